Source: an optimization exercise on an open RTL-to-GDS flow (aim: small area and a short achievable clock period). Production flows keep margins and buffers that such runs may drop. RTL that was checked went through simulation tests only; none was proved equivalent to the original. The runs stand in the order in which they began. Some may have run side by side, so a run need not build on the results above it, and the first need not be the original design. The series may have gaps, and a smaller design here may also do less where the tests do not look. Function not checked in run 2: the RTL went through the layout flow alone. Power is estimated from default activity; no workload was simulated.

[design/flow/design.v]
module dff (
    output reg q,   
    input d,   
    input wen,   
    input clk,
    input rst   
);
  always @(posedge clk) begin
    q <= rst ? 0 : (wen ? d : q);
  end
endmodule   
module pldff #(
    parameter WIDTH = 2
) (
    output reg [WIDTH-1:0] q,   
    input [WIDTH-1:0] d,   
    input wen,   
    input clk,
    input rst   
);
  always @(posedge clk) begin
    q <= rst ? 'h0 : (wen ? d : q);
  end
endmodule   
module full_adder (
    input a,
    input b,
    input cin,
    output sum,
    output cout
);
wire w1, w2, w3;
assign w1 = a^b;
assign w2 = w1 & cin;
assign w3 = a & b;
assign sum = w1 ^ cin;
assign cout = w2 | w3;
endmodule
module CLA4 (
    input [3:0]a,
    input [3:0]b,
    input cin,
    output [3:0]sum,
    output cout,
    output ovfl,
    output tg,
    output tp
    );
    wire [4:0]c;
    wire [3:0]g;
    wire [3:0]p;
    assign g[0] = a[0] & b[0];
    assign g[1] = a[1] & b[1];
    assign g[2] = a[2] & b[2];
    assign g[3] = a[3] & b[3];
    assign p[0] = a[0] | b[0];
    assign p[1] = a[1] | b[1];
    assign p[2] = a[2] | b[2];
    assign p[3] = a[3] | b[3];
    assign tp = p[3] & p[2] & p[1] & p[0];
    assign tg = g[3] | (p[3] & g[2]) | (p[3] & p[2] & g[1]) | (p[3] & p[2] & p[1] & g[0]);
    assign c[0] = cin;
    assign c[1] = g[0] | (p[0] & c[0]);
    assign c[2] = g[1] | (p[1] & c[1]);
    assign c[3] = g[2] | (p[2] & c[2]);
    assign c[4] = g[3] | (p[3] & c[3]);
    assign cout = c[4];
    full_adder U_fullAdder_1bit_0(
        .a(a[0]),
        .b(b[0]),
        .cin(c[0]),
        .sum(sum[0]),
        .cout()
        );
    full_adder U_fullAdder_1bit_1(
        .a(a[1]),
        .b(b[1]),
        .cin(c[1]),
        .sum(sum[1]),
        .cout()
        );
    full_adder U_fullAdder_1bit_2(
        .a(a[2]),
        .b(b[2]),
        .cin(c[2]),
        .sum(sum[2]),
        .cout()
        );
    full_adder U_fullAdder_1bit_3(
        .a(a[3]),
        .b(b[3]),
        .cin(c[3]),
        .sum(sum[3]),
        .cout()
        );
    assign ovfl = (b[3] ~^ a[3]) & (sum[3] != a[3]);
endmodule
module adder_sub_16bit (
    input [15:0]  a,  
    input [15:0]  b,  
    input        is_sub,  
    output [15:0] sum,  
    output       ovfl
);
    wire [4:0]c;
    wire [15:0]b_in;
    wire [3:0]g;
    wire [3:0]p;
    wire [15:0]sum_temp;
    assign b_in = is_sub ? ~b : b;
    assign c[0] = is_sub;
    assign c[1] = g[0] | (p[0] & c[0]);
    assign c[2] = g[1] | (p[1] & c[1]);
    assign c[3] = g[2] | (p[2] & c[2]);
    assign c[4] = g[3] | (p[3] & c[3]);
    CLA4 U_CLA4_0(
        .a(a[3:0]),
        .b(b_in[3:0]),
        .cin(c[0]),
        .sum(sum_temp[3:0]),
        .cout(),
        .ovfl(),
        .tg(g[0]),
        .tp(p[0])
        );
    CLA4 U_CLA4_1(
        .a(a[7:4]),
        .b(b_in[7:4]),
        .cin(c[1]),
        .sum(sum_temp[7:4]),
        .cout(),
        .ovfl(),
        .tg(g[1]),
        .tp(p[1])
        );
    CLA4 U_CLA4_2(
        .a(a[11:8]),
        .b(b_in[11:8]),
        .cin(c[2]),
        .sum(sum_temp[11:8]),
        .cout(),
        .ovfl(),
        .tg(g[2]),
        .tp(p[2])
        );
    CLA4 U_CLA4_3(
        .a(a[15:12]),
        .b(b_in[15:12]),
        .cin(c[3]),
        .sum(sum_temp[15:12]),
        .cout(),
        .ovfl(),
        .tg(g[3]),
        .tp(p[3])
        );
    assign ovfl = is_sub ? 
                 ((a[15] ^ b[15]) & (sum_temp[15] == a[15])) :
                 ((~(a[15] ^ b[15])) & (sum_temp[15] ^ a[15]));
    assign sum = ovfl ? (sum_temp[15] ? 16'h8000 : 16'h7fff) : sum_temp;
endmodule
module psa_16bit (
	input  [15:0] a,  
  	input  [15:0] b,  
  	output [15:0] sum  
);
	wire ovfl1, ovfl2, ovfl3, ovfl4;
	wire[15:0] temp_sum;
	wire[3:0] is_positive;
	wire[3:0] is_negative;
	wire positive_ovfl1, negative_ovfl1,positive_ovfl2, negative_ovfl2, positive_ovfl3, negative_ovfl3, positive_ovfl4, negative_ovfl4;
	assign is_negative[0] = a[3] & b[3];
	assign is_positive[0] = ~(a[3]|b[3]);
	assign is_negative[1] = a[7] & b[7];
	assign is_positive[1] = ~(a[7]|b[7]);
	assign is_negative[2] = a[11] & b[11];
	assign is_positive[2] = ~(a[11]|b[11]);
	assign is_negative[3] = a[15] & b[15];
	assign is_positive[3] = ~(a[15]|b[15]);
	CLA4 add1(.a(a[3:0]), .b(b[3:0]), .cin(1'b0), .sum(temp_sum[3:0]), .cout(), .ovfl(ovfl1), .tg(), .tp());
	assign positive_ovfl1 = is_positive[0] & ovfl1;
	assign negative_ovfl1 = is_negative[0] & ovfl1;
	assign sum[3:0] = positive_ovfl1 ? 4'b0111 :
	                  negative_ovfl1 ? 4'b1111 :
	                  temp_sum[3:0];
	CLA4 add2(.a(a[7:4]), .b(b[7:4]), .cin(1'b0), .sum(temp_sum[7:4]), .cout(), .ovfl(ovfl2), .tg(), .tp());
	assign positive_ovfl2 = is_positive[1] & ovfl2;
	assign negative_ovfl2 = is_negative[1] & ovfl2;
	assign sum[7:4] = positive_ovfl2 ? 4'b0111 :
	                  negative_ovfl2 ? 4'b1111 :
	                  temp_sum[7:4];
	CLA4 add3(.a(a[11:8]), .b(b[11:8]), .cin(1'b0), .sum(temp_sum[11:8]), .cout(), .ovfl(ovfl3), .tg(), .tp());
	assign positive_ovfl3 = is_positive[2] & ovfl3;
	assign negative_ovfl3 = is_negative[2] & ovfl3;
	assign sum[11:8] = positive_ovfl3 ? 4'b0111 :
	                   negative_ovfl3 ? 4'b1111 :
	                   temp_sum[11:8];
	CLA4 add4(.a(a[15:12]), .b(b[15:12]), .cin(1'b0), .sum(temp_sum[15:12]), .cout(), .ovfl(ovfl4), .tg(), .tp());
	assign positive_ovfl4 = is_positive[3] & ovfl4;
	assign negative_ovfl4 = is_negative[3] & ovfl4;
	assign sum[15:12] = positive_ovfl4 ? 4'b0111 :
	                    negative_ovfl4 ? 4'b1111 :
	                    temp_sum[15:12];
endmodule  
module RED (
    input [15:0]rs,
    input [15:0]rt,
    output [15:0]rd,
    output ovfl
);
    wire c1,c2,c3,c4,c5,c6,c7,c8;
    wire d1,d2,d3,d4,d5,d6,d7,d8;
    wire e1,e2,e3,e4,e5,e6,e7,e8,e9;
    wire [8:0]sum1, sum2;
    wire [8:0]final_sum;
    full_adder fa0 (rs[0] ,rt[0] ,1'b0,sum1[0],c1);
    full_adder fa1 (rs[1] ,rt[1] ,c1 ,sum1[1] ,c2);
    full_adder fa2 (rs[2] ,rt[2] ,c2 ,sum1[2] ,c3);
    full_adder fa3 (rs[3] ,rt[3] ,c3 ,sum1[3] ,c4);
    full_adder fa4 (rs[4] ,rt[4] ,c4 ,sum1[4] ,c5);
    full_adder fa5 (rs[5] ,rt[5] ,c5 ,sum1[5] ,c6);
    full_adder fa6 (rs[6] ,rt[6] ,c6 ,sum1[6] ,c7);
    full_adder fa7 (rs[7] ,rt[7] ,c7 ,sum1[7] ,c8);
    assign sum1[8] = c8 ^ rs[8] ^ rt[8];
    full_adder fb0 (rs[8] ,rt[8] ,1'b0,sum2[0],d1);
    full_adder fb1 (rs[9] ,rt[9] ,d1 ,sum2[1] ,d2);
    full_adder fb2 (rs[10] ,rt[10] ,d2 ,sum2[2] ,d3);
    full_adder fb3 (rs[11] ,rt[11] ,d3 ,sum2[3] ,d4);
    full_adder fb4 (rs[12] ,rt[12] ,d4 ,sum2[4] ,d5);
    full_adder fb5 (rs[13] ,rt[13] ,d5 ,sum2[5] ,d6);
    full_adder fb6 (rs[14] ,rt[14] ,d6 ,sum2[6] ,d7);
    full_adder fb7 (rs[15] ,rt[15] ,d7 ,sum2[7] ,d8);
    assign sum2[8] = d8 ^ rs[15] ^ rt[15];
    full_adder fc0 (sum1[0] ,sum2[0] ,1'b0  ,final_sum[0] ,e1);
    full_adder fc1 (sum1[1] ,sum2[1] ,e1 ,final_sum[1] ,e2);
    full_adder fc2 (sum1[2] ,sum2[2] ,e2 ,final_sum[2] ,e3);
    full_adder fc3 (sum1[3] ,sum2[3] ,e3 ,final_sum[3] ,e4);
    full_adder fc4 (sum1[4] ,sum2[4] ,e4 ,final_sum[4] ,e5);
    full_adder fc5 (sum1[5] ,sum2[5] ,e5 ,final_sum[5] ,e6);
    full_adder fc6 (sum1[6] ,sum2[6] ,e6 ,final_sum[6] ,e7);
    full_adder fc7 (sum1[7] ,sum2[7] ,e7 ,final_sum[7] ,e8);
    full_adder fc8 (sum1[8] ,sum2[8] ,e8 ,final_sum[8] ,e9);
    assign ovfl = e9;
    assign rd = {{7{e9}}, final_sum[8:0]};
endmodule
module mux_3_1 (
    input in0,
    input in1,
    input in2,
    input [1:0]sel,
    output reg out
);
    always @(*) begin
        case(sel)
            2'b00:out=in0;
            2'b01:out=in1;
            2'b10:out=in2;
            default: out=in0;
        endcase
    end
endmodule
module shifter (
	input [15:0]  shift_in,   
	input [15:0]   shift_val,  
	input [1:0]   mode,       
	output [15:0] shift_out   
);
	reg [5:0]cnt;
	wire [15:0]sll_row1, sll_row2, sll_row3;
	wire [15:0]sra_row1, sra_row2, sra_row3;
	wire [15:0]ror_row1, ror_row2, ror_row3;
	always @(*) begin
		case (shift_val[3:0])
			4'b0000:cnt=6'b00_00_00;  
			4'b0001:cnt=6'b00_00_01;  
			4'b0010:cnt=6'b00_00_10;  
			4'b0011:cnt=6'b00_01_00;  
			4'b0100:cnt=6'b00_01_01;  
			4'b0101:cnt=6'b00_01_10;  
			4'b0110:cnt=6'b00_10_00;  
			4'b0111:cnt=6'b00_10_01;  
			4'b1000:cnt=6'b00_10_10;  
			4'b1001:cnt=6'b01_00_00;  
			4'b1010:cnt=6'b01_00_01;  
			4'b1011:cnt=6'b01_00_10;  
			4'b1100:cnt=6'b01_01_00;  
			4'b1101:cnt=6'b01_01_01;  
			4'b1110:cnt=6'b01_01_10;  
			4'b1111:cnt=6'b01_10_00;  
		endcase
	end
	mux_3_1 sll0 (.in0(shift_in[0]), .in1(1'b0), .in2(1'b0), .sel(cnt[1:0]), .out(sll_row1[0]));
	mux_3_1 sll1 (.in0(shift_in[1]), .in1(shift_in[0]), .in2(1'b0), .sel(cnt[1:0]), .out(sll_row1[1]));
	mux_3_1 sll2 (.in0(shift_in[2]), .in1(shift_in[1]), .in2(shift_in[0]), .sel(cnt[1:0]), .out(sll_row1[2]));
	mux_3_1 sll3 (.in0(shift_in[3]), .in1(shift_in[2]), .in2(shift_in[1]), .sel(cnt[1:0]), .out(sll_row1[3]));
	mux_3_1 sll4 (.in0(shift_in[4]), .in1(shift_in[3]), .in2(shift_in[2]), .sel(cnt[1:0]), .out(sll_row1[4]));
	mux_3_1 sll5 (.in0(shift_in[5]), .in1(shift_in[4]), .in2(shift_in[3]), .sel(cnt[1:0]), .out(sll_row1[5]));
	mux_3_1 sll6 (.in0(shift_in[6]), .in1(shift_in[5]), .in2(shift_in[4]), .sel(cnt[1:0]), .out(sll_row1[6]));
	mux_3_1 sll7 (.in0(shift_in[7]), .in1(shift_in[6]), .in2(shift_in[5]), .sel(cnt[1:0]), .out(sll_row1[7]));
	mux_3_1 sll8 (.in0(shift_in[8]), .in1(shift_in[7]), .in2(shift_in[6]), .sel(cnt[1:0]), .out(sll_row1[8]));
	mux_3_1 sll9 (.in0(shift_in[9]), .in1(shift_in[8]), .in2(shift_in[7]), .sel(cnt[1:0]), .out(sll_row1[9]));
	mux_3_1 sll10 (.in0(shift_in[10]), .in1(shift_in[9]), .in2(shift_in[8]), .sel(cnt[1:0]), .out(sll_row1[10]));
	mux_3_1 sll11 (.in0(shift_in[11]), .in1(shift_in[10]), .in2(shift_in[9]), .sel(cnt[1:0]), .out(sll_row1[11]));
	mux_3_1 sll12 (.in0(shift_in[12]), .in1(shift_in[11]), .in2(shift_in[10]), .sel(cnt[1:0]), .out(sll_row1[12]));
	mux_3_1 sll13 (.in0(shift_in[13]), .in1(shift_in[12]), .in2(shift_in[11]), .sel(cnt[1:0]), .out(sll_row1[13]));
	mux_3_1 sll14 (.in0(shift_in[14]), .in1(shift_in[13]), .in2(shift_in[12]), .sel(cnt[1:0]), .out(sll_row1[14]));
	mux_3_1 sll15 (.in0(shift_in[15]), .in1(shift_in[14]), .in2(shift_in[13]), .sel(cnt[1:0]), .out(sll_row1[15]));
	mux_3_1 sll16 (.in0(sll_row1[0]), .in1(1'b0), .in2(1'b0), .sel(cnt[3:2]), .out(sll_row2[0]));
	mux_3_1 sll17 (.in0(sll_row1[1]), .in1(1'b0), .in2(1'b0), .sel(cnt[3:2]), .out(sll_row2[1]));
	mux_3_1 sll18 (.in0(sll_row1[2]), .in1(1'b0), .in2(1'b0), .sel(cnt[3:2]), .out(sll_row2[2]));
	mux_3_1 sll19 (.in0(sll_row1[3]), .in1(sll_row1[0]), .in2(1'b0), .sel(cnt[3:2]), .out(sll_row2[3]));
	mux_3_1 sll20 (.in0(sll_row1[4]), .in1(sll_row1[1]), .in2(1'b0), .sel(cnt[3:2]), .out(sll_row2[4]));
	mux_3_1 sll21 (.in0(sll_row1[5]), .in1(sll_row1[2]), .in2(1'b0), .sel(cnt[3:2]), .out(sll_row2[5]));
	mux_3_1 sll22 (.in0(sll_row1[6]), .in1(sll_row1[3]), .in2(sll_row1[0]), .sel(cnt[3:2]), .out(sll_row2[6]));
	mux_3_1 sll23 (.in0(sll_row1[7]), .in1(sll_row1[4]), .in2(sll_row1[1]), .sel(cnt[3:2]), .out(sll_row2[7]));
	mux_3_1 sll24 (.in0(sll_row1[8]), .in1(sll_row1[5]), .in2(sll_row1[2]), .sel(cnt[3:2]), .out(sll_row2[8]));
	mux_3_1 sll25 (.in0(sll_row1[9]), .in1(sll_row1[6]), .in2(sll_row1[3]), .sel(cnt[3:2]), .out(sll_row2[9]));
	mux_3_1 sll26 (.in0(sll_row1[10]), .in1(sll_row1[7]), .in2(sll_row1[4]), .sel(cnt[3:2]), .out(sll_row2[10]));
	mux_3_1 sll27 (.in0(sll_row1[11]), .in1(sll_row1[8]), .in2(sll_row1[5]), .sel(cnt[3:2]), .out(sll_row2[11]));
	mux_3_1 sll28 (.in0(sll_row1[12]), .in1(sll_row1[9]), .in2(sll_row1[6]), .sel(cnt[3:2]), .out(sll_row2[12]));
	mux_3_1 sll29 (.in0(sll_row1[13]), .in1(sll_row1[10]), .in2(sll_row1[7]), .sel(cnt[3:2]), .out(sll_row2[13]));
	mux_3_1 sll30 (.in0(sll_row1[14]), .in1(sll_row1[11]), .in2(sll_row1[8]), .sel(cnt[3:2]), .out(sll_row2[14]));
	mux_3_1 sll31 (.in0(sll_row1[15]), .in1(sll_row1[12]), .in2(sll_row1[9]), .sel(cnt[3:2]), .out(sll_row2[15]));
	mux_3_1 sll32 (.in0(sll_row2[0]), .in1(1'b0), .in2(1'b0), .sel(cnt[5:4]), .out(sll_row3[0]));
	mux_3_1 sll33 (.in0(sll_row2[1]), .in1(1'b0), .in2(1'b0), .sel(cnt[5:4]), .out(sll_row3[1]));
	mux_3_1 sll34 (.in0(sll_row2[2]), .in1(1'b0), .in2(1'b0), .sel(cnt[5:4]), .out(sll_row3[2]));
	mux_3_1 sll35 (.in0(sll_row2[3]), .in1(1'b0), .in2(1'b0), .sel(cnt[5:4]), .out(sll_row3[3]));
	mux_3_1 sll36 (.in0(sll_row2[4]), .in1(1'b0), .in2(1'b0), .sel(cnt[5:4]), .out(sll_row3[4]));
	mux_3_1 sll37 (.in0(sll_row2[5]), .in1(1'b0), .in2(1'b0), .sel(cnt[5:4]), .out(sll_row3[5]));
	mux_3_1 sll38 (.in0(sll_row2[6]), .in1(1'b0), .in2(1'b0), .sel(cnt[5:4]), .out(sll_row3[6]));
	mux_3_1 sll39 (.in0(sll_row2[7]), .in1(1'b0), .in2(1'b0), .sel(cnt[5:4]), .out(sll_row3[7]));
	mux_3_1 sll40 (.in0(sll_row2[8]), .in1(1'b0), .in2(1'b0), .sel(cnt[5:4]), .out(sll_row3[8]));
	mux_3_1 sll41 (.in0(sll_row2[9]), .in1(sll_row2[0]), .in2(1'b0), .sel(cnt[5:4]), .out(sll_row3[9]));
	mux_3_1 sll42 (.in0(sll_row2[10]), .in1(sll_row2[1]), .in2(1'b0), .sel(cnt[5:4]), .out(sll_row3[10]));
	mux_3_1 sll43 (.in0(sll_row2[11]), .in1(sll_row2[2]), .in2(1'b0), .sel(cnt[5:4]), .out(sll_row3[11]));
	mux_3_1 sll44 (.in0(sll_row2[12]), .in1(sll_row2[3]), .in2(1'b0), .sel(cnt[5:4]), .out(sll_row3[12]));
	mux_3_1 sll45 (.in0(sll_row2[13]), .in1(sll_row2[4]), .in2(1'b0), .sel(cnt[5:4]), .out(sll_row3[13]));
	mux_3_1 sll46 (.in0(sll_row2[14]), .in1(sll_row2[5]), .in2(1'b0), .sel(cnt[5:4]), .out(sll_row3[14]));
	mux_3_1 sll47 (.in0(sll_row2[15]), .in1(sll_row2[6]), .in2(1'b0), .sel(cnt[5:4]), .out(sll_row3[15]));
	mux_3_1 sra0 (.in0(shift_in[0]), .in1(shift_in[1]), .in2(shift_in[2]), .sel(cnt[1:0]), .out(sra_row1[0]));
	mux_3_1 sra1 (.in0(shift_in[1]), .in1(shift_in[2]), .in2(shift_in[3]), .sel(cnt[1:0]), .out(sra_row1[1]));
	mux_3_1 sra2 (.in0(shift_in[2]), .in1(shift_in[3]), .in2(shift_in[4]), .sel(cnt[1:0]), .out(sra_row1[2]));
	mux_3_1 sra3 (.in0(shift_in[3]), .in1(shift_in[4]), .in2(shift_in[5]), .sel(cnt[1:0]), .out(sra_row1[3]));
	mux_3_1 sra4 (.in0(shift_in[4]), .in1(shift_in[5]), .in2(shift_in[6]), .sel(cnt[1:0]), .out(sra_row1[4]));
	mux_3_1 sra5 (.in0(shift_in[5]), .in1(shift_in[6]), .in2(shift_in[7]), .sel(cnt[1:0]), .out(sra_row1[5]));
	mux_3_1 sra6 (.in0(shift_in[6]), .in1(shift_in[7]), .in2(shift_in[8]), .sel(cnt[1:0]), .out(sra_row1[6]));
	mux_3_1 sra7 (.in0(shift_in[7]), .in1(shift_in[8]), .in2(shift_in[9]), .sel(cnt[1:0]), .out(sra_row1[7]));
	mux_3_1 sra8 (.in0(shift_in[8]), .in1(shift_in[9]), .in2(shift_in[10]), .sel(cnt[1:0]), .out(sra_row1[8]));
	mux_3_1 sra9 (.in0(shift_in[9]), .in1(shift_in[10]), .in2(shift_in[11]), .sel(cnt[1:0]), .out(sra_row1[9]));
	mux_3_1 sra10 (.in0(shift_in[10]), .in1(shift_in[11]), .in2(shift_in[12]), .sel(cnt[1:0]), .out(sra_row1[10]));
	mux_3_1 sra11 (.in0(shift_in[11]), .in1(shift_in[12]), .in2(shift_in[13]), .sel(cnt[1:0]), .out(sra_row1[11]));
	mux_3_1 sra12 (.in0(shift_in[12]), .in1(shift_in[13]), .in2(shift_in[14]), .sel(cnt[1:0]), .out(sra_row1[12]));
	mux_3_1 sra13 (.in0(shift_in[13]), .in1(shift_in[14]), .in2(shift_in[15]), .sel(cnt[1:0]), .out(sra_row1[13]));
	mux_3_1 sra14 (.in0(shift_in[14]), .in1(shift_in[15]), .in2(shift_in[15]), .sel(cnt[1:0]), .out(sra_row1[14]));
	mux_3_1 sra15 (.in0(shift_in[15]), .in1(shift_in[15]), .in2(shift_in[15]), .sel(cnt[1:0]), .out(sra_row1[15]));
	mux_3_1 sra16 (.in0(sra_row1[0]), .in1(sra_row1[3]), .in2(sra_row1[6]), .sel(cnt[3:2]), .out(sra_row2[0]));
	mux_3_1 sra17 (.in0(sra_row1[1]), .in1(sra_row1[4]), .in2(sra_row1[7]), .sel(cnt[3:2]), .out(sra_row2[1]));
	mux_3_1 sra18 (.in0(sra_row1[2]), .in1(sra_row1[5]), .in2(sra_row1[8]), .sel(cnt[3:2]), .out(sra_row2[2]));
	mux_3_1 sra19 (.in0(sra_row1[3]), .in1(sra_row1[6]), .in2(sra_row1[9]), .sel(cnt[3:2]), .out(sra_row2[3]));
	mux_3_1 sra20 (.in0(sra_row1[4]), .in1(sra_row1[7]), .in2(sra_row1[10]), .sel(cnt[3:2]), .out(sra_row2[4]));
	mux_3_1 sra21 (.in0(sra_row1[5]), .in1(sra_row1[8]), .in2(sra_row1[11]), .sel(cnt[3:2]), .out(sra_row2[5]));
	mux_3_1 sra22 (.in0(sra_row1[6]), .in1(sra_row1[9]), .in2(sra_row1[12]), .sel(cnt[3:2]), .out(sra_row2[6]));
	mux_3_1 sra23 (.in0(sra_row1[7]), .in1(sra_row1[10]), .in2(sra_row1[13]), .sel(cnt[3:2]), .out(sra_row2[7]));
	mux_3_1 sra24 (.in0(sra_row1[8]), .in1(sra_row1[11]), .in2(sra_row1[14]), .sel(cnt[3:2]), .out(sra_row2[8]));
	mux_3_1 sra25 (.in0(sra_row1[9]), .in1(sra_row1[12]), .in2(sra_row1[15]), .sel(cnt[3:2]), .out(sra_row2[9]));
	mux_3_1 sra26 (.in0(sra_row1[10]), .in1(sra_row1[13]), .in2(sra_row1[15]), .sel(cnt[3:2]), .out(sra_row2[10]));
	mux_3_1 sra27 (.in0(sra_row1[11]), .in1(sra_row1[14]), .in2(sra_row1[15]), .sel(cnt[3:2]), .out(sra_row2[11]));
	mux_3_1 sra28 (.in0(sra_row1[12]), .in1(sra_row1[15]), .in2(sra_row1[15]), .sel(cnt[3:2]), .out(sra_row2[12]));
	mux_3_1 sra29 (.in0(sra_row1[13]), .in1(sra_row1[15]), .in2(sra_row1[15]), .sel(cnt[3:2]), .out(sra_row2[13]));
	mux_3_1 sra30 (.in0(sra_row1[14]), .in1(sra_row1[15]), .in2(sra_row1[15]), .sel(cnt[3:2]), .out(sra_row2[14]));
	mux_3_1 sra31 (.in0(sra_row1[15]), .in1(sra_row1[15]), .in2(sra_row1[15]), .sel(cnt[3:2]), .out(sra_row2[15]));
	mux_3_1 sra32 (.in0(sra_row2[0]), .in1(sra_row2[9]), .in2(sra_row2[15]), .sel(cnt[5:4]), .out(sra_row3[0]));
	mux_3_1 sra33 (.in0(sra_row2[1]), .in1(sra_row2[10]), .in2(sra_row2[15]), .sel(cnt[5:4]), .out(sra_row3[1]));
	mux_3_1 sra34 (.in0(sra_row2[2]), .in1(sra_row2[11]), .in2(sra_row2[15]), .sel(cnt[5:4]), .out(sra_row3[2]));
	mux_3_1 sra35 (.in0(sra_row2[3]), .in1(sra_row2[12]), .in2(sra_row2[15]), .sel(cnt[5:4]), .out(sra_row3[3]));
	mux_3_1 sra36 (.in0(sra_row2[4]), .in1(sra_row2[13]), .in2(sra_row2[15]), .sel(cnt[5:4]), .out(sra_row3[4]));
	mux_3_1 sra37 (.in0(sra_row2[5]), .in1(sra_row2[14]), .in2(sra_row2[15]), .sel(cnt[5:4]), .out(sra_row3[5]));
	mux_3_1 sra38 (.in0(sra_row2[6]), .in1(sra_row2[15]), .in2(sra_row2[15]), .sel(cnt[5:4]), .out(sra_row3[6]));
	mux_3_1 sra39 (.in0(sra_row2[7]), .in1(sra_row2[15]), .in2(sra_row2[15]), .sel(cnt[5:4]), .out(sra_row3[7]));
	mux_3_1 sra40 (.in0(sra_row2[8]), .in1(sra_row2[15]), .in2(sra_row2[15]), .sel(cnt[5:4]), .out(sra_row3[8]));
	mux_3_1 sra41 (.in0(sra_row2[9]), .in1(sra_row2[15]), .in2(sra_row2[15]), .sel(cnt[5:4]), .out(sra_row3[9]));
	mux_3_1 sra42 (.in0(sra_row2[10]), .in1(sra_row2[15]), .in2(sra_row2[15]), .sel(cnt[5:4]), .out(sra_row3[10]));
	mux_3_1 sra43 (.in0(sra_row2[11]), .in1(sra_row2[15]), .in2(sra_row2[15]), .sel(cnt[5:4]), .out(sra_row3[11]));
	mux_3_1 sra44 (.in0(sra_row2[12]), .in1(sra_row2[15]), .in2(sra_row2[15]), .sel(cnt[5:4]), .out(sra_row3[12]));
	mux_3_1 sra45 (.in0(sra_row2[13]), .in1(sra_row2[15]), .in2(sra_row2[15]), .sel(cnt[5:4]), .out(sra_row3[13]));
	mux_3_1 sra46 (.in0(sra_row2[14]), .in1(sra_row2[15]), .in2(sra_row2[15]), .sel(cnt[5:4]), .out(sra_row3[14]));
	mux_3_1 sra47 (.in0(sra_row2[15]), .in1(sra_row2[15]), .in2(sra_row2[15]), .sel(cnt[5:4]), .out(sra_row3[15]));
	mux_3_1 ror0 (.in0(shift_in[0]), .in1(shift_in[1]), .in2(shift_in[2]), .sel(cnt[1:0]), .out(ror_row1[0]));
	mux_3_1 ror1 (.in0(shift_in[1]), .in1(shift_in[2]), .in2(shift_in[3]), .sel(cnt[1:0]), .out(ror_row1[1]));
	mux_3_1 ror2 (.in0(shift_in[2]), .in1(shift_in[3]), .in2(shift_in[4]), .sel(cnt[1:0]), .out(ror_row1[2]));
	mux_3_1 ror3 (.in0(shift_in[3]), .in1(shift_in[4]), .in2(shift_in[5]), .sel(cnt[1:0]), .out(ror_row1[3]));
	mux_3_1 ror4 (.in0(shift_in[4]), .in1(shift_in[5]), .in2(shift_in[6]), .sel(cnt[1:0]), .out(ror_row1[4]));
	mux_3_1 ror5 (.in0(shift_in[5]), .in1(shift_in[6]), .in2(shift_in[7]), .sel(cnt[1:0]), .out(ror_row1[5]));
	mux_3_1 ror6 (.in0(shift_in[6]), .in1(shift_in[7]), .in2(shift_in[8]), .sel(cnt[1:0]), .out(ror_row1[6]));
	mux_3_1 ror7 (.in0(shift_in[7]), .in1(shift_in[8]), .in2(shift_in[9]), .sel(cnt[1:0]), .out(ror_row1[7]));
	mux_3_1 ror8 (.in0(shift_in[8]), .in1(shift_in[9]), .in2(shift_in[10]), .sel(cnt[1:0]), .out(ror_row1[8]));
	mux_3_1 ror9 (.in0(shift_in[9]), .in1(shift_in[10]), .in2(shift_in[11]), .sel(cnt[1:0]), .out(ror_row1[9]));
	mux_3_1 ror10 (.in0(shift_in[10]), .in1(shift_in[11]), .in2(shift_in[12]), .sel(cnt[1:0]), .out(ror_row1[10]));
	mux_3_1 ror11 (.in0(shift_in[11]), .in1(shift_in[12]), .in2(shift_in[13]), .sel(cnt[1:0]), .out(ror_row1[11]));
	mux_3_1 ror12 (.in0(shift_in[12]), .in1(shift_in[13]), .in2(shift_in[14]), .sel(cnt[1:0]), .out(ror_row1[12]));
	mux_3_1 ror13 (.in0(shift_in[13]), .in1(shift_in[14]), .in2(shift_in[15]), .sel(cnt[1:0]), .out(ror_row1[13]));
	mux_3_1 ror14 (.in0(shift_in[14]), .in1(shift_in[15]), .in2(shift_in[0]), .sel(cnt[1:0]), .out(ror_row1[14]));
	mux_3_1 ror15 (.in0(shift_in[15]), .in1(shift_in[0]), .in2(shift_in[1]), .sel(cnt[1:0]), .out(ror_row1[15]));
	mux_3_1 ror16 (.in0(ror_row1[0]), .in1(ror_row1[3]), .in2(ror_row1[6]), .sel(cnt[3:2]), .out(ror_row2[0]));
	mux_3_1 ror17 (.in0(ror_row1[1]), .in1(ror_row1[4]), .in2(ror_row1[7]), .sel(cnt[3:2]), .out(ror_row2[1]));
	mux_3_1 ror18 (.in0(ror_row1[2]), .in1(ror_row1[5]), .in2(ror_row1[8]), .sel(cnt[3:2]), .out(ror_row2[2]));
	mux_3_1 ror19 (.in0(ror_row1[3]), .in1(ror_row1[6]), .in2(ror_row1[9]), .sel(cnt[3:2]), .out(ror_row2[3]));
	mux_3_1 ror20 (.in0(ror_row1[4]), .in1(ror_row1[7]), .in2(ror_row1[10]), .sel(cnt[3:2]), .out(ror_row2[4]));
	mux_3_1 ror21 (.in0(ror_row1[5]), .in1(ror_row1[8]), .in2(ror_row1[11]), .sel(cnt[3:2]), .out(ror_row2[5]));
	mux_3_1 ror22 (.in0(ror_row1[6]), .in1(ror_row1[9]), .in2(ror_row1[12]), .sel(cnt[3:2]), .out(ror_row2[6]));
	mux_3_1 ror23 (.in0(ror_row1[7]), .in1(ror_row1[10]), .in2(ror_row1[13]), .sel(cnt[3:2]), .out(ror_row2[7]));
	mux_3_1 ror24 (.in0(ror_row1[8]), .in1(ror_row1[11]), .in2(ror_row1[14]), .sel(cnt[3:2]), .out(ror_row2[8]));
	mux_3_1 ror25 (.in0(ror_row1[9]), .in1(ror_row1[12]), .in2(ror_row1[15]), .sel(cnt[3:2]), .out(ror_row2[9]));
	mux_3_1 ror26 (.in0(ror_row1[10]), .in1(ror_row1[13]), .in2(ror_row1[0]), .sel(cnt[3:2]), .out(ror_row2[10]));
	mux_3_1 ror27 (.in0(ror_row1[11]), .in1(ror_row1[14]), .in2(ror_row1[1]), .sel(cnt[3:2]), .out(ror_row2[11]));
	mux_3_1 ror28 (.in0(ror_row1[12]), .in1(ror_row1[15]), .in2(ror_row1[2]), .sel(cnt[3:2]), .out(ror_row2[12]));
	mux_3_1 ror29 (.in0(ror_row1[13]), .in1(ror_row1[0]), .in2(ror_row1[3]), .sel(cnt[3:2]), .out(ror_row2[13]));
	mux_3_1 ror30 (.in0(ror_row1[14]), .in1(ror_row1[1]), .in2(ror_row1[4]), .sel(cnt[3:2]), .out(ror_row2[14]));
	mux_3_1 ror31 (.in0(ror_row1[15]), .in1(ror_row1[2]), .in2(ror_row1[5]), .sel(cnt[3:2]), .out(ror_row2[15]));
	mux_3_1 ror32 (.in0(ror_row2[0]), .in1(ror_row2[9]), .in2(ror_row2[3]), .sel(cnt[5:4]), .out(ror_row3[0]));
	mux_3_1 ror33 (.in0(ror_row2[1]), .in1(ror_row2[10]), .in2(ror_row2[4]), .sel(cnt[5:4]), .out(ror_row3[1]));
	mux_3_1 ror34 (.in0(ror_row2[2]), .in1(ror_row2[11]), .in2(ror_row2[5]), .sel(cnt[5:4]), .out(ror_row3[2]));
	mux_3_1 ror35 (.in0(ror_row2[3]), .in1(ror_row2[12]), .in2(ror_row2[6]), .sel(cnt[5:4]), .out(ror_row3[3]));
	mux_3_1 ror36 (.in0(ror_row2[4]), .in1(ror_row2[13]), .in2(ror_row2[7]), .sel(cnt[5:4]), .out(ror_row3[4]));
	mux_3_1 ror37 (.in0(ror_row2[5]), .in1(ror_row2[14]), .in2(ror_row2[8]), .sel(cnt[5:4]), .out(ror_row3[5]));
	mux_3_1 ror38 (.in0(ror_row2[6]), .in1(ror_row2[15]), .in2(ror_row2[9]), .sel(cnt[5:4]), .out(ror_row3[6]));
	mux_3_1 ror39 (.in0(ror_row2[7]), .in1(ror_row2[0]), .in2(ror_row2[10]), .sel(cnt[5:4]), .out(ror_row3[7]));
	mux_3_1 ror40 (.in0(ror_row2[8]), .in1(ror_row2[1]), .in2(ror_row2[11]), .sel(cnt[5:4]), .out(ror_row3[8]));
	mux_3_1 ror41 (.in0(ror_row2[9]), .in1(ror_row2[2]), .in2(ror_row2[12]), .sel(cnt[5:4]), .out(ror_row3[9]));
	mux_3_1 ror42 (.in0(ror_row2[10]), .in1(ror_row2[3]), .in2(ror_row2[13]), .sel(cnt[5:4]), .out(ror_row3[10]));
	mux_3_1 ror43 (.in0(ror_row2[11]), .in1(ror_row2[4]), .in2(ror_row2[14]), .sel(cnt[5:4]), .out(ror_row3[11]));
	mux_3_1 ror44 (.in0(ror_row2[12]), .in1(ror_row2[5]), .in2(ror_row2[15]), .sel(cnt[5:4]), .out(ror_row3[12]));
	mux_3_1 ror45 (.in0(ror_row2[13]), .in1(ror_row2[6]), .in2(ror_row2[0]), .sel(cnt[5:4]), .out(ror_row3[13]));
	mux_3_1 ror46 (.in0(ror_row2[14]), .in1(ror_row2[7]), .in2(ror_row2[1]), .sel(cnt[5:4]), .out(ror_row3[14]));
	mux_3_1 ror47 (.in0(ror_row2[15]), .in1(ror_row2[8]), .in2(ror_row2[2]), .sel(cnt[5:4]), .out(ror_row3[15]));
	mux_3_1 res0(.in0(sll_row3[0]), .in1(sra_row3[0]), .in2(ror_row3[0]), .sel(mode), .out(shift_out[0]));
	mux_3_1 res1(.in0(sll_row3[1]), .in1(sra_row3[1]), .in2(ror_row3[1]), .sel(mode), .out(shift_out[1]));
	mux_3_1 res2(.in0(sll_row3[2]), .in1(sra_row3[2]), .in2(ror_row3[2]), .sel(mode), .out(shift_out[2]));
	mux_3_1 res3(.in0(sll_row3[3]), .in1(sra_row3[3]), .in2(ror_row3[3]), .sel(mode), .out(shift_out[3]));
	mux_3_1 res4(.in0(sll_row3[4]), .in1(sra_row3[4]), .in2(ror_row3[4]), .sel(mode), .out(shift_out[4]));
	mux_3_1 res5(.in0(sll_row3[5]), .in1(sra_row3[5]), .in2(ror_row3[5]), .sel(mode), .out(shift_out[5]));
	mux_3_1 res6(.in0(sll_row3[6]), .in1(sra_row3[6]), .in2(ror_row3[6]), .sel(mode), .out(shift_out[6]));
	mux_3_1 res7(.in0(sll_row3[7]), .in1(sra_row3[7]), .in2(ror_row3[7]), .sel(mode), .out(shift_out[7]));
	mux_3_1 res8(.in0(sll_row3[8]), .in1(sra_row3[8]), .in2(ror_row3[8]), .sel(mode), .out(shift_out[8]));
	mux_3_1 res9(.in0(sll_row3[9]), .in1(sra_row3[9]), .in2(ror_row3[9]), .sel(mode), .out(shift_out[9]));
	mux_3_1 res10(.in0(sll_row3[10]), .in1(sra_row3[10]), .in2(ror_row3[10]), .sel(mode), .out(shift_out[10]));
	mux_3_1 res11(.in0(sll_row3[11]), .in1(sra_row3[11]), .in2(ror_row3[11]), .sel(mode), .out(shift_out[11]));
	mux_3_1 res12(.in0(sll_row3[12]), .in1(sra_row3[12]), .in2(ror_row3[12]), .sel(mode), .out(shift_out[12]));
	mux_3_1 res13(.in0(sll_row3[13]), .in1(sra_row3[13]), .in2(ror_row3[13]), .sel(mode), .out(shift_out[13]));
	mux_3_1 res14(.in0(sll_row3[14]), .in1(sra_row3[14]), .in2(ror_row3[14]), .sel(mode), .out(shift_out[14]));
	mux_3_1 res15(.in0(sll_row3[15]), .in1(sra_row3[15]), .in2(ror_row3[15]), .sel(mode), .out(shift_out[15]));
endmodule
module alu_16bit(
	input [15:0] alu_in1,
	input [15:0] alu_in2,
	input [3:0] opcode,
	output [15:0] alu_out,
	output zero,
	output reg err
);
	wire [15:0] temp_sub_result,temp_add_result, add_result, sub_result, xor_result, paddsb_result, red_result, shift_result, pcs_result;
	wire [1:0]mode;
	wire ovfl1,ovfl2,ovfl3;
	wire add_is_positive, sub_is_positive, add_is_negative, sub_is_negative;
	wire positive_ovfl1, positive_ovfl2;
	wire negative_ovfl1, negative_ovfl2;
	wire [15:0]	llb_result, lhb_result;	
	adder_sub_16bit add1(.a(alu_in1), .b(alu_in2), .is_sub(1'b0), .sum(temp_add_result), .ovfl(ovfl1));
	assign positive_ovfl1 = (~alu_in1[15]) & (~alu_in2[15]) & temp_add_result[15] ;
	assign negative_ovfl1 = alu_in1[15] & alu_in2[15] & (~temp_add_result[15]);
	assign add_result = positive_ovfl1 ? 16'b0111111111111111 :
	                    negative_ovfl1 ? 16'b1000000000000000 :
	                    temp_add_result;
	adder_sub_16bit sub1(.a(alu_in1), .b(alu_in2), .is_sub(1'b1), .sum(temp_sub_result), .ovfl(ovfl2));
	assign positive_ovfl2 = (~alu_in1[15])& alu_in2[15] & temp_sub_result[15];
	assign negative_ovfl2 = alu_in1[15] & (~alu_in2[15])& ~temp_sub_result[15];
	assign sub_result = positive_ovfl2 ? 16'b0111111111111111 :
	                    negative_ovfl2 ? 16'b1000000000000000 :
	                    temp_sub_result;
	assign xor_result = alu_in1^alu_in2;
	psa_16bit psa(.a(alu_in1), .b(alu_in2), .sum(paddsb_result));
	RED red1(.rs(alu_in1), .rt(alu_in2), .rd(red_result), .ovfl(ovfl3));
	assign mode = (opcode == 4'b0100) ? 2'b00:  
	              (opcode == 4'b0101) ? 2'b01:  
	              2'b10;                        
	shifter shift(.shift_in(alu_in1), .shift_val(alu_in2), .mode(mode), .shift_out(shift_result));           
	assign	llb_result = (opcode == 4'b1010) ? ((alu_in1 & 16'hff00)| alu_in2): 16'b0; 
    assign  lhb_result = (opcode == 4'b1011) ? ((alu_in1 & 16'h00ff)| alu_in2): 16'b0; 
	assign alu_out = (opcode == 4'b0000) ? add_result:
	         (opcode == 4'b1110) ? add_result:  
			 (opcode == 4'b0001) ? sub_result:
			 (opcode == 4'b0010) ? xor_result:
			 (opcode == 4'b0011) ? red_result:
			 (opcode == 4'b0111) ? paddsb_result:
			 (opcode == 4'b1000) ? add_result:
			 (opcode == 4'b1001) ? add_result:
			 (opcode == 4'b1010) ? llb_result:    
             (opcode == 4'b1011) ? lhb_result:    
			 shift_result;
    assign zero = (alu_out == 16'b0) ? 1'b1 : 1'b0;
	always@(*)
		begin
			err=0;
			case(ovfl1|ovfl2|ovfl3)
				1'b1:err=1;
				1'b0:err=0;
			endcase
		end
endmodule
module FLAG_Register(
    input clk,
    input rst,
    input [15:0] alu_result,
    input [15:0] EX_instr,
    input [3:0] opcode,
    input FLAG_Enable,
    input alu_overflow,
    output [2:0] f  
    );
    wire First_instr;
    wire nop;
    assign First_instr = EX_instr == 16'b0;
    assign nop = EX_instr == 16'h4000;
    wire Z_enable = ~nop & ~First_instr & FLAG_Enable & (rst == 1'b0) ;
    wire V_enable = ~nop & ~First_instr & FLAG_Enable & (rst == 1'b0) & (opcode[3:0] == 4'b0000 | opcode[3:0] == 4'b0001);
    wire N_enable = ~nop & ~First_instr & FLAG_Enable & (rst == 1'b0) & (opcode[3:0] == 4'b0000 | opcode[3:0] == 4'b0001);
    reg Z_q, V_q, N_q;
    wire Z_out = rst ? 1'b0 : Z_enable ? (alu_result == 16'b0) : Z_q;
    wire V_out = rst ? 1'b0 : V_enable ? alu_overflow : V_q;
    wire N_out = rst ? 1'b0 : N_enable ? alu_result[15] : N_q;
    always @(posedge clk) begin
        Z_q <= Z_out;
        V_q <= V_out;
        N_q <= N_out;
    end
    assign f = {Z_out, V_out, N_out};
endmodule
module read_decoder_4_16(
  input [3:0] reg_id,
  output [15:0] wordline
);
  assign wordline[0]  = ~reg_id[3] & ~reg_id[2] & ~reg_id[1] & ~reg_id[0];
  assign wordline[1]  = ~reg_id[3] & ~reg_id[2] & ~reg_id[1] &  reg_id[0];
  assign wordline[2]  = ~reg_id[3] & ~reg_id[2] &  reg_id[1] & ~reg_id[0];
  assign wordline[3]  = ~reg_id[3] & ~reg_id[2] &  reg_id[1] &  reg_id[0];
  assign wordline[4]  = ~reg_id[3] &  reg_id[2] & ~reg_id[1] & ~reg_id[0];
  assign wordline[5]  = ~reg_id[3] &  reg_id[2] & ~reg_id[1] &  reg_id[0];
  assign wordline[6]  = ~reg_id[3] &  reg_id[2] &  reg_id[1] & ~reg_id[0];
  assign wordline[7]  = ~reg_id[3] &  reg_id[2] &  reg_id[1] &  reg_id[0];
  assign wordline[8]  =  reg_id[3] & ~reg_id[2] & ~reg_id[1] & ~reg_id[0];
  assign wordline[9]  =  reg_id[3] & ~reg_id[2] & ~reg_id[1] &  reg_id[0];
  assign wordline[10] =  reg_id[3] & ~reg_id[2] &  reg_id[1] & ~reg_id[0];
  assign wordline[11] =  reg_id[3] & ~reg_id[2] &  reg_id[1] &  reg_id[0];
  assign wordline[12] =  reg_id[3] &  reg_id[2] & ~reg_id[1] & ~reg_id[0];
  assign wordline[13] =  reg_id[3] &  reg_id[2] & ~reg_id[1] &  reg_id[0];
  assign wordline[14] =  reg_id[3] &  reg_id[2] &  reg_id[1] & ~reg_id[0];
  assign wordline[15] =  reg_id[3] &  reg_id[2] &  reg_id[1] &  reg_id[0];
endmodule 
module write_decoder_4_16(
  input [3:0] reg_id,
  input write_reg,
  output [15:0] wordline
);
  wire [15:0] wordline_temp;
  assign wordline_temp[0]  = ~reg_id[3] & ~reg_id[2] & ~reg_id[1] & ~reg_id[0];
  assign wordline_temp[1]  = ~reg_id[3] & ~reg_id[2] & ~reg_id[1] &  reg_id[0];
  assign wordline_temp[2]  = ~reg_id[3] & ~reg_id[2] &  reg_id[1] & ~reg_id[0];
  assign wordline_temp[3]  = ~reg_id[3] & ~reg_id[2] &  reg_id[1] &  reg_id[0];
  assign wordline_temp[4]  = ~reg_id[3] &  reg_id[2] & ~reg_id[1] & ~reg_id[0];
  assign wordline_temp[5]  = ~reg_id[3] &  reg_id[2] & ~reg_id[1] &  reg_id[0];
  assign wordline_temp[6]  = ~reg_id[3] &  reg_id[2] &  reg_id[1] & ~reg_id[0];
  assign wordline_temp[7]  = ~reg_id[3] &  reg_id[2] &  reg_id[1] &  reg_id[0];
  assign wordline_temp[8]  =  reg_id[3] & ~reg_id[2] & ~reg_id[1] & ~reg_id[0];
  assign wordline_temp[9]  =  reg_id[3] & ~reg_id[2] & ~reg_id[1] &  reg_id[0];
  assign wordline_temp[10] =  reg_id[3] & ~reg_id[2] &  reg_id[1] & ~reg_id[0];
  assign wordline_temp[11] =  reg_id[3] & ~reg_id[2] &  reg_id[1] &  reg_id[0];
  assign wordline_temp[12] =  reg_id[3] &  reg_id[2] & ~reg_id[1] & ~reg_id[0];
  assign wordline_temp[13] =  reg_id[3] &  reg_id[2] & ~reg_id[1] &  reg_id[0];
  assign wordline_temp[14] =  reg_id[3] &  reg_id[2] &  reg_id[1] & ~reg_id[0];
  assign wordline_temp[15] =  reg_id[3] &  reg_id[2] &  reg_id[1] &  reg_id[0];
  assign wordline = write_reg ? wordline_temp : 16'b0;
endmodule
module bit_cell(
  input clk,
  input rst,
  input d,
  input wren,
  input rden1,
  input rden2,
  output bitline1,
  output bitline2
  );
    wire q;
    dff dff1(.q(q), .d(d), .wen(wren), .clk(clk), .rst(rst));
        assign bitline1 = rden1 ? q : 1'b0;
        assign bitline2 = rden2 ? q : 1'b0;
endmodule
module register(
  input clk,
  input rst,
  input [15:0] d,
  input write_reg,
  input rden1,
  input rden2,
  output [15:0] bitline1,
  output [15:0] bitline2
  );
    bit_cell c0(.clk(clk), .rst(rst), .d(d[0]), .wren(write_reg), .rden1(rden1), .rden2(rden2), .bitline1(bitline1[0]), .bitline2(bitline2[0]));
    bit_cell c1(.clk(clk), .rst(rst), .d(d[1]), .wren(write_reg), .rden1(rden1), .rden2(rden2), .bitline1(bitline1[1]), .bitline2(bitline2[1]));
    bit_cell c2(.clk(clk), .rst(rst), .d(d[2]), .wren(write_reg), .rden1(rden1), .rden2(rden2), .bitline1(bitline1[2]), .bitline2(bitline2[2]));
    bit_cell c3(.clk(clk), .rst(rst), .d(d[3]), .wren(write_reg), .rden1(rden1), .rden2(rden2), .bitline1(bitline1[3]), .bitline2(bitline2[3]));
    bit_cell c4(.clk(clk), .rst(rst), .d(d[4]), .wren(write_reg), .rden1(rden1), .rden2(rden2), .bitline1(bitline1[4]), .bitline2(bitline2[4]));
    bit_cell c5(.clk(clk), .rst(rst), .d(d[5]), .wren(write_reg), .rden1(rden1), .rden2(rden2), .bitline1(bitline1[5]), .bitline2(bitline2[5]));
    bit_cell c6(.clk(clk), .rst(rst), .d(d[6]), .wren(write_reg), .rden1(rden1), .rden2(rden2), .bitline1(bitline1[6]), .bitline2(bitline2[6]));
    bit_cell c7(.clk(clk), .rst(rst), .d(d[7]), .wren(write_reg), .rden1(rden1), .rden2(rden2), .bitline1(bitline1[7]), .bitline2(bitline2[7]));
    bit_cell c8(.clk(clk), .rst(rst), .d(d[8]), .wren(write_reg), .rden1(rden1), .rden2(rden2), .bitline1(bitline1[8]), .bitline2(bitline2[8]));
    bit_cell c9(.clk(clk), .rst(rst), .d(d[9]), .wren(write_reg), .rden1(rden1), .rden2(rden2), .bitline1(bitline1[9]), .bitline2(bitline2[9]));
    bit_cell c10(.clk(clk), .rst(rst), .d(d[10]), .wren(write_reg), .rden1(rden1), .rden2(rden2), .bitline1(bitline1[10]), .bitline2(bitline2[10]));
    bit_cell c11(.clk(clk), .rst(rst), .d(d[11]), .wren(write_reg), .rden1(rden1), .rden2(rden2), .bitline1(bitline1[11]), .bitline2(bitline2[11]));
    bit_cell c12(.clk(clk), .rst(rst), .d(d[12]), .wren(write_reg), .rden1(rden1), .rden2(rden2), .bitline1(bitline1[12]), .bitline2(bitline2[12]));
    bit_cell c13(.clk(clk), .rst(rst), .d(d[13]), .wren(write_reg), .rden1(rden1), .rden2(rden2), .bitline1(bitline1[13]), .bitline2(bitline2[13]));
    bit_cell c14(.clk(clk), .rst(rst), .d(d[14]), .wren(write_reg), .rden1(rden1), .rden2(rden2), .bitline1(bitline1[14]), .bitline2(bitline2[14]));
    bit_cell c15(.clk(clk), .rst(rst), .d(d[15]), .wren(write_reg), .rden1(rden1), .rden2(rden2), .bitline1(bitline1[15]), .bitline2(bitline2[15]));
endmodule
module register_file(
    input clk,
    input rst,
    input [3:0] src_reg1,
    input [3:0] src_reg2,
    input [3:0] dst_reg,
    input write_reg,
    input [15:0] dst_data,
    output [15:0] src_data1,
    output [15:0] src_data2
);
    wire [15:0] read_wordline1;
	wire [15:0] read_wordline2;
	wire [15:0] write_wordline;
    wire [15:0] bitline1_0,bitline1_1,bitline1_2,bitline1_3,bitline1_4,bitline1_5,bitline1_6,bitline1_7,bitline1_8,bitline1_9,bitline1_10,bitline1_11,bitline1_12,bitline1_13,bitline1_14,bitline1_15;
	wire [15:0] bitline2_0,bitline2_1,bitline2_2,bitline2_3,bitline2_4,bitline2_5,bitline2_6,bitline2_7,bitline2_8,bitline2_9,bitline2_10,bitline2_11,bitline2_12,bitline2_13,bitline2_14,bitline2_15;
    read_decoder_4_16 r1(.reg_id(src_reg1), .wordline(read_wordline1));
    read_decoder_4_16 r2(.reg_id(src_reg2), .wordline(read_wordline2));
    write_decoder_4_16 w1(.reg_id(dst_reg), .write_reg(write_reg), .wordline(write_wordline));
    register reg0(
        .clk(clk),
        .rst(rst),
        .d(dst_data),
        .write_reg(write_wordline[0]),
        .rden1(read_wordline1[0]),
        .rden2(read_wordline2[0]),
        .bitline1(bitline1_0),
        .bitline2(bitline2_0)
      );
    register reg1(
        .clk(clk),
        .rst(rst),
        .d(dst_data),
        .write_reg(write_wordline[1]),
        .rden1(read_wordline1[1]),
        .rden2(read_wordline2[1]),
        .bitline1(bitline1_1),
        .bitline2(bitline2_1)
      );
    register reg2(
        .clk(clk),
        .rst(rst),
        .d(dst_data),
        .write_reg(write_wordline[2]),
        .rden1(read_wordline1[2]),
        .rden2(read_wordline2[2]),
        .bitline1(bitline1_2),
        .bitline2(bitline2_2)
      );
    register reg3(
        .clk(clk),
        .rst(rst),
        .d(dst_data),
        .write_reg(write_wordline[3]),
        .rden1(read_wordline1[3]),
        .rden2(read_wordline2[3]),
        .bitline1(bitline1_3),
        .bitline2(bitline2_3)
      );
    register reg4(
        .clk(clk),
        .rst(rst),
        .d(dst_data),
        .write_reg(write_wordline[4]),
        .rden1(read_wordline1[4]),
        .rden2(read_wordline2[4]),
        .bitline1(bitline1_4),
        .bitline2(bitline2_4)
      );
    register reg5(
        .clk(clk),
        .rst(rst),
        .d(dst_data),
        .write_reg(write_wordline[5]),
        .rden1(read_wordline1[5]),
        .rden2(read_wordline2[5]),
        .bitline1(bitline1_5),
        .bitline2(bitline2_5)
      );
    register reg6(
        .clk(clk),
        .rst(rst),
        .d(dst_data),
        .write_reg(write_wordline[6]),
        .rden1(read_wordline1[6]),
        .rden2(read_wordline2[6]),
        .bitline1(bitline1_6),
        .bitline2(bitline2_6)
      );
    register reg7(
        .clk(clk),
        .rst(rst),
        .d(dst_data),
        .write_reg(write_wordline[7]),
        .rden1(read_wordline1[7]),
        .rden2(read_wordline2[7]),
        .bitline1(bitline1_7),
        .bitline2(bitline2_7)
      );
    register reg8(
        .clk(clk),
        .rst(rst),
        .d(dst_data),
        .write_reg(write_wordline[8]),
        .rden1(read_wordline1[8]),
        .rden2(read_wordline2[8]),
        .bitline1(bitline1_8),
        .bitline2(bitline2_8)
      );
    register reg9(
        .clk(clk),
        .rst(rst),
        .d(dst_data),
        .write_reg(write_wordline[9]),
        .rden1(read_wordline1[9]),
        .rden2(read_wordline2[9]),
        .bitline1(bitline1_9),
        .bitline2(bitline2_9)
      );
    register reg10(
        .clk(clk),
        .rst(rst),
        .d(dst_data),
        .write_reg(write_wordline[10]),
        .rden1(read_wordline1[10]),
        .rden2(read_wordline2[10]),
        .bitline1(bitline1_10),
        .bitline2(bitline2_10)
      );
    register reg11(
        .clk(clk),
        .rst(rst),
        .d(dst_data),
        .write_reg(write_wordline[11]),
        .rden1(read_wordline1[11]),
        .rden2(read_wordline2[11]),
        .bitline1(bitline1_11),
        .bitline2(bitline2_11)
      );
     register reg12(
        .clk(clk),
        .rst(rst),
        .d(dst_data),
        .write_reg(write_wordline[12]),
        .rden1(read_wordline1[12]),
        .rden2(read_wordline2[12]),
        .bitline1(bitline1_12),
        .bitline2(bitline2_12)
      );
    register reg13(
        .clk(clk),
        .rst(rst),
        .d(dst_data),
        .write_reg(write_wordline[13]),
        .rden1(read_wordline1[13]),
        .rden2(read_wordline2[13]),
        .bitline1(bitline1_13),
        .bitline2(bitline2_13)
      );
    register reg14(
        .clk(clk),
        .rst(rst),
        .d(dst_data),
        .write_reg(write_wordline[14]),
        .rden1(read_wordline1[14]),
        .rden2(read_wordline2[14]),
        .bitline1(bitline1_14),
        .bitline2(bitline2_14)
      );
    register reg15(
        .clk(clk),
        .rst(rst),
        .d(dst_data),
        .write_reg(write_wordline[15]),
        .rden1(read_wordline1[15]),
        .rden2(read_wordline2[15]),
        .bitline1(bitline1_15),
        .bitline2(bitline2_15)
      );
    assign src_data1 =  (write_reg && (dst_reg == src_reg1)) ? dst_data :
                        (read_wordline1[0]) ? 16'b0:
						(read_wordline1[1]) ? bitline1_1:
						(read_wordline1[2]) ? bitline1_2:
						(read_wordline1[3]) ? bitline1_3:
						(read_wordline1[4]) ? bitline1_4:
						(read_wordline1[5]) ? bitline1_5:
						(read_wordline1[6]) ? bitline1_6:
						(read_wordline1[7]) ? bitline1_7:
						(read_wordline1[8]) ? bitline1_8:
						(read_wordline1[9]) ? bitline1_9:
						(read_wordline1[10]) ? bitline1_10:
						(read_wordline1[11]) ? bitline1_11:
						(read_wordline1[12]) ? bitline1_12:
						(read_wordline1[13]) ? bitline1_13:
						(read_wordline1[14]) ? bitline1_14:
						(read_wordline1[15]) ? bitline1_15: 16'b0;
	assign src_data2 =  (write_reg && (dst_reg == src_reg2)) ? dst_data :
	                    (read_wordline2[0]) ? 16'b0:
						(read_wordline2[1]) ? bitline2_1:
						(read_wordline2[2]) ? bitline2_2:
						(read_wordline2[3]) ? bitline2_3:
						(read_wordline2[4]) ? bitline2_4:
						(read_wordline2[5]) ? bitline2_5:
						(read_wordline2[6]) ? bitline2_6:
						(read_wordline2[7]) ? bitline2_7:
						(read_wordline2[8]) ? bitline2_8:
						(read_wordline2[9]) ? bitline2_9:
						(read_wordline2[10]) ? bitline2_10:
						(read_wordline2[11]) ? bitline2_11:
						(read_wordline2[12]) ? bitline2_12:
						(read_wordline2[13]) ? bitline2_13:
						(read_wordline2[14]) ? bitline2_14:
						(read_wordline2[15]) ? bitline2_15: 16'b0;
endmodule
module pc_register(
	input clk, rst, WriteEnable,
	input [15:0] d,
	output [15:0] q
);
dff ff0(.q(q[0]), .d(d[0]), .wen(WriteEnable), .clk(clk), .rst(rst));
dff ff1(.q(q[1]), .d(d[1]), .wen(WriteEnable), .clk(clk), .rst(rst));
dff ff2(.q(q[2]), .d(d[2]), .wen(WriteEnable), .clk(clk), .rst(rst));
dff ff3(.q(q[3]), .d(d[3]), .wen(WriteEnable), .clk(clk), .rst(rst));
dff ff4(.q(q[4]), .d(d[4]), .wen(WriteEnable), .clk(clk), .rst(rst));
dff ff5(.q(q[5]), .d(d[5]), .wen(WriteEnable), .clk(clk), .rst(rst));
dff ff6(.q(q[6]), .d(d[6]), .wen(WriteEnable), .clk(clk), .rst(rst));
dff ff7(.q(q[7]), .d(d[7]), .wen(WriteEnable), .clk(clk), .rst(rst));
dff ff8(.q(q[8]), .d(d[8]), .wen(WriteEnable), .clk(clk), .rst(rst));
dff ff9(.q(q[9]), .d(d[9]), .wen(WriteEnable), .clk(clk), .rst(rst));
dff ff10(.q(q[10]), .d(d[10]), .wen(WriteEnable), .clk(clk), .rst(rst));
dff ff11(.q(q[11]), .d(d[11]), .wen(WriteEnable), .clk(clk), .rst(rst));
dff ff12(.q(q[12]), .d(d[12]), .wen(WriteEnable), .clk(clk), .rst(rst));
dff ff13(.q(q[13]), .d(d[13]), .wen(WriteEnable), .clk(clk), .rst(rst));
dff ff14(.q(q[14]), .d(d[14]), .wen(WriteEnable), .clk(clk), .rst(rst));
dff ff15(.q(q[15]), .d(d[15]), .wen(WriteEnable), .clk(clk), .rst(rst));
endmodule
module pc_control(
    input [2:0] c,
    input [8:0] i, 
    input [2:0] f,
    input Branch,
    input BranchReg,
    input Halt, 
    input [15:0] Rs_data,
    input [15:0] pc_in, 
    output [15:0] pc_out,
    output reg Branch_taken
);
    wire [15:0] offset;
    wire [15:0] target;
    wire [15:0] pc_next;
    wire FLAG_Z, FLAG_V, FLAG_N;
    reg [15:0] next_pc;
    assign {FLAG_Z,FLAG_V,FLAG_N} = f;
    assign offset = {{7{i[8]}}, i} << 1;
    adder_sub_16bit pc_add(.a(pc_in), .b(16'd2), .is_sub(1'b0), .sum(pc_next), .ovfl());
    adder_sub_16bit target_add(.a(pc_in), .b(offset), .is_sub(1'b0), .sum(target), .ovfl());
    reg Branch_cond;
    always @(*) begin
            case(c)
                    3'b000: Branch_cond = ~FLAG_Z;
                    3'b001: Branch_cond = FLAG_Z;
                    3'b010: Branch_cond = ~FLAG_Z & ~FLAG_N;
                    3'b011: Branch_cond = FLAG_N;
                    3'b100: Branch_cond = FLAG_N | (~FLAG_Z & ~FLAG_N);
                    3'b101: Branch_cond = FLAG_N | FLAG_Z;
                    3'b110: Branch_cond = FLAG_V;
                    3'b111: Branch_cond = 1'b1;
                    default: Branch_cond = 1'b0;
            endcase
            end
    always @(*) begin
        case ({Branch, BranchReg})
            2'b10: Branch_taken = Branch_cond;
            2'b01: Branch_taken = Branch_cond;
            default: Branch_taken = 1'b0;
        endcase
    end
    always @(*) begin
                case({BranchReg, Branch, Branch_taken})
                    3'b000: next_pc = pc_next;
                    3'b001: next_pc = pc_next;
                    3'b010: next_pc = pc_next;
                    3'b011: next_pc = target;
                    3'b100: next_pc = pc_next;
                    3'b101: next_pc = Rs_data;
                    3'b110: next_pc = pc_next;
                    3'b111: next_pc = pc_next;
                    default: next_pc = pc_next;
                endcase
    end
    wire [15:0]pc_target;
    assign pc_target = Halt ? pc_in : next_pc;
    assign pc_out = pc_target;
endmodule 
module Control_Unit(
	input [15:0]instr,
	input [3:0] opcode,
	input rst,
	output  RegDst,
	output  Branch,
	output  MemRead,
	output  MemtoReg,
	output  MemWrite,
	output  ALUSrc,
	output  RegWrite,
	output  BranchReg,
	output  MemEnable,
	output  LoadUpper,
	output  PCSave,
	output  Halt,
	output  FLAG_Enable
);
	wire nop;
	assign nop = (instr==16'h4000);
         reg r_RegDst;
         reg r_Branch;
         reg r_MemRead;
         reg r_MemtoReg;
         reg r_MemWrite;
         reg r_ALUSrc;
         reg r_RegWrite;
	     reg r_BranchReg;
	     reg r_MemEnable;
	     reg r_LoadUpper;
	     reg r_PCSave;
	     reg r_Halt;
	     reg r_FLAG_Enable;
	always @(*) begin
          r_RegDst = 1'b0;
          r_Branch = 1'b0;
          r_MemRead = 1'b0;
          r_MemtoReg = 1'b0;
          r_MemWrite = 1'b0;
          r_ALUSrc = 1'b0;
          r_RegWrite = 1'b0;
	      r_BranchReg = 1'b0;
	      r_MemEnable = 1'b0;
	      r_LoadUpper =1'b0;
	      r_PCSave = 1'b0;
	      r_Halt = 1'b0;
	      r_FLAG_Enable = 1'b0;
      case(opcode)
        4'b0000: begin  	 
                r_RegDst = 1'b1;
                r_RegWrite = 1'b1;
		        r_ALUSrc = 1'b0;
		        r_FLAG_Enable = 1'b1 && (~rst);
            end
 	    4'b0001: begin	 
                r_RegDst = 1'b1;
                r_RegWrite = 1'b1;
		        r_ALUSrc = 1'b0;
		        r_FLAG_Enable = 1'b1;
            end
	    4'b0010: begin	 
                r_RegDst = 1'b1;
                r_RegWrite = 1'b1;
		        r_ALUSrc = 1'b0;
		        r_FLAG_Enable = 1'b1;
            end
	    4'b0011: begin	 
                r_RegDst = 1'b1;
                r_RegWrite = 1'b1;
		        r_ALUSrc = 1'b0;
				r_FLAG_Enable = 1'b0;
            end
	    4'b0111: begin	 
                r_RegDst = 1'b1;
                r_RegWrite = 1'b1;
		        r_ALUSrc = 1'b0;
				r_FLAG_Enable = 1'b0;
            end
	    4'b0100: begin	 
		        r_ALUSrc = 1'b1;
		        r_RegDst = 1'b1;
		        r_RegWrite = 1'b1;
		        r_FLAG_Enable = 1'b1;
	        end
	    4'b0101: begin	 
		        r_ALUSrc = 1'b1;
		        r_RegDst = 1'b1;
		        r_RegWrite = 1'b1;
		        r_FLAG_Enable = 1'b1;
	        end
	    4'b0110: begin	 
		        r_ALUSrc = 1'b1;
		        r_RegDst = 1'b1;
		        r_RegWrite = 1'b1;
		        r_FLAG_Enable = 1'b1;
	        end
	    4'b1000: begin	 
		        r_ALUSrc = 1'b1;
		        r_MemRead = 1'b1;
		        r_MemtoReg = 1'b1;
		        r_RegWrite = 1'b1;
		        r_MemEnable = 1'b1;
		        r_RegDst = 1'b1;
				r_FLAG_Enable = 1'b0;
	        end
	    4'b1001: begin	 
		        r_ALUSrc = 1'b1;
		        r_MemWrite = 1'b1;
		        r_MemEnable = 1'b1;
				r_FLAG_Enable = 1'b0;
	        end
	    4'b1010: begin 	 
		        r_RegDst = 1'b1;
		        r_RegWrite = 1'b1;
		        r_ALUSrc = 1'b1;
				r_FLAG_Enable = 1'b0;
	        end
	    4'b1011: begin 	 
		        r_RegDst = 1'b1;
		        r_RegWrite = 1'b1;
		        r_ALUSrc = 1'b1;
				r_FLAG_Enable = 1'b0;
	        end
	    4'b1100: begin 	 
		        r_Branch = 1'b1;
		        r_BranchReg =1'b0;
				r_FLAG_Enable = 1'b0;
	        end	
	    4'b1101: begin	 
		        r_Branch = 1'b0;
		        r_BranchReg = 1'b1;
				r_FLAG_Enable = 1'b0;
	        end
	    4'b1110: begin	 
		        r_RegWrite = 1'b1;
		        r_PCSave = 1'b1;
		        r_RegDst = 1'b1;
				r_FLAG_Enable = 1'b0;
	        end
	    4'b1111: begin	 
		        r_Halt = 1'b1;
				r_RegDst = 1'b1;
				r_FLAG_Enable = 1'b0;
	        end
      endcase
    end
    assign  RegDst = nop ? 1'b0 : r_RegDst;
	assign  Branch = r_Branch;
	assign  MemRead = r_MemRead;
	assign  MemtoReg = nop ? 1'b0 : r_MemtoReg;
	assign  MemWrite = r_MemWrite;
	assign  ALUSrc = nop ? 1'b0 : r_ALUSrc;
	assign  RegWrite = nop ? 1'b0 : r_RegWrite;
	assign  BranchReg = r_BranchReg;
	assign  MemEnable = r_MemEnable;
	assign  LoadUpper = r_LoadUpper;
	assign  PCSave = r_PCSave;
	assign  Halt = r_Halt;
	assign FLAG_Enable = nop ? 1'b0 :  r_FLAG_Enable;
endmodule
module Forwarding_Unit (
    input [3:0]EX_rs,
    input [3:0]EX_rt,
    input [3:0]EX_rd,
    input [3:0]EX_opcode,
    input [3:0]MEM_opcode,
    input [3:0]MEM_rd,
    input MEM_RegWrite,
    input MEM_MemWrite,
    input [3:0]WB_rd,
    input WB_RegWrite,
    output reg [1:0] ForwardA,
    output reg [1:0] ForwardB,
    output mem_to_mem
);
    wire MEM_rd_isnotzero = (MEM_rd != 0) ? 1'b1 : 1'b0;
    wire WB_rd_isnotzero = (WB_rd != 0) ? 1'b1 : 1'b0;
    wire EX_isLB = (EX_opcode == 4'b1010) | (EX_opcode == 4'b1011);
    wire EX_isSave = (EX_opcode == 4'b1001) ? 1'b1 : 1'b0;
    assign mem_to_mem =(MEM_MemWrite) & (WB_RegWrite) & (WB_rd != 4'b0000) & (WB_rd == MEM_rd);
    wire is_ForwardA;
    assign is_ForwardA = WB_RegWrite & WB_rd_isnotzero & (WB_rd==EX_rs);
    always @(*)begin  
        case({MEM_RegWrite, MEM_rd_isnotzero, (MEM_rd==EX_rs)})
            3'b111: ForwardA = 2'b10; 
            default
                ForwardA = is_ForwardA ? 2'b01 : 2'b00;
        endcase
    end
    wire is_ForwardB, is_LBorSave;
    assign is_ForwardB = WB_RegWrite & WB_rd_isnotzero & (WB_rd==EX_rt);
    assign is_LBorSave = EX_isLB | EX_isSave;
    always @(*)begin  
        case({MEM_RegWrite, MEM_rd_isnotzero, (MEM_rd==EX_rt),EX_isLB, EX_isSave})
            5'b11100: ForwardB = 2'b10; 
            default ForwardB = is_ForwardB ? 
                              (is_LBorSave ? 2'b00 : 2'b01) : 2'b00;
        endcase
    end
endmodule 
 module Hazard_Detection_Unit(
    input [3:0] ID_rs,
    input [3:0] ID_rt,
    input [3:0] EX_rs,
    input [3:0] EX_rd,
    input [3:0] MEM_rd,
    input [15:0]ID_instr,
    input [15:0]EX_instr,
    input [15:0]MEM_instr,
    input ID_MemRead,
    input EX_RegWrite,
    input MEM_RegWrite,
    input EX_MemRead,
    input Branch_taken,
    output  stall,
    output  flush,
    output LoadToUse_rs,
    output LoadToSave,
    output reg LoadToUse
);
    wire ID_isBranch = ((ID_instr[15:12] == 4'b1100) ||(ID_instr[15:12] == 4'b1101)) ? 1'b1 : 1'b0;
    wire ID_isStore = (ID_instr[15:12] == 4'b1001) ? 1'b1 : 1'b0;
    wire EX_isLoad = (EX_instr[15:12] == 4'b1000) ? 1'b1 : 1'b0;
    wire LoadToUse_rt = (EX_isLoad && (ID_rt == EX_rd) && (ID_isStore)) ? 1'b1: 1'b0;
    wire MEM_isLoad = (MEM_instr[15:12] == 4'b1000) ? 1'b1: 1'b0;
    assign LoadToSave = (MEM_isLoad & (ID_instr[15:12] == 4'b1001));
    assign LoadToUse_rs = (MEM_isLoad) & (EX_rs == MEM_rd);  
    reg Branch;    
    wire branch_data_hazard = 
        (ID_isBranch && 
         ((EX_RegWrite && (EX_rd != 4'b0) && (EX_rd == ID_rs)) || 
          (MEM_RegWrite && (MEM_rd != 4'b0) && (MEM_rd == ID_rs)))); 
    always @(*) begin
        case((LoadToUse_rt) && ~MEM_isLoad)
            1'b0:LoadToUse = 1'b0;
            1'b1:LoadToUse = 1'b1;
        endcase
    end
    always @(*) begin
        case(ID_isBranch & Branch_taken)
            1'b0:Branch = 1'b0;
            1'b1:Branch = 1'b1;
        endcase
    end
    assign stall = (ID_isBranch & MEM_isLoad & ID_rs == MEM_rd) ? 1'b1 : 1'b0;
    assign flush = Branch;
endmodule 
module IFID(
    input clk,
    input rst,
    input flush,
    input stall,
    input [15:0] IF_pc,
    input [15:0] IF_instr,
    output [15:0] ID_pc,
    output [15:0] ID_instr
);
    wire write_en = ~stall;
    wire [15:0]pc_in, instr_in;
    assign pc_in = flush ? 16'b0 : IF_pc;
    assign instr_in = flush ? 16'h4000 : IF_instr;
    pldff #(.WIDTH(16)) pc_pldff(
        .clk(clk),
        .rst(rst),
        .wen(write_en),
        .d(pc_in),
        .q(ID_pc)
    );
    pldff #(.WIDTH(16)) instr_pldff(
        .clk(clk),
        .rst(rst),
        .wen(write_en),
        .d(instr_in),
        .q(ID_instr)
    );
endmodule
module IDEX(
    input clk,
    input rst,
    input flush,
    input stall,
    input [15:0]ID_pc,
    input [15:0]ID_instr,
    input [15:0]ID_ReadData1,
    input [15:0]ID_ReadData2,
    input [15:0]ID_Imm,
    input [3:0]ID_rd,
    input [3:0]ID_rs,
    input [3:0]ID_rt,
    input  ID_RegDst,
	input  ID_Branch,
	input  ID_MemRead,
	input  ID_MemtoReg,
	input  ID_MemWrite,
	input  ID_ALUSrc,
	input  ID_RegWrite,
	input  ID_BranchReg,
	input  ID_MemEnable,
	input  ID_LoadUpper,
	input  ID_PCSave,
	input  ID_Halt,
	input  ID_FLAG_Enable,
    output  EX_RegDst,
	output  EX_Branch,
	output  EX_MemRead,
	output  EX_MemtoReg,
	output  EX_MemWrite,
	output  EX_ALUSrc,
	output  EX_RegWrite,
	output  EX_BranchReg,
	output  EX_MemEnable,
	output  EX_LoadUpper,
	output  EX_PCSave,
	output  EX_Halt,
	output  EX_FLAG_Enable,
    output [15:0]EX_pc,
    output [15:0]EX_instr,
    output [15:0]EX_ReadData1,
    output [15:0]EX_ReadData2,
    output [15:0]EX_Imm,
    output [3:0]EX_rd,
    output [3:0]EX_rs,
    output [3:0]EX_rt
);
    wire write_en = ~stall;
    wire [15:0]pc_in;
    wire [15:0]instr_in;
    wire [15:0]ReadData1_in;
    wire [15:0]ReadData2_in;
    wire [15:0]Imm_in;
    wire [3:0]rd_in;
    wire [3:0]rs_in;
    wire [3:0]rt_in;
    wire  RegDst_in;
	wire  Branch_in;
	wire  MemRead_in;
	wire  MemtoReg_in;
	wire  MemWrite_in;
	wire  ALUSrc_in;
	wire  RegWrite_in;
	wire  BranchReg_in;
	wire  MemEnable_in;
	wire  LoadUpper_in;
	wire  PCSave_in;
	wire  Halt_in;
	wire  FLAG_Enable_in;
    assign pc_in = flush ? 16'b0 : ID_pc;
    assign instr_in = flush ? 16'h4000 : ID_instr;
    assign ReadData1_in = flush ? 16'b0 : ID_ReadData1;
    assign ReadData2_in = flush ? 16'b0 : ID_ReadData2;
    assign Imm_in = flush ? 16'b0 : ID_Imm;
    assign rd_in = flush ? 4'b0 : ID_rd;
    assign rs_in = flush ? 4'b0 : ID_rs;
    assign rt_in = flush ? 4'b0 : ID_rt;
    assign RegDst_in = flush ? 1'b0 : ID_RegDst;
    assign Branch_in = flush ? 1'b0 : ID_Branch;
    assign MemRead_in = flush ? 1'b0 : ID_MemRead;
    assign MemtoReg_in = flush ? 1'b0 : ID_MemtoReg;
    assign MemWrite_in = flush ? 1'b0 : ID_MemWrite;
    assign ALUSrc_in = flush ? 1'b0 : ID_ALUSrc;
    assign RegWrite_in = flush ? 1'b0 : ID_RegWrite;
    assign BranchReg_in = flush ? 1'b0 : ID_BranchReg;
    assign MemEnable_in = flush ? 1'b0 : ID_MemEnable;
    assign LoadUpper_in = flush ? 1'b0 : ID_LoadUpper;
    assign PCSave_in = flush ? 1'b0 : ID_PCSave;
    assign Halt_in = flush ? 1'b0 : ID_Halt;
    assign FLAG_Enable_in = flush ? 1'b0 : ID_FLAG_Enable;
    pldff #(.WIDTH(16)) pc_pldff(
        .clk(clk),
        .rst(rst|flush),
        .wen(write_en),
        .d(pc_in),
        .q(EX_pc)
    );
    pldff #(.WIDTH(16)) instr_pldff(
        .clk(clk),
        .rst(rst|flush),
        .wen(write_en),
        .d(instr_in),
        .q(EX_instr)
    );
    pldff #(.WIDTH(16)) ReadData1_pldff(
        .clk(clk),
        .rst(rst|flush),
        .wen(write_en),
        .d(ReadData1_in),
        .q(EX_ReadData1)
    );
    pldff #(.WIDTH(16)) ReadData2_pldff(
        .clk(clk),
        .rst(rst|flush),
        .wen(write_en),
        .d(ReadData2_in),
        .q(EX_ReadData2)
    );
    pldff #(.WIDTH(16)) Imm_pldff(
        .clk(clk),
        .rst(rst|flush),
        .wen(write_en),
        .d(Imm_in),
        .q(EX_Imm)
    );
    pldff #(.WIDTH(4)) rd_pldff(
        .clk(clk),
        .rst(rst|flush),
        .wen(write_en),
        .d(rd_in),
        .q(EX_rd)
    );
    pldff #(.WIDTH(4)) rs_pldff(
        .clk(clk),
        .rst(rst|flush),
        .wen(write_en),
        .d(rs_in),
        .q(EX_rs)
    );
    pldff #(.WIDTH(4)) rt_pldff(
        .clk(clk),
        .rst(rst|flush),
        .wen(write_en),
        .d(rt_in),
        .q(EX_rt)
    );
    pldff #(.WIDTH(13)) control_pldff(
        .clk(clk),
        .rst(rst|flush),
        .wen(write_en),
        .d({RegDst_in,Branch_in,MemRead_in,MemtoReg_in,MemWrite_in,ALUSrc_in,RegWrite_in,BranchReg_in,MemEnable_in,LoadUpper_in,PCSave_in,Halt_in,FLAG_Enable_in}),
        .q({EX_RegDst,EX_Branch,EX_MemRead,EX_MemtoReg,EX_MemWrite,EX_ALUSrc,EX_RegWrite,EX_BranchReg,EX_MemEnable,EX_LoadUpper,EX_PCSave,EX_Halt,EX_FLAG_Enable})
    );
endmodule
module EXMEM (
   input clk, 
   input rst,
   input stall,
   input wire EX_MemRead,
   input wire EX_MemtoReg,
   input wire EX_MemWrite,
   input wire EX_RegWrite,
   input wire EX_Halt,
   input wire EX_PCSave,
   input wire [3:0]EX_rd,  
   input wire [15:0]EX_AluResult, 
   input wire [15:0]EX_ReadData2,
   input wire [15:0]EX_instr,
   input wire [15:0]EX_pc,
   output wire MEM_Halt,
   output wire MEM_MemRead,
   output wire MEM_MemWrite,
   output wire MEM_MemtoReg,
   output wire MEM_RegWrite,
   output wire MEM_PCSave,
   output wire [3:0]MEM_rd,  
   output wire [15:0]MEM_AluResult,
   output wire [15:0]MEM_ReadData2,   
   output wire [15:0]MEM_instr,
   output wire [15:0]MEM_pc
);  
wire write_en = ~stall;
pldff #(.WIDTH(16)) AluResult_pldff(
    .clk(clk),
    .rst(rst),
    .wen(write_en),
    .d(EX_AluResult),
    .q(MEM_AluResult)
);
pldff #(.WIDTH(16)) instr_pldff(
    .clk(clk),
    .rst(rst),
    .wen(write_en),
    .d(EX_instr),
    .q(MEM_instr)
);
pldff #(.WIDTH(16)) ReadData2_pldff(
    .clk(clk),
    .rst(rst),
    .wen(write_en),
    .d(EX_ReadData2),
    .q(MEM_ReadData2)
);
pldff #(.WIDTH(4)) rd_pldff(
    .clk(clk),
    .rst(rst),
    .wen(write_en),
    .d(EX_rd),
    .q(MEM_rd)
);
pldff #(.WIDTH(16)) pc_pldff(
    .clk(clk),
    .rst(rst),
    .wen(write_en),
    .d(EX_pc),
    .q(MEM_pc)
);
pldff #(.WIDTH(6)) control_pldff(
      .clk(clk),
      .rst(rst),
      .wen(write_en),
      .d({EX_MemRead, EX_MemWrite, EX_MemtoReg, EX_RegWrite, EX_Halt, EX_PCSave}),
      .q({MEM_MemRead, MEM_MemWrite, MEM_MemtoReg, MEM_RegWrite, MEM_Halt, MEM_PCSave})
);
endmodule
module MEMWB(
    input clk,
    input rst,
    input stall,
    input MEM_RegWrite,
    input MEM_MemtoReg,
    input MEM_Halt,
    input MEM_PCSave,
    input [3:0]MEM_rd,   
    input [15:0]MEM_AluResult,
    input [15:0]MEM_ReadData2,  
    input [15:0]MEM_DataOut,
    input [15:0]MEM_instr,
    input [15:0]MEM_pc,
    output WB_RegWrite,
    output WB_MemtoReg,
    output WB_Halt,
    output WB_PCSave,
    output [3:0]WB_rd,   
    output [15:0]WB_AluResult,
    output [15:0]WB_ReadData2,    
    output [15:0]WB_instr,
    output [15:0]WB_pc,
    output [15:0]WB_MemDataOut
);
    wire write_en=~stall; 
    pldff #(.WIDTH(16)) AluResult_pldff(
        .clk(clk),
        .rst(rst),
        .wen(write_en),
        .d(MEM_AluResult),
        .q(WB_AluResult)
    );
    pldff #(.WIDTH(16)) ReadData2_pldff(
        .clk(clk),
        .rst(rst),
        .wen(write_en),
        .d(MEM_ReadData2),
        .q(WB_ReadData2)
    );
     pldff #(.WIDTH(16)) MemData_pldff(
        .clk(clk),
        .rst(rst),
        .wen(write_en),
        .d(MEM_DataOut),
        .q(WB_MemDataOut)
    );
    pldff #(.WIDTH(16)) instr_pldff(
        .clk(clk),
        .rst(rst),
        .wen(write_en),
        .d(MEM_instr),
        .q(WB_instr)
    );
    pldff #(.WIDTH(16)) pc_pldff(
        .clk(clk),
        .rst(rst),
        .wen(write_en),
        .d(MEM_pc),
        .q(WB_pc)
    );
    pldff #(.WIDTH(4)) rd_pldff(
        .clk(clk),
        .rst(rst),
        .wen(write_en),
        .d(MEM_rd),
        .q(WB_rd)
    );
    pldff #(.WIDTH(4)) control_pldff(
        .clk(clk),
        .rst(rst),
        .wen(write_en),
        .d({MEM_RegWrite, MEM_MemtoReg, MEM_Halt, MEM_PCSave}),
        .q({WB_RegWrite, WB_MemtoReg, WB_Halt, WB_PCSave})
    );
endmodule
module one_hot_8 (
    input [2:0] offset,
    output [7:0] word_select
);
    wire [7:0]result;
    assign result =(offset == 3'b000) ? 8'b00000001 :
                   (offset == 3'b001) ? 8'b00000010 :
                   (offset == 3'b010) ? 8'b00000100 :
                   (offset == 3'b011) ? 8'b00001000 :
                   (offset == 3'b100) ? 8'b00010000 :
                   (offset == 3'b101) ? 8'b00100000 :
                   (offset == 3'b110) ? 8'b01000000 :
                   (offset == 3'b111) ? 8'b10000000 : 8'b0;
    assign word_select= result;
endmodule
module one_hot_64(
    input [5:0] offset,
    output [63:0] set_enable
);
    wire [63:0] shift_source = 64'd1;
    wire [63:0] stage1, stage2, stage3, stage4, stage5, stage6;
    assign stage1 = (offset[0] == 1) ? (shift_source << 1) : shift_source;
    assign stage2 = (offset[1] == 1) ? (stage1 << 2) : stage1;
    assign stage3 = (offset[2] == 1) ? (stage2 << 4) : stage2;
    assign stage4 = (offset[3] == 1) ? (stage3 << 8) : stage3;
    assign stage5 = (offset[4] == 1) ? (stage4 << 16) : stage4;
    assign stage6 = (offset[5] == 1) ? (stage5 << 32) : stage5;
    assign set_enable = stage6;
endmodule
module one_hot_4(
    input [1:0] offset,
    output [3:0] set_enable
);
    assign set_enable = 4'd1 << offset;
endmodule
module cache_cell (
    input  clk,
    input  rst,
    input  data_in,
    input  wen,
    input  enable,
    output data_out
);
  wire q;
  assign data_out = enable ? q : 1'b0;
  dff dffm (
      .q  (q),
      .d  (data_in),
      .wen(enable & wen),
      .clk(clk),
      .rst(rst)
  );
endmodule
module cache_word #(
    parameter WIDTH = 16
) (
    input clk,
    input rst,
    input [WIDTH-1:0] data_in,
    input wen,
    input enable,
    output [WIDTH-1:0] data_out
);
  cache_cell cells[WIDTH-1:0] (
      .clk(clk),
      .rst(rst),
      .data_in(data_in),
      .wen(wen),
      .enable(enable),
      .data_out(data_out)
  );
endmodule   
module data_set (
    input clk,
    input rst,
    input [15:0] data_in,
    input wen,
    input enable,
    input [7:0] word_enable,
    output [15:0] data_out
);
  wire [7:0] set_and_word_enable = {8{enable}} & word_enable;
  wire [16*8-1:0] word_out;
  cache_word #(
      .WIDTH(16)
  ) words[7:0] (
      .clk(clk),
      .rst(rst),
      .data_in(data_in),
      .wen(wen),
      .enable(set_and_word_enable),
      .data_out(word_out)
  );
  assign data_out = word_out[15:0]   | word_out[31:16]  | word_out[47:32]  | word_out[63:48] |
                    word_out[79:64]  | word_out[95:80]  | word_out[111:96] | word_out[127:112];
endmodule
module data_way_array (
    input clk,
    input rst,
    input [15:0] data_in,
    input wen,
    input [3:0] set_enable,
    input [7:0] word_enable,
    output [15:0] data_out
);
  wire [16*4-1:0] set_out;
  data_set sets[3:0] (
      .clk(clk),
      .rst(rst),
      .data_in(data_in),
      .wen(wen),
      .enable(set_enable),
      .word_enable(word_enable),
      .data_out(set_out)
  );
  assign data_out = set_out[15:0] | set_out[31:16] | set_out[47:32] | set_out[63:48];
endmodule
module metadata_way_array (
    input clk,
    input rst,
    input [11:0] data_in,    
    input wen,
    input [3:0] set_enable,
    output [11:0] tag_out
);
    wire LRU, Valid;
    wire [11:0]metadata;
    wire [12*4-1:0] set_out;
    assign LRU = data_in[0];
    assign Valid = wen;
    assign metadata = {data_in[11:2], Valid, LRU};
  cache_word #(
      .WIDTH(12)
  ) sets[3:0] (
      .clk(clk),
      .rst(rst),
      .data_in(metadata),
      .wen(wen),
      .enable(set_enable),
      .data_out(set_out)
  );
  assign tag_out = set_out[11:0] | set_out[23:12] | set_out[35:24] | set_out[47:36];
endmodule
module cache(
    input clk,
    input rst,
    input DataEnable, 
    input TagEnable,
    input way0,
    input way1,      
    input [7:0] word_select,
    input [11:0] tag_in,
    input [15:0] data_in,
    input [3:0] SetEnable,
    output [11:0] tag_out0,
    output [11:0] tag_out1,
    output [15:0] data_out0,
    output [15:0] data_out1
);
    data_way_array way_0(
        .clk(clk),
        .rst(rst),
        .data_in(data_in),
        .wen(DataEnable & way0),
        .set_enable(SetEnable),
        .word_enable(word_select),
        .data_out(data_out0)
    );
    data_way_array way_1(
        .clk(clk),
        .rst(rst),
        .data_in(data_in),
        .wen(DataEnable & way1),
        .set_enable(SetEnable),
        .word_enable(word_select),
        .data_out(data_out1)
    );
    metadata_way_array way0_meta(
        .clk(clk),
        .rst(rst),
        .data_in(tag_in),
        .wen(TagEnable & way0),
        .set_enable(SetEnable),
        .tag_out(tag_out0)
    );
    metadata_way_array way1_meta(
        .clk(clk),
        .rst(rst),
        .data_in(tag_in),
        .wen(TagEnable & way1),
        .set_enable(SetEnable),
        .tag_out(tag_out1)
    );
endmodule
module cache_fill_fsm(
    input clk,
    input rst, 
    input miss_detected,  
    input [15:0] miss_address,  
    output fsm_busy,  
    output write_data_array,  
    output write_tag_array,  
    output [7:0] word_select,    
    output [15:0] memory_address,  
    input memory_data_valid  
);
    wire [15:0] fill_address;
    wire current_state, next_state;  
    wire fsm_busy_in, fsm_busy_out;
    wire chunks_left;
    wire [7:0] word_sel;
    wire [3:0] req_cout_in, req_cout_out, req_cout_sum;      
    wire [3:0] recv_cout_in, recv_cout_out, recv_cout_sum;   
    dff state_dff(
        .clk(clk),
        .rst(rst),
        .d(next_state),
        .q(current_state),
        .wen(1'b1)
    );
    dff fsm_busy_dff(
        .clk(clk),
        .rst(rst),
        .d(fsm_busy_in),
        .q(fsm_busy_out),
        .wen(1'b1)
    );
    dff req_counter_dff[3:0] (
        .clk(clk),
        .rst(rst | (req_cout_out == 4'b1011)), 
        .d(req_cout_in),
        .q(req_cout_out),
        .wen(next_state)
    );
    dff recv_counter_dff[3:0] (
        .clk(clk),
        .rst(rst | ~current_state | ~memory_data_valid),
        .d(recv_cout_in),
        .q(recv_cout_out),
        .wen(memory_data_valid)
    );
    CLA4 req_inc(
        .a(req_cout_out),
        .b(4'b1),
        .cin(4'b0),
        .sum(req_cout_sum),
        .cout(),
        .ovfl(),
        .tg(),
        .tp()
    );
    CLA4 recv_inc(
        .a(recv_cout_out),
        .b(4'b1),
        .cin(4'b0),
        .sum(recv_cout_in),
        .cout(),
        .ovfl(),
        .tg(),
        .tp()
    );
    one_hot_8 word_sel1(
        .offset(fill_address[3:1]),
        .word_select(word_sel)
    );
    assign next_state = (~current_state)? miss_detected: chunks_left;
    assign chunks_left = (current_state & ~(req_cout_out ==4'b1011)); 
    assign req_cout_in = (~current_state)? 1'b1 :
                         (miss_detected)? req_cout_sum : req_cout_out;
    assign fsm_busy_in = (~current_state)? miss_detected : chunks_left;
    assign write_data_array = current_state  && memory_data_valid;
    assign write_tag_array = current_state && (req_cout_out == 4'b1011); 
    assign fill_address = ~miss_detected ? 16'h0000 : {miss_address[15:4], recv_cout_out[2:0], 1'b0};
    assign memory_address = ~miss_detected ? 16'h0000 : {miss_address[15:4], req_cout_out[2:0], 1'b0};
    assign word_select = miss_detected & memory_data_valid ? word_sel : 8'b0;
    assign fsm_busy = fsm_busy_out | next_state;
endmodule 
module pipelined_cache_control(
    input clk,
    input rst,
    input Icache_write,
    input Icache_read,
    input Dcache_write,
    input Dcache_read,
    input [15:0] Icache_addr,
    input [15:0] Dcache_addr,
    input [15:0] memory_data_in,
    output [15:0] Icache_instr_out,
    output [15:0] Dcache_data_out,
    output Icache_stall,
    output Dcache_stall,
    output Icache_Hit,
    output Dcache_Hit,
    output [15:0] mem_addr,
    output mem_enable,
    output mem_wr,
    output [15:0] mem_data_in,
    input [15:0] mem_data_out,
    input mem_data_valid
);
    wire [15:0] miss_address, memory_data_out, memory_address, memory_out, Icache_miss_address, Dcache_miss_address;
    wire [15:0] Dcache_data_in, Icache_data_in, Icache_instr_out0, Icache_instr_out1, Dcache_data_out0, Dcache_data_out1, Icache_memory_address, Dcache_memory_address;
    wire memory_data_valid, Icache_memory_data_valid, Dcache_memory_data_valid;
    wire Icache_LRU, Dcache_LRU;
    wire CacheEnable, Instr_VaildWay0, Instr_VaildWay1, Data_VaildWay0, Data_VaildWay1;
    wire Icache_MissDetected, Dcache_MissDetected;
    wire Instr_write_way0, Instr_write_way1, Data_write_way0, Data_write_way1;
    wire Icache_fsm_DataWrite, Dcache_fsm_DataWrite, Dcache_fsm_TagWrite, Icache_fsm_TagWrite, Icache_fsm_busy, Dcache_fsm_busy;
    wire [3:0] Icache_set_enable, Dcache_set_enable;
    wire [7:0] Icache_word_select, Dcache_word_select, Icache_fsm_word_select, Dcache_fsm_word_select, Icache_word_sel, Dcache_word_sel;
    wire [11:0] Instr_metadata0, Instr_metadata1, Data_metadata0, Data_metadata1;
    wire [11:0] Instr_metadata0_out, Instr_metadata1_out, Data_metadata0_out, Data_metadata1_out;
    one_hot_4 IcacheIndex(.offset(Icache_addr[5:4]), .set_enable(Icache_set_enable));
    one_hot_4 DcacheIndex(.offset(Dcache_addr[5:4]), .set_enable(Dcache_set_enable));
    one_hot_8 IcacheOffset(.offset(Icache_addr[3:1]), .word_select(Icache_word_sel));
    one_hot_8 DcacheOffset(.offset(Dcache_addr[3:1]), .word_select(Dcache_word_sel));
    cache Instr_cache(
        .clk(clk),
        .rst(rst),
        .DataEnable(Icache_write | Icache_fsm_DataWrite),
        .TagEnable(Icache_fsm_TagWrite),
        .way0(Instr_VaildWay0 | Instr_write_way0),
        .way1(Instr_VaildWay1 | Instr_write_way1),
        .word_select(Icache_word_select),
        .tag_in({Icache_addr[15:6], 1'b1, Icache_LRU}),
        .data_in(Icache_data_in),
        .SetEnable(Icache_set_enable),
        .tag_out0(Instr_metadata0),
        .tag_out1(Instr_metadata1),
        .data_out0(Icache_instr_out0),
        .data_out1(Icache_instr_out1)
    );
    cache Data_cache(
        .clk(clk),
        .rst(rst),
        .DataEnable(Dcache_write | Dcache_fsm_DataWrite),
        .TagEnable(Dcache_fsm_TagWrite),
        .way0(Data_VaildWay0 | Data_write_way0),
        .way1(Data_VaildWay1 | Data_write_way1),
        .word_select(Dcache_word_select),
        .tag_in({Dcache_addr[15:6], Dcache_read, Dcache_LRU}),
        .data_in(Dcache_data_in),
        .SetEnable(Dcache_set_enable),
        .tag_out0(Data_metadata0),
        .tag_out1(Data_metadata1),
        .data_out0(Dcache_data_out0),
        .data_out1(Dcache_data_out1)
    );
    cache_fill_fsm Icache_fsm(
        .clk(clk),
        .rst(rst),
        .miss_detected(Icache_MissDetected),
        .miss_address(Icache_miss_address),
        .fsm_busy(Icache_fsm_busy),
        .write_data_array(Icache_fsm_DataWrite),
        .write_tag_array(Icache_fsm_TagWrite),
        .word_select(Icache_fsm_word_select),
        .memory_address(Icache_memory_address),
        .memory_data_valid(Icache_memory_data_valid)
    );
    cache_fill_fsm Dcache_fsm(
        .clk(clk),
        .rst(rst),
        .miss_detected((Dcache_read | Dcache_write) & (Dcache_MissDetected)),
        .miss_address(Dcache_miss_address),
        .fsm_busy(Dcache_fsm_busy),
        .write_data_array(Dcache_fsm_DataWrite),
        .write_tag_array(Dcache_fsm_TagWrite),
        .word_select(Dcache_fsm_word_select),
        .memory_address(Dcache_memory_address),
        .memory_data_valid(Dcache_memory_data_valid)
    );
    assign mem_addr = memory_address;
    assign mem_enable = Icache_fsm_busy | Dcache_fsm_busy;
    assign mem_wr = Dcache_write & ~Dcache_fsm_busy;
    assign mem_data_in = memory_data_in;
    assign memory_data_out = mem_data_out;
    assign memory_data_valid = mem_data_valid;
    dff InstrMetadata0[11:0](.q(Instr_metadata0_out), .d(Instr_metadata0), .wen(1'b1), .clk(clk), .rst(rst));
    dff InstrMetadata1[11:0](.q(Instr_metadata1_out), .d(Instr_metadata1), .wen(1'b1), .clk(clk), .rst(rst));
    dff DataMetadata0[11:0](.q(Data_metadata0_out), .d(Data_metadata0), .wen(1'b1), .clk(clk), .rst(rst));
    dff DataMetadata1[11:0](.q(Data_metadata1_out), .d(Data_metadata1), .wen(1'b1), .clk(clk), .rst(rst));
    assign CacheEnable = Icache_read | Icache_write | Dcache_read | Dcache_write;
    assign memory_address = Icache_MissDetected ? Icache_memory_address : Dcache_memory_address;
    assign Instr_VaildWay0 = ((Icache_addr[15:6] == Instr_metadata0[11:2]) & Instr_metadata0[1]) & ~Icache_fsm_TagWrite;
    assign Instr_VaildWay1 = ((Icache_addr[15:6] == Instr_metadata1[11:2]) & Instr_metadata1[1]) & ~Icache_fsm_TagWrite;
    assign Data_VaildWay0 = ((Dcache_addr[15:6] == Data_metadata0[11:2]) & Data_metadata0[1]) & ~Dcache_fsm_TagWrite;
    assign Data_VaildWay1 = ((Dcache_addr[15:6] == Data_metadata1[11:2]) & Data_metadata1[1]) & ~Dcache_fsm_TagWrite;
    assign Dcache_LRU = Data_VaildWay0 ? 1'b1 : 
                        Data_VaildWay1 ? 1'b0 :
                        Data_metadata0_out[0];
    assign Icache_LRU = Instr_VaildWay0 ? 1'b1 : 
                        Instr_VaildWay1 ? 1'b0 :
                        Instr_metadata0_out[0];
    assign Icache_MissDetected = ~(Instr_VaildWay0 | Instr_VaildWay1) & Icache_read;
    assign Icache_Hit = ~Icache_MissDetected;
    assign Dcache_MissDetected = ~(Data_VaildWay0 | Data_VaildWay1) & (Dcache_read | Dcache_write);
    assign Dcache_Hit = ~Dcache_MissDetected & (Dcache_read | Dcache_write);
    assign Icache_miss_address = Icache_addr;
    assign Dcache_miss_address = Dcache_addr;
    assign Dcache_data_in = (Dcache_MissDetected & Dcache_memory_data_valid) ? memory_data_out : memory_data_in; 
    assign Icache_data_in = (Icache_MissDetected & Icache_memory_data_valid) ? memory_data_out : 16'h4000;
    assign Icache_word_select = Icache_MissDetected ? Icache_fsm_word_select: Icache_word_sel;
    assign Dcache_word_select = Dcache_MissDetected ? Dcache_fsm_word_select : Dcache_word_sel;
    assign Icache_memory_data_valid = (Icache_MissDetected) & memory_data_valid;
    assign Dcache_memory_data_valid = (Dcache_MissDetected) & memory_data_valid;
    assign Icache_instr_out = (Icache_fsm_busy) ? 16'h4000 :
                              (Dcache_fsm_busy) ? 16'h4000 :
                              Instr_VaildWay0 ? Icache_instr_out0: Icache_instr_out1;
    assign Dcache_data_out = (Dcache_fsm_busy) ? 14'b0000 :
                             Data_VaildWay0 ? Dcache_data_out0 : Dcache_data_out1;
    assign Icache_stall = (Icache_read | Icache_write) & Icache_fsm_busy;
    assign Dcache_stall = (Dcache_read | Dcache_write) & Dcache_fsm_busy;
    assign Instr_write_way0 = (Instr_metadata0_out[0] == 0) ? 1'b1 : (Instr_metadata0_out[1]);
    assign Instr_write_way1 = (Instr_metadata1_out[0] == 0 & ~Instr_write_way0) ? 1'b1 : (Instr_metadata1_out[1]);
    assign Data_write_way0 = (Data_metadata0_out[0] == 0) ? 1'b1 : (Data_metadata0_out[1]);
    assign Data_write_way1 = (Data_metadata1_out[0] == 0 & ~Data_write_way0) ? 1'b1 : (Data_metadata1_out[1]);
endmodule
module cpu (
    input clk,rst,
    output hlt,
    output [15:0]pc,
    output [15:0]mem_addr,
    output mem_enable,
    output mem_wr,
    output [15:0]mem_data_in,
    input [15:0]mem_data_out,
    input mem_data_valid
);
wire [15:0]IF_pc, IF_pc_next, IF_instr, Cache_instr, IF_instr_next;
wire Icache_stall, Dcache_stall, Icache_Hit, Dcache_Hit;
wire stall_cache, nop;
wire [15:0]ID_pc, ID_instr, ID_ReadData1, ID_ReadData2, ID_ReadData2_rf, ID_Imm;
wire [3:0]ID_rd, ID_rs, ID_rt;
wire ID_RegDst, ID_Branch, ID_MemRead, ID_MemtoReg, ID_MemWrite, ID_ALUSrc;
wire ID_RegWrite, ID_BranchReg, ID_MemEnable,ID_LoadUpper, ID_PCSave, ID_Halt, ID_FLAG_Enable;
wire [15:0]EX_pc, EX_instr, EX_ReadData1, EX_ReadData2, EX_Imm, EX_AluResult, EX_aluB;
wire [3:0]EX_rd, EX_rs, EX_rt;
wire EX_RegDst, EX_Branch, EX_MemRead, EX_MemtoReg, EX_MemWrite, EX_ALUSrc;
wire EX_RegWrite, EX_BranchReg, EX_MemEnable, EX_LoadUpper, EX_PCSave, EX_Halt, EX_FLAG_Enable;
wire [2:0]EX_flags;
wire EX_alu_overflow, EX_alu_zero;
wire [15:0]alu_in1, alu_in2;
wire [15:0]MEM_instr, MEM_ReadData2, MEM_AluResult, MEM_pc, MEM_DataOut, MEM_DataIn;
wire [3:0]MEM_rd;
wire  MEM_Halt, MEM_MemRead, MEM_MemWrite, MEM_MemtoReg, MEM_RegWrite, MEM_PCSave;
wire [15:0]WB_instr,WB_ReadData2, WB_AluResult, WB_WriteData, WB_pc, WB_MemDataOut;
wire [3:0]WB_rd;
wire WB_Halt, WB_MemtoReg, WB_RegWrite, WB_PCSave;
wire [1:0]ForwardA, ForwardB;
wire stall, flush, LoadToUse;
wire Branch_taken, mem_to_mem;
wire LoadToUse_rt, LoadToUse_rs, LoadToSave;
pc_register pcReg(
	.clk(clk), 
	.rst(rst),  
	.WriteEnable(~stall & ~ID_Halt & ~stall_cache), 
    .d(IF_pc_next),
    .q(IF_pc)
);
pipelined_cache_control cache_ctrl(
    .clk(clk),
    .rst(rst),
    .Icache_write(1'b0),
    .Icache_read(~rst & ~stall),
    .Dcache_write(MEM_MemWrite),
    .Dcache_read(MEM_MemRead),
    .Icache_addr(IF_pc),
    .Dcache_addr(MEM_AluResult),
    .memory_data_in(MEM_DataIn),
    .Icache_instr_out(IF_instr),
    .Dcache_data_out(MEM_DataOut),
    .Icache_stall(Icache_stall),
    .Dcache_stall(Dcache_stall),
    .Icache_Hit(Icache_Hit),
    .Dcache_Hit(Dcache_Hit),
    .mem_addr(mem_addr),
    .mem_enable(mem_enable),
    .mem_wr(mem_wr),
    .mem_data_in(mem_data_in),
    .mem_data_out(mem_data_out),
    .mem_data_valid(mem_data_valid)
);
IFID if_id(
    .clk(clk),
    .rst(rst),
    .flush(flush),
    .stall(stall | Dcache_stall),
    .IF_pc(IF_pc),
    .IF_instr(IF_instr),
    .ID_pc(ID_pc),
    .ID_instr(ID_instr)
);
register_file rf(
    .clk(clk),
    .rst(rst),
    .src_reg1(ID_rs),
    .src_reg2(ID_rt),
    .dst_reg(WB_rd),
    .write_reg(WB_RegWrite),
    .dst_data(WB_WriteData),
    .src_data1(ID_ReadData1),
    .src_data2(ID_ReadData2_rf)
);
Control_Unit cu(
    .instr(ID_instr),
    .opcode(ID_instr[15:12]),
    .rst(rst),
    .RegDst(ID_RegDst),
    .Branch(ID_Branch),
    .MemRead(ID_MemRead),
    .MemtoReg(ID_MemtoReg),
    .MemWrite(ID_MemWrite),
    .ALUSrc(ID_ALUSrc),
    .RegWrite(ID_RegWrite),
    .BranchReg(ID_BranchReg),
    .MemEnable(ID_MemEnable),
    .LoadUpper(ID_LoadUpper),
    .PCSave(ID_PCSave),
    .Halt(),
    .FLAG_Enable(ID_FLAG_Enable)
);
IDEX id_ex(
    .clk(clk),
    .rst(rst),
    .flush(flush),
    .stall(Dcache_stall),
    .ID_pc(ID_pc),
    .ID_instr(ID_instr),
    .ID_ReadData1(ID_ReadData1),
    .ID_ReadData2(ID_ReadData2),
    .ID_Imm(ID_Imm),
    .ID_rd(ID_rd),
    .ID_rs(ID_rs),
    .ID_rt(ID_rt),
    .ID_RegDst(ID_RegDst),
    .ID_Branch(ID_Branch),
    .ID_MemRead(ID_MemRead),
    .ID_MemtoReg(ID_MemtoReg),
    .ID_MemWrite(ID_MemWrite),
    .ID_ALUSrc(ID_ALUSrc),
    .ID_RegWrite(ID_RegWrite),
    .ID_BranchReg(ID_BranchReg),
    .ID_MemEnable(ID_MemEnable),
    .ID_LoadUpper(ID_LoadUpper),
    .ID_PCSave(ID_PCSave),
    .ID_Halt(ID_Halt),
    .ID_FLAG_Enable(ID_FLAG_Enable),
    .EX_pc(EX_pc),
    .EX_instr(EX_instr),
    .EX_ReadData1(EX_ReadData1),
    .EX_ReadData2(EX_ReadData2),
    .EX_Imm(EX_Imm),
    .EX_rd(EX_rd),
    .EX_rs(EX_rs),
    .EX_rt(EX_rt),
    .EX_RegDst(EX_RegDst),
    .EX_Branch(EX_Branch),
    .EX_MemRead(EX_MemRead),
    .EX_MemtoReg(EX_MemtoReg),
    .EX_MemWrite(EX_MemWrite),
    .EX_ALUSrc(EX_ALUSrc),
    .EX_RegWrite(EX_RegWrite),
    .EX_BranchReg(EX_BranchReg),
    .EX_MemEnable(EX_MemEnable),
    .EX_LoadUpper(EX_LoadUpper),
    .EX_PCSave(EX_PCSave),
    .EX_Halt(EX_Halt),
    .EX_FLAG_Enable(EX_FLAG_Enable)
);
alu_16bit ALU(
    .alu_in1(alu_in1),
    .alu_in2(alu_in2),
    .opcode(EX_instr[15:12]),
    .alu_out(EX_AluResult),
    .zero(EX_alu_zero),
    .err(EX_alu_overflow)
);
FLAG_Register fr(
    .clk(clk),
    .rst(rst),
    .alu_result(EX_AluResult),
    .EX_instr(EX_instr),
    .opcode(EX_instr[15:12]),
    .FLAG_Enable(EX_FLAG_Enable),
    .alu_overflow(EX_alu_overflow),
    .f(EX_flags)
);
EXMEM ex_mem(
    .clk(clk),
    .rst(rst),
    .stall(Dcache_stall),
    .EX_MemRead(EX_MemRead),
    .EX_MemtoReg(EX_MemtoReg),
    .EX_MemWrite(EX_MemWrite),
    .EX_RegWrite(EX_RegWrite),
    .EX_Halt(EX_Halt),
    .EX_rd(EX_rd),
    .EX_AluResult(EX_AluResult),
    .EX_ReadData2(EX_ReadData2),
    .EX_instr(EX_instr),
    .EX_PCSave(EX_PCSave),
    .EX_pc(EX_pc),
    .MEM_Halt(MEM_Halt),
    .MEM_MemRead(MEM_MemRead),
    .MEM_MemWrite(MEM_MemWrite),
    .MEM_MemtoReg(MEM_MemtoReg),
    .MEM_RegWrite(MEM_RegWrite),
    .MEM_rd(MEM_rd),
    .MEM_AluResult(MEM_AluResult),
    .MEM_ReadData2(MEM_ReadData2),
    .MEM_instr(MEM_instr),
    .MEM_PCSave(MEM_PCSave),
    .MEM_pc(MEM_pc)
);
MEMWB mem_wb(
    .clk(clk),
    .rst(rst),
    .stall(Dcache_stall),
    .MEM_DataOut(MEM_DataOut),
    .MEM_RegWrite(MEM_RegWrite),
    .MEM_MemtoReg(MEM_MemtoReg),
    .MEM_Halt(MEM_Halt),
    .MEM_rd(MEM_rd),
    .MEM_AluResult(MEM_AluResult),
    .MEM_ReadData2(MEM_DataIn),
    .MEM_instr(MEM_instr),
    .MEM_PCSave(MEM_PCSave),
    .MEM_pc(MEM_pc),
    .WB_MemDataOut(WB_MemDataOut),
    .WB_RegWrite(WB_RegWrite),
    .WB_MemtoReg(WB_MemtoReg),
    .WB_Halt(WB_Halt),
    .WB_rd(WB_rd),
    .WB_AluResult(WB_AluResult),
    .WB_ReadData2(WB_ReadData2),
    .WB_instr(WB_instr),
    .WB_PCSave(WB_PCSave),
    .WB_pc(WB_pc)
);
pc_control pc_ctrl(
    .c(ID_instr[11:9]),
    .i(ID_instr[8:0]),
    .f(EX_flags),
    .Branch(ID_Branch),
    .BranchReg(ID_BranchReg),
    .Halt(ID_Halt),
    .Rs_data(ID_ReadData1),
    .pc_in(IF_pc),
    .pc_out(IF_pc_next),
    .Branch_taken(Branch_taken)
);
Forwarding_Unit forwarding(
    .EX_rs(EX_rs),
    .EX_rt(EX_rt),
    .EX_rd(EX_rd),
    .EX_opcode(EX_instr[15:12]),
    .MEM_opcode(MEM_instr[15:12]),
    .MEM_rd(MEM_rd),
    .MEM_RegWrite(MEM_RegWrite),
    .MEM_MemWrite(MEM_MemWrite),
    .WB_rd(WB_rd),
    .WB_RegWrite(WB_RegWrite),
    .ForwardA(ForwardA),
    .ForwardB(ForwardB),
    .mem_to_mem(mem_to_mem)
);
Hazard_Detection_Unit hazard(
    .ID_rs(ID_rs),
    .ID_rt(ID_rt),
    .EX_rd(EX_rd),
    .EX_rs(EX_rs),
    .MEM_rd(MEM_rd),
    .ID_instr(ID_instr),
    .EX_instr(EX_instr),
    .MEM_instr(MEM_instr),
    .EX_RegWrite(EX_RegWrite),
    .MEM_RegWrite(MEM_RegWrite),
    .ID_MemRead(ID_MemRead),
    .EX_MemRead(EX_MemRead),
    .Branch_taken(Branch_taken),
    .stall(stall),
    .flush(flush),
    .LoadToUse(LoadToUse),
    .LoadToUse_rs(LoadToUse_rs),
    .LoadToSave(LoadToSave)
);
assign ID_rs = (ID_instr[15:12] == 4'b1010) ? ID_rd :     
	           (ID_instr[15:12] == 4'b1011) ? ID_rd :     
	   		    ID_instr[7:4]; 
assign ID_rt = ID_MemEnable ? ID_instr[11:8]:
              (ID_instr[15:12]==4'b0100)? ID_rd:     
              (ID_instr[15:12]==4'b0101)? ID_rd:     
              (ID_instr[15:12]==4'b0110)? ID_rd:     
			   ID_instr[3:0];
assign ID_rd = ID_instr[11:8];
assign ID_Imm = (ID_instr[15:12] == 4'b1000) ? ({{12'b1{ID_instr[3]}},ID_instr[3:0]} << 1'b1) :  
                (ID_instr[15:12] == 4'b1001) ? ({{12'b1{ID_instr[3]}},ID_instr[3:0]} << 1'b1) :  
                (ID_instr[15:12] == 4'b1010) ? {8'b0,ID_instr[7:0]}:  
                (ID_instr[15:12] == 4'b1011) ? {ID_instr[7:0], 8'b0}:  
                {{5'd12{1'b0}},ID_instr[3:0]};
assign EX_aluB =(EX_ALUSrc) ? EX_Imm : EX_ReadData2;
assign alu_in1 =(LoadToUse_rs) ? MEM_DataOut : 
                (ForwardA == 2'b10) ? MEM_AluResult :
                (ForwardA == 2'b01) ?  WB_WriteData: 
                (EX_instr[15:12] == 4'b1110) ? EX_pc:
                EX_ReadData1;
assign alu_in2 = 
                (ForwardB == 2'b10) ? MEM_AluResult :
                (ForwardB == 2'b01) ? WB_WriteData :
                (EX_instr[15:12] == 4'b1110) ? 16'd2 :
                EX_aluB;
assign ID_ReadData2= LoadToSave ? MEM_DataOut : ID_ReadData2_rf;
assign WB_WriteData = (WB_MemtoReg) ? WB_MemDataOut : 
                       WB_AluResult;
assign MEM_DataIn = mem_to_mem ? WB_MemDataOut :
                    MEM_ReadData2;
assign stall_cache = Dcache_stall | Icache_stall;
assign nop = (IF_instr == 16'h4000);
assign ID_Halt = (ID_instr[15:12] == 4'b1111);
assign hlt = WB_Halt;
assign pc = IF_pc;
endmodule 
[design/flow/run.sh]
#!/bin/bash
# synth_recipe.tcl (not shown) runs the flow's synth.tcl, then flattens the netlist and writes it again
# the make line also repeats each setting of config.mk as NAME=value (left out here)
make -C /OpenROAD-flow-scripts/flow DESIGN_CONFIG=/design/flow/config.mk WORK_HOME=/design/flow/orfs CLKGATE_MAP_FILE= SYNTH_SCRIPT=/design/flow/synth_recipe.tcl finish
[design/flow/config.mk]
export PLATFORM = sky130hd
export DESIGN_NAME = cpu
export DESIGN_NICKNAME = cpu
export VERILOG_FILES = /design/flow/design.v
export SDC_FILE = /design/flow/constraint.sdc
export NUM_CORES = 4
export LEC_CHECK = 0
export CAP_MARGIN = 20
export CORE_MARGIN = 2
export CORE_UTILIZATION = 30
export SLEW_MARGIN = 20
[design/flow/constraint.sdc]
create_clock -name core_clock -period 14.2 [get_ports {clk}]
set_input_delay 2.8400 -clock core_clock [delete_from_list [all_inputs] [get_ports {clk}]]
set_output_delay 2.8400 -clock core_clock [all_outputs]
set_load 0.01 [all_outputs]
==> flow_metrics.tcl, run 1 <==
set metrics [dict create \
    status "no timing/DRC/antenna violations" \
    antenna_found_initial 33 \
    worst_path_max_delay_cell "a2111oi_0" \
    rr_worst_depth 44 \
    drt_iter0_drc 18900 \
    endpoint_kind "register" \
    drt-total-wl_um 619000 \
    ir_drop_mv 0.100 \
    ioPinCount 70 \
    die_area_um2 432000 \
    rrSetupSlack_ns 0.78 \
    synthAdderAreaFrac_pct 2.08 \
    fmax_ghz 0.0738 \
    crit_fanout 17 \
    highest_layer "met5" \
    syn2layout_area_growth_pct 13.7 \
    met2_length_um 259000 \
    grt_pass1_vias 115000 \
    synth_top_family_by_area "compound AO/OA/AOI/OAI gates" \
    cp.arrival_ns 14.36 \
    cp-start-kind "input pin" \
    initial_core_util_pct 30.2 \
    antenna_left 0 \
    crit_start "mem_data_valid" \
    setup-tns-final_ns 0 \
    h-tree-depth 5 \
    r2r_end "pcReg.ff12.q$_SDFFE_PP0P_" \
    synthSimpleGateAreaFrac_pct 21.6 \
    grt_setup_unrepaired "false" \
    relSlewSlack_pct 19.2 \
    tritoncts "yes" \
    yosysSeqAreaShare_pct 42.7 \
    critPathBufInv 11 \
    synth-xor-area-share_pct 0.690 \
    wl_met1_um 253000 \
    clock_skew_ns 0.0913 \
    io_buffers 68 \
    maxCapViolCount 0 \
    cp.depth 43 \
    post_synth_num_cell_types 112 \
    place_congestion 1.05 \
    cts_hold_buffers 0 \
    die_y_um 657 \
    post-dp-hpwl_um 415000 \
    clkSinkCount 2734 \
    std_cell_rows 239 \
    cts_resized 0 \
    worstSkewPairLatency_ns 0.99 \
    synth_ff_type "dfxtp_1" \
    routed-wl-met3_um 65600 \
    syn-mean-instance-area_um2 7.56 \
    crit_type "input pin to register" \
    drc_errors 0 \
    ys_seq_elements 2734 \
    core-area_um2 424000 \
    synth-edff-count 0 \
    track_usage_pct 27.2 \
    synth_compound_area_share_pct 23.5 \
    nNetsFinal 16500 \
    period_minus_slack_ns 13.54 \
    overflow 0 \
    final-hold-violation-count 0 \
    synthCells 16900 \
    grt_pass1_wl_um 873000 \
    fin_util_pct 34.3 \
    max_stage_delay_ns 1.00 \
    drv_slew 0 \
    synth.mux.area_fraction_pct 4.38 \
    post_cts_buffers 0 \
    power_density_nw_per_um2 113 \
    synthArstFlopShare_pct 0 \
    rr_startpoint "ex_mem.AluResult_pldff.q[5]$_SDFFE_PP0N_" \
    synth_area_um2 128000 \
    routed_via_density 5.76 \
    tightest_slew_ns 1.21 \
    vias 128000 \
    numCtsBuffers 298 \
    yosysWarnings 13 \
    setup_viol 0 \
    endpoint "pcReg.ff12.q$_SDFFE_PP0P_" \
    die_w_um 657 \
    firstDrtPassIters 9 \
    worstPathRequired_ns 15.01 \
    cts.clk_slew.worst_paths_ns 0.06 \
    p_leak_nw 46.8 \
    crit_top_cell "fa_1" \
    root_buffer "clkbuf_16" \
    wl_per_cell_um 27.8 \
    cts.path.max_buffers 4 \
    min_period_over_period_pct 95.4 \
    crit_family "compound AO/OA/AOI/OAI gates" \
    grt_max_degree 243 \
    drive_gt1_share_pct 8.82 \
    hold_path_class "register to register" \
    nFillCells 44600 \
]
-- worst min-delay path by stage --
stage                     slack (ns)  depth (start not counted)                                     start                                        to
final                           0.43                          2    ex_mem.control_pldff.q[3]$_SDFFE_PP0N_    mem_wb.control_pldff.q[2]$_SDFFE_PP0N_
after CTS                       0.44                          2    ex_mem.control_pldff.q[3]$_SDFFE_PP0N_    mem_wb.control_pldff.q[2]$_SDFFE_PP0N_
after global routing            0.46                          2  ex_mem.ReadData2_pldff.q[3]$_SDFFE_PP0N_  ex_mem.ReadData2_pldff.q[3]$_SDFFE_PP0N_
after detailed placement        0.44                          2                                  register                                  register
after global placement          0.43                          2                                  register                                  register
after floorplan                 0.42                          2                                  register                                  register
-- sequential cells by signal, indices dropped and copies added, names as in the netlist, 48 cells and up --
signal	flops
cache_ctrl.Instr_cache.way0_meta.sets.cells.dffm.q	48
cache_ctrl.Instr_cache.way_0.sets.words.cells.dffm.q	512
cache_ctrl.Data_cache.way0_meta.sets.cells.dffm.q	48
cache_ctrl.Instr_cache.way_1.sets.words.cells.dffm.q	512
cache_ctrl.Data_cache.way_1.sets.words.cells.dffm.q	512
cache_ctrl.Instr_cache.way1_meta.sets.cells.dffm.q	48
cache_ctrl.Data_cache.way1_meta.sets.cells.dffm.q	48
cache_ctrl.Data_cache.way_0.sets.words.cells.dffm.q	512
-- power breakdown --
part	switching [mW]	leakage, nW	internal (mW)	total (mW)
clock network	3.42	4.79	4.49	7.91
logic	0.648	20.0	0.175	0.823
registers	0.0332	22.0	7.68	7.72
total	4.10	46.8	12.3	16.4
-- worst min-delay path, cell delays in order, from the launching register on --
cell	delay, ns
dfxtp_1	0.31
nand2_1	0.05
a21oi_1	0.05
-- synth_stat cells (32+ instances only) --
cell type  instances  area share (%)
nand2_1         4283              13
dfxtp_1         2734              43
a21oi_1         2722              11
nor2_1          1822             5.3
clkbuf_1        1314             3.9
a211oi_1         400             2.3
o21ai_0          376             1.5
a22oi_1          300             1.8
mux2i_1          275             2.1
nor3_1           202            0.79
a22o_1           189             1.3
a221oi_1         183             1.3
nand3_1          182            0.71
inv_1            166            0.49
ha_1             114             1.1
nand4_1          107            0.52
mux4_2            90             1.6
o211ai_1          86            0.50
buf_1             85            0.25
o22ai_1           78            0.38
a31oi_1           76            0.37
mux2_2            70            0.62
buf_2             63            0.25
xnor2_1           63            0.43
fa_1              61            0.95
and3_1            51            0.25
nor4_1            46            0.22
a221o_1           44            0.34
nand2b_1          44            0.21
a32o_1            40            0.31
and2_1            38            0.19
o221ai_1          38            0.26
xor2_1            36            0.25
a2111oi_0         33            0.23
or3_1             32            0.16
-- routing by layer --
metal / track usage (%) / vias up
met5: 0 / -
met4: 15.4 / 26
met3: 5.92 / 1487
met2: 39.9 / 7497
met1: 36.9 / 61900
li1: - / 57300
-- cells in the final DEF, fill, tap and decap left out, drive strengths merged, types with 190 or more instances in the layout --
cell type / count
a21oi: 2723
dfxtp: 2734
nand2: 4285
nor2: 1825
nor3: 203
a211oi: 402
buf: 539
clkbuf: 444
inv: 190
mux2i: 276
a22oi: 300
o21ai: 392
-- final cells by class --
cell class / instances / area, µm² / area share, %
Multi-Input combinational cell: 12500 / 68300 / 46.9
Clock buffer: 443 / 8810 / 6.05
Sequential cell: 2734 / 54700 / 37.6
Tap cell: 5663 / 7090 / 4.87
Timing Repair Buffer: 607 / 5070 / 3.48
Clock inverter: 87 / 875 / 0.601
Antenna cell: 16 / 40.0 / 0.0275
Inverter: 175 / 657 / 0.451
-- cell families (layout without fill, tap and decap cells) --
kind of cell | after synthesis | in the layout
AO/OA/AOI/OAI | 4902 | 4902
XOR/XNOR | 100 | 100
adder cells (fa/ha/maj) | 176 | 176
buffers and inverters | 1671 | 1312
flip-flops | 2734 | 2734
multiplexers | 437 | 437
other | 1 | 17
AND/OR/NAND/NOR | 6908 | 6908
-- per-stage QoR --
step	area (µm²)	total power [mW]	instances	hold WS (ns)	worst slack, ns
4_1_cts	145000	16.4	22200	0.438	1.24
3_5_place_dp	136000	8.68	21700	0.436	0.293
5_1_grt	146000	16.8	22200	0.459	0.503
2_1_floorplan	128000	8.30	16900	0.422	2.35
3_3_place_gp	136000	8.68	21700	0.435	0.225
6_report	146000	16.4	22200	0.430	0.656
==> run 2, diff against run 1 <==
==> design/flow/design.v (replaced) <==
module cpu (
    input clk, rst,
    output hlt,
    output [15:0] pc,
    output [15:0] mem_addr,
    output mem_enable,
    output mem_wr,
    output [15:0] mem_data_in,
    input [15:0] mem_data_out,
    input mem_data_valid
);
reg [15:0] pc_q;
reg [15:0] id_pc, id_instr;
reg [15:0] ex_pc, ex_instr, ex_rd1, ex_rd2;
reg        ex_regwrite;
reg [15:0] mem_alu, mem_rd2;
reg [3:0]  mem_rd;
reg        mem_memread, mem_memwrite, mem_regwrite, mem_halt;
reg [15:0] wb_alu, wb_mdo;
reg [3:0]  wb_rd;
reg        wb_regwrite, wb_memtoreg, wb_halt;
reg        fz, fv, fn;
wire [15:0] wb_data = wb_memtoreg ? wb_mdo : wb_alu;
wire [3:0] id_op = id_instr[15:12];
wire id_nop = (id_instr == 16'h4000);
wire id_isLB = (id_op == 4'hA) | (id_op == 4'hB);
wire id_rtsel = (id_op == 4'h8) | (id_op == 4'h9) | (id_op == 4'h4) | (id_op == 4'h5) | (id_op == 4'h6);
wire [3:0] id_rs = id_isLB ? id_instr[11:8] : id_instr[7:4];
wire [3:0] id_rt = id_rtsel ? id_instr[11:8] : id_instr[3:0];
wire id_regwrite = ~id_nop & ~((id_op == 4'h9) | (id_op == 4'hC) | (id_op == 4'hD) | (id_op == 4'hF));
wire id_halt = (id_op == 4'hF);
wire id_isB = (id_op == 4'hC);
wire id_isBR = (id_op == 4'hD);
wire id_isBranch = id_isB | id_isBR;
reg [15:0] rf [1:15];
integer ri;
always @(posedge clk) begin
    if (rst) begin
        for (ri = 1; ri < 16; ri = ri + 1) rf[ri] <= 16'h0;
    end else if (wb_regwrite && wb_rd != 4'd0) begin
        rf[wb_rd] <= wb_data;
    end
end
wire [15:0] rf_r1 = (id_rs == 4'd0) ? 16'h0 : rf[id_rs];
wire [15:0] rf_r2 = (id_rt == 4'd0) ? 16'h0 : rf[id_rt];
wire [15:0] id_rd1 = (wb_regwrite && wb_rd == id_rs) ? wb_data : rf_r1;
wire [15:0] id_rd2_rf = (wb_regwrite && wb_rd == id_rt) ? wb_data : rf_r2;
wire [15:0] mem_dout;
wire id_load_to_save = mem_memread & (id_op == 4'h9);
wire [15:0] id_rd2 = id_load_to_save ? mem_dout : id_rd2_rf;
wire stall = id_isBranch & mem_memread & (id_rs == mem_rd);
wire [2:0] bc = id_instr[11:9];
wire Zf, Vf, Nf;
reg bcond;
always @(*) begin
    case (bc)
        3'b000: bcond = ~Zf;
        3'b001: bcond = Zf;
        3'b010: bcond = ~Zf & ~Nf;
        3'b011: bcond = Nf;
        3'b100: bcond = Nf | (~Zf & ~Nf);
        3'b101: bcond = Nf | Zf;
        3'b110: bcond = Vf;
        default: bcond = 1'b1;
    endcase
end
wire taken = id_isBranch & bcond;
wire flush = taken;
wire [15:0] pc_p2_raw = pc_q + 16'd2;
wire pc_p2_ov = ~pc_q[15] & pc_p2_raw[15];
wire [15:0] pc_p2 = pc_p2_ov ? 16'h8000 : pc_p2_raw;
wire [15:0] boff = {{6{id_instr[8]}}, id_instr[8:0], 1'b0};
wire [15:0] tgt_raw = pc_q + boff;
wire tgt_ov = ~(pc_q[15] ^ boff[15]) & (tgt_raw[15] ^ pc_q[15]);
wire [15:0] tgt = tgt_ov ? (tgt_raw[15] ? 16'h8000 : 16'h7fff) : tgt_raw;
wire [15:0] next_pc = (id_isB & taken) ? tgt : (id_isBR & taken) ? id_rd1 : pc_p2;
wire [3:0] ex_op = ex_instr[15:12];
wire ex_nop = (ex_instr == 16'h4000);
wire ex_isLB = (ex_op == 4'hA) | (ex_op == 4'hB);
wire ex_isSave = (ex_op == 4'h9);
wire ex_isMem = (ex_op == 4'h8) | (ex_op == 4'h9);
wire ex_rtsel = ex_isMem | (ex_op == 4'h4) | (ex_op == 4'h5) | (ex_op == 4'h6);
wire [3:0] ex_rs = ex_isLB ? ex_instr[11:8] : ex_instr[7:4];
wire [3:0] ex_rt = ex_rtsel ? ex_instr[11:8] : ex_instr[3:0];
wire [3:0] ex_rd = ex_instr[11:8];
wire ex_alusrc = ~ex_nop & (ex_rtsel | ex_isLB);
wire [15:0] ex_imm = ex_isMem ? {10'b0, ex_instr[3], ex_instr[3:0], 1'b0} :
                     (ex_op == 4'hA) ? {8'b0, ex_instr[7:0]} :
                     (ex_op == 4'hB) ? {ex_instr[7:0], 8'b0} :
                     {12'b0, ex_instr[3:0]};
wire ex_flag_en = ~ex_nop & ((ex_op == 4'h0) | (ex_op == 4'h1) | (ex_op == 4'h2) |
                             (ex_op == 4'h4) | (ex_op == 4'h5) | (ex_op == 4'h6));
wire ex_isPCS = (ex_op == 4'hE);
wire mem_fwd = mem_regwrite & (mem_rd != 4'd0);
wire wb_fwd = wb_regwrite & (wb_rd != 4'd0);
wire fa10 = mem_fwd & (mem_rd == ex_rs);
wire fa01 = wb_fwd & (wb_rd == ex_rs);
wire l2u = mem_memread & (ex_rs == mem_rd);
wire fb_dis = ex_isLB | ex_isSave;
wire fb10 = mem_fwd & (mem_rd == ex_rt) & ~fb_dis;
wire fb01 = wb_fwd & (wb_rd == ex_rt) & ~fb_dis;
wire [15:0] a = l2u ? mem_dout : fa10 ? mem_alu : fa01 ? wb_data : ex_isPCS ? ex_pc : ex_rd1;
wire [15:0] b = fb10 ? mem_alu : fb01 ? wb_data : ex_isPCS ? 16'd2 : (ex_alusrc ? ex_imm : ex_rd2);
wire [15:0] add_raw = a + b;
wire add_ov = ~(a[15] ^ b[15]) & (add_raw[15] ^ a[15]);
wire [15:0] add_res = add_ov ? (a[15] ? 16'h8000 : 16'h7fff) : add_raw;
wire [15:0] sub_raw = a - b;
wire sub_ovq = (a[15] ^ b[15]) & (sub_raw[15] == a[15]);    
wire [15:0] sub_res = (a[15] ^ b[15]) ? (a[15] ? 16'h8000 : 16'h7fff) : sub_raw;
wire [15:0] xor_res = a ^ b;
wire [8:0] red_s1 = {1'b0, a[7:0]} + {1'b0, b[7:0]};
wire [8:0] red_s2 = {1'b0, a[15:8]} + {1'b0, b[15:8]};
wire [8:0] red_h1 = {red_s1[8] ^ a[8] ^ b[8], red_s1[7:0]};
wire [8:0] red_h2 = {red_s2[8] ^ a[15] ^ b[15], red_s2[7:0]};
wire [9:0] red_f = {1'b0, red_h1} + {1'b0, red_h2};
wire [15:0] red_res = {{7{red_f[9]}}, red_f[8:0]};
wire [15:0] psa_res;
genvar gn;
generate for (gn = 0; gn < 4; gn = gn + 1) begin : PSA
    wire [3:0] an = a[4*gn+3:4*gn];
    wire [3:0] bn = b[4*gn+3:4*gn];
    wire [3:0] sn = an + bn;
    wire ovn = ~(an[3] ^ bn[3]) & (sn[3] ^ an[3]);
    assign psa_res[4*gn+3:4*gn] = ovn ? (an[3] ? 4'b1111 : 4'b0111) : sn;
end endgenerate
wire [3:0] sh = b[3:0];
wire [15:0] sll_res = a << sh;
wire [15:0] sra_res = $signed(a) >>> sh;
wire [31:0] ror_w = {a, a} >> sh;
wire [15:0] ror_res = ror_w[15:0];
wire [15:0] llb_res = (a & 16'hff00) | b;
wire [15:0] lhb_res = (a & 16'h00ff) | b;
reg [15:0] alu;
always @(*) begin
    case (ex_op)
        4'h0, 4'h8, 4'h9, 4'hE: alu = add_res;
        4'h1: alu = sub_res;
        4'h2: alu = xor_res;
        4'h3: alu = red_res;
        4'h7: alu = psa_res;
        4'hA: alu = llb_res;
        4'hB: alu = lhb_res;
        4'h4: alu = sll_res;
        4'h5: alu = sra_res;
        default: alu = ror_res;
    endcase
end
wire alu_err = add_ov | sub_ovq | red_f[9];
wire zen = ex_flag_en & (ex_instr != 16'h0) & ~rst;
wire vnen = zen & ((ex_op == 4'h0) | (ex_op == 4'h1));
assign Zf = rst ? 1'b0 : zen ? (alu == 16'h0) : fz;
assign Vf = rst ? 1'b0 : vnen ? alu_err : fv;
assign Nf = rst ? 1'b0 : vnen ? alu[15] : fn;
always @(posedge clk) begin
    fz <= Zf; fv <= Vf; fn <= Nf;
end
wire mem_to_mem = mem_memwrite & wb_fwd & (wb_rd == mem_rd);
wire [15:0] mem_din = mem_to_mem ? wb_mdo : mem_rd2;
wire dread = mem_memread, dwrite = mem_memwrite;
wire dacc = dread | dwrite;
wire iread = ~rst & ~stall;
wire [15:0] daddr = mem_alu;
wire [1:0] iset = pc_q[5:4];
wire [1:0] dset = daddr[5:4];
reg [9:0] it0 [0:3], it1 [0:3], dt0 [0:3], dt1 [0:3];
reg [3:0] iv0, iv1, il0, il1, dv0, dv1, dl0, dl1;
reg iml0, imv0, iml1, imv1, dml0, dmv0, dml1, dmv1;
reg icur, dcur;
reg [3:0] ireq, dreq;
reg [2:0] irecv, drecv;
wire itw = icur & (ireq == 4'd11);
wire dtw = dcur & (dreq == 4'd11);
wire iV0 = (pc_q[15:6] == it0[iset]) & iv0[iset] & ~itw;
wire iV1 = (pc_q[15:6] == it1[iset]) & iv1[iset] & ~itw;
wire dW0 = (daddr[15:6] == dt0[dset]) & dv0[dset] & ~dtw;
wire dW1 = (daddr[15:6] == dt1[dset]) & dv1[dset] & ~dtw;
wire imiss = ~(iV0 | iV1) & iread;
wire dmiss = ~(dW0 | dW1) & dacc;
wire inext = icur ? (ireq != 4'd11) : imiss;
wire dnext = dcur ? (dreq != 4'd11) : dmiss;
wire ibusy = icur | imiss;
wire dbusy = dcur | dmiss;
wire iww0 = ~iml0 | imv0;
wire iww1 = (~iml1 & ~iww0) | imv1;
wire dww0 = ~dml0 | dmv0;
wire dww1 = (~dml1 & ~dww0) | dmv1;
wire ifill = icur & imiss & mem_data_valid;
wire [4:0] iwidx = {iset, irecv};
wire iwe0 = ifill & iww0;
wire iwe1 = ifill & iww1;
wire dfillv = dmiss & mem_data_valid;
wire dde = dwrite | (dcur & dfillv);
wire dwsel = dmiss ? mem_data_valid : 1'b1;
wire [4:0] dwidx = {dset, dmiss ? drecv : daddr[3:1]};
wire dwe0 = dde & (dW0 | dww0) & dwsel;
wire dwe1 = dde & (dW1 | dww1) & dwsel;
wire [15:0] dwdata = dfillv ? mem_data_out : mem_din;
wire [4:0] iridx = {iset, pc_q[3:1]};
wire [4:0] dridx = {dset, daddr[3:1]};
wire [16*32-1:0] ic0f, ic1f, dc0f, dc1f;
genvar gw;
generate for (gw = 0; gw < 32; gw = gw + 1) begin : W
    reg [15:0] i0, i1, d0, d1;
    always @(posedge clk) begin
        if (rst) begin
            i0 <= 16'h0; i1 <= 16'h0; d0 <= 16'h0; d1 <= 16'h0;
        end else begin
            if (iwe0 && iwidx == gw) i0 <= mem_data_out;
            if (iwe1 && iwidx == gw) i1 <= mem_data_out;
            if (dwe0 && dwidx == gw) d0 <= dwdata;
            if (dwe1 && dwidx == gw) d1 <= dwdata;
        end
    end
    assign ic0f[16*gw +: 16] = i0;
    assign ic1f[16*gw +: 16] = i1;
    assign dc0f[16*gw +: 16] = d0;
    assign dc1f[16*gw +: 16] = d1;
end endgenerate
wire [15:0] ird0 = ic0f[16*iridx +: 16];
wire [15:0] ird1 = ic1f[16*iridx +: 16];
wire [15:0] drd0 = dc0f[16*dridx +: 16];
wire [15:0] drd1 = dc1f[16*dridx +: 16];
wire [15:0] if_instr = (ibusy | dbusy) ? 16'h4000 : (iV0 ? ird0 : ird1);
assign mem_dout = dbusy ? 16'h0 : (dW0 ? drd0 : drd1);
integer mi;
always @(posedge clk) begin
    if (rst) begin
        for (mi = 0; mi < 4; mi = mi + 1) begin
            it0[mi] <= 10'h0; it1[mi] <= 10'h0; dt0[mi] <= 10'h0; dt1[mi] <= 10'h0;
        end
        iv0 <= 4'h0; iv1 <= 4'h0; il0 <= 4'h0; il1 <= 4'h0;
        dv0 <= 4'h0; dv1 <= 4'h0; dl0 <= 4'h0; dl1 <= 4'h0;
    end else begin
        if (itw & iww0) begin it0[iset] <= pc_q[15:6]; iv0[iset] <= 1'b1; il0[iset] <= iml0; end
        if (itw & iww1) begin it1[iset] <= pc_q[15:6]; iv1[iset] <= 1'b1; il1[iset] <= iml0; end
        if (dtw & dww0) begin dt0[dset] <= daddr[15:6]; dv0[dset] <= 1'b1; dl0[dset] <= dml0; end
        if (dtw & dww1) begin dt1[dset] <= daddr[15:6]; dv1[dset] <= 1'b1; dl1[dset] <= dml0; end
    end
end
always @(posedge clk) begin
    if (rst) begin
        iml0 <= 1'b0; imv0 <= 1'b0; iml1 <= 1'b0; imv1 <= 1'b0;
        dml0 <= 1'b0; dmv0 <= 1'b0; dml1 <= 1'b0; dmv1 <= 1'b0;
        icur <= 1'b0; ireq <= 4'd0; irecv <= 3'd0;
        dcur <= 1'b0; dreq <= 4'd0; drecv <= 3'd0;
    end else begin
        iml0 <= il0[iset]; imv0 <= iv0[iset]; iml1 <= il1[iset]; imv1 <= iv1[iset];
        dml0 <= dl0[dset]; dmv0 <= dv0[dset]; dml1 <= dl1[dset]; dmv1 <= dv1[dset];
        icur <= inext;
        dcur <= dnext;
        if (ireq == 4'd11) ireq <= 4'd0;
        else if (inext) ireq <= icur ? (imiss ? ireq + 4'd1 : ireq) : 4'd1;
        if (dreq == 4'd11) dreq <= 4'd0;
        else if (dnext) dreq <= dcur ? (dmiss ? dreq + 4'd1 : dreq) : 4'd1;
        irecv <= (icur & imiss & mem_data_valid) ? irecv + 3'd1 : 3'd0;
        drecv <= (dcur & dmiss & mem_data_valid) ? drecv + 3'd1 : 3'd0;
    end
end
wire dcache_stall = dacc & dbusy;
wire icache_stall = iread & ibusy;
assign mem_addr = imiss ? {pc_q[15:4], ireq[2:0], 1'b0} :
                  dmiss ? {daddr[15:4], dreq[2:0], 1'b0} : 16'h0;
assign mem_enable = ibusy | dbusy;
assign mem_wr = dwrite & ~dbusy;
assign mem_data_in = mem_din;
always @(posedge clk) begin
    if (rst) pc_q <= 16'h0;
    else if (~stall & ~id_halt & ~(dcache_stall | icache_stall)) pc_q <= next_pc;
    if (rst) begin
        id_pc <= 16'h0; id_instr <= 16'h0;
    end else if (~(stall | dcache_stall)) begin
        id_pc <= flush ? 16'h0 : pc_q;
        id_instr <= flush ? 16'h4000 : if_instr;
    end
    if (rst | flush) begin
        ex_pc <= 16'h0; ex_instr <= 16'h0; ex_rd1 <= 16'h0; ex_rd2 <= 16'h0; ex_regwrite <= 1'b0;
    end else if (~dcache_stall) begin
        ex_pc <= id_pc; ex_instr <= id_instr; ex_rd1 <= id_rd1; ex_rd2 <= id_rd2; ex_regwrite <= id_regwrite;
    end
    if (rst) begin
        mem_alu <= 16'h0; mem_rd2 <= 16'h0; mem_rd <= 4'h0;
        mem_memread <= 1'b0; mem_memwrite <= 1'b0; mem_regwrite <= 1'b0; mem_halt <= 1'b0;
    end else if (~dcache_stall) begin
        mem_alu <= alu; mem_rd2 <= ex_rd2; mem_rd <= ex_rd;
        mem_memread <= (ex_op == 4'h8); mem_memwrite <= (ex_op == 4'h9);
        mem_regwrite <= ex_regwrite; mem_halt <= (ex_op == 4'hF);
    end
    if (rst) begin
        wb_alu <= 16'h0; wb_mdo <= 16'h0; wb_rd <= 4'h0;
        wb_regwrite <= 1'b0; wb_memtoreg <= 1'b0; wb_halt <= 1'b0;
    end else if (~dcache_stall) begin
        wb_alu <= mem_alu; wb_mdo <= mem_dout; wb_rd <= mem_rd;
        wb_regwrite <= mem_regwrite; wb_memtoreg <= mem_memread; wb_halt <= mem_halt;
    end
end
assign hlt = wb_halt;
assign pc = pc_q;
endmodule
==> flow_metrics.tcl, run 2 <==
set metrics [dict create \
    worstSkewPairLatency_ns 0.97 \
    post-dp-hpwl_um 304000 \
    initial_core_util_pct 30.1 \
    syn-mean-instance-area_um2 8.68 \
    drt-total-wl_um 468000 \
    worst_path_max_delay_cell "dfxtp_1" \
    final_common_cell "nand2_1" \
    maxCapViolCount 0 \
    yosysMostFrequentCell "nand2_1" \
    nNetsFinal 14300 \
    hold_start "W[13].i0[1]$_SDFFE_PP0P_" \
    final-hold-violation-count 0 \
    syn2layout_area_growth_pct 12.5 \
    final_cell_mix "nand2_1, nor2_1, a21oi_1, dfxtp_1, mux4_2" \
    nFillCells 43600 \
    fmax_ghz 0.0781 \
    drv_slew 0 \
    endpoint_kind "register" \
    p_leak_nw 47.3 \
    die_area_um2 431000 \
    synth_ff_type "dfxtp_1" \
    routed_via_density 5.40 \
    ir_drop_mv 0.0947 \
    place_congestion 1.02 \
    core-area_um2 424000 \
    post_synth_num_cell_types 111 \
    io_buffers 68 \
    yosysSeqAreaShare_pct 45.8 \
    grt_pass1_wl_um 687000 \
    die_w_um 657 \
    drc_errors 0 \
    drive_gt1_share_pct 12.1 \
    cts.path.max_buffers 4 \
    status "no timing/DRC/antenna violations" \
    yosys.area.top_type "dfxtp_1" \
    antenna_left 0 \
    synth_common_cells "nand2_1, nor2_1, a21oi_1" \
    clock_skew_ns 0.111 \
    numCtsBuffers 305 \
    die_y_um 657 \
    max_stage_delay_ns 0.78 \
    grt_setup_unrepaired "false" \
    root_buffer "clkbuf_16" \
    setup_viol 0 \
    drt_iter0_drc 12800 \
    crit_type "register to register" \
    setup-tns-final_ns 0 \
    synth-edff-count 412 \
    clkSinkCount 2715 \
    vias 108000 \
    wl_per_cell_um 23.4 \
    min_period_over_period_pct 90.2 \
    std_cell_rows 239 \
    crit_fanout 49 \
    grt_pass1_vias 101000 \
    tritoncts "yes" \
    antenna_found_initial 12 \
    overflow 0 \
    whs_ns 0.449 \
    worstPathRequired_ns 15.07 \
    synthArstFlopShare_pct 0 \
    tightest_slew_ns 1.25 \
    synth_area_leaders "dfxtp_1, mux4_2, edfxtp_1, a21oi_1, nand2_1" \
    period_minus_slack_ns 12.81 \
    power_density_nw_per_um2 112 \
    cp-start-kind "register" \
    ys_seq_elements 2715 \
    synth_top_cell_area_share_pct 36.1 \
    cts.clk_slew.worst_paths_ns 0.06 \
    ioPinCount 70 \
    cp.arrival_ns 13.67 \
    h-tree-depth 5 \
    synth_area_um2 128000 \
    track_usage_pct 20.9 \
    yosysWarnings 1 \
    post_cts_buffers 0 \
    cts_resized 0 \
    relSlewSlack_pct 16.4 \
    cts_hold_buffers 0 \
    crit_top_cell "mux4_2" \
    finalWorstSetupSlack_ns 1.39 \
    place_ws_ns 1.69 \
    synthCells 14700 \
    grt_max_degree 212 \
    hold_path_class "register to register" \
    firstDrtPassIters 8 \
]
-- run 2: worst max-delay path: cells and delay by family (launching register included) --
kind | cells | cell delay [ns]
buffers and inverters | 5 | 1.53
XOR/XNOR | 2 | 0.45
adder cells (fa/ha/maj) | 3 | 1.16
AND/OR/NAND/NOR | 7 | 2.11
flip-flops | 1 | 0.78
AO/OA/AOI/OAI | 14 | 4.29
multiplexers | 4 | 2.31
-- run 2: path summary, 6_finish.rpt --
| path | slack [ns] | endpoint | cells after the start |
|---|---|---|---|
| max | 1.39 | ex_pc[13]$_SDFFE_PP0N_ | 35 |
| max reg2reg | 1.39 | ex_pc[13]$_SDFFE_PP0N_ | 35 |
| min reg2reg | 0.45 | W[13].i0[1]$_SDFFE_PP0P_ | 2 |
| min | 0.45 | W[13].i0[1]$_SDFFE_PP0P_ | 2 |
-- run 2: per-stage QoR --
step,std cells,power (mW),area [µm²],utilization [%]
3_5_place_dp,19500,8.47,134000,31.6
2_1_floorplan,14700,8.31,128000,-
4_1_cts,20000,16.2,144000,33.9
6_report,20000,16.1,144000,33.9
3_3_place_gp,19500,8.47,134000,31.6
5_1_grt,20000,16.5,144000,33.9
-- run 2: cell type report --
class	count	area, µm²	share of cell area, %
Antenna cell	3	7.51	0.00522
Tap cell	5663	7090	4.93
Inverter	160	608	0.423
Clock inverter	90	905	0.629
Multi-Input combinational cell	10500	64300	44.7
Timing Repair Buffer	420	3450	2.40
Sequential cell	2715	58500	40.7
Clock buffer	446	8900	6.19
-- run 2: report_power, final --
| group | switching, mW | internal [mW] | leakage [nW] | total [mW] |
|---|---|---|---|---|
| Sequential | 0.0317 | 7.84 | 22.8 | 7.87 |
| Combinational | 0.343 | 0.0988 | 19.7 | 0.442 |
| Clock | 3.36 | 4.46 | 4.84 | 7.82 |
-- run 2: kinds of logic after synthesis --
kind of cell	after synthesis	share of synthesized area [%]
buffers and inverters	1476	4.47
muxes	967	14.7
other	1	0.00294
and+or+nand+nor	6169	19.3
DFF	2715	45.8
adders and majority gates	98	1.00
AOI/OAI and AO/OA	3172	13.9
xor gates and xnor gates	119	0.822
-- run 2: metal layers --
| layer | GRT usage [%] | wire length [µm] | vias up |
|---|---|---|---|
| met5 | 0.177 | 130 | - |
| met2 | 32.8 | 211000 | 5071 |
| met4 | 10.4 | 26800 | 6 |
| met1 | 27.3 | 187000 | 52500 |
| li1 | - | - | 49700 |
| met3 | 4.02 | 43500 | 918 |
==> run 3, diff against run 2 <==
--- a/design/flow/design.v
+++ b/design/flow/design.v
@@ -125,7 +125,8 @@
 end endgenerate
 wire [3:0] sh = b[3:0];
 wire [15:0] sll_res = a << sh;
-wire [15:0] sra_res = $signed(a) >>> sh;
+wire [31:0] sra_w = {{16{a[15]}}, a} >> sh;
+wire [15:0] sra_res = sra_w[15:0];
 wire [31:0] ror_w = {a, a} >> sh;
 wire [15:0] ror_res = ror_w[15:0];
 wire [15:0] llb_res = (a & 16'hff00) | b;
@@ -148,9 +149,25 @@
 wire alu_err = add_ov | sub_ovq | red_f[9];
 wire zen = ex_flag_en & (ex_instr != 16'h0) & ~rst;
 wire vnen = zen & ((ex_op == 4'h0) | (ex_op == 4'h1));
-assign Zf = rst ? 1'b0 : zen ? (alu == 16'h0) : fz;
+wire [15:0] axb = a ^ b;
+wire [15:0] aob = a | b;
+wire z_addraw = ~axb[0] & (&(axb[15:1] ~^ aob[14:0]));    
+wire z_add = z_addraw & ~(a[15] & b[15]);
+wire z_eq = (axb == 16'h0);
+reg z_new;
+always @(*) begin
+    case (ex_op[2:0])
+        3'd0: z_new = z_add;
+        3'd1, 3'd2: z_new = z_eq;
+        3'd4: z_new = (sll_res == 16'h0);
+        3'd5: z_new = (sra_res == 16'h0);
+        default: z_new = (a == 16'h0);
+    endcase
+end
+wire n_new = ex_op[0] ? ((a[15] ^ b[15]) ? a[15] : sub_raw[15]) : (add_ov ? a[15] : add_raw[15]);
+assign Zf = rst ? 1'b0 : zen ? z_new : fz;
 assign Vf = rst ? 1'b0 : vnen ? alu_err : fv;
-assign Nf = rst ? 1'b0 : vnen ? alu[15] : fn;
+assign Nf = rst ? 1'b0 : vnen ? n_new : fn;
 always @(posedge clk) begin
     fz <= Zf; fv <= Vf; fn <= Nf;
 end
@@ -216,10 +233,23 @@
     assign dc0f[16*gw +: 16] = d0;
     assign dc1f[16*gw +: 16] = d1;
 end endgenerate
-wire [15:0] ird0 = ic0f[16*iridx +: 16];
-wire [15:0] ird1 = ic1f[16*iridx +: 16];
-wire [15:0] drd0 = dc0f[16*dridx +: 16];
-wire [15:0] drd1 = dc1f[16*dridx +: 16];
+wire [31:0] isel = 32'b1 << iridx;
+wire [31:0] dsel = 32'b1 << dridx;
+wire [15:0] ird0, ird1, drd0, drd1;
+genvar gb, gk;
+generate for (gb = 0; gb < 16; gb = gb + 1) begin : RB
+    wire [31:0] ci0, ci1, cd0, cd1;
+    for (gk = 0; gk < 32; gk = gk + 1) begin : K
+        assign ci0[gk] = ic0f[16*gk + gb];
+        assign ci1[gk] = ic1f[16*gk + gb];
+        assign cd0[gk] = dc0f[16*gk + gb];
+        assign cd1[gk] = dc1f[16*gk + gb];
+    end
+    assign ird0[gb] = |(ci0 & isel);
+    assign ird1[gb] = |(ci1 & isel);
+    assign drd0[gb] = |(cd0 & dsel);
+    assign drd1[gb] = |(cd1 & dsel);
+end endgenerate
 wire [15:0] if_instr = (ibusy | dbusy) ? 16'h4000 : (iV0 ? ird0 : ird1);
 assign mem_dout = dbusy ? 16'h0 : (dW0 ? drd0 : drd1);
 integer mi;
--- a/design/flow/config.mk
+++ b/design/flow/config.mk
@@ -7,5 +7,6 @@
 export LEC_CHECK = 0
 export CAP_MARGIN = 20
 export CORE_MARGIN = 2
-export CORE_UTILIZATION = 30
+export CORE_UTILIZATION = 50
+export PLACE_DENSITY = 0.75
 export SLEW_MARGIN = 20
==> flow_metrics.tcl, run 3 <==
set metrics [dict create \
    synthArstFlopShare_pct 0 \
    yosysMostFrequentCell "nor2_1" \
    std_cell_rows 183 \
    cts.path.max_buffers 4 \
    p_total_mw 16.2 \
    period_minus_slack_ns 10.94 \
    firstDrtPassIters 9 \
    setup-tns-final_ns 0 \
    swShare_pct 22.9 \
    setup_viol 0 \
    status "no timing/DRC/antenna violations" \
    drc_errors 0 \
    seqPwrFrac_pct 48.7 \
    drive_gt1_share_pct 8.09 \
    p_int_mw 12.5 \
    post-dp-hpwl_um 325000 \
    synthAdderAreaFrac_pct 1.09 \
    p_leak_nw 47.1 \
    p_clk_share_pct 48.1 \
    post_cts_buffers 0 \
    worst_path_max_delay_cell "a311oi_1" \
    synth_ff_type "dfxtp_1" \
    final-hold-violation-count 0 \
    yosysWarnings 1 \
    cts_hold_buffers 0 \
    place_congestion 1.02 \
    min_period_over_period_pct 77.0 \
    synth-edff-count 411 \
    synth_area_leaders "dfxtp_1, edfxtp_1, a21oi_1, nor2_1, nand2_1" \
    synth_top_cell_area_share_pct 37.1 \
    maxCapViolCount 0 \
    grt_pass1_wl_um 750000 \
    overflow 0 \
    clock_skew_ns 0.117 \
    tightest_slew_ns 1.37 \
    relSlewSlack_pct 8.88 \
    grt_pass1_vias 111000 \
    yosys.area.top_type "dfxtp_1" \
    nNetsFinal 15100 \
    tritoncts "yes" \
    drt_iter0_drc 22300 \
    drt-total-wl_um 526000 \
    grt_max_degree 200 \
    grt_setup_unrepaired "false" \
    die_y_um 503 \
    synth_compound_area_share_pct 19.5 \
    root_buffer "clkbuf_16" \
    drv_slew 0 \
    synth-xor-area-share_pct 0.986 \
    ir_drop_mv 0.144 \
    die_w_um 503 \
    wl_per_cell_um 28.4 \
    fin_util_pct 55.5 \
    vias 123000 \
    final_common_cell "nor2_1" \
    power_density_nw_per_um2 118 \
    hold_path_class "register to register" \
    worstSkewPairLatency_ns 1.04 \
    worstPathRequired_ns 15.07 \
    clkSinkCount 2714 \
    antenna_found_initial 27 \
    final_cell_mix "nor2_1, nand2_1, dfxtp_1, a21oi_1, buf_4" \
    crit_type "register to register" \
    cp.arrival_ns 11.80 \
    die_area_um2 253000 \
    initial_core_util_pct 50.2 \
    ioPinCount 70 \
    p_comb_share_pct 3.2 \
    synthCells 15600 \
    p_switching_mw 3.70 \
    nFillCells 22300 \
    synth_common_cells "nor2_1, nand2_1, dfxtp_1" \
    numCtsBuffers 300 \
    h-tree-depth 5 \
    ys_seq_elements 2714 \
    antenna_left 0 \
    cts_resized 0 \
    synthSimpleGateAreaFrac_pct 22.2 \
    synth.mux.area_fraction_pct 4.42 \
    syn-mean-instance-area_um2 8.00 \
    cp-start-kind "register" \
    cts.clk_slew.worst_paths_ns 0.06 \
    fmax_ghz 0.0914 \
    core-area_um2 248000 \
    endpoint_kind "register" \
    syn2layout_area_growth_pct 10.6 \
    synth_area_um2 124000 \
    crit_top_cell "o21a_1" \
    post_synth_num_cell_types 102 \
    track_usage_pct 39.8 \
    max_stage_delay_ns 0.79 \
    synth_top_family_by_area "simple AND/OR/NAND/NOR gates" \
    yosysSeqAreaShare_pct 47.0 \
    routed_via_density 6.62 \
    crit_fanout 42 \
    io_buffers 68 \
]
run 3: worst paths after layout:
path,startpoint,end,slack [ns],cells after the start
max,mem_alu[4]$_SDFFE_PP0N_,pc_q[15]$_SDFFE_PP0P_,3.26,35
min reg2reg,ex_regwrite$_SDFFE_PP0N_,mem_regwrite$_SDFFE_PP0N_,0.44,2
min,ex_regwrite$_SDFFE_PP0N_,mem_regwrite$_SDFFE_PP0N_,0.44,2
max reg2reg,mem_alu[4]$_SDFFE_PP0N_,pc_q[15]$_SDFFE_PP0P_,3.26,35
run 3: layout make-up:
type	instances	area (µm²)	share of cell area (%)
flip-flops and latches	2714	58500	42.5
clock buffers	424	8640	6.28
multi-input cells	11300	60900	44.3
clock inverters	86	931	0.677
diodes	11	27.5	0.0200
well taps	3330	4170	3.03
repair buffers	476	3750	2.72
inverters	182	683	0.497
run 3: metal layers:
metal	track usage, %	up-vias	wire length [µm]
met3	14.6	2842	86600
li1	-	52500	-
met4	28.5	30	46700
met1	50.2	56900	183000
met5	0.362	-	332
met2	55.9	10200	209000
run 3: metrics by stage:
stage / std cells / setup WS (ns) / instance area, µm² / hold slack, ns
2_1_floorplan: 15600 / 6.69 / 124000 / 0.431
3_3_place_gp: 18000 / 4.11 / 128000 / 0.437
3_5_place_dp: 18000 / 3.90 / 128000 / 0.444
4_1_cts: 18500 / 3.78 / 137000 / 0.446
5_1_grt: 18500 / 2.99 / 138000 / 0.461
6_report: 18500 / 3.26 / 138000 / 0.438
run 3: worst max-delay path: cells and delay by family, from the launching register on:
kind,cells,cell delay [ns]
compound gates,16,4.14
simple gates,12,3.39
buf+inv,3,1.17
fa+ha+maj,2,0.82
flops,1,0.74
mux,1,0.39
xor+xnor,1,0.08
run 3: cells by family after synthesis:
logic type | count (synthesis)
AOI/OAI and AO/OA | 3940
xor gates and xnor gates | 140
adders and majority gates | 103
buffers and inverters | 1563
DFF | 2714
muxes | 421
other | 1
and+or+nand+nor | 6670
run 3: power groups by stage:
stage	registers [mW]	logic, mW	clock network (mW)
after floorplan	8.03	0.288	0
after global placement	8.04	0.481	0
after detailed placement	8.05	0.482	0
after CTS	7.88	0.483	7.74
after global routing	7.88	0.517	8.05
final	7.88	0.514	7.79
==> run 4, diff against run 3 <==
--- a/design/flow/config.mk
+++ b/design/flow/config.mk
@@ -9,4 +9,5 @@
 export CORE_MARGIN = 2
 export CORE_UTILIZATION = 50
 export PLACE_DENSITY = 0.75
+export SETUP_SLACK_MARGIN = 5
 export SLEW_MARGIN = 20
==> flow_metrics.tcl, run 4 <==
set metrics [dict create \
    endpoint_kind "output port" \
    status "no timing/DRC/antenna violations" \
    yosys.area.top_type "dfxtp_1" \
    numCtsBuffers 300 \
    drive_gt1_share_pct 8.39 \
    antenna_left 0 \
    grt_pass1_vias 111000 \
    rr_worst_depth 38 \
    yosysWarnings 1 \
    syn2layout_area_growth_pct 11.0 \
    cp-start-kind "register" \
    hold_path_class "register to register" \
    die_area_um2 253000 \
    period_minus_slack_ns 9.25 \
    rrSetupSlack_ns 5.17 \
    ys_seq_elements 2714 \
    drt-total-wl_um 527000 \
    crit_fanout 35 \
    synthArstFlopShare_pct 0 \
    path_cells "nor2b_1 > nand2_1 > mux2i_2 > xnor2_1 > nor3_1 > nand4_1 > and3b_1 > nand2_1 > buf_4 > nand3_1 > o21ai_0 > clkdlybuf4s50_1" \
    max_stage_delay_ns 0.94 \
    std_cell_rows 183 \
    routed_via_density 6.63 \
    wl_per_cell_um 28.4 \
    ioPinCount 70 \
    grt_max_degree 200 \
    crit_start "id_instr[15]$_SDFFE_PP0N_" \
    nNetsFinal 15100 \
    cts.path.max_buffers 4 \
    grt_setup_unrepaired "true" \
    whs_ns 0.443 \
    p_leak_nw 47.2 \
    maxCapViolCount 0 \
    clock_skew_ns 0.115 \
    fmax_ghz 0.108 \
    synth_ff_type "dfxtp_1" \
    ir_drop_mv 0.143 \
    worst_path_max_delay_cell "mux2i_2" \
    drc_errors 0 \
    relSlewSlack_pct 7.62 \
    clkSinkCount 2714 \
    power_density_nw_per_um2 117 \
    firstDrtPassIters 8 \
    synth_area_um2 124000 \
    synth_common_cells "nor2_1, nand2_1, dfxtp_1" \
    initial_core_util_pct 50.2 \
    setup-tns-final_ns 0 \
    crit_top_cell "nand2_1" \
    syn-mean-instance-area_um2 8.00 \
    synthCells 15600 \
    final-hold-violation-count 0 \
    post-dp-hpwl_um 325000 \
    synth_top_cell_area_share_pct 37.1 \
    io_buffers 68 \
    track_usage_pct 39.9 \
    root_buffer "clkbuf_16" \
    hold_end "mem_regwrite$_SDFFE_PP0N_" \
    min_period_over_period_pct 65.2 \
    yosysMostFrequentCell "nor2_1" \
    overflow 0 \
    grt_pass1_wl_um 752000 \
    antenna_found_initial 28 \
    vias 123000 \
    worstPathRequired_ns 11.36 \
    die_y_um 503 \
    die_w_um 503 \
    cp.arrival_ns 6.41 \
    crit_type "register to output port" \
    final_cells 18500 \
    r2r_end "ex_rd1[2]$_SDFFE_PP0N_" \
    final_cell_mix "nor2_1, nand2_1, dfxtp_1, a21oi_1, buf_4" \
    crit_family "simple AND/OR/NAND/NOR gates" \
    hold_start "ex_regwrite$_SDFFE_PP0N_" \
    synth_area_leaders "dfxtp_1, edfxtp_1, a21oi_1, nor2_1, nand2_1" \
    h-tree-depth 5 \
    hold_path_depth 2 \
    setup_viol 0 \
    drv_slew 0 \
    rr_startpoint "mem_alu[4]$_SDFFE_PP0N_" \
    core-area_um2 248000 \
    tritoncts "yes" \
    drt_iter0_drc 21900 \
    final_common_cell "nor2_1" \
    yosysSeqAreaShare_pct 47.0 \
    place_congestion 1.02 \
    tightest_slew_ns 1.37 \
    worstSkewPairLatency_ns 1.02 \
    cts_hold_buffers 0 \
    critPathBufInv 2 \
    post_synth_num_cell_types 102 \
    synth-edff-count 411 \
    dp.cells 18000 \
    cts.clk_slew.worst_paths_ns 0.06 \
]
-- run 4: cell types whose count changed in the layout (fill, tap and decap cells not counted), sizes merged --
| cell | delta |
|---|---|
| clkbuf | +1 |
| buf | +11 |
| nor2 | +1 |
-- run 4: stage by stage --
step / total power [mW] / area, µm² / utilization [%] / worst slack [ns]
global placement: 8.52 / 128000 / 51.5 / 4.11
detailed placement: 8.53 / 128000 / 51.6 / 3.90
floorplan: 8.32 / 124000 / - / 6.69
CTS: 16.1 / 138000 / 55.5 / 5.03
global route: 16.4 / 138000 / 55.6 / 4.94
finish: 16.2 / 138000 / 55.7 / 4.95
-- run 4: area by class of cell --
cell class              instances  area [µm²]
fillers                     22200      110000
clock buffers                 424        8640
diodes                         11        27.5
multi-input cells           11300       61200
inverters                     182         683
well taps                    3330        4170
repair buffers                488        3930
clock inverters                86         931
flip-flops and latches       2714       58500
-- run 4: where the power goes --
part | total [mW] | leakage (nW) | internal [mW] | switching [mW]
Sequential | 7.88 | 22.8 | 7.84 | 0.0356
Combinational | 0.516 | 19.7 | 0.0989 | 0.417
Clock | 7.78 | 4.70 | 4.53 | 3.24
Total | 16.2 | 47.2 | 12.5 | 3.70
-- run 4: per-layer routing --
metal	wire (µm)	vias to the layer above	GRT usage, %
li1	-	52600	-
met2	210000	10300	55.9
met4	47300	36	28.6
met1	183000	57000	50.2
met5	220	-	0
met3	86400	2859	14.8
-- run 4: kinds of logic (layout without fill, tap and decap cells) --
logic type | Yosys count | in the layout | synth area share (%)
XOR/XNOR | 140 | 140 | 0.986
AO/OA/AOI/OAI | 3940 | 3940 | 19.5
flip-flops | 2714 | 2714 | 47.0
multiplexers | 421 | 421 | 4.42
other | 1 | 23 | 0.00302
buffers and inverters | 1563 | 1180 | 4.80
adder cells (fa/ha/maj) | 103 | 103 | 1.09
AND/OR/NAND/NOR | 6670 | 6671 | 22.2
-- run 4: worst max path at each step --
| stage | cells after the start | endpoint | slack, ns |
|---|---|---|---|
| 3_5_place_dp | 35 | pc_q[15]$_SDFFE_PP0P_ | 3.90 |
| 4_1_cts | 35 | ex_rd1[8]$_SDFFE_PP0N_ | 5.03 |
| 5_1_grt | 37 | id_instr[0]$_SDFFE_PP0N_ | 4.94 |
| 6_report | 12 | mem_addr[3] | 4.95 |
| 2_1_floorplan | 35 | ex_rd1[14]$_SDFFE_PP0N_ | 6.69 |
| 3_3_place_gp | 36 | pc_q[15]$_SDFFE_PP0P_ | 4.11 |
-- run 4: worst min-delay path: cells and delay by family, from the launching register on --
kind	cells	cell delay, ns
flip-flops	1	0.31
AND/OR/NAND/NOR	1	0.05
AO/OA/AOI/OAI	1	0.05
-- run 4: what timing repair did --
action / 4_1_cts / 5_1_grt
setup buffers: 3 / 8
pin swaps: 4 / 5
gates resized for setup: 38 / 43
cloned: 1 / 1
hold endpoints to repair: 0 / 0
endpoints found under the setup margin: 130 / 121
==> run 5, diff against run 4 <==
--- a/design/flow/design.v
+++ b/design/flow/design.v
@@ -1,3 +1,136 @@
+module ks_carry #(parameter W = 16) (
+    input [W-1:0] x,
+    input [W-1:0] y,
+    input cin,
+    output [W:0] c
+);
+    localparam L = (W <= 2) ? 1 : (W <= 4) ? 2 : (W <= 8) ? 3 : (W <= 16) ? 4 : 5;
+    wire [W-1:0] G [0:L];
+    wire [W-1:0] P [0:L];
+    assign G[0] = (x & y) | {{(W-1){1'b0}}, (x[0] | y[0]) & cin};
+    assign P[0] = x | y;
+    genvar l, i;
+    generate for (l = 0; l < L; l = l + 1) begin : LV
+        for (i = 0; i < W; i = i + 1) begin : B
+            if (i >= (1 << l)) begin : M
+                assign G[l+1][i] = G[l][i] | (P[l][i] & G[l][i-(1<<l)]);
+                assign P[l+1][i] = P[l][i] & P[l][i-(1<<l)];
+            end else begin : T
+                assign G[l+1][i] = G[l][i];
+                assign P[l+1][i] = P[l][i];
+            end
+        end
+    end endgenerate
+    assign c = {G[L], cin};
+endmodule
+module alu_16bit (
+    input [15:0] a,
+    input [15:0] b,
+    input [3:0] op,
+    output [15:0] alu
+);
+wire [3:0] ex_op = op;
+wire [16:0] ca, cs;
+ks_carry #(16) u_ca (.x(a), .y(b), .cin(1'b0), .c(ca));
+ks_carry #(16) u_cs (.x(a), .y(~b), .cin(1'b1), .c(cs));
+wire [15:0] add_raw = a ^ b ^ ca[15:0];
+wire add_ov = ~(a[15] ^ b[15]) & (add_raw[15] ^ a[15]);
+wire [15:0] add_res = add_ov ? (a[15] ? 16'h8000 : 16'h7fff) : add_raw;
+wire [15:0] sub_raw = a ^ ~b ^ cs[15:0];
+wire sub_ovq = (a[15] ^ b[15]) & (sub_raw[15] == a[15]);    
+wire [15:0] sub_res = (a[15] ^ b[15]) ? (a[15] ? 16'h8000 : 16'h7fff) : sub_raw;
+wire [15:0] xor_res = a ^ b;
+wire [8:0] rc1, rc2, rk;
+ks_carry #(8) u_r1 (.x(a[7:0]), .y(b[7:0]), .cin(1'b0), .c(rc1));
+ks_carry #(8) u_r2 (.x(a[15:8]), .y(b[15:8]), .cin(1'b0), .c(rc2));
+wire [7:0] red_s1 = a[7:0] ^ b[7:0] ^ rc1[7:0];
+wire [7:0] red_s2 = a[15:8] ^ b[15:8] ^ rc2[7:0];
+wire h1_8 = rc1[8] ^ a[8] ^ b[8];
+wire h2_8 = rc2[8] ^ a[15] ^ b[15];
+ks_carry #(8) u_rk (.x(red_s1), .y(red_s2), .cin(1'b0), .c(rk));
+wire [9:0] red_f = {(h1_8 & h2_8) | (rk[8] & (h1_8 | h2_8)), h1_8 ^ h2_8 ^ rk[8], red_s1 ^ red_s2 ^ rk[7:0]};
+wire [15:0] red_res = {{7{red_f[9]}}, red_f[8:0]};
+wire [15:0] psa_res;
+genvar gn;
+generate for (gn = 0; gn < 4; gn = gn + 1) begin : PSA
+    wire [3:0] an = a[4*gn+3:4*gn];
+    wire [3:0] bn = b[4*gn+3:4*gn];
+    wire [3:0] sn = an + bn;
+    wire ovn = ~(an[3] ^ bn[3]) & (sn[3] ^ an[3]);
+    assign psa_res[4*gn+3:4*gn] = ovn ? (an[3] ? 4'b1111 : 4'b0111) : sn;
+end endgenerate
+wire [3:0] sh = b[3:0];
+wire [15:0] sll_res = a << sh;
+wire [31:0] sra_w = {{16{a[15]}}, a} >> sh;
+wire [15:0] sra_res = sra_w[15:0];
+wire [31:0] ror_w = {a, a} >> sh;
+wire [15:0] ror_res = ror_w[15:0];
+wire [15:0] llb_res = (a & 16'hff00) | b;
+wire [15:0] lhb_res = (a & 16'h00ff) | b;
+reg [15:0] alu_r;
+always @(*) begin
+    case (ex_op)
+        4'h0, 4'h8, 4'h9, 4'hE: alu_r = add_res;
+        4'h1: alu_r = sub_res;
+        4'h2: alu_r = xor_res;
+        4'h3: alu_r = red_res;
+        4'h7: alu_r = psa_res;
+        4'hA: alu_r = llb_res;
+        4'hB: alu_r = lhb_res;
+        4'h4: alu_r = sll_res;
+        4'h5: alu_r = sra_res;
+        default: alu_r = ror_res;
+    endcase
+end
+assign alu = alu_r;
+endmodule
+module flag_unit (
+    input [15:0] a,
+    input [15:0] b,
+    input [3:0] op,
+    output z,
+    output n,
+    output v
+);
+wire [16:0] ca, cs;
+ks_carry #(16) u_ca (.x(a), .y(b), .cin(1'b0), .c(ca));
+ks_carry #(16) u_cs (.x(a), .y(~b), .cin(1'b1), .c(cs));
+wire same = ~(a[15] ^ b[15]);
+wire add_ov = same & (ca[15] ^ a[15]);
+wire n_add = same ? a[15] : ~ca[15];
+wire sub_ovq = ~same & (cs[15] == a[15]);
+wire n_sub = same ? ~cs[15] : a[15];
+wire [8:0] rc1, rc2, rk;
+ks_carry #(8) u_r1 (.x(a[7:0]), .y(b[7:0]), .cin(1'b0), .c(rc1));
+ks_carry #(8) u_r2 (.x(a[15:8]), .y(b[15:8]), .cin(1'b0), .c(rc2));
+wire [7:0] red_s1 = a[7:0] ^ b[7:0] ^ rc1[7:0];
+wire [7:0] red_s2 = a[15:8] ^ b[15:8] ^ rc2[7:0];
+wire h1_8 = rc1[8] ^ a[8] ^ b[8];
+wire h2_8 = rc2[8] ^ a[15] ^ b[15];
+ks_carry #(8) u_rk (.x(red_s1), .y(red_s2), .cin(1'b0), .c(rk));
+wire red_c = (h1_8 & h2_8) | (rk[8] & (h1_8 | h2_8));
+wire [3:0] sh = b[3:0];
+wire [15:0] sll_res = a << sh;
+wire [31:0] sra_w = {{16{a[15]}}, a} >> sh;
+wire [15:0] axb = a ^ b;
+wire [15:0] aob = a | b;
+wire z_addraw = ~axb[0] & (&(axb[15:1] ~^ aob[14:0]));    
+wire z_add = z_addraw & ~(a[15] & b[15]);
+wire z_eq = (axb == 16'h0);
+reg z_r;
+always @(*) begin
+    case (op[2:0])
+        3'd0: z_r = z_add;
+        3'd1, 3'd2: z_r = z_eq;
+        3'd4: z_r = (sll_res == 16'h0);
+        3'd5: z_r = (sra_w[15:0] == 16'h0);
+        default: z_r = (a == 16'h0);
+    endcase
+end
+assign z = z_r;
+assign n = op[0] ? n_sub : n_add;
+assign v = add_ov | sub_ovq | red_c;
+endmodule
 module cpu (
     input clk, rst,
     output hlt,
@@ -46,6 +179,10 @@
 wire [15:0] id_rd1 = (wb_regwrite && wb_rd == id_rs) ? wb_data : rf_r1;
 wire [15:0] id_rd2_rf = (wb_regwrite && wb_rd == id_rt) ? wb_data : rf_r2;
 wire [15:0] mem_dout;
+wire [15:0] drd0, drd1;
+wire dW0, dW1;
+reg dcur;
+wire dcache_stall;
 wire id_load_to_save = mem_memread & (id_op == 4'h9);
 wire [15:0] id_rd2 = id_load_to_save ? mem_dout : id_rd2_rf;
 wire stall = id_isBranch & mem_memread & (id_rs == mem_rd);
@@ -93,78 +230,48 @@
 wire ex_isPCS = (ex_op == 4'hE);
 wire mem_fwd = mem_regwrite & (mem_rd != 4'd0);
 wire wb_fwd = wb_regwrite & (wb_rd != 4'd0);
-wire fa10 = mem_fwd & (mem_rd == ex_rs);
-wire fa01 = wb_fwd & (wb_rd == ex_rs);
-wire l2u = mem_memread & (ex_rs == mem_rd);
-wire fb_dis = ex_isLB | ex_isSave;
-wire fb10 = mem_fwd & (mem_rd == ex_rt) & ~fb_dis;
-wire fb01 = wb_fwd & (wb_rd == ex_rt) & ~fb_dis;
-wire [15:0] a = l2u ? mem_dout : fa10 ? mem_alu : fa01 ? wb_data : ex_isPCS ? ex_pc : ex_rd1;
-wire [15:0] b = fb10 ? mem_alu : fb01 ? wb_data : ex_isPCS ? 16'd2 : (ex_alusrc ? ex_imm : ex_rd2);
-wire [15:0] add_raw = a + b;
-wire add_ov = ~(a[15] ^ b[15]) & (add_raw[15] ^ a[15]);
-wire [15:0] add_res = add_ov ? (a[15] ? 16'h8000 : 16'h7fff) : add_raw;
-wire [15:0] sub_raw = a - b;
-wire sub_ovq = (a[15] ^ b[15]) & (sub_raw[15] == a[15]);    
-wire [15:0] sub_res = (a[15] ^ b[15]) ? (a[15] ? 16'h8000 : 16'h7fff) : sub_raw;
-wire [15:0] xor_res = a ^ b;
-wire [8:0] red_s1 = {1'b0, a[7:0]} + {1'b0, b[7:0]};
-wire [8:0] red_s2 = {1'b0, a[15:8]} + {1'b0, b[15:8]};
-wire [8:0] red_h1 = {red_s1[8] ^ a[8] ^ b[8], red_s1[7:0]};
-wire [8:0] red_h2 = {red_s2[8] ^ a[15] ^ b[15], red_s2[7:0]};
-wire [9:0] red_f = {1'b0, red_h1} + {1'b0, red_h2};
-wire [15:0] red_res = {{7{red_f[9]}}, red_f[8:0]};
-wire [15:0] psa_res;
-genvar gn;
-generate for (gn = 0; gn < 4; gn = gn + 1) begin : PSA
-    wire [3:0] an = a[4*gn+3:4*gn];
-    wire [3:0] bn = b[4*gn+3:4*gn];
-    wire [3:0] sn = an + bn;
-    wire ovn = ~(an[3] ^ bn[3]) & (sn[3] ^ an[3]);
-    assign psa_res[4*gn+3:4*gn] = ovn ? (an[3] ? 4'b1111 : 4'b0111) : sn;
-end endgenerate
-wire [3:0] sh = b[3:0];
-wire [15:0] sll_res = a << sh;
-wire [31:0] sra_w = {{16{a[15]}}, a} >> sh;
-wire [15:0] sra_res = sra_w[15:0];
-wire [31:0] ror_w = {a, a} >> sh;
-wire [15:0] ror_res = ror_w[15:0];
-wire [15:0] llb_res = (a & 16'hff00) | b;
-wire [15:0] lhb_res = (a & 16'h00ff) | b;
-reg [15:0] alu;
-always @(*) begin
-    case (ex_op)
-        4'h0, 4'h8, 4'h9, 4'hE: alu = add_res;
-        4'h1: alu = sub_res;
-        4'h2: alu = xor_res;
-        4'h3: alu = red_res;
-        4'h7: alu = psa_res;
-        4'hA: alu = llb_res;
-        4'hB: alu = lhb_res;
-        4'h4: alu = sll_res;
-        4'h5: alu = sra_res;
-        default: alu = ror_res;
-    endcase
+reg l2u;
+reg sa_mem, sa_wb, sa_pc, sa_rd1;             
+reg sb_mem, sb_wb, sb_two, sb_imm, sb_rd2;     
+wire id_fb_dis = id_isLB | (id_op == 4'h9);
+wire id_isPCS = (id_op == 4'hE);
+wire id_alusrc = ~id_nop & (id_rtsel | id_isLB);
+wire ex_fwd = ex_regwrite & (ex_rd != 4'd0);
+wire ex_isLoad = (ex_op == 4'h8);
+wire fa10_adv = ex_fwd & (ex_rd == id_rs);
+wire l2u_adv = ex_isLoad & (ex_rd == id_rs);
+wire fa01_adv = mem_fwd & (mem_rd == id_rs);
+wire fb10_adv = ex_fwd & (ex_rd == id_rt) & ~id_fb_dis;
+wire fb01_adv = mem_fwd & (mem_rd == id_rt) & ~id_fb_dis;
+wire l2u_fl_adv = ex_isLoad & (ex_rd == 4'd0);
+wire l2u_fl_hold = mem_memread & (mem_rd == 4'd0);
+wire a_nf = ~fa10_adv & ~fa01_adv;
+wire b_nf = ~fb10_adv & ~fb01_adv;
+always @(posedge clk) begin
+    if (rst | flush) begin
+        sa_mem <= 1'b0; sa_wb <= 1'b0; sa_pc <= 1'b0; sa_rd1 <= 1'b1;
+        sb_mem <= 1'b0; sb_wb <= 1'b0; sb_two <= 1'b0; sb_imm <= 1'b0; sb_rd2 <= 1'b1;
+        l2u <= rst ? 1'b0 : dcache_stall ? l2u_fl_hold : l2u_fl_adv;
+    end else if (~dcache_stall) begin
+        sa_mem <= fa10_adv; sa_wb <= ~fa10_adv & fa01_adv;
+        sa_pc <= a_nf & id_isPCS; sa_rd1 <= a_nf & ~id_isPCS;
+        sb_mem <= fb10_adv; sb_wb <= ~fb10_adv & fb01_adv;
+        sb_two <= b_nf & id_isPCS; sb_imm <= b_nf & ~id_isPCS & id_alusrc;
+        sb_rd2 <= b_nf & ~id_isPCS & ~id_alusrc;
+        l2u <= l2u_adv;
+    end
 end
-wire alu_err = add_ov | sub_ovq | red_f[9];
+wire [15:0] a_fwd = ({16{sa_mem}} & mem_alu) | ({16{sa_wb}} & wb_data) |
+                    ({16{sa_pc}} & ex_pc) | ({16{sa_rd1}} & ex_rd1);
+wire [15:0] a = l2u ? mem_dout : a_fwd;
+wire [15:0] b = ({16{sb_mem}} & mem_alu) | ({16{sb_wb}} & wb_data) | {14'b0, sb_two, 1'b0} |
+                ({16{sb_imm}} & ex_imm) | ({16{sb_rd2}} & ex_rd2);
+wire [15:0] alu;
+wire z_new, n_new, alu_err;
+alu_16bit u_alu (.a(a), .b(b), .op(ex_op), .alu(alu));
+flag_unit u_fl (.a(a), .b(b), .op(ex_op), .z(z_new), .n(n_new), .v(alu_err));
 wire zen = ex_flag_en & (ex_instr != 16'h0) & ~rst;
 wire vnen = zen & ((ex_op == 4'h0) | (ex_op == 4'h1));
-wire [15:0] axb = a ^ b;
-wire [15:0] aob = a | b;
-wire z_addraw = ~axb[0] & (&(axb[15:1] ~^ aob[14:0]));    
-wire z_add = z_addraw & ~(a[15] & b[15]);
-wire z_eq = (axb == 16'h0);
-reg z_new;
-always @(*) begin
-    case (ex_op[2:0])
-        3'd0: z_new = z_add;
-        3'd1, 3'd2: z_new = z_eq;
-        3'd4: z_new = (sll_res == 16'h0);
-        3'd5: z_new = (sra_res == 16'h0);
-        default: z_new = (a == 16'h0);
-    endcase
-end
-wire n_new = ex_op[0] ? ((a[15] ^ b[15]) ? a[15] : sub_raw[15]) : (add_ov ? a[15] : add_raw[15]);
 assign Zf = rst ? 1'b0 : zen ? z_new : fz;
 assign Vf = rst ? 1'b0 : vnen ? alu_err : fv;
 assign Nf = rst ? 1'b0 : vnen ? n_new : fn;
@@ -182,15 +289,15 @@
 reg [9:0] it0 [0:3], it1 [0:3], dt0 [0:3], dt1 [0:3];
 reg [3:0] iv0, iv1, il0, il1, dv0, dv1, dl0, dl1;
 reg iml0, imv0, iml1, imv1, dml0, dmv0, dml1, dmv1;
-reg icur, dcur;
+reg icur;
 reg [3:0] ireq, dreq;
 reg [2:0] irecv, drecv;
 wire itw = icur & (ireq == 4'd11);
 wire dtw = dcur & (dreq == 4'd11);
 wire iV0 = (pc_q[15:6] == it0[iset]) & iv0[iset] & ~itw;
 wire iV1 = (pc_q[15:6] == it1[iset]) & iv1[iset] & ~itw;
-wire dW0 = (daddr[15:6] == dt0[dset]) & dv0[dset] & ~dtw;
-wire dW1 = (daddr[15:6] == dt1[dset]) & dv1[dset] & ~dtw;
+assign dW0 = (daddr[15:6] == dt0[dset]) & dv0[dset] & ~dtw;
+assign dW1 = (daddr[15:6] == dt1[dset]) & dv1[dset] & ~dtw;
 wire imiss = ~(iV0 | iV1) & iread;
 wire dmiss = ~(dW0 | dW1) & dacc;
 wire inext = icur ? (ireq != 4'd11) : imiss;
@@ -235,7 +342,7 @@
 end endgenerate
 wire [31:0] isel = 32'b1 << iridx;
 wire [31:0] dsel = 32'b1 << dridx;
-wire [15:0] ird0, ird1, drd0, drd1;
+wire [15:0] ird0, ird1;
 genvar gb, gk;
 generate for (gb = 0; gb < 16; gb = gb + 1) begin : RB
     wire [31:0] ci0, ci1, cd0, cd1;
@@ -286,7 +393,7 @@
         drecv <= (dcur & dmiss & mem_data_valid) ? drecv + 3'd1 : 3'd0;
     end
 end
-wire dcache_stall = dacc & dbusy;
+assign dcache_stall = dacc & dbusy;
 wire icache_stall = iread & ibusy;
 assign mem_addr = imiss ? {pc_q[15:4], ireq[2:0], 1'b0} :
                   dmiss ? {daddr[15:4], dreq[2:0], 1'b0} : 16'h0;
==> design/flow/flow/run.sh (new file) <==
#!/bin/bash
set -euo pipefail
bash standard.sh SETUP_SLACK_MARGIN=8 finish > standard_flow.log 2>&1
==> design/flow/standard.sh (new file) <==
#!/bin/bash
# synth_recipe.tcl (not shown) runs the flow's synth.tcl, then flattens the netlist and writes it again
# the make line also repeats each setting of config.mk as NAME=value (left out here)
make -C /OpenROAD-flow-scripts/flow DESIGN_CONFIG=/design/flow/config.mk WORK_HOME=/design/flow/orfs CLKGATE_MAP_FILE= SYNTH_SCRIPT=/design/flow/synth_recipe.tcl "${@:-finish}"
--- a/design/flow/config.mk
+++ b/design/flow/config.mk
@@ -9,5 +9,4 @@
 export CORE_MARGIN = 2
 export CORE_UTILIZATION = 50
 export PLACE_DENSITY = 0.75
-export SETUP_SLACK_MARGIN = 5
 export SLEW_MARGIN = 20
removed: design/flow/run.sh
==> flow_metrics.tcl, run 5 <==
set metrics [dict create \
    maxCapViolCount 0 \
    setup_viol 0 \
    fin_util_pct 58.1 \
    nNetsFinal 15600 \
    hold_path_depth 2 \
    synth-edff-count 411 \
    die_w_um 503 \
    syn-mean-instance-area_um2 7.88 \
    vias 128000 \
    tritoncts "yes" \
    track_usage_pct 42.2 \
    cp.arrival_ns 7.67 \
    synth_ff_type "dfxtp_1" \
    drv_slew 0 \
    yosysWarnings 5 \
    hold_path_class "register to register" \
    firstDrtPassIters 15 \
    worstSkewPairLatency_ns 1.00 \
    cp-start-kind "register" \
    place_congestion 1.03 \
    ys_seq_elements 2723 \
    numCtsBuffers 305 \
    hold_start "dl1[1]$_SDFFE_PP0P_" \
    clock_skew_ns 0.0962 \
    synth_area_um2 125000 \
    min_period_over_period_pct 48.5 \
    h-tree-depth 5 \
    ir_drop_mv 0.131 \
    overflow 0 \
    antenna_found_initial 38 \
    grt_pass1_wl_um 791000 \
    post-dp-hpwl_um 339000 \
    synth_area_leaders "dfxtp_1, nand2_1, edfxtp_1, a21oi_1, nor2_1" \
    drive_gt1_share_pct 11.9 \
    critPathBufInv 5 \
    routed_via_density 6.73 \
    r2r_end "mem_alu[8]$_SDFFE_PP0N_" \
    drt_iter0_drc 25500 \
    cts_hold_buffers 0 \
    crit_top_cell "buf_4" \
    cts.path.max_buffers 4 \
    root_buffer "clkbuf_16" \
    crit_type "register to register" \
    cts.clk_slew.worst_paths_ns 0.06 \
    power_density_nw_per_um2 115 \
    post_synth_num_cell_types 99 \
    die_area_um2 253000 \
    grt_pass1_vias 114000 \
    yosysMostFrequentCell "nand2_1" \
    nFillCells 21500 \
    status "no timing/DRC/antenna violations" \
    max_stage_delay_ns 0.60 \
    hold_end "dl1[1]$_SDFFE_PP0P_" \
    final-hold-violation-count 0 \
    tightest_slew_ns 1.36 \
    die_y_um 503 \
    std_cell_rows 183 \
    syn2layout_area_growth_pct 15.7 \
    crit_family "compound AO/OA/AOI/OAI gates" \
    relSlewSlack_pct 9.44 \
    antenna_left 0 \
    final_common_cell "nand2_1" \
    synthCells 15800 \
    clkSinkCount 2723 \
    grt_max_degree 104 \
    period_minus_slack_ns 6.88 \
    yosys.area.top_type "dfxtp_1" \
    yosysSeqAreaShare_pct 47.0 \
    core-area_um2 248000 \
    fmax_ghz 0.145 \
    ioPinCount 70 \
    p_leak_nw 49.2 \
    rr_startpoint "mem_alu[1]$_SDFFE_PP0N_" \
    final_cell_mix "nand2_1, dfxtp_1, a21oi_1, nor2_1, buf_4" \
    endpoint_kind "register" \
    io_buffers 68 \
    setup-tns-final_ns 0 \
    rr_worst_depth 25 \
    worstPathRequired_ns 14.99 \
    drt-total-wl_um 565000 \
    grt_setup_unrepaired "true" \
    synth_top_cell_area_share_pct 37.1 \
    drc_errors 0 \
    synthArstFlopShare_pct 0 \
    wl_per_cell_um 29.7 \
    crit_fanout 24 \
    synth_common_cells "nand2_1, a21oi_1, dfxtp_1" \
    worst_path_max_delay_cell "or3b_2" \
    initial_core_util_pct 50.2 \
    rrSetupSlack_ns 7.32 \
]
-- run 5: changes by cell type after synthesis, sizes merged, moves of 29 or more --
cell	delta
o21ai	-66
a22o	-58
nor2b	-29
nor3	+44
nor2	-1304
a221oi	-38
a21oi	+48
mux2i	-60
nand2	+1428
a22oi	+131
mux4	-58
and3	+86
and2	+58
-- run 5: cell families (layout without fill, tap and decap cells) --
group	after synthesis	count (layout)	synth area share, %
simple gates	6944	6947	23.2
other cells	1	41	0.00301
buf+inv	1594	1448	4.94
flops	2723	2723	47.0
compound gates	3996	4003	19.8
mux	286	286	2.71
xor+xnor	152	152	1.07
fa+ha+maj	123	123	1.29
-- run 5: routing by layer --
layer | vias up | track usage (%) | part of all wire, % | routed length, µm
li1 | 53900 | - | - | -
met1 | 59300 | 53.1 | 34 | 193000
met2 | 11700 | 57.3 | 39 | 219000
met3 | 3199 | 18.8 | 18 | 103000
met4 | 46 | 29.0 | 8.8 | 50000
met5 | - | 0.381 | 0.073 | 415
-- run 5: final cells by class --
cell class	instances	area, µm²	share of cell area, %
Antenna cell	30	75.1	0.0520
Tap cell	3330	4170	2.89
Sequential cell	2723	58700	40.7
Clock inverter	99	1200	0.832
Inverter	183	724	0.502
Clock buffer	426	8770	6.08
Timing Repair Buffer	738	7010	4.86
Timing Repair inverter	2	32.5	0.0226
Multi-Input combinational cell	11500	63600	44.1
-- run 5: worst max path at each step --
stage | from | end | slack (ns) | cells past startpoint
4_1_cts | rst | mem_addr[15] | 7.41 | 8
3_3_place_gp | mem_alu[2]$_SDFFE_PP0N_ | sb_rd2$_SDFFE_PP1N_ | 5.25 | 28
3_5_place_dp | mem_alu[4]$_SDFFE_PP0N_ | sb_rd2$_SDFFE_PP1N_ | 5.12 | 28
2_1_floorplan | rst | mem_addr[10] | 7.74 | 6
5_1_grt | register | mem_alu[8]$_SDFFE_PP0N_ | 7.13 | 30
6_report | mem_alu[1]$_SDFFE_PP0N_ | mem_alu[8]$_SDFFE_PP0N_ | 7.32 | 25
-- run 5: timing repair --
action | CTS | global route
buffers inserted | 150 | 66
endpoints found under the hold margin | 0 | 0
pin swaps | 150 | 98
resized for setup | 532 | 208
endpoints found under the setup margin | 407 | 455
cloned | 31 | 8
-- run 5: power breakdown --
part | internal (mW) | total, mW | leakage, nW | switching, mW
clock network | 4.73 | 8.04 | 4.90 | 3.32
registers | 7.87 | 7.90 | 22.9 | 0.0384
logic | 0.107 | 0.602 | 21.5 | 0.496
total | 12.7 | 16.6 | 49.2 | 3.85
-- run 5: through the flow --
step	std cells	area (µm²)	hold WS [ns]	worst slack, ns	power [mW]
finish	19100	144000	0.450	7.32	16.6
global route	19000	144000	0.465	7.13	16.8
CTS	18900	142000	0.450	7.41	16.4
detailed placement	18200	128000	0.442	5.12	8.58
global placement	18200	128000	0.438	5.25	8.57
floorplan	15800	125000	0.429	7.74	8.34
-- run 5: tightest hold or removal path: cells and delay by family, from the launching register on --
| family | cells | cell delay, ns |
|---|---|---|
| flops | 1 | 0.31 |
| compound gates | 1 | 0.05 |
| simple gates | 1 | 0.05 |
==> run 6, diff against run 5 <==
--- a/design/flow/design.v
+++ b/design/flow/design.v
@@ -249,8 +249,8 @@
 wire b_nf = ~fb10_adv & ~fb01_adv;
 always @(posedge clk) begin
     if (rst | flush) begin
-        sa_mem <= 1'b0; sa_wb <= 1'b0; sa_pc <= 1'b0; sa_rd1 <= 1'b1;
-        sb_mem <= 1'b0; sb_wb <= 1'b0; sb_two <= 1'b0; sb_imm <= 1'b0; sb_rd2 <= 1'b1;
+        sa_mem <= 1'b0; sa_wb <= 1'b0; sa_pc <= 1'b0; sa_rd1 <= 1'b0;
+        sb_mem <= 1'b0; sb_wb <= 1'b0; sb_two <= 1'b0; sb_imm <= 1'b0; sb_rd2 <= 1'b0;
         l2u <= rst ? 1'b0 : dcache_stall ? l2u_fl_hold : l2u_fl_adv;
     end else if (~dcache_stall) begin
         sa_mem <= fa10_adv; sa_wb <= ~fa10_adv & fa01_adv;
@@ -270,19 +270,19 @@
 wire z_new, n_new, alu_err;
 alu_16bit u_alu (.a(a), .b(b), .op(ex_op), .alu(alu));
 flag_unit u_fl (.a(a), .b(b), .op(ex_op), .z(z_new), .n(n_new), .v(alu_err));
-wire zen = ex_flag_en & (ex_instr != 16'h0) & ~rst;
+wire zen = ex_flag_en & (ex_instr != 16'h0);
 wire vnen = zen & ((ex_op == 4'h0) | (ex_op == 4'h1));
-assign Zf = rst ? 1'b0 : zen ? z_new : fz;
-assign Vf = rst ? 1'b0 : vnen ? alu_err : fv;
-assign Nf = rst ? 1'b0 : vnen ? n_new : fn;
+assign Zf = zen ? z_new : fz;
+assign Vf = vnen ? alu_err : fv;
+assign Nf = vnen ? n_new : fn;
 always @(posedge clk) begin
-    fz <= Zf; fv <= Vf; fn <= Nf;
+    fz <= ~rst & Zf; fv <= ~rst & Vf; fn <= ~rst & Nf;
 end
 wire mem_to_mem = mem_memwrite & wb_fwd & (wb_rd == mem_rd);
 wire [15:0] mem_din = mem_to_mem ? wb_mdo : mem_rd2;
 wire dread = mem_memread, dwrite = mem_memwrite;
 wire dacc = dread | dwrite;
-wire iread = ~rst & ~stall;
+wire iread = ~stall;    
 wire [15:0] daddr = mem_alu;
 wire [1:0] iset = pc_q[5:4];
 wire [1:0] dset = daddr[5:4];
@@ -409,10 +409,15 @@
         id_pc <= flush ? 16'h0 : pc_q;
         id_instr <= flush ? 16'h4000 : if_instr;
     end
+    if (rst) begin
+        ex_pc <= 16'h0; ex_rd1 <= 16'h0; ex_rd2 <= 16'h0;
+    end else if (~dcache_stall) begin
+        ex_pc <= id_pc; ex_rd1 <= id_rd1; ex_rd2 <= id_rd2;
+    end
     if (rst | flush) begin
-        ex_pc <= 16'h0; ex_instr <= 16'h0; ex_rd1 <= 16'h0; ex_rd2 <= 16'h0; ex_regwrite <= 1'b0;
+        ex_instr <= 16'h0; ex_regwrite <= 1'b0;
     end else if (~dcache_stall) begin
-        ex_pc <= id_pc; ex_instr <= id_instr; ex_rd1 <= id_rd1; ex_rd2 <= id_rd2; ex_regwrite <= id_regwrite;
+        ex_instr <= id_instr; ex_regwrite <= id_regwrite;
     end
     if (rst) begin
         mem_alu <= 16'h0; mem_rd2 <= 16'h0; mem_rd <= 4'h0;
==> design/flow/flow/run.sh (replaced) <==
#!/bin/bash
set -euo pipefail
bash standard.sh SETUP_SLACK_MARGIN=9 finish > standard_flow.log 2>&1
--- a/design/flow/config.mk
+++ b/design/flow/config.mk
@@ -8,5 +8,7 @@
 export CAP_MARGIN = 20
 export CORE_MARGIN = 2
 export CORE_UTILIZATION = 50
+export CTS_CLUSTER_DIAMETER = 50
+export CTS_CLUSTER_SIZE = 16
 export PLACE_DENSITY = 0.75
 export SLEW_MARGIN = 20
==> flow_metrics.tcl, run 6 <==
set metrics [dict create \
    status "no timing/DRC/antenna violations" \
    setup_viol 0 \
    cp-start-kind "register" \
    h-tree-depth 5 \
    std_cell_rows 183 \
    nNetsFinal 15700 \
    drc_errors 0 \
    tritoncts "yes" \
    ys_seq_elements 2726 \
    post-dp-hpwl_um 321000 \
    clkSinkCount 2726 \
    grt_pass1_vias 116000 \
    worst_path_max_delay_cell "fa_2" \
    synth_ff_type "dfxtp_1" \
    endpoint_kind "register" \
    maxCapViolCount 0 \
    max_stage_delay_ns 0.63 \
    synthArstFlopShare_pct 0 \
    drive_gt1_share_pct 12.0 \
    setup-tns-final_ns 0 \
    power_density_nw_per_um2 109 \
    vias 128000 \
    relSlewSlack_pct 7.12 \
    die_y_um 505 \
    grt_max_degree 227 \
    yosysSeqAreaShare_pct 46.8 \
    ir_drop_mv 0.146 \
    cts_hold_buffers 0 \
    tightest_slew_ns 1.38 \
    final_cell_mix "nand2_1, nor2_1, dfxtp_1, a21oi_1, buf_4" \
    wl_per_cell_um 28.6 \
    p_leak_nw 49.3 \
    antenna_found_initial 23 \
    track_usage_pct 40.5 \
    cts.path.max_buffers 4 \
    cts.clk_slew.worst_paths_ns 0.07 \
    synthCells 16000 \
    final_common_cell "nand2_1" \
    die_w_um 505 \
    yosysMostFrequentCell "nand2_1" \
    syn-mean-instance-area_um2 7.85 \
    syn2layout_area_growth_pct 15.2 \
    fmax_ghz 0.141 \
    post_synth_num_cell_types 110 \
    grt_setup_unrepaired "true" \
    crit_fanout 11 \
    drv_slew 0 \
    drt_iter0_drc 24700 \
    clock_skew_ns 0.0789 \
    final-hold-violation-count 0 \
    io_buffers 68 \
    worstPathRequired_ns 15.13 \
    root_buffer "clkbuf_16" \
    period_minus_slack_ns 7.11 \
    critPathBufInv 7 \
    fin_util_pct 58.0 \
    synth-edff-count 414 \
    crit_family "compound AO/OA/AOI/OAI gates" \
    die_area_um2 255000 \
    grt_pass1_wl_um 778000 \
    core-area_um2 249000 \
    yosysWarnings 5 \
    synth_common_cells "nand2_1, nor2_1, a21oi_1" \
    hold_path_class "register to register" \
    min_period_over_period_pct 50.1 \
    worstSkewPairLatency_ns 1.02 \
    routed_via_density 6.72 \
    cp.arrival_ns 8.04 \
    initial_core_util_pct 50.4 \
    p_total_mw 15.7 \
    yosys.area.top_type "dfxtp_1" \
    ioPinCount 70 \
    place_congestion 1.03 \
    synth_area_leaders "dfxtp_1, edfxtp_1, a21oi_1, nand2_1, nor2_1" \
    overflow 0 \
    firstDrtPassIters 14 \
    synth_top_cell_area_share_pct 36.9 \
    numCtsBuffers 277 \
    synth_area_um2 125000 \
    crit_type "register to register" \
    antenna_left 0 \
    drt-total-wl_um 547000 \
]
run 6: changes by cell type after synthesis, sizes merged, moves of 29 or more:
cell | previous run | this run
a2111oi | 58 | 29
nand2 | 3989 | 2963
a22oi | 545 | 424
nand3 | 342 | 514
nor2 | 1691 | 2836
and3 | 263 | 116
and2 | 131 | 92
o21ai | 159 | 202
run 6: final timing paths:
kind | startpoint | slack (ns) | end | cells after the start
max reg2reg | register | 7.09 | ex_instr[11]$_SDFFE_PP0N_ | 33
min reg2reg | id_pc[1]$_SDFFE_PP0N_ | 0.44 | ex_pc[1]$_SDFFE_PP0N_ | 2
min | id_pc[1]$_SDFFE_PP0N_ | 0.44 | ex_pc[1]$_SDFFE_PP0N_ | 2
max | register | 7.09 | ex_instr[11]$_SDFFE_PP0N_ | 33
run 6: layer usage:
layer  up-vias  wire length (µm)  global-route usage (%)
met2     11600            216000                    56.3
met1     59300            184000                    50.3
met3      3254             94100                    16.1
li1      54200                 -                       -
met4        22             52600                    30.0
met5         -               354                   0.882
run 6: worst reg2reg max path, delay by kind of cell (launching register included):
kind | cells | cell delay [ns]
fa+ha+maj | 4 | 1.60
simple gates | 9 | 1.10
buf+inv | 7 | 1.10
compound gates | 10 | 1.77
mux | 2 | 0.81
xor+xnor | 1 | 0.26
flops | 1 | 0.43
run 6: what timing repair did:
item	CTS	global route
pin swaps	135	80
endpoints found under the setup margin	2267	1402
setup buffers	206	57
gates cloned	31	3
resized for setup	687	216
run 6: cells by family after synthesis:
kind of cell | after synthesis | share of synthesized area (%)
AOI/OAI and AO/OA | 3949 | 19.4
DFF | 2726 | 46.8
adders and majority gates | 123 | 1.28
other | 1 | 0.00299
and+or+nand+nor | 7076 | 23.3
xor gates and xnor gates | 152 | 1.06
muxes | 327 | 3.07
buffers and inverters | 1624 | 5.04
run 6: final cells by class:
class,count,area [µm²]
multi-input combinational,11700,64300
antenna,14,35.0
clock inverter,130,1470
sequential,2726,58800
timing repair buffer,730,7330
fill,21500,104000
clock buffer,329,7530
inverter,202,779
tap,3330,4170
run 6: where the power goes:
group | leakage [nW] | switching [mW] | internal (mW) | total [mW]
sequential | 22.9 | 0.0252 | 7.86 | 7.89
combinational | 22.0 | 0.277 | 0.0509 | 0.328
clock | 4.40 | 3.38 | 4.13 | 7.51
total | 49.3 | 3.68 | 12.0 | 15.7
run 6: stage by stage:
step                setup WS [ns]  cell area [µm²]  instances  hold WS, ns
finish                       7.09           144000      19100        0.439
global route                 7.01           144000      19100        0.466
CTS                          7.36           143000      19000        0.447
detailed placement           4.59           129000      18300        0.446
global placement             4.83           129000      18300        0.440
floorplan                    7.94           126000      16000        0.429
==> run 7, diff against run 6 <==
--- a/design/flow/design.v
+++ b/design/flow/design.v
@@ -23,10 +23,28 @@
     end endgenerate
     assign c = {G[L], cin};
 endmodule
+module red_unit (
+    input [15:0] a,
+    input [15:0] b,
+    output [15:0] res,
+    output c9
+);
+wire [8:0] rc1, rc2, rk;
+ks_carry #(8) u_r1 (.x(a[7:0]), .y(b[7:0]), .cin(1'b0), .c(rc1));
+ks_carry #(8) u_r2 (.x(a[15:8]), .y(b[15:8]), .cin(1'b0), .c(rc2));
+wire [7:0] s1 = a[7:0] ^ b[7:0] ^ rc1[7:0];
+wire [7:0] s2 = a[15:8] ^ b[15:8] ^ rc2[7:0];
+wire h1_8 = rc1[8] ^ a[8] ^ b[8];
+wire h2_8 = rc2[8] ^ a[15] ^ b[15];
+ks_carry #(8) u_rk (.x(s1), .y(s2), .cin(1'b0), .c(rk));
+assign c9 = (h1_8 & h2_8) | (rk[8] & (h1_8 | h2_8));
+assign res = {{7{c9}}, h1_8 ^ h2_8 ^ rk[8], s1 ^ s2 ^ rk[7:0]};
+endmodule
 module alu_16bit (
     input [15:0] a,
     input [15:0] b,
     input [3:0] op,
+    input [15:0] red_res,
     output [15:0] alu
 );
 wire [3:0] ex_op = op;
@@ -40,16 +58,6 @@
 wire sub_ovq = (a[15] ^ b[15]) & (sub_raw[15] == a[15]);    
 wire [15:0] sub_res = (a[15] ^ b[15]) ? (a[15] ? 16'h8000 : 16'h7fff) : sub_raw;
 wire [15:0] xor_res = a ^ b;
-wire [8:0] rc1, rc2, rk;
-ks_carry #(8) u_r1 (.x(a[7:0]), .y(b[7:0]), .cin(1'b0), .c(rc1));
-ks_carry #(8) u_r2 (.x(a[15:8]), .y(b[15:8]), .cin(1'b0), .c(rc2));
-wire [7:0] red_s1 = a[7:0] ^ b[7:0] ^ rc1[7:0];
-wire [7:0] red_s2 = a[15:8] ^ b[15:8] ^ rc2[7:0];
-wire h1_8 = rc1[8] ^ a[8] ^ b[8];
-wire h2_8 = rc2[8] ^ a[15] ^ b[15];
-ks_carry #(8) u_rk (.x(red_s1), .y(red_s2), .cin(1'b0), .c(rk));
-wire [9:0] red_f = {(h1_8 & h2_8) | (rk[8] & (h1_8 | h2_8)), h1_8 ^ h2_8 ^ rk[8], red_s1 ^ red_s2 ^ rk[7:0]};
-wire [15:0] red_res = {{7{red_f[9]}}, red_f[8:0]};
 wire [15:0] psa_res;
 genvar gn;
 generate for (gn = 0; gn < 4; gn = gn + 1) begin : PSA
@@ -88,6 +96,7 @@
     input [15:0] a,
     input [15:0] b,
     input [3:0] op,
+    input red_c,
     output z,
     output n,
     output v
@@ -100,15 +109,6 @@
 wire n_add = same ? a[15] : ~ca[15];
 wire sub_ovq = ~same & (cs[15] == a[15]);
 wire n_sub = same ? ~cs[15] : a[15];
-wire [8:0] rc1, rc2, rk;
-ks_carry #(8) u_r1 (.x(a[7:0]), .y(b[7:0]), .cin(1'b0), .c(rc1));
-ks_carry #(8) u_r2 (.x(a[15:8]), .y(b[15:8]), .cin(1'b0), .c(rc2));
-wire [7:0] red_s1 = a[7:0] ^ b[7:0] ^ rc1[7:0];
-wire [7:0] red_s2 = a[15:8] ^ b[15:8] ^ rc2[7:0];
-wire h1_8 = rc1[8] ^ a[8] ^ b[8];
-wire h2_8 = rc2[8] ^ a[15] ^ b[15];
-ks_carry #(8) u_rk (.x(red_s1), .y(red_s2), .cin(1'b0), .c(rk));
-wire red_c = (h1_8 & h2_8) | (rk[8] & (h1_8 | h2_8));
 wire [3:0] sh = b[3:0];
 wire [15:0] sll_res = a << sh;
 wire [31:0] sra_w = {{16{a[15]}}, a} >> sh;
@@ -268,8 +268,19 @@
                 ({16{sb_imm}} & ex_imm) | ({16{sb_rd2}} & ex_rd2);
 wire [15:0] alu;
 wire z_new, n_new, alu_err;
-alu_16bit u_alu (.a(a), .b(b), .op(ex_op), .alu(alu));
-flag_unit u_fl (.a(a), .b(b), .op(ex_op), .z(z_new), .n(n_new), .v(alu_err));
+wire [15:0] red_f, red_0, red_1, red_z;
+wire rc_f, rc_0, rc_1, rc_z;
+red_unit u_rf (.a(a_fwd), .b(b), .res(red_f), .c9(rc_f));
+red_unit u_r0 (.a(drd0), .b(b), .res(red_0), .c9(rc_0));
+red_unit u_r1 (.a(drd1), .b(b), .res(red_1), .c9(rc_1));
+red_unit u_rz (.a(16'h0), .b(b), .res(red_z), .c9(rc_z));
+wire l2u_w0 = l2u & ~dcur & dW0;
+wire l2u_w1 = l2u & ~dcur & ~dW0 & dW1;
+wire l2u_z = l2u & ~l2u_w0 & ~l2u_w1;
+wire [15:0] red_res = ({16{~l2u}} & red_f) | ({16{l2u_w0}} & red_0) | ({16{l2u_w1}} & red_1) | ({16{l2u_z}} & red_z);
+wire red_c = (~l2u & rc_f) | (l2u_w0 & rc_0) | (l2u_w1 & rc_1) | (l2u_z & rc_z);
+alu_16bit u_alu (.a(a), .b(b), .op(ex_op), .red_res(red_res), .alu(alu));
+flag_unit u_fl (.a(a), .b(b), .op(ex_op), .red_c(red_c), .z(z_new), .n(n_new), .v(alu_err));
 wire zen = ex_flag_en & (ex_instr != 16'h0);
 wire vnen = zen & ((ex_op == 4'h0) | (ex_op == 4'h1));
 assign Zf = zen ? z_new : fz;
==> flow_metrics.tcl, run 7 <==
set metrics [dict create \
    ioPinCount 70 \
    hold_path_depth 2 \
    p_total_mw 16.2 \
    routed_via_density 6.71 \
    cts.clk_slew.worst_paths_ns 0.07 \
    drc_errors 0 \
    overflow 0 \
    syn2layout_area_growth_pct 19.2 \
    r2r_end "pc_q[7]$_SDFFE_PP0P_" \
    drive_gt1_share_pct 14.2 \
    synth_compound_area_share_pct 17.3 \
    worst_path_max_delay_cell "o211ai_1" \
    drt-total-wl_um 579000 \
    ys_seq_elements 2728 \
    die_area_um2 262000 \
    setup-tns-final_ns 0 \
    syn-mean-instance-area_um2 7.80 \
    grt_pass1_wl_um 819000 \
    worstSkewPairLatency_ns 1.02 \
    fmax_ghz 0.141 \
    post-dp-hpwl_um 324000 \
    clock_skew_ns 0.127 \
    maxCapViolCount 0 \
    root_buffer "clkbuf_16" \
    grt_max_degree 203 \
    setup_viol 0 \
    final-hold-violation-count 0 \
    p_leak_nw 54.1 \
    synth-xor-area-share_pct 1.45 \
    synth_area_leaders "dfxtp_1, edfxtp_1, a21oi_1, nand2_1, nor2_1" \
    rr_worst_depth 28 \
    hold_start "W[8].i0[4]$_SDFFE_PP0P_" \
    std_cell_rows 186 \
    yosysMostFrequentCell "nand2_1" \
    synthArstFlopShare_pct 0 \
    synth_top_family_by_area "simple AND/OR/NAND/NOR gates" \
    crit_family "compound AO/OA/AOI/OAI gates" \
    crit_fanout 7 \
    place_congestion 1.04 \
    die_y_um 512 \
    hold_end "W[8].i0[4]$_SDFFE_PP0P_" \
    synth_area_um2 129000 \
    endpoint_kind "register" \
    initial_core_util_pct 50.2 \
    power_density_nw_per_um2 106 \
    tritoncts "yes" \
    io_buffers 68 \
    synthCells 16500 \
    synth_ff_type "dfxtp_1" \
    yosysWarnings 5 \
    antenna_found_initial 44 \
    firstDrtPassIters 12 \
    synthSimpleGateAreaFrac_pct 24.9 \
    synthAdderAreaFrac_pct 2.69 \
    rr_startpoint "mem_alu[3]$_SDFFE_PP0N_" \
    ir_drop_mv 0.112 \
    nNetsFinal 16700 \
    worstPathRequired_ns 14.95 \
    cp.arrival_ns 7.87 \
    yosys.area.top_type "dfxtp_1" \
    final_cell_mix "nand2_1, nor2_1, a21oi_1, dfxtp_1, nand3_1" \
    core-area_um2 257000 \
    relSlewSlack_pct 8.95 \
    h-tree-depth 5 \
    wl_per_cell_um 29.0 \
    cp-start-kind "register" \
    grt_pass1_vias 121000 \
    cts_hold_buffers 0 \
    synth_common_cells "nand2_1, nor2_1, a21oi_1" \
    critPathBufInv 8 \
    min_period_over_period_pct 50.1 \
    synth-edff-count 416 \
    whs_ns 0.453 \
    hold_path_class "register to register" \
    rrSetupSlack_ns 7.09 \
    track_usage_pct 41.6 \
    die_w_um 512 \
    clkSinkCount 2728 \
    crit_type "register to register" \
    vias 134000 \
    drv_slew 0 \
    grt_setup_unrepaired "true" \
    drt_iter0_drc 24900 \
    final_common_cell "nand2_1" \
    post_synth_num_cell_types 101 \
    period_minus_slack_ns 7.11 \
    yosysSeqAreaShare_pct 45.6 \
    numCtsBuffers 284 \
    tightest_slew_ns 1.33 \
    synth_top_cell_area_share_pct 35.9 \
    synth.mux.area_fraction_pct 2.88 \
    status "no timing/DRC/antenna violations" \
    antenna_left 0 \
    max_stage_delay_ns 0.82 \
    cts.path.max_buffers 4 \
]
run 7: what timing repair did:
action	4_1_cts	5_1_grt
setup endpoints to repair	1317	367
pin swaps	174	156
buffers inserted	312	142
cloned	58	14
resized for setup	845	335
run 7: report_power, final:
part | switching [mW] | internal, mW
clock | 3.66 | 4.35
sequential | 0.0244 | 7.87
combinational | 0.268 | 0.0610
total | 3.95 | 12.3
run 7: logic make-up (layout without fill, tap and decap cells):
family                   Yosys count  after routing
adder cells (fa/ha/maj)          265            265
flip-flops                      2728           2728
buffers and inverters           1763           1819
XOR/XNOR                         213            213
AND/OR/NAND/NOR                 7643           7647
AO/OA/AOI/OAI                   3673           3676
other                              1             46
multiplexers                     233            234
run 7: layer usage:
metal	GRT usage [%]	share of wire (%)	vias to the layer above
li1	-	-	56500
met1	51.7	34	62300
met2	57.8	39	11800
met3	16.2	17	3492
met4	31.8	9.7	36
met5	0.292	0.088	-
run 7: worst register-to-register path, delay by kind of cell, from the launching register on:
kind	cells	cell delay (ns)
xor gates and xnor gates	1	0.27
adders and majority gates	1	0.19
DFF	1	0.41
buffers and inverters	8	1.11
muxes	1	0.11
AOI/OAI and AO/OA	12	3.57
and+or+nand+nor	5	1.30
run 7: layout make-up:
class                   instances  area [µm²]
well taps                    3384        4230
diodes                         30        75.1
fillers                     21600      103000
repair buffers               1009       11000
inverters                     302        1220
multi-input cells           12100       68200
clock inverters               180        2360
flip-flops and latches       2728       58900
clock buffers                 328        7590
run 7: through the flow:
step / area, µm² / utilization [%] / worst slack [ns] / cells
after floorplan: 130000 / - / 8.17 / 16500
after global placement: 133000 / 51.7 / 4.80 / 18900
after detailed placement: 133000 / 51.8 / 4.75 / 18900
after CTS: 150000 / 58.6 / 7.28 / 19800
after global routing: 154000 / 59.8 / 7.08 / 20000
final: 154000 / 59.8 / 7.09 / 20000
run 7: worst max-delay path by stage:
stage / from / to / slack [ns] / cells after the start
2_1_floorplan: register / l2u$_DFFE_PP_ / 8.17 / 30
3_3_place_gp: mem_alu[1]$_SDFFE_PP0N_ / sa_mem$_SDFFE_PP0N_ / 4.80 / 26
3_5_place_dp: wb_memtoreg$_SDFFE_PP0N_ / id_instr[0]$_SDFFE_PP0N_ / 4.75 / 30
4_1_cts: register / mem_addr[5] / 7.28 / 12
5_1_grt: register / pc_q[7]$_SDFFE_PP0P_ / 7.08 / 29
6_report: mem_alu[3]$_SDFFE_PP0N_ / pc_q[7]$_SDFFE_PP0P_ / 7.09 / 28
==> run 8, diff against run 7 <==
--- a/design/flow/design.v
+++ b/design/flow/design.v
@@ -23,28 +23,11 @@
     end endgenerate
     assign c = {G[L], cin};
 endmodule
-module red_unit (
-    input [15:0] a,
-    input [15:0] b,
-    output [15:0] res,
-    output c9
-);
-wire [8:0] rc1, rc2, rk;
-ks_carry #(8) u_r1 (.x(a[7:0]), .y(b[7:0]), .cin(1'b0), .c(rc1));
-ks_carry #(8) u_r2 (.x(a[15:8]), .y(b[15:8]), .cin(1'b0), .c(rc2));
-wire [7:0] s1 = a[7:0] ^ b[7:0] ^ rc1[7:0];
-wire [7:0] s2 = a[15:8] ^ b[15:8] ^ rc2[7:0];
-wire h1_8 = rc1[8] ^ a[8] ^ b[8];
-wire h2_8 = rc2[8] ^ a[15] ^ b[15];
-ks_carry #(8) u_rk (.x(s1), .y(s2), .cin(1'b0), .c(rk));
-assign c9 = (h1_8 & h2_8) | (rk[8] & (h1_8 | h2_8));
-assign res = {{7{c9}}, h1_8 ^ h2_8 ^ rk[8], s1 ^ s2 ^ rk[7:0]};
-endmodule
 module alu_16bit (
     input [15:0] a,
     input [15:0] b,
     input [3:0] op,
-    input [15:0] red_res,
+    input [9:0] osel,
     output [15:0] alu
 );
 wire [3:0] ex_op = op;
@@ -58,6 +41,16 @@
 wire sub_ovq = (a[15] ^ b[15]) & (sub_raw[15] == a[15]);    
 wire [15:0] sub_res = (a[15] ^ b[15]) ? (a[15] ? 16'h8000 : 16'h7fff) : sub_raw;
 wire [15:0] xor_res = a ^ b;
+wire [8:0] rc1, rc2, rk;
+ks_carry #(8) u_r1 (.x(a[7:0]), .y(b[7:0]), .cin(1'b0), .c(rc1));
+ks_carry #(8) u_r2 (.x(a[15:8]), .y(b[15:8]), .cin(1'b0), .c(rc2));
+wire [7:0] red_s1 = a[7:0] ^ b[7:0] ^ rc1[7:0];
+wire [7:0] red_s2 = a[15:8] ^ b[15:8] ^ rc2[7:0];
+wire h1_8 = rc1[8] ^ a[8] ^ b[8];
+wire h2_8 = rc2[8] ^ a[15] ^ b[15];
+ks_carry #(8) u_rk (.x(red_s1), .y(red_s2), .cin(1'b0), .c(rk));
+wire [9:0] red_f = {(h1_8 & h2_8) | (rk[8] & (h1_8 | h2_8)), h1_8 ^ h2_8 ^ rk[8], red_s1 ^ red_s2 ^ rk[7:0]};
+wire [15:0] red_res = {{7{red_f[9]}}, red_f[8:0]};
 wire [15:0] psa_res;
 genvar gn;
 generate for (gn = 0; gn < 4; gn = gn + 1) begin : PSA
@@ -75,28 +68,17 @@
 wire [15:0] ror_res = ror_w[15:0];
 wire [15:0] llb_res = (a & 16'hff00) | b;
 wire [15:0] lhb_res = (a & 16'h00ff) | b;
-reg [15:0] alu_r;
-always @(*) begin
-    case (ex_op)
-        4'h0, 4'h8, 4'h9, 4'hE: alu_r = add_res;
-        4'h1: alu_r = sub_res;
-        4'h2: alu_r = xor_res;
-        4'h3: alu_r = red_res;
-        4'h7: alu_r = psa_res;
-        4'hA: alu_r = llb_res;
-        4'hB: alu_r = lhb_res;
-        4'h4: alu_r = sll_res;
-        4'h5: alu_r = sra_res;
-        default: alu_r = ror_res;
-    endcase
-end
+wire [15:0] alu_r = ({16{osel[0]}} & add_res) | ({16{osel[1]}} & sub_res) |
+                    ({16{osel[2]}} & xor_res) | ({16{osel[3]}} & red_res) |
+                    ({16{osel[4]}} & psa_res) | ({16{osel[5]}} & llb_res) |
+                    ({16{osel[6]}} & lhb_res) | ({16{osel[7]}} & sll_res) |
+                    ({16{osel[8]}} & sra_res) | ({16{osel[9]}} & ror_res);
 assign alu = alu_r;
 endmodule
 module flag_unit (
     input [15:0] a,
     input [15:0] b,
     input [3:0] op,
-    input red_c,
     output z,
     output n,
     output v
@@ -109,6 +91,15 @@
 wire n_add = same ? a[15] : ~ca[15];
 wire sub_ovq = ~same & (cs[15] == a[15]);
 wire n_sub = same ? ~cs[15] : a[15];
+wire [8:0] rc1, rc2, rk;
+ks_carry #(8) u_r1 (.x(a[7:0]), .y(b[7:0]), .cin(1'b0), .c(rc1));
+ks_carry #(8) u_r2 (.x(a[15:8]), .y(b[15:8]), .cin(1'b0), .c(rc2));
+wire [7:0] red_s1 = a[7:0] ^ b[7:0] ^ rc1[7:0];
+wire [7:0] red_s2 = a[15:8] ^ b[15:8] ^ rc2[7:0];
+wire h1_8 = rc1[8] ^ a[8] ^ b[8];
+wire h2_8 = rc2[8] ^ a[15] ^ b[15];
+ks_carry #(8) u_rk (.x(red_s1), .y(red_s2), .cin(1'b0), .c(rk));
+wire red_c = (h1_8 & h2_8) | (rk[8] & (h1_8 | h2_8));
 wire [3:0] sh = b[3:0];
 wire [15:0] sll_res = a << sh;
 wire [31:0] sra_w = {{16{a[15]}}, a} >> sh;
@@ -268,19 +259,27 @@
                 ({16{sb_imm}} & ex_imm) | ({16{sb_rd2}} & ex_rd2);
 wire [15:0] alu;
 wire z_new, n_new, alu_err;
-wire [15:0] red_f, red_0, red_1, red_z;
-wire rc_f, rc_0, rc_1, rc_z;
-red_unit u_rf (.a(a_fwd), .b(b), .res(red_f), .c9(rc_f));
-red_unit u_r0 (.a(drd0), .b(b), .res(red_0), .c9(rc_0));
-red_unit u_r1 (.a(drd1), .b(b), .res(red_1), .c9(rc_1));
-red_unit u_rz (.a(16'h0), .b(b), .res(red_z), .c9(rc_z));
-wire l2u_w0 = l2u & ~dcur & dW0;
-wire l2u_w1 = l2u & ~dcur & ~dW0 & dW1;
-wire l2u_z = l2u & ~l2u_w0 & ~l2u_w1;
-wire [15:0] red_res = ({16{~l2u}} & red_f) | ({16{l2u_w0}} & red_0) | ({16{l2u_w1}} & red_1) | ({16{l2u_z}} & red_z);
-wire red_c = (~l2u & rc_f) | (l2u_w0 & rc_0) | (l2u_w1 & rc_1) | (l2u_z & rc_z);
-alu_16bit u_alu (.a(a), .b(b), .op(ex_op), .red_res(red_res), .alu(alu));
-flag_unit u_fl (.a(a), .b(b), .op(ex_op), .red_c(red_c), .z(z_new), .n(n_new), .v(alu_err));
+reg [9:0] ex_osel;
+function [9:0] op_onehot(input [3:0] op);
+    case (op)
+        4'h0, 4'h8, 4'h9, 4'hE: op_onehot = 10'b0000000001;
+        4'h1: op_onehot = 10'b0000000010;
+        4'h2: op_onehot = 10'b0000000100;
+        4'h3: op_onehot = 10'b0000001000;
+        4'h7: op_onehot = 10'b0000010000;
+        4'hA: op_onehot = 10'b0000100000;
+        4'hB: op_onehot = 10'b0001000000;
+        4'h4: op_onehot = 10'b0010000000;
+        4'h5: op_onehot = 10'b0100000000;
+        default: op_onehot = 10'b1000000000;
+    endcase
+endfunction
+always @(posedge clk) begin
+    if (rst | flush) ex_osel <= 10'b0000000001;
+    else if (~dcache_stall) ex_osel <= op_onehot(id_op);
+end
+alu_16bit u_alu (.a(a), .b(b), .op(ex_op), .osel(ex_osel), .alu(alu));
+flag_unit u_fl (.a(a), .b(b), .op(ex_op), .z(z_new), .n(n_new), .v(alu_err));
 wire zen = ex_flag_en & (ex_instr != 16'h0);
 wire vnen = zen & ((ex_op == 4'h0) | (ex_op == 4'h1));
 assign Zf = zen ? z_new : fz;
==> design/flow/flow/run.sh (replaced) <==
#!/bin/bash
set -euo pipefail
bash standard.sh SETUP_SLACK_MARGIN=8 finish > standard_flow.log 2>&1
==> flow_metrics.tcl, run 8 <==
set metrics [dict create \
    synthArstFlopShare_pct 0 \
    power_density_nw_per_um2 113 \
    worstSkewPairLatency_ns 1.05 \
    seqPwrFrac_pct 49.0 \
    grt_pass1_vias 112000 \
    cts.clk_slew.worst_paths_ns 0.07 \
    synthCells 15500 \
    die_w_um 504 \
    numCtsBuffers 293 \
    cp.arrival_ns 8.05 \
    critPathBufInv 5 \
    p_leak_nw 49.6 \
    cts.path.max_buffers 4 \
    yosysSeqAreaShare_pct 47.1 \
    h-tree-depth 5 \
    tritoncts "yes" \
    whs_ns 0.423 \
    final_common_cell "nor2_1" \
    hold_end "mem_rd2[0]$_SDFFE_PP0N_" \
    setup_viol 0 \
    placement.cell_area_um2 129000 \
    synth_ff_type "dfxtp_1" \
    met1_usage_pct 51.7 \
    std_cell_rows 183 \
    drive_gt1_share_pct 12.0 \
    ioPinCount 70 \
    post_synth_num_cell_types 119 \
    top_usage_layer "met2" \
    maxCapViolCount 0 \
    swShare_pct 23.7 \
    clkSinkCount 2737 \
    max_stage_delay_ns 0.48 \
    nNetsFinal 15300 \
    synth_area_um2 125000 \
    hold_path_class "register to register" \
    p_clk_share_pct 48.8 \
    place_congestion 1.05 \
    worstPathRequired_ns 14.89 \
    overflow 0 \
    initial_core_util_pct 50.3 \
    antenna_found_initial 42 \
    syn2layout_area_growth_pct 14.0 \
    endpoint_kind "register" \
    track_usage_pct 41.4 \
    cts_hold_buffers 0 \
    syn-mean-instance-area_um2 8.07 \
    grt_max_degree 228 \
    root_buffer "clkbuf_16" \
    synth_top_cell_area_share_pct 37.2 \
    routed_via_density 6.69 \
    synth_common_cells "nor2_1, nand2_1, a21oi_1" \
    hold_start "ex_rd2[0]$_SDFFE_PP0N_" \
    yosysMostFrequentCell "nor2_1" \
    drt_iter0_drc 24900 \
    p_comb_share_pct 2.1 \
    crit_family "simple AND/OR/NAND/NOR gates" \
    yosys.area.top_type "dfxtp_1" \
    fmax_ghz 0.136 \
    path_cells "buf_8 > or3b_4 > nor2_2 > buf_4 > a22o_1 > nor3_1 > nand3_1 > a21oi_1 > nand2_2 > inv_1 > ha_1 > or3_1 > o211ai_1 > a311oi_2 > o31a_1 > inv_1 > o2111ai_1 > a21oi_1 > nor2b_1 > nor3_4 > buf_4 > a22o_4 > nand3b_1 > a21oi_1" \
    min_period_over_period_pct 51.8 \
    synth_area_leaders "dfxtp_1, edfxtp_1, a21oi_1, nor2_1, nand2_1" \
    met3_usage_pct 16.5 \
    ir_drop_mv 0.150 \
    crit_top_cell "a21oi_1" \
    p_int_mw 12.3 \
    drc_errors 0 \
    p_switching_mw 3.83 \
    ys_seq_elements 2737 \
    rr_startpoint "mem_alu[4]$_SDFFE_PP0N_" \
    io_buffers 68 \
    crit_fanout 17 \
    synth-edff-count 415 \
    met2_usage_pct 58.3 \
    setup-tns-final_ns 0 \
    period_minus_slack_ns 7.36 \
    yosysWarnings 4 \
    die_area_um2 254000 \
    post-dp-hpwl_um 340000 \
    vias 125000 \
    status "no timing/DRC/antenna violations" \
    final_area_um2 143000 \
    rrSetupSlack_ns 6.84 \
    hold_path_depth 2 \
    die_y_um 504 \
    firstDrtPassIters 14 \
    drv_slew 0 \
    rr_worst_depth 24 \
    crit_type "register to register" \
    core-area_um2 249000 \
    grt_setup_unrepaired "true" \
    final_cell_mix "nor2_1, nand2_1, a21oi_1, dfxtp_1, buf_4" \
    worst_path_max_delay_cell "or3b_4" \
    clock_skew_ns 0.124 \
    grt_pass1_wl_um 783000 \
    antenna_left 0 \
    relSlewSlack_pct 7.69 \
    nFillCells 21800 \
    tightest_slew_ns 1.38 \
    drt-total-wl_um 555000 \
    r2r_end "l2u$_DFFE_PP_" \
    cp-start-kind "register" \
    wl_per_cell_um 29.7 \
    final-hold-violation-count 0 \
]
## run 8: worst reg2reg max path, cell delays in order (launching register included)
cell and delay [ns]:
dfxtp_4 0.44, buf_8 0.19, or3b_4 0.50, nor2_2 0.16, buf_4 0.39, a22o_1 0.43
nor3_1 0.11, nand3_1 0.43, a21oi_1 0.31, nand2_2 0.33, inv_1 0.12, ha_1 0.22
or3_1 0.38, o211ai_1 0.40, a311oi_2 0.21, o31a_1 0.38, inv_1 0.07, o2111ai_1 0.17
a21oi_1 0.39, nor2b_1 0.16, nor3_4 0.42, buf_4 0.33, a22o_4 0.26, nand3b_1 0.14
a21oi_1 0.07
## run 8: metal layers
layer	routed length, µm	vias to the layer above	part of all wire [%]
met5	591	-	0.11
met4	48900	46	8.8
met3	92700	2983	17
met2	222000	11100	40
met1	191000	57900	34
li1	-	52900	-
## run 8: through the flow
| stage | std cells | setup WS [ns] | power, mW | utilization (%) |
|---|---|---|---|---|
| after global placement | 17900 | 5.26 | 8.41 | 51.7 |
| after floorplan | 15500 | 7.51 | 8.30 | - |
| after CTS | 18600 | 7.07 | 16.1 | 56.5 |
| final | 18700 | 6.84 | 16.2 | 57.4 |
| after detailed placement | 17900 | 5.20 | 8.42 | 51.7 |
| after global routing | 18700 | 6.78 | 16.4 | 57.3 |
## run 8: cells by family after synthesis
logic type      count (synthesis)  share of synthesized area [%]
xor+xnor                      154                           1.08
other cells                     1                        0.00300
mux                           362                           4.53
fa+ha+maj                     123                           1.28
compound gates               3904                           19.1
simple gates                 6628                           21.9
flops                        2737                           47.1
buf+inv                      1584                           4.96
## run 8: layout make-up
| type | count | area, µm² | share of cell area [%] |
|---|---|---|---|
| Antenna cell | 32 | 80.1 | 0.0561 |
| Clock buffer | 337 | 7850 | 5.50 |
| Clock inverter | 158 | 1800 | 1.26 |
| Inverter | 215 | 821 | 0.576 |
| Multi-Input combinational cell | 11200 | 62800 | 44.1 |
| Sequential cell | 2737 | 59000 | 41.4 |
| Tap cell | 3330 | 4170 | 2.92 |
| Timing Repair Buffer | 671 | 6060 | 4.25 |
## run 8: worst max-delay path by stage
stage	from	endpoint	slack, ns	cells past startpoint
after global routing	register	id_instr[13]$_SDFFE_PP0N_	6.78	31
final	mem_alu[4]$_SDFFE_PP0N_	l2u$_DFFE_PP_	6.84	24
after floorplan	register	id_instr[10]$_SDFFE_PP0N_	7.51	34
after CTS	register	register	7.07	28
after detailed placement	mem_alu[3]$_SDFFE_PP0N_	id_instr[11]$_SDFFE_PP0N_	5.20	28
after global placement	mem_alu[3]$_SDFFE_PP0N_	id_instr[10]$_SDFFE_PP0N_	5.26	28
## run 8: power by group through the flow
stage	combinational (mW)	sequential (mW)	clock, mW
finish	0.343	7.92	7.89
global route	0.347	7.92	8.14
CTS	0.321	7.92	7.83
detailed placement	0.317	8.10	0
global placement	0.317	8.10	0
floorplan	0.211	8.09	0
## run 8: what timing repair did
action | CTS | global route
pin swaps | 67 | 101
setup endpoints to repair | 864 | 521
resized for setup | 287 | 295
buffers inserted | 101 | 90
gates cloned | 24 | 7
==> run 9, diff against run 8 <==
--- a/design/flow/design.v
+++ b/design/flow/design.v
@@ -27,7 +27,6 @@
     input [15:0] a,
     input [15:0] b,
     input [3:0] op,
-    input [9:0] osel,
     output [15:0] alu
 );
 wire [3:0] ex_op = op;
@@ -68,11 +67,21 @@
 wire [15:0] ror_res = ror_w[15:0];
 wire [15:0] llb_res = (a & 16'hff00) | b;
 wire [15:0] lhb_res = (a & 16'h00ff) | b;
-wire [15:0] alu_r = ({16{osel[0]}} & add_res) | ({16{osel[1]}} & sub_res) |
-                    ({16{osel[2]}} & xor_res) | ({16{osel[3]}} & red_res) |
-                    ({16{osel[4]}} & psa_res) | ({16{osel[5]}} & llb_res) |
-                    ({16{osel[6]}} & lhb_res) | ({16{osel[7]}} & sll_res) |
-                    ({16{osel[8]}} & sra_res) | ({16{osel[9]}} & ror_res);
+reg [15:0] alu_r;
+always @(*) begin
+    case (ex_op)
+        4'h0, 4'h8, 4'h9, 4'hE: alu_r = add_res;
+        4'h1: alu_r = sub_res;
+        4'h2: alu_r = xor_res;
+        4'h3: alu_r = red_res;
+        4'h7: alu_r = psa_res;
+        4'hA: alu_r = llb_res;
+        4'hB: alu_r = lhb_res;
+        4'h4: alu_r = sll_res;
+        4'h5: alu_r = sra_res;
+        default: alu_r = ror_res;
+    endcase
+end
 assign alu = alu_r;
 endmodule
 module flag_unit (
@@ -259,26 +268,7 @@
                 ({16{sb_imm}} & ex_imm) | ({16{sb_rd2}} & ex_rd2);
 wire [15:0] alu;
 wire z_new, n_new, alu_err;
-reg [9:0] ex_osel;
-function [9:0] op_onehot(input [3:0] op);
-    case (op)
-        4'h0, 4'h8, 4'h9, 4'hE: op_onehot = 10'b0000000001;
-        4'h1: op_onehot = 10'b0000000010;
-        4'h2: op_onehot = 10'b0000000100;
-        4'h3: op_onehot = 10'b0000001000;
-        4'h7: op_onehot = 10'b0000010000;
-        4'hA: op_onehot = 10'b0000100000;
-        4'hB: op_onehot = 10'b0001000000;
-        4'h4: op_onehot = 10'b0010000000;
-        4'h5: op_onehot = 10'b0100000000;
-        default: op_onehot = 10'b1000000000;
-    endcase
-endfunction
-always @(posedge clk) begin
-    if (rst | flush) ex_osel <= 10'b0000000001;
-    else if (~dcache_stall) ex_osel <= op_onehot(id_op);
-end
-alu_16bit u_alu (.a(a), .b(b), .op(ex_op), .osel(ex_osel), .alu(alu));
+alu_16bit u_alu (.a(a), .b(b), .op(ex_op), .alu(alu));
 flag_unit u_fl (.a(a), .b(b), .op(ex_op), .z(z_new), .n(n_new), .v(alu_err));
 wire zen = ex_flag_en & (ex_instr != 16'h0);
 wire vnen = zen & ((ex_op == 4'h0) | (ex_op == 4'h1));
--- a/design/flow/config.mk
+++ b/design/flow/config.mk
@@ -8,7 +8,7 @@
 export CAP_MARGIN = 20
 export CORE_MARGIN = 2
 export CORE_UTILIZATION = 50
-export CTS_CLUSTER_DIAMETER = 50
-export CTS_CLUSTER_SIZE = 16
+export CTS_CLUSTER_DIAMETER = 80
+export CTS_CLUSTER_SIZE = 30
 export PLACE_DENSITY = 0.75
 export SLEW_MARGIN = 20
==> flow_metrics.tcl, run 9 <==
set metrics [dict create \
    drv_slew 0 \
    root_buffer "clkbuf_16" \
    ys_seq_elements 2726 \
    drt-total-wl_um 539000 \
    place_ws_ns 4.81 \
    drive_gt1_share_pct 9.87 \
    rrSetupSlack_ns 7.29 \
    grt_pass1_wl_um 767000 \
    worstSkewPairLatency_ns 0.93 \
    yosysSeqAreaShare_pct 46.8 \
    cts_hold_buffers 0 \
    finalWorstSetupSlack_ns 7.27 \
    synth_top_cell_area_share_pct 36.9 \
    synth-edff-count 414 \
    rr_worst_depth 26 \
    post-dp-hpwl_um 323000 \
    met1_usage_pct 50.1 \
    min_period_over_period_pct 48.8 \
    grt_setup_unrepaired "true" \
    synthArstFlopShare_pct 0 \
    ioPinCount 70 \
    syn2layout_area_growth_pct 10.6 \
    grt_pass1_vias 112000 \
    routed_via_density 6.71 \
    post_synth_num_cell_types 110 \
    top_usage_layer "met2" \
    drt_iter0_drc 25600 \
    final_cell_mix "nand2_1, nor2_1, dfxtp_1, a21oi_1, buf_4" \
    period_minus_slack_ns 6.93 \
    die_y_um 505 \
    clkSinkCount 2726 \
    relSlewSlack_pct 7.82 \
    firstDrtPassIters 13 \
    p_leak_nw 46.4 \
    final-hold-violation-count 0 \
    yosys.area.top_type "dfxtp_1" \
    tritoncts "yes" \
    core-area_um2 249000 \
    worstPathRequired_ns 11.36 \
    hold_path_class "register to register" \
    p_comb_share_pct 2.5 \
    crit_fanout 6 \
    std_cell_rows 183 \
    synth_ff_type "dfxtp_1" \
    vias 126000 \
    synth_common_cells "nand2_1, nor2_1, a21oi_1" \
    die_area_um2 255000 \
    grt_max_degree 235 \
    cts.path.max_buffers 3 \
    tightest_slew_ns 1.38 \
    cts.clk_slew.worst_paths_ns 0.10 \
    crit_type "register to output port" \
    drc_errors 0 \
    cp.arrival_ns 4.09 \
    p_int_mw 9.94 \
    met3_usage_pct 15.1 \
    swShare_pct 24.2 \
    p_switching_mw 3.17 \
    cp-start-kind "register" \
    synthCells 16000 \
    fmax_ghz 0.144 \
    track_usage_pct 40.0 \
    nNetsFinal 15500 \
    p_total_mw 13.1 \
    wl_per_cell_um 28.6 \
    yosysMostFrequentCell "nand2_1" \
    place_congestion 1.06 \
    endpoint "mem_addr[13]" \
    initial_core_util_pct 50.4 \
    ir_drop_mv 0.131 \
    p_clk_share_pct 37.4 \
    seqPwrFrac_pct 60.2 \
    r2r_end "pc_q[11]$_SDFFE_PP0P_" \
    power_density_nw_per_um2 94.5 \
    maxCapViolCount 0 \
    antenna_found_initial 32 \
    final_common_cell "nand2_1" \
    h-tree-depth 4 \
    numCtsBuffers 132 \
    endpoint_kind "output port" \
    status "no timing/DRC/antenna violations" \
    clock_skew_ns 0.0806 \
    io_buffers 68 \
    setup-tns-final_ns 0 \
    die_w_um 505 \
    yosysWarnings 5 \
    overflow 0 \
    antenna_left 0 \
    setup_viol 0 \
    synth_area_um2 125000 \
    syn-mean-instance-area_um2 7.85 \
    synth_area_leaders "dfxtp_1, edfxtp_1, a21oi_1, nand2_1, nor2_1" \
    met2_usage_pct 56.0 \
    rr_startpoint "mem_alu[5]$_SDFFE_PP0N_" \
]
==> run 9: cell types whose count changed after synthesis, moves of 51 or more <==
cell	delta
mux4_2	-118
mux2i_1	+84
clkbuf_1	+55
a22oi_1	-51
nand2_1	+224
a311oi_1	+65
a211oi_1	+75
and2_1	+62
nand3_1	+239
==> run 9: per-layer routing <==
| layer | share of wire [%] | wire length [µm] |
|---|---|---|
| met3 | 17 | 91500 |
| met1 | 34 | 184000 |
| met4 | 9.2 | 49700 |
| met2 | 40 | 214000 |
| met5 | 0.086 | 461 |
==> run 9: kinds of logic (layout without fill, tap and decap cells) <==
logic type / after synthesis / after routing / synth area share (%)
mux: 327 / 333 / 3.07
compound gates: 3949 / 3949 / 19.4
flops: 2726 / 2726 / 46.8
other cells: 1 / 33 / 0.00299
simple gates: 7076 / 7081 / 23.3
fa+ha+maj: 123 / 123 / 1.28
xor+xnor: 152 / 152 / 1.06
buf+inv: 1624 / 1100 / 5.04
==> run 9: layout make-up <==
type,instances,area [µm²]
antenna,19,47.5
clock buffer,153,3580
clock inverter,71,996
fill,22300,110000
inverter,202,768
multi-input combinational,11700,63800
sequential,2726,58800
tap,3330,4170
timing repair buffer,674,6580
==> run 9: metrics by stage <==
stage               cells  hold slack (ns)  utilization, %  instance area [µm²]
floorplan           16000            0.429               -               126000
global placement    18400            0.438            51.7               129000
detailed placement  18400            0.444            51.7               129000
CTS                 18800            0.460            55.2               137000
global route        18800            0.472            55.7               139000
finish              18800            0.457            55.7               139000
==> run 9: what timing repair did <==
item	in CTS	in global routing
hold endpoints to repair	0	0
gates cloned	27	3
setup buffers	151	40
setup endpoints to repair	911	265
resized for setup	581	164
pin swaps	130	76
==> run 9: critical path: stages, from the launching register on <==
cell and delay [ns]:
dfxtp_4 0.48, mux4_2 0.56, xnor2_2 0.15, nand2_1 0.10, or4_4 0.54, o32ai_4 0.33, buf_12 0.18, buf_4 0.12
nor2_4 0.06, buf_4 0.14, buf_12 0.12, buf_16 0.15, nand2_8 0.08, o21ai_4 0.06, buf_6 0.13
==> run 9: how the worst min path moves through the flow <==
stage	startpoint	endpoint	cells past startpoint
2_1_floorplan	dl0[1]$_SDFFE_PP0P_	dl0[1]$_SDFFE_PP0P_	2
3_3_place_gp	mem_rd2[2]$_SDFFE_PP0N_	mem_rd2[2]$_SDFFE_PP0N_	2
3_5_place_dp	mem_rd2[0]$_SDFFE_PP0N_	mem_rd2[0]$_SDFFE_PP0N_	2
4_1_cts	id_pc[12]$_SDFFE_PP0N_	id_pc[12]$_SDFFE_PP0N_	2
5_1_grt	W[10].i1[5]$_SDFFE_PP0P_	W[10].i1[5]$_SDFFE_PP0P_	2
6_report	W[2].i1[3]$_SDFFE_PP0P_	W[2].i1[3]$_SDFFE_PP0P_	2
==> run 9: power groups by stage <==
| stage | clock network (mW) | logic (mW) | registers [mW] |
|---|---|---|---|
| detailed placement | 0 | 0.298 | 8.06 |
| global placement | 0 | 0.297 | 8.06 |
| CTS | 4.84 | 0.303 | 7.89 |
| finish | 4.90 | 0.325 | 7.89 |
| global route | 5.11 | 0.331 | 7.90 |
| floorplan | 0 | 0.195 | 8.06 |
==> run 10, diff against run 9 <==
--- a/design/flow/config.mk
+++ b/design/flow/config.mk
@@ -8,7 +8,9 @@
 export CAP_MARGIN = 20
 export CORE_MARGIN = 2
 export CORE_UTILIZATION = 50
-export CTS_CLUSTER_DIAMETER = 80
-export CTS_CLUSTER_SIZE = 30
+export CTS_CLUSTER_DIAMETER = 60
+export CTS_CLUSTER_SIZE = 22
 export PLACE_DENSITY = 0.75
 export SLEW_MARGIN = 20
+export SYNTH_HIERARCHICAL = 1
+export SYNTH_MINIMUM_KEEP_SIZE = 0
==> flow_metrics.tcl, run 10 <==
set metrics [dict create \
    ir_drop_mv 0.111 \
    setup-tns-final_ns 0 \
    cts.path.max_buffers 3 \
    drt_iter0_drc 20200 \
    worstPathRequired_ns 14.96 \
    ioPinCount 70 \
    final_cell_mix "dfxtp_1, mux2i_1, nand2_1, nor2_1" \
    period_minus_slack_ns 7.07 \
    yosysWarnings 11 \
    tightest_slew_ns 1.26 \
    cts.clk_slew.worst_paths_ns 0.08 \
    final-hold-violation-count 0 \
    r2r_end "pc_q[2]$_SDFFE_PP0P_" \
    drive_gt1_share_pct 13.2 \
    worst_path_max_delay_cell "dfxtp_1" \
    crit_start "mem_alu[11]$_SDFFE_PP0N_" \
    syn-mean-instance-area_um2 9.42 \
    antenna_left 0 \
    grt_max_degree 242 \
    nFillCells 21800 \
    cp.arrival_ns 7.82 \
    endpoint_kind "register" \
    drc_errors 0 \
    wl_per_cell_um 29.6 \
    endpoint "pc_q[2]$_SDFFE_PP0P_" \
    cts_hold_buffers 0 \
    firstDrtPassIters 17 \
    drt-total-wl_um 500000 \
    placement.cell_area_um2 132000 \
    grt_setup_unrepaired "true" \
    swShare_pct 23.6 \
    die_area_um2 261000 \
    nNetsFinal 13500 \
    root_buffer "clkbuf_16" \
    overflow 0 \
    rrSetupSlack_ns 7.13 \
    power_density_nw_per_um2 95.1 \
    crit_family "compound AO/OA/AOI/OAI gates" \
    p_comb_share_pct 2.8 \
    crit_type "register to register" \
    post-dp-hpwl_um 289000 \
    synthCells 13700 \
    h-tree-depth 4 \
    std_cell_rows 186 \
    die_w_um 511 \
    clock_skew_ns 0.0632 \
    synth_area_um2 129000 \
    p_leak_nw 53.6 \
    track_usage_pct 35.9 \
    regArea_um2 58800 \
    p_clk_share_pct 39.5 \
    critPathBufInv 4 \
    vias 114000 \
    io_buffers 68 \
    final_common_cell "dfxtp_1" \
    core-area_um2 256000 \
    max_stage_delay_ns 0.80 \
    multi_input_area_um2 67400 \
    numCtsBuffers 165 \
    cp.depth 26 \
    initial_core_util_pct 50.2 \
    die_y_um 511 \
    rr_startpoint "mem_alu[11]$_SDFFE_PP0N_" \
    crit_fanout 16 \
    status "no timing/DRC/antenna violations" \
    worstSkewPairLatency_ns 0.90 \
    fmax_ghz 0.142 \
    final_area_um2 144000 \
    grt_pass1_wl_um 709000 \
    min_period_over_period_pct 49.8 \
    drv_slew 0 \
    p_int_mw 10.4 \
    rr_worst_depth 26 \
    relSlewSlack_pct 15.7 \
    tritoncts "yes" \
    grt_pass1_vias 104000 \
    p_switching_mw 3.22 \
    clkSinkCount 2726 \
    routed_via_density 6.74 \
    setup_viol 0 \
    maxCapViolCount 0 \
    syn2layout_area_growth_pct 11.5 \
    antenna_found_initial 20 \
    place_congestion 1.02 \
    cp-start-kind "register" \
    seqPwrFrac_pct 57.8 \
    hold_path_class "register to register" \
]
[run 10: worst min path at each step]
| stage | from | to | cells past startpoint | slack (ns) |
|---|---|---|---|---|
| 2_1_floorplan | mem_rd2[15]$_SDFFE_PP0N_ | mem_rd2[15]$_SDFFE_PP0N_ | 2 | 0.43 |
| 3_3_place_gp | mem_rd2[10]$_SDFFE_PP0N_ | mem_rd2[10]$_SDFFE_PP0N_ | 2 | 0.44 |
| 3_5_place_dp | id_pc[10]$_SDFFE_PP0N_ | id_pc[10]$_SDFFE_PP0N_ | 2 | 0.44 |
| 4_1_cts | mem_alu[7]$_SDFFE_PP0N_ | mem_alu[7]$_SDFFE_PP0N_ | 2 | 0.45 |
| 5_1_grt | W[29].d1[6]$_SDFFE_PP0P_ | W[29].d1[6]$_SDFFE_PP0P_ | 2 | 0.47 |
| 6_report | mem_alu[7]$_SDFFE_PP0N_ | mem_alu[7]$_SDFFE_PP0N_ | 2 | 0.45 |
[run 10: routing by layer]
metal | global-route usage, % | vias to the layer above | routed length (µm)
met4 | 19.5 | 22 | 35300
met3 | 12.2 | 2159 | 77500
li1 | - | 48200 | -
met5 | 0 | - | 329
met1 | 47.7 | 54300 | 183000
met2 | 51.2 | 9075 | 203000
[run 10: worst reg2reg max path, delay by kind of cell (launching register included)]
kind            cells  cell delay [ns]
compound gates     10             2.44
simple gates        8             1.64
buf+inv             4             0.92
flops               1             0.80
mux                 2             0.68
fa+ha+maj           1             0.26
xor+xnor            1             0.19
[run 10: power by group through the flow]
stage,clock (mW),combinational [mW],sequential (mW)
floorplan,0,0.242,8.06
global placement,0,0.343,8.07
detailed placement,0,0.343,8.07
CTS,5.35,0.355,7.89
global route,5.62,0.389,7.89
finish,5.39,0.376,7.89
[run 10: cell type report]
class	instances	area share [%]
repair buffers	741	4.94
inverters	141	0.379
repair inverters	1	0.00349
clock inverters	78	0.689
diodes	15	0.0262
well taps	3384	2.95
flip-flops and latches	2726	40.9
multi-input cells	9603	46.9
clock buffers	199	3.13
[run 10: timing repair]
action / in CTS / in global routing
pin swaps: 162 / 102
gates cloned: 28 / 14
buffers inserted: 208 / 69
setup endpoints to repair: 132 / 124
resized for setup: 568 / 174
[run 10: through the flow]
step                util, %  hold WS, ns  worst slack [ns]  total power, mW  std cells
floorplan                 -        0.428              8.01             8.30      13700
global placement       51.5        0.435              4.89             8.41      16300
detailed placement     51.5        0.444              4.84             8.41      16300
CTS                    55.3        0.454              7.39             13.6      16800
global route           55.9        0.473              7.07             13.9      16900
finish                 56.0        0.454              7.13             13.7      16900
==> run 11, diff against run 10 <==
--- a/design/flow/config.mk
+++ b/design/flow/config.mk
@@ -8,9 +8,7 @@
 export CAP_MARGIN = 20
 export CORE_MARGIN = 2
 export CORE_UTILIZATION = 50
-export CTS_CLUSTER_DIAMETER = 60
-export CTS_CLUSTER_SIZE = 22
+export CTS_CLUSTER_DIAMETER = 70
+export CTS_CLUSTER_SIZE = 26
 export PLACE_DENSITY = 0.75
 export SLEW_MARGIN = 20
-export SYNTH_HIERARCHICAL = 1
-export SYNTH_MINIMUM_KEEP_SIZE = 0
==> flow_metrics.tcl, run 11 <==
set metrics [dict create \
    final_common_cell "nand2_1" \
    place_ws_ns 4.81 \
    yosysMostFrequentCell "nand2_1" \
    hold_start "W[18].i0[9]$_SDFFE_PP0P_" \
    cts.clk_slew.worst_paths_ns 0.10 \
    synth_area_leaders "dfxtp_1, edfxtp_1, a21oi_1, nand2_1, nor2_1" \
    worstPathRequired_ns 14.99 \
    synth_common_cells "nand2_1, nor2_1, a21oi_1" \
    place_congestion 1.06 \
    drt_iter0_drc 24400 \
    io_buffers 68 \
    rrSetupSlack_ns 7.03 \
    min_period_over_period_pct 50.5 \
    p_switching_mw 3.26 \
    hold_path_depth 2 \
    fmax_ghz 0.139 \
    initial_core_util_pct 50.4 \
    crit_fanout 23 \
    final_cells 18900 \
    crit_type "register to register" \
    clock_skew_ns 0.0813 \
    cts_hold_buffers 0 \
    synth_compound_area_share_pct 19.4 \
    grt_max_degree 235 \
    drc_errors 0 \
    grt_pass1_wl_um 766000 \
    synth_area_um2 125000 \
    std_cell_rows 183 \
    synthAdderAreaFrac_pct 1.28 \
    seqPwrFrac_pct 58.2 \
    finalWorstSetupSlack_ns 7.03 \
    r2r_end "pc_q[10]$_SDFFE_PP0P_" \
    root_buffer "clkbuf_16" \
    syn2layout_area_growth_pct 11.6 \
    synth_ff_type "dfxtp_1" \
    fin_util_pct 56.2 \
    whs_ns 0.457 \
    tightest_slew_ns 1.36 \
    nNetsFinal 15600 \
    syn-mean-instance-area_um2 7.85 \
    yosysWarnings 5 \
    setup-tns-final_ns 0 \
    relSlewSlack_pct 8.66 \
    die_area_um2 255000 \
    p_total_mw 13.5 \
    drive_gt1_share_pct 10.3 \
    synth_top_family_by_area "simple AND/OR/NAND/NOR gates" \
    core-area_um2 249000 \
    synth-edff-count 414 \
    routed_via_density 6.70 \
    setup_viol 0 \
    ioPinCount 70 \
    dp.cells 18400 \
    final-hold-violation-count 0 \
    final_cell_mix "nand2_1, nor2_1, dfxtp_1, a21oi_1, buf_4" \
    rr_startpoint "mem_alu[5]$_SDFFE_PP0N_" \
    synth-xor-area-share_pct 1.06 \
    power_density_nw_per_um2 96.8 \
    vias 127000 \
    maxCapViolCount 0 \
    worstSkewPairLatency_ns 0.91 \
    overflow 0 \
    hold_end "W[18].i0[9]$_SDFFE_PP0P_" \
    p_comb_share_pct 2.4 \
    synthCells 16000 \
    synthArstFlopShare_pct 0 \
    placement.cell_area_um2 129000 \
    swShare_pct 24.1 \
    post-dp-hpwl_um 323000 \
    drt-total-wl_um 540000 \
    yosys.area.top_type "dfxtp_1" \
    cp.arrival_ns 7.96 \
    synthSimpleGateAreaFrac_pct 23.3 \
    drv_slew 0 \
    synth_top_cell_area_share_pct 36.9 \
    track_usage_pct 39.9 \
    p_int_mw 10.3 \
    cp-start-kind "register" \
    tritoncts "yes" \
    final_area_um2 140000 \
    yosysSeqAreaShare_pct 46.8 \
    antenna_left 0 \
    status "no timing/DRC/antenna violations" \
    grt_setup_unrepaired "true" \
    h-tree-depth 4 \
    synth.mux.area_fraction_pct 3.07 \
    ys_seq_elements 2726 \
    numCtsBuffers 151 \
    p_leak_nw 47.0 \
    firstDrtPassIters 13 \
    die_w_um 505 \
    wl_per_cell_um 28.6 \
    p_clk_share_pct 39.4 \
    rr_worst_depth 27 \
    post_synth_num_cell_types 110 \
    hold_path_class "register to register" \
    die_y_um 505 \
    clkSinkCount 2726 \
    endpoint_kind "register" \
    cts.path.max_buffers 3 \
    grt_pass1_vias 112000 \
    antenna_found_initial 22 \
    ir_drop_mv 0.138 \
    period_minus_slack_ns 7.17 \
]
[run 11: per-layer routing]
metal	vias to the layer above	global-route usage, %	part of all wire (%)
met4	18	27.6	9.1
met2	11200	56.0	40
met3	3015	15.6	17
met1	58600	50.0	34
met5	-	0.469	0.063
li1	53800	-	-
[run 11: power groups by stage]
stage          Combinational, mW  Clock, mW  Sequential [mW]
2_1_floorplan              0.195          0             8.06
3_3_place_gp               0.297          0             8.06
3_5_place_dp               0.298          0             8.06
4_1_cts                    0.302       5.28             7.89
5_1_grt                    0.329       5.56             7.89
6_report                   0.323       5.33             7.89
[run 11: worst max-delay path by stage]
| stage | from | endpoint |
|---|---|---|
| 2_1_floorplan | register | pc_q[15]$_SDFFE_PP0P_ |
| 3_3_place_gp | mem_alu[1]$_SDFFE_PP0N_ | id_instr[3]$_SDFFE_PP0N_ |
| 3_5_place_dp | mem_alu[1]$_SDFFE_PP0N_ | id_instr[15]$_SDFFE_PP0N_ |
| 4_1_cts | register | l2u$_DFFE_PP_ |
| 5_1_grt | mem_alu[5]$_SDFFE_PP0N_ | id_instr[7]$_SDFFE_PP0N_ |
| 6_report | mem_alu[5]$_SDFFE_PP0N_ | pc_q[10]$_SDFFE_PP0P_ |
[run 11: final cells by class]
class	count	area (µm²)
tap	3330	4170
clock buffer	174	4030
timing repair buffer	705	7010
fill	22200	109000
inverter	202	769
clock inverter	93	1280
sequential	2726	58800
multi-input combinational	11700	63900
antenna	16	40.0
[run 11: cell families (layout without fill, tap and decap cells)]
kind of cell             after synthesis  in the layout
buffers and inverters               1624           1174
adder cells (fa/ha/maj)              123            123
XOR/XNOR                             152            152
multiplexers                         327            333
other                                  1             30
AO/OA/AOI/OAI                       3949           3949
flip-flops                          2726           2726
AND/OR/NAND/NOR                     7076           7080
[run 11: timing repair]
action	4_1_cts	5_1_grt
setup buffers	133	80
gates cloned	26	12
endpoints found under the setup margin	943	261
pin swaps	131	91
resized for setup	547	214
[run 11: worst max-delay path, cell delays in order, from the launching register on]
cell and delay (ns):
dfxtp_4 0.45, buf_16 0.19, buf_4 0.14, nor3b_4 0.67, buf_12 0.27, buf_8 0.25
nand3_1 0.11, nand4_1 0.13, nor4_2 0.09, a211oi_2 0.70, a31oi_4 0.20, a21oi_2 0.19
buf_4 0.32, ha_1 0.17, buf_4 0.29, clkinv_1 0.31, xnor2_1 0.38, inv_1 0.08
ha_1 0.21, o21bai_2 0.22, fa_2 0.30, nor2_2 0.05, a21oi_2 0.18, o211ai_1 0.12
mux2_4 0.37, buf_6 0.15, or2_4 0.25, o211a_1 0.23
==> run 12, diff against run 11 <==
--- a/design/flow/design.v
+++ b/design/flow/design.v
@@ -249,8 +249,8 @@
 wire b_nf = ~fb10_adv & ~fb01_adv;
 always @(posedge clk) begin
     if (rst | flush) begin
-        sa_mem <= 1'b0; sa_wb <= 1'b0; sa_pc <= 1'b0; sa_rd1 <= 1'b0;
-        sb_mem <= 1'b0; sb_wb <= 1'b0; sb_two <= 1'b0; sb_imm <= 1'b0; sb_rd2 <= 1'b0;
+        sa_mem <= 1'b0; sa_wb <= 1'b0; sa_pc <= 1'b0; sa_rd1 <= 1'b1;
+        sb_mem <= 1'b0; sb_wb <= 1'b0; sb_two <= 1'b0; sb_imm <= 1'b0; sb_rd2 <= 1'b1;
         l2u <= rst ? 1'b0 : dcache_stall ? l2u_fl_hold : l2u_fl_adv;
     end else if (~dcache_stall) begin
         sa_mem <= fa10_adv; sa_wb <= ~fa10_adv & fa01_adv;
@@ -270,19 +270,19 @@
 wire z_new, n_new, alu_err;
 alu_16bit u_alu (.a(a), .b(b), .op(ex_op), .alu(alu));
 flag_unit u_fl (.a(a), .b(b), .op(ex_op), .z(z_new), .n(n_new), .v(alu_err));
-wire zen = ex_flag_en & (ex_instr != 16'h0);
+wire zen = ex_flag_en & (ex_instr != 16'h0) & ~rst;
 wire vnen = zen & ((ex_op == 4'h0) | (ex_op == 4'h1));
-assign Zf = zen ? z_new : fz;
-assign Vf = vnen ? alu_err : fv;
-assign Nf = vnen ? n_new : fn;
+assign Zf = rst ? 1'b0 : zen ? z_new : fz;
+assign Vf = rst ? 1'b0 : vnen ? alu_err : fv;
+assign Nf = rst ? 1'b0 : vnen ? n_new : fn;
 always @(posedge clk) begin
-    fz <= ~rst & Zf; fv <= ~rst & Vf; fn <= ~rst & Nf;
+    fz <= Zf; fv <= Vf; fn <= Nf;
 end
 wire mem_to_mem = mem_memwrite & wb_fwd & (wb_rd == mem_rd);
 wire [15:0] mem_din = mem_to_mem ? wb_mdo : mem_rd2;
 wire dread = mem_memread, dwrite = mem_memwrite;
 wire dacc = dread | dwrite;
-wire iread = ~stall;    
+wire iread = ~rst & ~stall;
 wire [15:0] daddr = mem_alu;
 wire [1:0] iset = pc_q[5:4];
 wire [1:0] dset = daddr[5:4];
@@ -409,15 +409,10 @@
         id_pc <= flush ? 16'h0 : pc_q;
         id_instr <= flush ? 16'h4000 : if_instr;
     end
-    if (rst) begin
-        ex_pc <= 16'h0; ex_rd1 <= 16'h0; ex_rd2 <= 16'h0;
-    end else if (~dcache_stall) begin
-        ex_pc <= id_pc; ex_rd1 <= id_rd1; ex_rd2 <= id_rd2;
-    end
     if (rst | flush) begin
-        ex_instr <= 16'h0; ex_regwrite <= 1'b0;
+        ex_pc <= 16'h0; ex_instr <= 16'h0; ex_rd1 <= 16'h0; ex_rd2 <= 16'h0; ex_regwrite <= 1'b0;
     end else if (~dcache_stall) begin
-        ex_instr <= id_instr; ex_regwrite <= id_regwrite;
+        ex_pc <= id_pc; ex_instr <= id_instr; ex_rd1 <= id_rd1; ex_rd2 <= id_rd2; ex_regwrite <= id_regwrite;
     end
     if (rst) begin
         mem_alu <= 16'h0; mem_rd2 <= 16'h0; mem_rd <= 4'h0;
==> flow_metrics.tcl, run 12 <==
set metrics [dict create \
    p_total_mw 13.8 \
    syn-mean-instance-area_um2 7.88 \
    p_int_mw 10.2 \
    firstDrtPassIters 14 \
    clock_skew_ns 0.0892 \
    final_cell_mix "nand2_1, dfxtp_1, a21oi_1, nor2_1, buf_4" \
    post-dp-hpwl_um 339000 \
    regArea_um2 58700 \
    drv_slew 0 \
    place_ws_ns 5.12 \
    grt_setup_unrepaired "true" \
    crit_type "register to register" \
    hold_path_class "register to register" \
    drc_errors 0 \
    synth_ff_type "dfxtp_1" \
    p_comb_share_pct 4.4 \
    nFillCells 22200 \
    die_w_um 503 \
    drt-total-wl_um 556000 \
    tritoncts "yes" \
    status "no timing/DRC/antenna violations" \
    ir_drop_mv 0.139 \
    multi_input_area_um2 63700 \
    synth-xor-area-share_pct 1.07 \
    grt_pass1_wl_um 778000 \
    grt_max_degree 104 \
    grt_pass1_vias 112000 \
    period_minus_slack_ns 7.01 \
    root_buffer "clkbuf_16" \
    drive_gt1_share_pct 10.8 \
    fmax_ghz 0.143 \
    die_area_um2 253000 \
    yosysSeqAreaShare_pct 47.0 \
    wl_per_cell_um 29.6 \
    synth_compound_area_share_pct 19.8 \
    setup_viol 0 \
    synth-edff-count 411 \
    final_common_cell "nand2_1" \
    setup-tns-final_ns 0 \
    routed-wl-met3_um 99200 \
    endpoint_kind "register" \
    synth_common_cells "nand2_1, a21oi_1, dfxtp_1" \
    overflow 0 \
    power_density_nw_per_um2 98.5 \
    numCtsBuffers 151 \
    yosys.area.top_type "dfxtp_1" \
    worst_path_max_delay_cell "nor4_1" \
    routed_via_density 6.74 \
    yosysWarnings 5 \
    initial_core_util_pct 50.2 \
    highest_layer "met5" \
    hold_path_depth 2 \
    synth_top_cell_area_share_pct 37.1 \
    max_stage_delay_ns 0.89 \
    std_cell_rows 183 \
    core-area_um2 248000 \
    rrSetupSlack_ns 7.19 \
    synthArstFlopShare_pct 0 \
    synthSimpleGateAreaFrac_pct 23.2 \
    endpoint "mem_alu[8]$_SDFFE_PP0N_" \
    synth_area_um2 125000 \
    synth.mux.area_fraction_pct 2.71 \
    p_switching_mw 3.51 \
    swShare_pct 25.6 \
    cts.path.max_buffers 3 \
    crit_fanout 8 \
    cp.arrival_ns 7.71 \
    p_clk_share_pct 38.2 \
    die_y_um 503 \
    worstSkewPairLatency_ns 0.92 \
    seqPwrFrac_pct 57.4 \
    synth_top_family_by_area "simple AND/OR/NAND/NOR gates" \
    io_buffers 68 \
    antenna_found_initial 32 \
    antenna_left 0 \
    cp-start-kind "register" \
    crit_start "mem_alu[1]$_SDFFE_PP0N_" \
    p_leak_nw 47.0 \
    drt_iter0_drc 25000 \
    min_period_over_period_pct 49.4 \
    worstPathRequired_ns 14.90 \
    ys_seq_elements 2723 \
    vias 127000 \
    clkSinkCount 2723 \
    met2_length_um 216000 \
    r2r_end "mem_alu[8]$_SDFFE_PP0N_" \
    wl_met1_um 192000 \
    finalWorstSetupSlack_ns 7.19 \
    yosysMostFrequentCell "nand2_1" \
    maxCapViolCount 0 \
    synthAdderAreaFrac_pct 1.29 \
    fin_util_pct 56.2 \
    synthCells 15800 \
    h-tree-depth 4 \
    synth_area_leaders "dfxtp_1, nand2_1, edfxtp_1, a21oi_1, nor2_1" \
    relSlewSlack_pct 9.64 \
    tightest_slew_ns 1.34 \
    rr_startpoint "mem_alu[1]$_SDFFE_PP0N_" \
    nNetsFinal 15500 \
    rr_worst_depth 26 \
    place_congestion 1.03 \
    post_synth_num_cell_types 99 \
    crit_top_cell "buf_4" \
    syn2layout_area_growth_pct 12.0 \
    track_usage_pct 41.6 \
    final-hold-violation-count 0 \
    cts.clk_slew.worst_paths_ns 0.09 \
    ioPinCount 70 \
]
[run 12: cell types whose count changed after synthesis, sizes merged, moves of 27 or more]
cell     before   now
nor2       2836  1691
nand2      2963  3989
nand3       514   342
and3        116   263
a22oi       424   545
o21ai       202   159
and2         92   131
a2111oi      29    58
a311oi       85    58
mux2i       257   230
[run 12: worst min path at each step]
stage,start,slack (ns),to
after global routing,W[17].d1[6]$_SDFFE_PP0P_,0.47,W[17].d1[6]$_SDFFE_PP0P_
after CTS,W[18].d1[12]$_SDFFE_PP0P_,0.46,W[18].d1[12]$_SDFFE_PP0P_
after global placement,W[18].d1[12]$_SDFFE_PP0P_,0.44,W[18].d1[12]$_SDFFE_PP0P_
after floorplan,dl0[1]$_SDFFE_PP0P_,0.43,dl0[1]$_SDFFE_PP0P_
after detailed placement,W[18].d1[12]$_SDFFE_PP0P_,0.44,W[18].d1[12]$_SDFFE_PP0P_
final,dl1[1]$_SDFFE_PP0P_,0.46,dl1[1]$_SDFFE_PP0P_
[run 12: layout make-up]
class	instances	share of cell area, %
clock buffer	167	2.83
timing repair inverter	2	0.0233
inverter	183	0.523
tap	3330	2.98
multi-input combinational	11500	45.6
clock inverter	89	0.900
sequential	2723	42.0
timing repair buffer	752	5.02
antenna	25	0.0448
[run 12: power groups by stage]
stage	registers, mW	clock network (mW)	logic [mW]
finish	7.90	5.26	0.601
global route	7.90	5.47	0.594
CTS	7.89	5.19	0.542
detailed placement	8.07	0	0.504
global placement	8.07	0	0.504
floorplan	8.06	0	0.283
[run 12: timing repair]
| action | 4_1_cts | 5_1_grt |
|---|---|---|
| resized for setup | 545 | 209 |
| pin swaps | 142 | 102 |
| setup buffers | 172 | 64 |
| gates cloned | 30 | 5 |
| endpoints found under the setup margin | 462 | 459 |
| hold buffers | 0 | 0 |
[run 12: routing by layer]
layer	GRT usage, %	vias to the layer above
li1	-	53500
met5	0.761	-
met4	27.6	43
met2	56.8	11300
met3	17.9	2923
met1	52.9	58900
[run 12: critical path, delay by kind of cell, from the launching register on]
family	cells	cell delay (ns)
xor+xnor	1	0.17
fa+ha+maj	3	1.00
simple gates	5	2.02
compound gates	11	2.42
buf+inv	6	0.80
flops	1	0.37
[run 12: cells by family after synthesis]
logic type	after synthesis
compound gates	3996
xor+xnor	152
fa+ha+maj	123
buf+inv	1594
flops	2723
mux	286
other cells	1
simple gates	6944
[run 12: through the flow]
step	instances	hold WS [ns]	instance area [µm²]
floorplan	15800	0.429	125000
global placement	18200	0.438	128000
detailed placement	18200	0.442	128000
CTS	18700	0.456	138000
global route	18800	0.471	140000
finish	18800	0.455	140000
==> run 13, diff against run 12 <==
--- a/design/flow/config.mk
+++ b/design/flow/config.mk
@@ -8,7 +8,7 @@
 export CAP_MARGIN = 20
 export CORE_MARGIN = 2
 export CORE_UTILIZATION = 50
-export CTS_CLUSTER_DIAMETER = 70
-export CTS_CLUSTER_SIZE = 26
+export CTS_CLUSTER_DIAMETER = 80
+export CTS_CLUSTER_SIZE = 30
 export PLACE_DENSITY = 0.75
 export SLEW_MARGIN = 20
==> flow_metrics.tcl, run 13 <==
set metrics [dict create \
    multi_input_area_um2 63600 \
    cp-start-kind "register" \
    place_congestion 1.03 \
    setup_viol 0 \
    p_switching_mw 3.33 \
    final-hold-violation-count 0 \
    hold_end "dl1[1]$_SDFFE_PP0P_" \
    rr_startpoint "mem_alu[1]$_SDFFE_PP0N_" \
    initial_core_util_pct 50.2 \
    final_cell_mix "nand2_1, dfxtp_1, a21oi_1, nor2_1, buf_4" \
    hold_path_depth 2 \
    ir_drop_mv 0.137 \
    rr_worst_depth 30 \
    crit_fanout 13 \
    overflow 0 \
    numCtsBuffers 120 \
    drive_gt1_share_pct 10.3 \
    seqPwrFrac_pct 60.3 \
    rrSetupSlack_ns 7.23 \
    final_common_cell "nand2_1" \
    period_minus_slack_ns 6.97 \
    drt_iter0_drc 24500 \
    power_density_nw_per_um2 94.8 \
    p_int_mw 9.77 \
    crit_type "register to register" \
    maxCapViolCount 0 \
    die_area_um2 253000 \
    r2r_end "id_instr[14]$_SDFFE_PP0N_" \
    yosys.area.top_type "dfxtp_1" \
    synth_common_cells "nand2_1, a21oi_1, dfxtp_1" \
    p_comb_share_pct 4.6 \
    antenna_found_initial 32 \
    firstDrtPassIters 13 \
    core-area_um2 248000 \
    vias 125000 \
    post-dp-hpwl_um 339000 \
    status "no timing/DRC/antenna violations" \
    place_ws_ns 5.12 \
    std_cell_rows 183 \
    tritoncts "yes" \
    final_area_um2 138000 \
    hold_start "dl1[1]$_SDFFE_PP0P_" \
    min_period_over_period_pct 49.1 \
    syn2layout_area_growth_pct 10.9 \
    regArea_um2 58700 \
    h-tree-depth 3 \
    syn-mean-instance-area_um2 7.88 \
    synth_ff_type "dfxtp_1" \
    clkSinkCount 2723 \
    grt_pass1_vias 111000 \
    whs_ns 0.455 \
    p_clk_share_pct 35.1 \
    antenna_left 0 \
    max_stage_delay_ns 0.71 \
    worstSkewPairLatency_ns 0.92 \
    wl_per_cell_um 29.6 \
    synth-edff-count 411 \
    ioPinCount 70 \
    placement.cell_area_um2 128000 \
    hold_path_class "register to register" \
    nNetsFinal 15400 \
    grt_pass1_wl_um 777000 \
    root_buffer "clkbuf_16" \
    grt_setup_unrepaired "true" \
    nFillCells 22400 \
    die_y_um 503 \
    grt_max_degree 104 \
    synth_area_leaders "dfxtp_1, nand2_1, edfxtp_1, a21oi_1, nor2_1" \
    die_w_um 503 \
    tightest_slew_ns 1.39 \
    cp.arrival_ns 7.75 \
    synth_area_um2 125000 \
    cts.path.max_buffers 3 \
    clock_skew_ns 0.104 \
    drt-total-wl_um 553000 \
    swShare_pct 25.4 \
    synthCells 15800 \
    cts.clk_slew.worst_paths_ns 0.11 \
    fin_util_pct 55.7 \
    ys_seq_elements 2723 \
    yosysMostFrequentCell "nand2_1" \
    finalWorstSetupSlack_ns 7.23 \
    post_synth_num_cell_types 99 \
    drv_slew 0 \
    worst_path_max_delay_cell "nor4_1" \
    drc_errors 0 \
    routed_via_density 6.70 \
    fmax_ghz 0.144 \
    io_buffers 68 \
    relSlewSlack_pct 7.21 \
    yosysSeqAreaShare_pct 47.0 \
    endpoint_kind "register" \
    yosysWarnings 5 \
    synth_top_cell_area_share_pct 37.1 \
    worstPathRequired_ns 14.99 \
    synthArstFlopShare_pct 0 \
    track_usage_pct 41.5 \
    p_leak_nw 46.2 \
    setup-tns-final_ns 0 \
]
-- run 13: power groups by stage --
stage	combinational (mW)	sequential, mW	clock, mW
global placement	0.504	8.07	0
detailed placement	0.504	8.07	0
finish	0.599	7.90	4.60
floorplan	0.283	8.06	0
CTS	0.540	7.89	4.54
global route	0.592	7.90	4.81
-- run 13: worst max path at each step --
stage | end | start
2_1_floorplan | mem_addr[10] | rst
3_3_place_gp | sb_rd2$_SDFFE_PP1N_ | mem_alu[2]$_SDFFE_PP0N_
3_5_place_dp | sb_rd2$_SDFFE_PP1N_ | mem_alu[4]$_SDFFE_PP0N_
4_1_cts | mem_addr[15] | rst
5_1_grt | mem_alu[8]$_SDFFE_PP0N_ | register
6_report | id_instr[14]$_SDFFE_PP0N_ | mem_alu[1]$_SDFFE_PP0N_
-- run 13: layout make-up --
class	count	share of cell area (%)
diodes	22	0.0398
clock buffers	136	2.28
clock inverters	67	0.711
inverters	183	0.524
multi-input cells	11500	46.0
flip-flops and latches	2723	42.4
well taps	3330	3.01
repair buffers	721	4.96
repair inverters	2	0.0235
-- run 13: metrics by stage --
step | std cells | power (mW)
3_3_place_gp | 18200 | 8.57
6_report | 18700 | 13.1
3_5_place_dp | 18200 | 8.58
2_1_floorplan | 15800 | 8.34
4_1_cts | 18600 | 13.0
5_1_grt | 18700 | 13.3
-- run 13: per-layer routing --
layer,wire [µm],track usage (%)
met5,419,0.209
met4,48200,26.9
met3,98200,17.7
met2,215000,56.8
met1,192000,52.9
-- run 13: what timing repair did --
| action | 4_1_cts | 5_1_grt |
|---|---|---|
| gates cloned | 27 | 8 |
| pin swaps | 130 | 89 |
| endpoints found under the setup margin | 443 | 454 |
| setup buffers | 141 | 62 |
| hold buffers | 0 | 0 |
| resized for setup | 529 | 223 |
-- run 13: critical path: cells and delay by family (launching register included) --
family          cells  cell delay, ns
buf+inv             6            0.91
fa+ha+maj           3            0.83
simple gates        9            2.00
flops               1            0.44
xor+xnor            1            0.19
compound gates     11            2.43
-- run 13: cell families (layout without fill, tap and decap cells) --
group	Yosys count	after routing	share of synthesized area, %
other cells	1	33	0.00301
flops	2723	2723	47.0
buf+inv	1594	1109	4.94
simple gates	6944	6946	23.2
compound gates	3996	4002	19.8
fa+ha+maj	123	123	1.29
xor+xnor	152	152	1.07
mux	286	286	2.71

## re-timing with driven ports
The flow's constraints put no driver on any port. The routed layouts listed below were extracted and timed again, unchanged, in two steps. Step 1 sets driving cells, clkbuf_16 on the clock port and buf_2 on the other inputs (assumed; they add their load-dependent delay and slew). Step 2 also shifts input and output timing later by t, the mid clock arrival at the registers, as if the neighbouring blocks saw the same clock. Three values: ideal, step 1, step 2; two values: the first two.
| run | t, ns | setup WS [ns] | worst hold slack (ns) |
|---|---|---|---|
| run 1 | 1.071 | 0.656 / 0.750 / -0.321 | 0.430 / 0.430 / 0.430 |
| run 2 | 1.026 | 1.393 / 1.393 / 1.393 | 0.449 / 0.449 / 0.449 |
| run 3 | 1.074 | 3.265 / 3.265 / 3.265 | 0.438 / 0.438 / 0.438 |
| run 4 | 1.068 | 4.948 / 4.841 / 4.848 | 0.443 / 0.443 / 0.443 |
| run 5 | 1.048 | 7.319 / 7.058 / 6.746 | 0.450 / 0.450 / 0.450 |
| run 6 | 1.084 | 7.093 / 7.085 / 7.093 | 0.439 / 0.439 / 0.439 |
| run 7 | 1.055 | 7.088 / 7.080 / 7.088 | 0.453 / 0.453 / 0.453 |
| run 8 | 1.092 | 6.840 / 6.840 / 6.840 | 0.423 / 0.423 / 0.423 |
| run 9 | 0.984 | 7.268 / 7.167 / 7.217 | 0.457 / 0.457 / 0.457 |
| run 10 | 0.975 | 7.134 / 7.134 / 7.134 | 0.454 / 0.454 / 0.454 |
| run 11 | 0.970 | 7.028 / 7.028 / 7.028 | 0.457 / 0.457 / 0.457 |
| run 12 | 0.976 | 7.190 / 7.060 / 6.871 | 0.455 / 0.455 / 0.455 |
| run 13 | 0.979 | 7.232 / 7.001 / 6.829 | 0.455 / 0.455 / 0.455 |
Met with ideal ports but missed after step 2: setup timing in run 1. The setup slack of run 1, which loses most, moves by +0.094 ns with the drivers and by -0.977 ns with both steps.
